What follows belongs to an exercise in optimizing a design on an open flow for small area; a production flow would make more cautious choices.
Where RTL was checked, it was by simulation tests only, not by an equivalence proof against the original.
Runs are listed by start time; runs that overlapped did not see each other's results, and the first one shown may already differ from the original design.
The series may have gaps, and a smaller design here may also do less where the tests do not look.
Only the layout flow was run in runs 3, 6, 9 and 15; the RTL was not checked for function there.
Power is estimated from default activity; no workload was simulated.

[flow/config.mk]
export PLATFORM = sky130hd
export DESIGN_NAME = KFPS2KB
export DESIGN_NICKNAME = KFPS2KB
export VERILOG_FILES = /design/flow/design.v
export SDC_FILE = /design/flow/constraint.sdc
export NUM_CORES = 4
export LEC_CHECK = 0
export CAP_MARGIN = 20
export CORE_MARGIN = 2
export CORE_UTILIZATION = 40
export SLEW_MARGIN = 20
[flow/run.sh]
#!/bin/bash
# synth_recipe.tcl (not shown) runs the flow's synth.tcl, then flattens the netlist and writes it again
# the make line also repeats each setting of config.mk as NAME=value (left out here)
make -C /OpenROAD-flow-scripts/flow DESIGN_CONFIG=/design/flow/config.mk WORK_HOME=/design/flow/orfs CLKGATE_MAP_FILE= SYNTH_SCRIPT=/design/flow/synth_recipe.tcl finish
[flow/design.v]
module KFPS2KB_Shift_Register #(
    parameter over_time = 16'd1000
) (
    input   logic           clock,
    input   logic           reset,
    input   logic           device_clock,
    input   logic           device_data,
    output  logic   [7:0]   register,
    output  logic           recieved_flag,
    output  logic           error_flag
);
    typedef enum {READY, RECEIVING, STOPBIT} shit_state_t;
    logic           prev_device_clock;
    logic           device_clock_edge;
    logic   [8:0]   shift_register;
    logic   [3:0]   bit_count;
    logic           parity_bit;
    logic   [15:0]  receiving_time;
    logic           over_receiving_time;
    shit_state_t    next_state;
    shit_state_t    state;
    always_ff @(negedge clock, posedge reset) begin
        if (reset)
            prev_device_clock <= 1'b0;
        else
            prev_device_clock <= device_clock;
    end
    assign device_clock_edge = (prev_device_clock != device_clock) & (device_clock == 1'b0);
    always_ff @(negedge clock, posedge reset) begin
        if (reset)
            shift_register <= 9'b0_0000_0000;
        else if ((state == RECEIVING) & (device_clock_edge))
            shift_register <= {device_data, shift_register[8:1]};
        else
            shift_register <= shift_register;
    end
    always_ff @(negedge clock, posedge reset) begin
        if (reset)
            bit_count <= 4'b0000;
        else if (state == READY)
            bit_count <= 4'b0000;
        else if ((state == RECEIVING) & (device_clock_edge))
            bit_count <= bit_count + 4'b0001;
        else
            bit_count <= bit_count;
    end
    assign parity_bit = ~(shift_register[0]
                        + shift_register[1]
                        + shift_register[2]
                        + shift_register[3]
                        + shift_register[4]
                        + shift_register[5]
                        + shift_register[6]
                        + shift_register[7]);
    always_ff @(negedge clock, posedge reset) begin
        if (reset)
            receiving_time <= 16'h0000;
        else if (state == READY)
            receiving_time <= 16'h0000;
        else if (device_clock_edge)
            receiving_time <= 16'h0000;
        else if (over_receiving_time == 1'b0)
            receiving_time <= receiving_time + 16'h0001;
        else
            receiving_time <= receiving_time;
    end
    assign over_receiving_time = (receiving_time >= over_time) ? 1'b1 : 1'b0;
    always_ff @(negedge clock, posedge reset) begin
        if (reset) begin
            recieved_flag <= 1'b0;
            error_flag    <= 1'b0;
        end
        else if (over_receiving_time) begin
            recieved_flag <= 1'b0;
            error_flag    <= 1'b1;
        end
        else if (state == STOPBIT) begin
            if (device_clock_edge) begin
                if ((device_data == 1'b1) && (shift_register[8] == parity_bit)) begin
                    recieved_flag <= 1'b1;
                    error_flag    <= 1'b0;
                end
                else begin
                    recieved_flag <= 1'b0;
                    error_flag    <= 1'b1;
                end
            end
            else begin
                recieved_flag <= 1'b0;
                error_flag    <= 1'b0;
            end
        end
        else begin
            recieved_flag <= 1'b0;
            error_flag    <= 1'b0;
        end
    end
    always_ff @(negedge clock, posedge reset) begin
        if (reset)
            register <= 8'h00;
        else if ((state == STOPBIT) && (device_clock_edge))
            register <= shift_register[7:0];
        else
            register <= register;
    end
    always_comb begin
        next_state = READY;
        case (state)
            READY: begin
                if ((device_clock_edge) && (device_data == 1'b0))
                    next_state = RECEIVING;
                else
                    next_state = READY;
            end
            RECEIVING: begin
                if (bit_count >= 4'b1001)
                    next_state = STOPBIT;
                else
                    next_state = RECEIVING;
            end
            STOPBIT: begin
                if (device_clock_edge)
                    next_state = READY;
                else
                    next_state = STOPBIT;
            end
        endcase
        if (over_receiving_time)
            next_state = READY;
    end
    always_ff @(negedge clock, posedge reset) begin
        if (reset)
            state <= READY;
        else
            state <= next_state;
    end
endmodule
module KFPS2KB #(
    parameter over_time = 16'd1000
) (
    input   logic           clock,
    input   logic           reset,
    input   logic           device_clock,
    input   logic           device_data,
    output  logic           irq,
    output  logic   [7:0]   keycode,
    input   logic           clear_keycode
);
    logic   [7:0]   register;
    logic           recieved_flag;
    logic           error_flag;
    logic           break_flag;
    KFPS2KB_Shift_Register #(
        .over_time      (over_time)
    ) u_Shift_Register (
        .clock          (clock),
        .reset          (reset),
        .device_clock   (device_clock),
        .device_data    (device_data),
        .register       (register),
        .recieved_flag  (recieved_flag),
        .error_flag     (error_flag)
    );
    function logic [7:0] scancode_converter (input [7:0] code);
        casez (code)
            8'h00: scancode_converter = 8'hFF;
            8'h01: scancode_converter = 8'h43;   
            8'h02: scancode_converter = 8'h41;
            8'h03: scancode_converter = 8'h3F;   
            8'h04: scancode_converter = 8'h3D;   
            8'h05: scancode_converter = 8'h3B;   
            8'h06: scancode_converter = 8'h3C;   
            8'h07: scancode_converter = 8'h58;   
            8'h08: scancode_converter = 8'h64;
            8'h09: scancode_converter = 8'h44;   
            8'h0A: scancode_converter = 8'h42;   
            8'h0B: scancode_converter = 8'h40;   
            8'h0C: scancode_converter = 8'h3E;   
            8'h0D: scancode_converter = 8'h0F;   
            8'h0E: scancode_converter = 8'h29;   
            8'h0F: scancode_converter = 8'h59;
            8'h10: scancode_converter = 8'h65;
            8'h11: scancode_converter = 8'h38;   
            8'h12: scancode_converter = 8'h2A;   
            8'h13: scancode_converter = 8'h70;   
            8'h14: scancode_converter = 8'h1D;   
            8'h15: scancode_converter = 8'h10;   
            8'h16: scancode_converter = 8'h02;   
            8'h17: scancode_converter = 8'h5A;
            8'h18: scancode_converter = 8'h66;
            8'h19: scancode_converter = 8'h71;
            8'h1A: scancode_converter = 8'h2C;   
            8'h1B: scancode_converter = 8'h1F;   
            8'h1C: scancode_converter = 8'h1E;   
            8'h1D: scancode_converter = 8'h11;   
            8'h1E: scancode_converter = 8'h03;   
            8'h1F: scancode_converter = 8'h5B;   
            8'h20: scancode_converter = 8'h67;
            8'h21: scancode_converter = 8'h2E;   
            8'h22: scancode_converter = 8'h2D;   
            8'h23: scancode_converter = 8'h20;   
            8'h24: scancode_converter = 8'h12;   
            8'h25: scancode_converter = 8'h05;   
            8'h26: scancode_converter = 8'h04;   
            8'h27: scancode_converter = 8'h5C;   
            8'h28: scancode_converter = 8'h68;
            8'h29: scancode_converter = 8'h39;   
            8'h2A: scancode_converter = 8'h2F;   
            8'h2B: scancode_converter = 8'h21;   
            8'h2C: scancode_converter = 8'h14;   
            8'h2D: scancode_converter = 8'h13;   
            8'h2E: scancode_converter = 8'h06;   
            8'h2F: scancode_converter = 8'h5D;   
            8'h30: scancode_converter = 8'h69;
            8'h31: scancode_converter = 8'h31;   
            8'h32: scancode_converter = 8'h30;   
            8'h33: scancode_converter = 8'h23;   
            8'h34: scancode_converter = 8'h22;   
            8'h35: scancode_converter = 8'h15;   
            8'h36: scancode_converter = 8'h07;   
            8'h37: scancode_converter = 8'h5E;
            8'h38: scancode_converter = 8'h6A;
            8'h39: scancode_converter = 8'h72;
            8'h3A: scancode_converter = 8'h32;   
            8'h3B: scancode_converter = 8'h24;   
            8'h3C: scancode_converter = 8'h16;   
            8'h3D: scancode_converter = 8'h08;   
            8'h3E: scancode_converter = 8'h09;   
            8'h3F: scancode_converter = 8'h5F;
            8'h40: scancode_converter = 8'h6B;
            8'h41: scancode_converter = 8'h33;   
            8'h42: scancode_converter = 8'h25;   
            8'h43: scancode_converter = 8'h17;   
            8'h44: scancode_converter = 8'h18;   
            8'h45: scancode_converter = 8'h0B;   
            8'h46: scancode_converter = 8'h0A;   
            8'h47: scancode_converter = 8'h60;
            8'h48: scancode_converter = 8'h6C;
            8'h49: scancode_converter = 8'h34;   
            8'h4A: scancode_converter = 8'h35;   
            8'h4B: scancode_converter = 8'h26;   
            8'h4C: scancode_converter = 8'h27;   
            8'h4D: scancode_converter = 8'h19;   
            8'h4E: scancode_converter = 8'h0C;   
            8'h4F: scancode_converter = 8'h61;
            8'h50: scancode_converter = 8'h6D;
            8'h51: scancode_converter = 8'h7D;   
            8'h52: scancode_converter = 8'h28;   
            8'h53: scancode_converter = 8'h74;
            8'h54: scancode_converter = 8'h1A;   
            8'h55: scancode_converter = 8'h0D;   
            8'h56: scancode_converter = 8'h62;
            8'h57: scancode_converter = 8'h6E;
            8'h58: scancode_converter = 8'h3A;   
            8'h59: scancode_converter = 8'h36;   
            8'h5A: scancode_converter = 8'h1C;   
            8'h5B: scancode_converter = 8'h1B;   
            8'h5C: scancode_converter = 8'h75;
            8'h5D: scancode_converter = 8'h2B;   
            8'h5E: scancode_converter = 8'h63;
            8'h5F: scancode_converter = 8'h76;
            8'h60: scancode_converter = 8'h55;
            8'h61: scancode_converter = 8'h56;
            8'h62: scancode_converter = 8'h77;
            8'h63: scancode_converter = 8'h78;
            8'h64: scancode_converter = 8'h79;   
            8'h65: scancode_converter = 8'h7A;
            8'h66: scancode_converter = 8'h0E;   
            8'h67: scancode_converter = 8'h7B;   
            8'h68: scancode_converter = 8'h7C;
            8'h69: scancode_converter = 8'h4F;   
            8'h6A: scancode_converter = 8'h7D;
            8'h6B: scancode_converter = 8'h4B;   
            8'h6C: scancode_converter = 8'h47;   
            8'h6D: scancode_converter = 8'h7E;
            8'h6E: scancode_converter = 8'h7F;
            8'h6F: scancode_converter = 8'h6F;
            8'h70: scancode_converter = 8'h52;   
            8'h71: scancode_converter = 8'h53;   
            8'h72: scancode_converter = 8'h50;   
            8'h73: scancode_converter = 8'h4C;   
            8'h74: scancode_converter = 8'h4D;   
            8'h75: scancode_converter = 8'h48;   
            8'h76: scancode_converter = 8'h01;   
            8'h77: scancode_converter = 8'h45;   
            8'h78: scancode_converter = 8'h57;   
            8'h79: scancode_converter = 8'h4E;   
            8'h7A: scancode_converter = 8'h51;   
            8'h7B: scancode_converter = 8'h4A;   
            8'h7C: scancode_converter = 8'h37;   
            8'h7D: scancode_converter = 8'h49;   
            8'h7E: scancode_converter = 8'h46;   
            8'h7F: scancode_converter = 8'h54;
            8'h80: scancode_converter = 8'h81;
            8'h81: scancode_converter = 8'h82;
            8'h82: scancode_converter = 8'h83;
            8'h83: scancode_converter = 8'h41;   
            8'h84: scancode_converter = 8'h84;
            8'h85: scancode_converter = 8'h85;
            8'h86: scancode_converter = 8'h86;
            8'h87: scancode_converter = 8'h87;
            8'h88: scancode_converter = 8'h88;
            8'h89: scancode_converter = 8'h89;
            8'h8A: scancode_converter = 8'h8A;
            8'h8B: scancode_converter = 8'h8B;
            8'h8C: scancode_converter = 8'h8C;
            8'h8D: scancode_converter = 8'h8D;
            8'h8E: scancode_converter = 8'h8E;
            8'h8F: scancode_converter = 8'h8F;
            default:
                scancode_converter = code;
        endcase
    endfunction
    always_ff @(negedge clock, posedge reset) begin
        if (reset) begin
            irq         <= 1'b0;
            keycode     <= 8'h00;
            break_flag  <= 1'b0;
        end
        else if (clear_keycode) begin
            irq         <= 1'b0;
            keycode     <= 8'h00;
            break_flag  <= 1'b0;
        end
        else if (error_flag) begin
            irq         <= 1'b1;
            keycode     <= 8'hFF;
            break_flag  <= 1'b0;
        end
        else if (recieved_flag) begin
            if (irq == 1'b1) begin
                irq         <= 1'b1;
                keycode     <= 8'hFF;
                break_flag  <= 1'b0;
            end
            else if (register == 8'hF0) begin
                irq         <= 1'b0;
                keycode     <= 8'h00;
                break_flag  <= 1'b1;
            end
            else begin
                irq         <= 1'b1;
                keycode     <= scancode_converter(register) | (break_flag ? 8'h80 : 8'h00);
                break_flag  <= 1'b0;
            end
        end
        else begin
            irq         <= irq;
            keycode     <= keycode;
            break_flag  <= break_flag;
        end
    end
endmodule
[flow/constraint.sdc]
create_clock -name core_clock -period 10.0 [get_ports {clock}]
set_input_delay 2.0000 -clock core_clock [delete_from_list [all_inputs] [get_ports {clock}]]
set_output_delay 2.0000 -clock core_clock [all_outputs]
set_load 0.01 [all_outputs]
==> results.txt, run 1 <==
## Outcome
- **status** no timing/DRC/antenna violations

## Power and ir drop
- **switching power as a share of total power** 42.5%
- **power spent charging and discharging nets** 414 uW
- **Internal Power** 562 uW
- **cell area power density** 185 nW/um^2
- **sequential share of power** 30.6%
- **highest ir drop seen on vdd** 0.173 mV
- **clock network fraction of total power** 20.9%
- **share of total power in combinational logic** 48.5%
- **leakage power summed over all cells** 0.00192 uW

## Logic synthesis
- **area share of the leading cell type in the synthesized netlist** 26.2%
- **number of instances in the synthesized netlist** 646
- **post-synthesis instance area** 4970 sq um
- **mean instance size in the synthesized netlist** 7.69 sq um
- **Synth area leaders** sky130_fd_sc_hd__dfrtn_1 26%, sky130_fd_sc_hd__nor2_1 5.4%, sky130_fd_sc_hd__nand2_1 3.8%
- **post-synthesis sequential element count** 52
- **sequential fraction of the synthesis area** 26.2%
- **Synth Net Count** 656
- **Ys Warns** 2
- **Most used DFF post-synth** sky130_fd_sc_hd__dfrtn_1
- **leading area contributor after synthesis** sky130_fd_sc_hd__dfrtn_1
- **count of distinct cell types in the synthesized netlist** 77
- **share of async-settable or async-resettable flops after synthesis** 100%
- **Post-synth EDFFs** 0

## Floorplanning
- **Core ar.** 12100 sq um
- **effective utilization at floorplan** 41.2%
- **die span in x** 115 microns
- **std cell rows** 40
- **Die Footprint** 13300 sq um
- **number of top-level pins** 14
- **Chip Height** 115 microns

## Worst setup path
- **delay of the slowest critical-path stage** 500 ps
- **category of the worst setup path launch point** input pin
- **family with the most delay on the worst path** buffers and inverters
- **end of the worst register-to-register path** keycode[2]
- **cell count of the worst reg-to-reg path** 9
- **ordered cell list for the critical path** clkdlybuf4s50_1, nor3_1, buf_4, nor3_1, a221oi_1, o21ai_0, nor4_1, o2111a_1, nor2_1
- **Req. time, crit path** 5170 ps
- **type of the setup path with the least slack** input pin to register
- **Slowest-stage cell, CP** sky130_fd_sc_hd__clkdlybuf4s50_1
- **start of the worst register-to-register path** u_Shift_Register.register[2]
- **worst setup path endpoint** keycode[5]
- **top fanout value on the critical path** 13
- **cell depth of the worst setup path** 9
- **crit path from** clear_keycode
- **reg-to-reg setup timing slack** 6310 ps
- **arrival time of data at the critical path endpoint** 3940 ps
- **Critical Path Most Common Cell** sky130_fd_sc_hd__nor3_1
- **count of buffering cells on the critical path with inverters included** 2
- **crit end category** register

## Cells and area
- **most common cell after layout, fill and taps aside** sky130_fd_sc_hd__nor2_1
- **number of inserted filler cells in the final layout** 1192
- **multi-input gate area in the final layout** 3290 sq um
- **number of nets in the finished design** 628
- **synthesis-to-finish area growth** 6.40%
- **commonest cells after routing, fill and taps aside** 71 x sky130_fd_sc_hd__nor2_1, 52 x sky130_fd_sc_hd__dfrtn_1, 50 x sky130_fd_sc_hd__nand2_1
- **antenna diode count** 0
- **non-filler cells in the finished layout** 787
- **ratio of cells with drive above 1 in the final layout** 10.2%
- **register area** 1300 sq um

## Global routing
- **first-pass GRT wire length** 27600 microns
- **via count of the first global-routing pass** 5022
- **global route total overflow** 0
- **total global routing track utilization** 26.6%
- **number of antenna violations at the first check in global routing** 0
- **maximum number of pins on one net before global-route repair** 69

## Clocking
- **CTS tree** built
- **quantity of gates resized following cts** 0
- **number of buffers inserted by post-CTS setup repair** 0
- **latest clock arrival within the worst-skew pair** 320 ps
- **maximum level of the CTS H-tree** 2
- **number of buffers created by CTS** 5
- **Clock Path Buffers** 2
- **cts hold-fix bufs** 0
- **CTS sink cnt** 52
- **Clock Pin Slew Worst Setup and Hold Paths** 50 ps
- **Root Driver** sky130_fd_sc_hd__clkbuf_16

## Run
- **maxcap violations** 0

## Drt
- **drt initial violations** 1230
- **remaining routing DRC violations** 0
- **Routed WL** 17600 microns
- **detailed-router iteration count before antenna repair** 6
- **average vias per placed instance** 6.78
- **total via count after detailed routing** 5338
- **average wire length per cell after detail routing** 22.3 microns
- **Routed Antenna Nets** 0

## Min path
- **Hold Crit Class** register to register

## STA
- **count of endpoints failing setup in the final report** 0
- **pin slew with the least headroom to its limit** 923 ps
- **max_slew headroom** 37.9%
- **hold violation total from the final report** 0
- **setup repair after global routing missed its margin** false
- **clock skew after layout** 4.91 ps
- **fin. max-slew vios** 0
- **Total Negative Setup Slacks** 0 ps

## Place
- **Port Buf Inserts** 13
- **routability cong.** 0.995
- **number of instances in the placed design** 779
- **DP HPWL** 11800 microns

power groups by stage:
stage	Clock [uW]	Combinational (uW)	Sequential, uW
floorplan	0	347	296
global placement	0	460	301
detailed placement	0	458	304
CTS	210	461	300
global route	218	503	307
finish	204	473	299
logic make-up (layout without fill, tap and decap cells):
kind of cell	after synthesis	after routing	share of synthesized area (%)
fa+ha+maj	5	5	1.26
buf+inv	79	52	7.79
xor+xnor	24	24	4.23
compound gates	193	193	27.0
mux	15	15	3.33
simple gates	278	278	30.2
flops	52	52	26.2
registers in the layout (all words and copies together) (netlist names), 2 cells and up:
register / count
u_Shift_Register.shift_register: 9
u_Shift_Register.state: 2
u_Shift_Register.register: 8
u_Shift_Register.receiving_time: 16
u_Shift_Register.bit_count: 4
keycode: 8
metrics by stage:
stage / total power, uW / hold slack, ps / area, sq um / util, % / worst slack [ps]
2_1_floorplan: 643 / 426 / 4970 / - / 1460
3_3_place_gp: 761 / 437 / 5110 / 42.3 / 983
3_5_place_dp: 762 / 447 / 5110 / 42.3 / 910
4_1_cts: 970 / 447 / 5280 / 43.8 / 1230
5_1_grt: 1030 / 472 / 5280 / 43.8 / 1120
6_report: 976 / 444 / 5280 / 43.8 / 1230
Yosys cell counts (6+ instances only):
cell	count
sky130_fd_sc_hd__nand3_1	25
sky130_fd_sc_hd__o21ai_0	35
sky130_fd_sc_hd__buf_2	27
sky130_fd_sc_hd__inv_1	15
sky130_fd_sc_hd__nor2b_1	7
sky130_fd_sc_hd__a21oi_1	35
sky130_fd_sc_hd__a22oi_1	6
sky130_fd_sc_hd__o211ai_1	11
sky130_fd_sc_hd__nor3_1	36
sky130_fd_sc_hd__o32ai_1	6
sky130_fd_sc_hd__nand4_1	13
sky130_fd_sc_hd__a211oi_1	10
sky130_fd_sc_hd__buf_6	6
sky130_fd_sc_hd__o31ai_1	7
sky130_fd_sc_hd__xnor2_1	15
sky130_fd_sc_hd__a31oi_1	15
sky130_fd_sc_hd__xor2_1	9
sky130_fd_sc_hd__nor2_1	71
sky130_fd_sc_hd__o2111ai_1	6
sky130_fd_sc_hd__nor4_1	9
sky130_fd_sc_hd__o22ai_1	12
sky130_fd_sc_hd__nand2_1	50
sky130_fd_sc_hd__a32oi_1	7
sky130_fd_sc_hd__dfrtn_1	52
sky130_fd_sc_hd__a32o_1	7
sky130_fd_sc_hd__nand2b_1	18
sky130_fd_sc_hd__clkbuf_1	23
sky130_fd_sc_hd__mux2_2	12
metal layers:
layer | track usage (%) | share of wire (%) | vias to the layer above
met5 | 0 | 0 | -
met4 | 15.7 | 5.9 | 0
met3 | 6.12 | 11 | 94
met2 | 40.2 | 44 | 345
met1 | 34.7 | 39 | 2526
li1 | - | - | 2373
how the worst min path moves through the flow:
| stage | from | to | slack [ps] | cells past startpoint |
|---|---|---|---|---|
| 3_5_place_dp | keycode[7] | keycode[7] | 450 | 1 |
| 5_1_grt | keycode[6] | keycode[6] | 470 | 1 |
| 2_1_floorplan | u_Shift_Register.receiving_time[15] | u_Shift_Register.receiving_time[15] | 430 | 1 |
| 6_report | keycode[7] | keycode[7] | 440 | 1 |
| 4_1_cts | keycode[7] | keycode[7] | 450 | 1 |
| 3_3_place_gp | u_Shift_Register.receiving_time[15] | u_Shift_Register.receiving_time[15] | 440 | 1 |
cell type report:
| class | instances | area share (%) |
|---|---|---|
| multi-input combinational | 515 | 62.3 |
| sequential | 52 | 24.6 |
| timing repair buffer | 29 | 4.74 |
| tap | 168 | 3.98 |
| clock buffer | 5 | 2.37 |
| inverter | 15 | 1.09 |
| clock inverter | 3 | 0.947 |
==> run 2, diff against run 1 <==
--- a/flow/design.v
+++ b/flow/design.v
@@ -1,4 +1,2 @@
-module KFPS2KB_Shift_Register #(
-    parameter over_time = 16'd1000
-) (
+module KFPS2KB_Shift_Register (
     input   logic           clock,
@@ -11,87 +9,48 @@
 );
-    typedef enum {READY, RECEIVING, STOPBIT} shit_state_t;
+    localparam logic [9:0] LFSR_OVER = 10'h164;
     logic           prev_device_clock;
     logic           device_clock_edge;
-    logic   [8:0]   shift_register;
-    logic   [3:0]   bit_count;
-    logic           parity_bit;
-    logic   [15:0]  receiving_time;
-    logic           over_receiving_time;
-    shit_state_t    next_state;
-    shit_state_t    state;
-    always_ff @(negedge clock, posedge reset) begin
-        if (reset)
-            prev_device_clock <= 1'b0;
-        else
-            prev_device_clock <= device_clock;
-    end
-    assign device_clock_edge = (prev_device_clock != device_clock) & (device_clock == 1'b0);
-    always_ff @(negedge clock, posedge reset) begin
-        if (reset)
-            shift_register <= 9'b0_0000_0000;
-        else if ((state == RECEIVING) & (device_clock_edge))
-            shift_register <= {device_data, shift_register[8:1]};
-        else
-            shift_register <= shift_register;
-    end
-    always_ff @(negedge clock, posedge reset) begin
-        if (reset)
-            bit_count <= 4'b0000;
-        else if (state == READY)
-            bit_count <= 4'b0000;
-        else if ((state == RECEIVING) & (device_clock_edge))
-            bit_count <= bit_count + 4'b0001;
-        else
-            bit_count <= bit_count;
-    end
-    assign parity_bit = ~(shift_register[0]
-                        + shift_register[1]
-                        + shift_register[2]
-                        + shift_register[3]
-                        + shift_register[4]
-                        + shift_register[5]
-                        + shift_register[6]
-                        + shift_register[7]);
-    always_ff @(negedge clock, posedge reset) begin
-        if (reset)
-            receiving_time <= 16'h0000;
-        else if (state == READY)
-            receiving_time <= 16'h0000;
-        else if (device_clock_edge)
-            receiving_time <= 16'h0000;
-        else if (over_receiving_time == 1'b0)
-            receiving_time <= receiving_time + 16'h0001;
-        else
-            receiving_time <= receiving_time;
-    end
-    assign over_receiving_time = (receiving_time >= over_time) ? 1'b1 : 1'b0;
+    logic           busy;
+    logic   [1:0]   flag;
+    logic   [9:0]   shift_register;
+    logic   [9:0]   timer;
+    logic           over;
+    logic           timeout_cycle;
+    logic           start;
+    logic           stop_edge;
+    logic           good;
+    assign device_clock_edge = prev_device_clock & ~device_clock;
+    assign over          = busy & (timer == LFSR_OVER);
+    assign timeout_cycle = ~busy & flag[1] & flag[0];
+    assign start         = ~busy & ~timeout_cycle & device_clock_edge & ~device_data;
+    assign stop_edge     = busy & shift_register[0] & device_clock_edge;
+    assign good          = device_data & ^shift_register[9:1];
+    assign register      = shift_register[8:1];
+    assign recieved_flag = flag[0] & ~flag[1];
+    assign error_flag    = flag[1];
     always_ff @(negedge clock, posedge reset) begin
         if (reset) begin
-            recieved_flag <= 1'b0;
-            error_flag    <= 1'b0;
-        end
-        else if (over_receiving_time) begin
-            recieved_flag <= 1'b0;
-            error_flag    <= 1'b1;
+            prev_device_clock <= 1'b0;
+            busy              <= 1'b0;
+            flag              <= 2'b00;
         end
-        else if (state == STOPBIT) begin
-            if (device_clock_edge) begin
-                if ((device_data == 1'b1) && (shift_register[8] == parity_bit)) begin
-                    recieved_flag <= 1'b1;
-                    error_flag    <= 1'b0;
-                end
-                else begin
-                    recieved_flag <= 1'b0;
-                    error_flag    <= 1'b1;
-                end
+        else begin
+            prev_device_clock <= device_clock;
+            if (over) begin
+                busy <= 1'b0;
+                flag <= {1'b1, ~device_clock_edge};
+            end
+            else if (timeout_cycle) begin
+                busy <= 1'b0;
+                flag <= 2'b10;
+            end
+            else if (stop_edge) begin
+                busy <= 1'b0;
+                flag <= good ? 2'b01 : 2'b10;
             end
             else begin
-                recieved_flag <= 1'b0;
-                error_flag    <= 1'b0;
+                busy <= busy | start;
+                flag <= 2'b00;
             end
         end
-        else begin
-            recieved_flag <= 1'b0;
-            error_flag    <= 1'b0;
-        end
     end
@@ -99,32 +58,7 @@
         if (reset)
-            register <= 8'h00;
-        else if ((state == STOPBIT) && (device_clock_edge))
-            register <= shift_register[7:0];
-        else
-            register <= register;
-    end
-    always_comb begin
-        next_state = READY;
-        case (state)
-            READY: begin
-                if ((device_clock_edge) && (device_data == 1'b0))
-                    next_state = RECEIVING;
-                else
-                    next_state = READY;
-            end
-            RECEIVING: begin
-                if (bit_count >= 4'b1001)
-                    next_state = STOPBIT;
-                else
-                    next_state = RECEIVING;
-            end
-            STOPBIT: begin
-                if (device_clock_edge)
-                    next_state = READY;
-                else
-                    next_state = STOPBIT;
-            end
-        endcase
-        if (over_receiving_time)
-            next_state = READY;
+            shift_register <= 10'b0;
+        else if (start)
+            shift_register <= 10'b10_0000_0000;
+        else if (busy & ~shift_register[0] & device_clock_edge)
+            shift_register <= {device_data, shift_register[9:1]};
     end
@@ -132,5 +66,7 @@
         if (reset)
-            state <= READY;
+            timer <= 10'b0;
+        else if (busy & ~device_clock_edge)
+            timer <= {timer[8:0], ~(timer[9] ^ timer[6])};
         else
-            state <= next_state;
+            timer <= 10'b0;
     end
@@ -152,5 +88,3 @@
     logic           break_flag;
-    KFPS2KB_Shift_Register #(
-        .over_time      (over_time)
-    ) u_Shift_Register (
+    KFPS2KB_Shift_Register u_Shift_Register (
         .clock          (clock),
@@ -313,2 +247,4 @@
     endfunction
+    logic is_break_code;
+    assign is_break_code = (register == 8'hF0);
     always_ff @(negedge clock, posedge reset) begin
@@ -324,3 +260,3 @@
         end
-        else if (error_flag) begin
+        else if (error_flag | (recieved_flag & irq)) begin
             irq         <= 1'b1;
@@ -330,23 +266,8 @@
         else if (recieved_flag) begin
-            if (irq == 1'b1) begin
-                irq         <= 1'b1;
-                keycode     <= 8'hFF;
-                break_flag  <= 1'b0;
-            end
-            else if (register == 8'hF0) begin
-                irq         <= 1'b0;
-                keycode     <= 8'h00;
-                break_flag  <= 1'b1;
-            end
-            else begin
+            break_flag  <= is_break_code;
+            if (~is_break_code) begin
                 irq         <= 1'b1;
-                keycode     <= scancode_converter(register) | (break_flag ? 8'h80 : 8'h00);
-                break_flag  <= 1'b0;
+                keycode     <= scancode_converter(register) | {break_flag, 7'h00};
             end
         end
-        else begin
-            irq         <= irq;
-            keycode     <= keycode;
-            break_flag  <= break_flag;
-        end
     end
==> results.txt, run 2 <==
## STA
- **clock skew after layout** 8.36 ps, +3.45 ps
- **setup repair after global routing missed its margin** false
- **max_slew headroom** 32.8%, -5.1 points
- **Total Negative Setup Slacks** 0 ps, unchanged
- **hold violation total from the final report** 0, unchanged
- **final setup margin** 1680 ps, +449 ps
- **pin slew with the least headroom to its limit** 1010 ps, +85.0 ps
- **count of endpoints failing setup in the final report** 0, unchanged
- **final worst hold slack** 447 ps, +3.19 ps
- **fin. max-slew vios** 0, unchanged

## Power and ir drop
- **leakage power summed over all cells** 0.00138 uW, -28%
- **power spent charging and discharging nets** 675 uW, +63%
- **sequential share of power** 18.3%, -12 points
- **clock network fraction of total power** 12.9%, -8.0 points
- **highest ir drop seen on vdd** 0.175 mV, +1.2%
- **switching power as a share of total power** 56.5%, +14 points
- **share of total power in combinational logic** 68.8%, +20 points
- **Internal Power** 519 uW, -7.5%
- **cell area power density** 324 nW/um^2, +75%

## Place
- **DP HPWL** 8780 microns, -25%
- **post-placement setup slack** 1380 ps, +474 ps
- **Placed Area** 3550 sq um, -31%
- **Port Buf Inserts** 13, unchanged
- **routability cong.** 0.967, -2.8%

## Floorplanning
- **std cell rows** 33, -18%
- **number of top-level pins** 14, unchanged
- **effective utilization at floorplan** 41.4%, +0.24 points
- **Die Footprint** 9300 sq um, -30%
- **Chip Height** 96.5 microns, -16%
- **die span in x** 96.5 microns, -16%
- **Core ar.** 8260 sq um, -32%

## Drt
- **Routed WL** 13000 microns, -26%
- **detailed-router iteration count before antenna repair** 6, unchanged
- **drt initial violations** 629, -49%
- **total via count after detailed routing** 4031, -24%
- **average wire length per cell after detail routing** 22.8 microns, +2.2%
- **Routed Antenna Nets** 0, unchanged
- **average vias per placed instance** 7.06, +4.1%
- **remaining routing DRC violations** 0, unchanged

## Cells and area
- **ratio of cells with drive above 1 in the final layout** 6.01%, -4.2 points
- **antenna diode count** 0, unchanged
- **commonest cells after routing, fill and taps aside** 68 x sky130_fd_sc_hd__nand2_1, 50 x sky130_fd_sc_hd__nor2_1, 41 x sky130_fd_sc_hd__a21oi_1
- **summed area of non-filler cells in the final layout** 3680 sq um, -30%
- **number of nets in the finished design** 486, -23%
- **synthesis-to-finish area growth** 7.76%
- **number of inserted filler cells in the final layout** 857, -28%
- **most common cell after layout, fill and taps aside** sky130_fd_sc_hd__nand2_1
- **biggest regs** u_Shift_Register.shift_register x10, u_Shift_Register.timer x10, keycode x8

## Clocking
- **Clock Pin Slew Worst Setup and Hold Paths** 60 ps, about the same
- **Clock Path Buffers** 2, unchanged
- **cts hold-fix bufs** 0, unchanged
- **maximum level of the CTS H-tree** 2, unchanged
- **number of buffers inserted by post-CTS setup repair** 0, unchanged
- **number of buffers created by CTS** 5, unchanged
- **CTS sink cnt** 34, -35%
- **CTS tree** built
- **quantity of gates resized following cts** 0, unchanged
- **Root Driver** sky130_fd_sc_hd__clkbuf_8
- **latest clock arrival within the worst-skew pair** 290 ps, -30 ps

## Logic synthesis
- **Synth Net Count** 506, -23%
- **most used standard cell by instance count after synthesis** sky130_fd_sc_hd__nand2_1
- **share of async-settable or async-resettable flops after synthesis** 100%, unchanged
- **leading area contributor after synthesis** sky130_fd_sc_hd__dfrtn_1
- **count of distinct cell types in the synthesized netlist** 60, -22%
- **post-synthesis sequential element count** 34, -35%
- **Most used DFF post-synth** sky130_fd_sc_hd__dfrtn_1
- **area share of the leading cell type in the synthesized netlist** 24.9%, -1.3 points
- **Post-synth EDFFs** 0, unchanged
- **post-synthesis instance area** 3420 sq um, -31%
- **most common library cells after synthesis** 68 x sky130_fd_sc_hd__nand2_1, 50 x sky130_fd_sc_hd__nor2_1, 41 x sky130_fd_sc_hd__a21oi_1
- **Ys Warns** 2, unchanged
- **mean instance size in the synthesized netlist** 7.05 sq um, -8.3%
- **sequential fraction of the synthesis area** 24.9%, -1.3 points
- **Synth area leaders** sky130_fd_sc_hd__dfrtn_1 25%, sky130_fd_sc_hd__nand2_1 7.5%, sky130_fd_sc_hd__a21oi_1 6.0%
- **number of instances in the synthesized netlist** 485, -25%

## Global routing
- **maximum number of pins on one net before global-route repair** 35, -49%
- **number of antenna violations at the first check in global routing** 0, unchanged
- **global route total overflow** 0, unchanged
- **first-pass GRT wire length** 20300 microns, -26%
- **total global routing track utilization** 29.0%, +2.4 points
- **via count of the first global-routing pass** 3691, -27%

## Run
- **maxcap violations** 0, unchanged

## Worst setup path
- **category of the worst setup path launch point** input pin
- **delay of the slowest critical-path stage** 430 ps, -70 ps
- **type of the setup path with the least slack** input pin to register
- **Req. time, crit path** 5130 ps, -40 ps
- **crit end category** register
- **Critical Path Most Common Cell** sky130_fd_sc_hd__nand2_1
- **Slowest-stage cell, CP** sky130_fd_sc_hd__clkdlybuf4s50_1
- **arrival time of data at the critical path endpoint** 3460 ps, -480 ps
- **ordered cell list for the critical path** clkdlybuf4s50_1, nor2b_1, nand2_1, or2_2, nand2_1, nand3b_1
- **top fanout value on the critical path** 9, -4

## Min path
- **Hold Crit Class** register to register

## Outcome
- **status** no timing/DRC/antenna violations

==> run 2: changes by cell type after synthesis, sizes merged, moves of 10 or more <==
| cell | change |
|---|---|
| dfrtn | -18 |
| clkbuf | +12 |
| nor3 | -22 |
| nor2 | -21 |
| xnor2 | -10 |
| nand2 | +18 |
| nand3 | -13 |
| nand2b | -17 |
| buf | -26 |
| mux2 | -12 |
| ha | +11 |
==> run 2: area by class of cell <==
| type | count | area (sq um) | share of cell area [%] |
|---|---|---|---|
| Multi-Input combinational cell | 388 | 2310 | 62.7 |
| Timing Repair Buffer | 23 | 205 | 5.57 |
| Clock buffer | 5 | 68.8 | 1.87 |
| Sequential cell | 34 | 851 | 23.1 |
| Clock inverter | 3 | 68.8 | 1.87 |
| Tap cell | 105 | 131 | 3.57 |
| Inverter | 13 | 48.8 | 1.32 |
==> run 2: kinds of logic after synthesis <==
kind of cell / share of synthesized area (%)
DFF: 24.9
and+or+nand+nor: 28.7
buffers and inverters: 7.54
adders and majority gates: 5.85
xor gates and xnor gates: 1.28
AOI/OAI and AO/OA: 31.7
==> run 2: path summary, 6_finish.rpt <==
check / slack (ps) / to / cells past startpoint / startpoint
hold / removal: 450 / u_Shift_Register.timer[3] / 1 / u_Shift_Register.timer[2]
setup / recovery: 1680 / u_Shift_Register.shift_register[9] / 6 / device_clock
max in group asynchronous: 2670 / u_Shift_Register.shift_register[1] / 3 / reset
min in group asynchronous: 6990 / keycode[7] / 3 / reset
setup reg to reg: 6240 / keycode[5] / 8 / u_Shift_Register.shift_register[1]
hold reg to reg: 450 / u_Shift_Register.timer[3] / 1 / u_Shift_Register.timer[2]
==> run 2: worst max-delay path, delay by kind of cell <==
family	cells	cell delay, ps
buffers and inverters	1	430
AND/OR/NAND/NOR	5	1020
==> run 2: stage by stage <==
step / total power (uW) / instances / util [%]
floorplan: 789 / 485 / -
global placement: 1010 / 563 / 43.0
detailed placement: 998 / 563 / 43.0
CTS: 1160 / 571 / 44.6
global route: 1260 / 571 / 44.6
finish: 1190 / 571 / 44.6
==> run 2: metal layers <==
metal,vias to the layer above,global-route usage [%],share of wire [%]
met1,1824,37.6,38
li1,1776,-,-
met3,90,4.34,11
met4,0,15.7,6.8
met5,-,0,0
met2,341,46.3,44
==> run 2: power by group through the flow <==
stage                     clock network [uW]  registers [uW]  logic (uW)
after floorplan                            0             205         584
after global placement                     0             221         794
after detailed placement                   0             221         777
after CTS                                156             219         781
after global routing                     163             225         876
final                                    154             219         822
==> run 3, diff against run 2 <==
==> flow/design.v (replaced) <==
module KFPS2KB_Shift_Register (
    input   logic           clock,
    input   logic           reset,
    input   logic           device_clock,
    input   logic           device_data,
    output  logic   [7:0]   register,
    output  logic           recieved_flag,
    output  logic           error_flag
);
    localparam logic [9:0] LFSR_OVER = 10'h164;
    logic           prev_device_clock;
    logic           device_clock_edge;
    logic           busy;
    logic   [1:0]   flag;
    logic   [9:0]   shift_register;
    logic   [9:0]   timer;
    logic           over;
    logic           timeout_cycle;
    logic           start;
    logic           stop_edge;
    logic           good;
    assign device_clock_edge = prev_device_clock & ~device_clock;
    assign over          = busy & (timer == LFSR_OVER);
    assign timeout_cycle = ~busy & flag[1] & flag[0];
    assign start         = ~busy & ~timeout_cycle & device_clock_edge & ~device_data;
    assign stop_edge     = busy & shift_register[0] & device_clock_edge;
    assign good          = device_data & ^shift_register[9:1];
    assign register      = shift_register[8:1];
    assign recieved_flag = flag[0] & ~flag[1];
    assign error_flag    = flag[1];
    always_ff @(negedge clock, posedge reset) begin
        if (reset) begin
            prev_device_clock <= 1'b0;
            busy              <= 1'b0;
            flag              <= 2'b00;
        end
        else begin
            prev_device_clock <= device_clock;
            if (over) begin
                busy <= 1'b0;
                flag <= {1'b1, ~device_clock_edge};
            end
            else if (timeout_cycle) begin
                busy <= 1'b0;
                flag <= 2'b10;
            end
            else if (stop_edge) begin
                busy <= 1'b0;
                flag <= good ? 2'b01 : 2'b10;
            end
            else begin
                busy <= busy | start;
                flag <= 2'b00;
            end
        end
    end
    always_ff @(negedge clock, posedge reset) begin
        if (reset)
            shift_register <= 10'b0;
        else if (start)
            shift_register <= 10'b10_0000_0000;
        else if (busy & ~shift_register[0] & device_clock_edge)
            shift_register <= {device_data, shift_register[9:1]};
    end
    always_ff @(negedge clock, posedge reset) begin
        if (reset)
            timer <= 10'b0;
        else if (busy & ~device_clock_edge)
            timer <= {timer[8:0], ~(timer[9] ^ timer[6])};
        else
            timer <= 10'b0;
    end
endmodule
module KFPS2KB #(
    parameter over_time = 16'd1000
) (
    input   logic           clock,
    input   logic           reset,
    input   logic           device_clock,
    input   logic           device_data,
    output  logic           irq,
    output  logic   [7:0]   keycode,
    input   logic           clear_keycode
);
    logic   [7:0]   register;
    logic           recieved_flag;
    logic           error_flag;
    logic           break_flag;
    KFPS2KB_Shift_Register u_Shift_Register (
        .clock          (clock),
        .reset          (reset),
        .device_clock   (device_clock),
        .device_data    (device_data),
        .register       (register),
        .recieved_flag  (recieved_flag),
        .error_flag     (error_flag)
    );
    logic   [7:0]   converted;
    KFPS2KB_Table u_Table (.code(register), .out(converted));
    logic is_break_code;
    assign is_break_code = (register == 8'hF0);
    always_ff @(negedge clock, posedge reset) begin
        if (reset) begin
            irq         <= 1'b0;
            keycode     <= 8'h00;
            break_flag  <= 1'b0;
        end
        else if (clear_keycode) begin
            irq         <= 1'b0;
            keycode     <= 8'h00;
            break_flag  <= 1'b0;
        end
        else if (error_flag | (recieved_flag & irq)) begin
            irq         <= 1'b1;
            keycode     <= 8'hFF;
            break_flag  <= 1'b0;
        end
        else if (recieved_flag) begin
            break_flag  <= is_break_code;
            if (~is_break_code) begin
                irq         <= 1'b1;
                keycode     <= converted | {break_flag, 7'h00};
            end
        end
    end
endmodule
module KFPS2KB_Table (
    input   logic   [7:0]   code,
    output  logic   [7:0]   out
);
    logic new_n17;
    logic new_n18;
    logic new_n19;
    logic new_n20;
    logic new_n21;
    logic new_n22;
    logic new_n23;
    logic new_n24;
    logic new_n25;
    logic new_n26;
    logic new_n27;
    logic new_n28;
    logic new_n29;
    logic new_n30;
    logic new_n31;
    logic new_n32;
    logic new_n33;
    logic new_n34;
    logic new_n35;
    logic new_n36;
    logic new_n37;
    logic new_n38;
    logic new_n39;
    logic new_n40;
    logic new_n41;
    logic new_n42;
    logic new_n43;
    logic new_n44;
    logic new_n45;
    logic new_n46;
    logic new_n47;
    logic new_n48;
    logic new_n49;
    logic new_n50;
    logic new_n51;
    logic new_n52;
    logic new_n53;
    logic new_n54;
    logic new_n55;
    logic new_n56;
    logic new_n57;
    logic new_n58;
    logic new_n59;
    logic new_n60;
    logic new_n61;
    logic new_n62;
    logic new_n63;
    logic new_n64;
    logic new_n65;
    logic new_n66;
    logic new_n67;
    logic new_n68;
    logic new_n69;
    logic new_n70;
    logic new_n71;
    logic new_n72;
    logic new_n73;
    logic new_n74;
    logic new_n75;
    logic new_n76;
    logic new_n77;
    logic new_n78;
    logic new_n79;
    logic new_n80;
    logic new_n81;
    logic new_n82;
    logic new_n83;
    logic new_n84;
    logic new_n85;
    logic new_n86;
    logic new_n87;
    logic new_n88;
    logic new_n89;
    logic new_n90;
    logic new_n91;
    logic new_n92;
    logic new_n93;
    logic new_n94;
    logic new_n95;
    logic new_n96;
    logic new_n97;
    logic new_n98;
    logic new_n99;
    logic new_n100;
    logic new_n101;
    logic new_n102;
    logic new_n103;
    logic new_n104;
    logic new_n105;
    logic new_n106;
    logic new_n107;
    logic new_n108;
    logic new_n109;
    logic new_n110;
    logic new_n111;
    logic new_n112;
    logic new_n113;
    logic new_n114;
    logic new_n115;
    logic new_n116;
    logic new_n117;
    logic new_n118;
    logic new_n119;
    logic new_n120;
    logic new_n121;
    logic new_n122;
    logic new_n123;
    logic new_n124;
    logic new_n125;
    logic new_n126;
    logic new_n127;
    logic new_n128;
    logic new_n130;
    logic new_n131;
    logic new_n132;
    logic new_n133;
    logic new_n134;
    logic new_n135;
    logic new_n136;
    logic new_n137;
    logic new_n138;
    logic new_n139;
    logic new_n140;
    logic new_n141;
    logic new_n142;
    logic new_n143;
    logic new_n144;
    logic new_n145;
    logic new_n146;
    logic new_n147;
    logic new_n148;
    logic new_n149;
    logic new_n150;
    logic new_n151;
    logic new_n152;
    logic new_n153;
    logic new_n154;
    logic new_n155;
    logic new_n156;
    logic new_n157;
    logic new_n158;
    logic new_n159;
    logic new_n160;
    logic new_n161;
    logic new_n162;
    logic new_n163;
    logic new_n164;
    logic new_n165;
    logic new_n166;
    logic new_n167;
    logic new_n168;
    logic new_n169;
    logic new_n170;
    logic new_n171;
    logic new_n172;
    logic new_n173;
    logic new_n174;
    logic new_n175;
    logic new_n176;
    logic new_n177;
    logic new_n178;
    logic new_n179;
    logic new_n180;
    logic new_n181;
    logic new_n182;
    logic new_n183;
    logic new_n184;
    logic new_n185;
    logic new_n186;
    logic new_n187;
    logic new_n189;
    logic new_n190;
    logic new_n191;
    logic new_n192;
    logic new_n193;
    logic new_n194;
    logic new_n195;
    logic new_n196;
    logic new_n197;
    logic new_n198;
    logic new_n199;
    logic new_n200;
    logic new_n201;
    logic new_n202;
    logic new_n203;
    logic new_n204;
    logic new_n205;
    logic new_n206;
    logic new_n207;
    logic new_n208;
    logic new_n209;
    logic new_n210;
    logic new_n211;
    logic new_n212;
    logic new_n213;
    logic new_n214;
    logic new_n215;
    logic new_n216;
    logic new_n217;
    logic new_n218;
    logic new_n219;
    logic new_n220;
    logic new_n221;
    logic new_n223;
    logic new_n224;
    logic new_n225;
    logic new_n226;
    logic new_n227;
    logic new_n228;
    logic new_n229;
    logic new_n230;
    logic new_n231;
    logic new_n232;
    logic new_n233;
    logic new_n234;
    logic new_n235;
    logic new_n236;
    logic new_n237;
    logic new_n238;
    logic new_n239;
    logic new_n240;
    logic new_n241;
    logic new_n242;
    logic new_n243;
    logic new_n244;
    logic new_n245;
    logic new_n246;
    logic new_n247;
    logic new_n248;
    logic new_n249;
    logic new_n250;
    logic new_n251;
    logic new_n252;
    logic new_n253;
    logic new_n255;
    logic new_n256;
    logic new_n257;
    logic new_n259;
    logic new_n260;
    logic new_n261;
    logic new_n262;
    logic new_n263;
    logic new_n264;
    logic new_n265;
    logic new_n266;
    logic new_n267;
    logic new_n268;
    logic new_n269;
    logic new_n270;
    logic new_n271;
    logic new_n272;
    logic new_n273;
    logic new_n275;
    logic new_n276;
    logic new_n277;
    logic new_n278;
    logic new_n279;
    logic new_n280;
    logic new_n281;
    logic new_n282;
    logic new_n283;
    logic new_n284;
    logic new_n285;
    logic new_n286;
    logic new_n287;
    logic new_n288;
    logic new_n289;
    logic new_n290;
    logic new_n291;
    logic new_n292;
    logic new_n293;
    logic new_n294;
    logic new_n296;
    logic new_n297;
    logic new_n298;
    logic new_n299;
    logic new_n300;
    logic new_n301;
    logic new_n302;
    logic new_n303;
    logic new_n304;
    logic new_n305;
    logic new_n306;
    logic new_n307;
    logic new_n308;
    assign new_n17 = code[5] & code[6];
    assign new_n18 = code[1] & ~code[3];
    assign new_n19 = new_n17 & ~new_n18;
    assign new_n20 = ~code[1] & code[3];
    assign new_n21 = code[1] & code[4];
    assign new_n22 = ~code[5] & ~code[6];
    assign new_n23 = ~new_n21 & ~new_n22;
    assign new_n24 = ~new_n20 & new_n23;
    assign new_n25 = ~new_n19 & new_n24;
    assign new_n26 = code[2] & ~code[7];
    assign new_n27 = ~code[2] & ~code[6];
    assign new_n28 = ~code[4] & new_n27;
    assign new_n29 = ~new_n26 & ~new_n28;
    assign new_n30 = ~new_n25 & ~new_n29;
    assign new_n31 = code[3] & code[4];
    assign new_n32 = ~new_n17 & new_n31;
    assign new_n33 = ~code[2] & ~new_n32;
    assign new_n34 = ~code[3] & code[4];
    assign new_n35 = new_n17 & new_n34;
    assign new_n36 = ~code[4] & new_n20;
    assign new_n37 = ~code[7] & ~new_n36;
    assign new_n38 = ~new_n35 & new_n37;
    assign new_n39 = new_n33 & new_n38;
    assign new_n40 = ~new_n30 & ~new_n39;
    assign new_n41 = ~code[2] & ~code[5];
    assign new_n42 = code[1] & ~new_n41;
    assign new_n43 = code[3] & ~code[6];
    assign new_n44 = ~new_n42 & new_n43;
    assign new_n45 = ~new_n40 & ~new_n44;
    assign new_n46 = ~code[0] & ~new_n45;
    assign new_n47 = code[7] & ~new_n45;
    assign new_n48 = ~code[2] & code[6];
    assign new_n49 = code[1] & code[3];
    assign new_n50 = ~code[5] & ~new_n49;
    assign new_n51 = new_n48 & ~new_n50;
    assign new_n52 = code[1] & ~code[4];
    assign new_n53 = code[3] & new_n17;
    assign new_n54 = new_n52 & new_n53;
    assign new_n55 = ~new_n51 & ~new_n54;
    assign new_n56 = ~code[0] & new_n55;
    assign new_n57 = code[0] & code[6];
    assign new_n58 = ~code[3] & ~code[6];
    assign new_n59 = code[4] & ~new_n58;
    assign new_n60 = ~new_n57 & ~new_n59;
    assign new_n61 = ~code[1] & ~new_n60;
    assign new_n62 = ~code[3] & ~code[4];
    assign new_n63 = ~new_n31 & ~new_n62;
    assign new_n64 = ~code[0] & ~code[6];
    assign new_n65 = ~new_n18 & new_n64;
    assign new_n66 = ~new_n63 & new_n65;
    assign new_n67 = ~new_n61 & ~new_n66;
    assign new_n68 = code[2] & code[4];
    assign new_n69 = code[5] & ~new_n68;
    assign new_n70 = ~new_n67 & new_n69;
    assign new_n71 = ~new_n48 & ~new_n70;
    assign new_n72 = new_n55 & ~new_n71;
    assign new_n73 = ~new_n17 & ~new_n22;
    assign new_n74 = new_n36 & new_n73;
    assign new_n75 = new_n18 & new_n22;
    assign new_n76 = code[0] & ~new_n75;
    assign new_n77 = ~new_n74 & new_n76;
    assign new_n78 = ~new_n72 & new_n77;
    assign new_n79 = ~new_n56 & ~new_n78;
    assign new_n80 = ~code[6] & new_n31;
    assign new_n81 = code[6] & ~new_n31;
    assign new_n82 = ~code[1] & ~new_n81;
    assign new_n83 = ~new_n80 & new_n82;
    assign new_n84 = ~code[1] & new_n27;
    assign new_n85 = ~new_n19 & ~new_n84;
    assign new_n86 = ~new_n83 & ~new_n85;
    assign new_n87 = ~code[0] & ~code[1];
    assign new_n88 = ~new_n17 & ~new_n87;
    assign new_n89 = new_n33 & ~new_n88;
    assign new_n90 = code[0] & code[1];
    assign new_n91 = code[2] & new_n90;
    assign new_n92 = ~new_n89 & ~new_n91;
    assign new_n93 = ~new_n86 & new_n92;
    assign new_n94 = ~new_n79 & new_n93;
    assign new_n95 = code[6] & new_n31;
    assign new_n96 = new_n79 & ~new_n93;
    assign new_n97 = new_n95 & ~new_n96;
    assign new_n98 = ~new_n94 & new_n97;
    assign new_n99 = ~code[7] & new_n83;
    assign new_n100 = code[2] & code[5];
    assign new_n101 = ~code[7] & ~new_n100;
    assign new_n102 = ~code[1] & ~new_n101;
    assign new_n103 = ~new_n99 & new_n102;
    assign new_n104 = ~code[2] & code[5];
    assign new_n105 = ~new_n63 & new_n104;
    assign new_n106 = code[3] & ~code[4];
    assign new_n107 = new_n41 & new_n106;
    assign new_n108 = ~new_n105 & ~new_n107;
    assign new_n109 = ~new_n103 & new_n108;
    assign new_n110 = code[0] & ~new_n109;
    assign new_n111 = code[2] & ~code[5];
    assign new_n112 = ~code[1] & new_n58;
    assign new_n113 = ~code[1] & ~code[3];
    assign new_n114 = code[0] & ~code[6];
    assign new_n115 = ~new_n113 & ~new_n114;
    assign new_n116 = code[2] & ~new_n115;
    assign new_n117 = ~new_n112 & new_n116;
    assign new_n118 = ~new_n111 & ~new_n117;
    assign new_n119 = new_n18 & ~new_n118;
    assign new_n120 = ~code[5] & new_n114;
    assign new_n121 = code[1] & ~code[2];
    assign new_n122 = ~new_n114 & new_n121;
    assign new_n123 = ~new_n120 & ~new_n122;
    assign new_n124 = new_n34 & ~new_n123;
    assign new_n125 = ~new_n119 & ~new_n124;
    assign new_n126 = ~new_n110 & new_n125;
    assign new_n127 = ~new_n98 & new_n126;
    assign new_n128 = ~new_n47 & ~new_n127;
    assign out[0] = ~new_n46 & ~new_n128;
    assign new_n130 = ~code[4] & code[5];
    assign new_n131 = ~code[6] & new_n130;
    assign new_n132 = new_n20 & ~new_n95;
    assign new_n133 = ~new_n131 & new_n132;
    assign new_n134 = new_n34 & new_n73;
    assign new_n135 = ~new_n53 & ~new_n134;
    assign new_n136 = ~new_n133 & new_n135;
    assign new_n137 = ~code[0] & ~new_n136;
    assign new_n138 = new_n36 & new_n114;
    assign new_n139 = new_n57 & new_n130;
    assign new_n140 = ~new_n138 & ~new_n139;
    assign new_n141 = ~new_n137 & new_n140;
    assign new_n142 = code[2] & ~new_n141;
    assign new_n143 = code[0] & ~code[5];
    assign new_n144 = ~new_n42 & new_n143;
    assign new_n145 = ~code[1] & ~code[2];
    assign new_n146 = ~code[0] & code[5];
    assign new_n147 = new_n145 & ~new_n146;
    assign new_n148 = ~new_n144 & ~new_n147;
    assign new_n149 = ~new_n62 & ~new_n95;
    assign new_n150 = ~new_n148 & ~new_n149;
    assign new_n151 = ~new_n70 & ~new_n150;
    assign new_n152 = ~new_n142 & new_n151;
    assign new_n153 = ~code[7] & ~new_n152;
    assign new_n154 = code[2] & ~code[6];
    assign new_n155 = ~new_n48 & ~new_n154;
    assign new_n156 = ~code[5] & ~new_n155;
    assign new_n157 = code[6] & new_n106;
    assign new_n158 = ~code[4] & ~new_n58;
    assign new_n159 = ~new_n157 & new_n158;
    assign new_n160 = ~new_n156 & new_n159;
    assign new_n161 = ~code[7] & ~new_n160;
    assign new_n162 = ~code[0] & ~new_n161;
    assign new_n163 = code[5] & new_n34;
    assign new_n164 = ~new_n68 & ~new_n163;
    assign new_n165 = code[5] & ~new_n114;
    assign new_n166 = ~new_n164 & ~new_n165;
    assign new_n167 = code[0] & code[3];
    assign new_n168 = new_n48 & new_n167;
    assign new_n169 = ~new_n166 & ~new_n168;
    assign new_n170 = ~new_n162 & new_n169;
    assign new_n171 = ~new_n47 & new_n170;
    assign new_n172 = ~code[1] & ~new_n171;
    assign new_n173 = ~new_n87 & ~new_n90;
    assign new_n174 = code[3] & new_n173;
    assign new_n175 = ~new_n52 & ~new_n174;
    assign new_n176 = new_n41 & ~new_n175;
    assign new_n177 = new_n20 & new_n104;
    assign new_n178 = ~code[0] & ~new_n145;
    assign new_n179 = ~code[1] & code[5];
    assign new_n180 = new_n34 & ~new_n179;
    assign new_n181 = ~new_n178 & new_n180;
    assign new_n182 = ~new_n177 & ~new_n181;
    assign new_n183 = ~new_n176 & new_n182;
    assign new_n184 = ~code[2] & new_n22;
    assign new_n185 = new_n183 & new_n184;
    assign new_n186 = new_n171 & ~new_n185;
    assign new_n187 = ~new_n172 & ~new_n186;
    assign out[1] = new_n153 | new_n187;
    assign new_n189 = ~code[2] & code[7];
    assign new_n190 = new_n113 & new_n130;
    assign new_n191 = ~code[2] & ~new_n190;
    assign new_n192 = ~new_n20 & new_n173;
    assign new_n193 = code[5] & ~new_n192;
    assign new_n194 = code[6] & new_n63;
    assign new_n195 = new_n193 & new_n194;
    assign new_n196 = code[5] & new_n88;
    assign new_n197 = ~new_n174 & new_n196;
    assign new_n198 = new_n22 & new_n62;
    assign new_n199 = ~code[0] & new_n198;
    assign new_n200 = code[3] & new_n87;
    assign new_n201 = new_n26 & ~new_n200;
    assign new_n202 = ~new_n199 & new_n201;
    assign new_n203 = ~new_n197 & new_n202;
    assign new_n204 = ~new_n195 & new_n203;
    assign new_n205 = ~new_n98 & new_n204;
    assign new_n206 = ~new_n191 & ~new_n205;
    assign new_n207 = ~new_n36 & ~new_n87;
    assign new_n208 = new_n22 & ~new_n207;
    assign new_n209 = ~code[0] & new_n106;
    assign new_n210 = new_n183 & ~new_n209;
    assign new_n211 = code[6] & ~new_n210;
    assign new_n212 = ~code[3] & new_n143;
    assign new_n213 = ~new_n146 & ~new_n212;
    assign new_n214 = new_n52 & ~new_n213;
    assign new_n215 = code[1] & new_n80;
    assign new_n216 = new_n213 & new_n215;
    assign new_n217 = ~new_n214 & ~new_n216;
    assign new_n218 = ~new_n111 & ~new_n217;
    assign new_n219 = ~new_n211 & ~new_n218;
    assign new_n220 = ~new_n208 & new_n219;
    assign new_n221 = ~new_n206 & new_n220;
    assign out[2] = ~new_n189 & ~new_n221;
    assign new_n223 = ~new_n27 & ~new_n68;
    assign new_n224 = ~new_n219 & ~new_n223;
    assign new_n225 = ~new_n62 & new_n155;
    assign new_n226 = new_n87 & ~new_n225;
    assign new_n227 = ~code[2] & ~new_n34;
    assign new_n228 = ~new_n68 & new_n173;
    assign new_n229 = ~new_n227 & new_n228;
    assign new_n230 = ~code[5] & ~new_n229;
    assign new_n231 = ~new_n226 & new_n230;
    assign new_n232 = ~new_n224 & new_n231;
    assign new_n233 = ~code[4] & new_n173;
    assign new_n234 = new_n196 & ~new_n233;
    assign new_n235 = ~new_n70 & ~new_n234;
    assign new_n236 = ~code[3] & ~new_n235;
    assign new_n237 = code[6] & ~new_n106;
    assign new_n238 = new_n146 & new_n237;
    assign new_n239 = new_n101 & ~new_n238;
    assign new_n240 = ~new_n234 & ~new_n239;
    assign new_n241 = new_n234 & new_n239;
    assign new_n242 = ~new_n240 & ~new_n241;
    assign new_n243 = ~new_n236 & new_n242;
    assign new_n244 = ~new_n232 & new_n243;
    assign new_n245 = new_n21 & new_n41;
    assign new_n246 = ~code[7] & ~new_n245;
    assign new_n247 = code[3] & ~new_n246;
    assign new_n248 = ~code[6] & ~new_n90;
    assign new_n249 = code[1] & code[6];
    assign new_n250 = ~new_n130 & new_n249;
    assign new_n251 = ~new_n248 & ~new_n250;
    assign new_n252 = new_n201 & new_n251;
    assign new_n253 = ~new_n247 & ~new_n252;
    assign out[3] = new_n244 | ~new_n253;
    assign new_n255 = ~code[4] & code[7];
    assign new_n256 = new_n62 & new_n64;
    assign new_n257 = ~code[7] & ~new_n256;
    assign out[7] = ~new_n186 & ~new_n257;
    assign new_n259 = ~code[3] & new_n139;
    assign new_n260 = new_n87 & ~new_n157;
    assign new_n261 = ~new_n163 & new_n260;
    assign new_n262 = ~new_n81 & new_n90;
    assign new_n263 = ~new_n198 & ~new_n262;
    assign new_n264 = ~new_n261 & new_n263;
    assign new_n265 = ~new_n27 & ~new_n89;
    assign new_n266 = ~new_n264 & new_n265;
    assign new_n267 = ~new_n259 & ~new_n266;
    assign new_n268 = ~new_n79 & new_n267;
    assign new_n269 = ~out[7] & new_n268;
    assign new_n270 = ~new_n255 & ~new_n269;
    assign new_n271 = ~new_n104 & ~new_n114;
    assign new_n272 = code[4] & ~new_n271;
    assign new_n273 = ~new_n193 & new_n272;
    assign out[4] = new_n270 | new_n273;
    assign new_n275 = new_n48 & ~new_n217;
    assign new_n276 = new_n155 & new_n233;
    assign new_n277 = new_n49 & new_n114;
    assign new_n278 = ~code[6] & new_n68;
    assign new_n279 = ~code[7] & ~new_n278;
    assign new_n280 = ~new_n277 & new_n279;
    assign new_n281 = ~new_n117 & new_n280;
    assign new_n282 = ~new_n276 & new_n281;
    assign new_n283 = ~new_n275 & new_n282;
    assign new_n284 = ~code[5] & ~new_n283;
    assign new_n285 = ~code[6] & ~new_n34;
    assign new_n286 = new_n87 & ~new_n285;
    assign new_n287 = ~new_n194 & new_n286;
    assign new_n288 = new_n100 & ~new_n139;
    assign new_n289 = ~new_n54 & new_n288;
    assign new_n290 = ~new_n287 & new_n289;
    assign new_n291 = new_n51 & ~new_n209;
    assign new_n292 = ~new_n25 & new_n291;
    assign new_n293 = ~new_n290 & ~new_n292;
    assign new_n294 = ~code[7] & ~new_n293;
    assign out[5] = ~new_n284 & ~new_n294;
    assign new_n296 = code[3] & new_n79;
    assign new_n297 = ~new_n79 & ~new_n95;
    assign new_n298 = new_n152 & ~new_n297;
    assign new_n299 = ~new_n296 & new_n298;
    assign new_n300 = code[6] & ~new_n34;
    assign new_n301 = code[4] & ~new_n249;
    assign new_n302 = ~new_n300 & ~new_n301;
    assign new_n303 = new_n232 & new_n302;
    assign new_n304 = ~code[7] & new_n93;
    assign new_n305 = ~new_n303 & new_n304;
    assign new_n306 = ~new_n299 & new_n305;
    assign new_n307 = ~code[6] & code[7];
    assign new_n308 = ~new_n186 & new_n307;
    assign out[6] = ~new_n306 & ~new_n308;
endmodule
==> flow/flow/run.sh (new file) <==
#!/bin/bash
# Layout flow: the standard ORFS flow with an area-oriented synthesis
# (no half/full-adder extraction, area-oriented ABC mapping), port buffers
# of the smallest buffer cell, and a clock tree without dummy loads.
set -euo pipefail
WD=$(pwd)
FD=$WD/flow
mkdir -p $WD/myflow
# synthesis script: the standard flow's, with ORFS's synth.tcl replaced by a copy that
# skips the adder extraction and runs ABC with flow/area.abc
sed "s#source \$::env(SCRIPTS_DIR)/synth.tcl#source $WD/myflow/synth_core.tcl#" synth_recipe.tcl > $WD/myflow/my_synth.tcl
grep -q "myflow/synth_core.tcl" $WD/myflow/my_synth.tcl
python3 - "$FLOW_HOME/scripts/synth.tcl" "$WD/myflow/synth_core.tcl" "$FD/area.abc" <<'P'
import sys
s = open(sys.argv[1]).read()
a = s.index('# Technology mapping of adders')
b = s.index('# Technology mapping of latches')
s = s[:a] + s[b:]
old = "  log_cmd abc {*}$abc_args\n"
assert old in s
s = s.replace(old, "  log_cmd abc -script %s {*}[lrange $abc_args 2 end]\n" % sys.argv[3])
open(sys.argv[2], 'w').write(s)
P
bash standard.sh \
  SYNTH_SCRIPT=$WD/myflow/my_synth.tcl \
  "BUFFER_PORTS_ARGS=-buffer_cell sky130_fd_sc_hd__buf_1" \
  "CTS_ARGS=-sink_clustering_enable -repair_clock_nets -dont_use_dummy_load" \
  finish > $WD/flow_make.log 2>&1
==> flow/flow/area.abc (new file) <==
strash
dch -f
amap
topo
dnsize -c
==> flow/standard.sh (new file) <==
#!/bin/bash
# synth_recipe.tcl (not shown) runs the flow's synth.tcl, then flattens the netlist and writes it again
# the make line also repeats each setting of config.mk as NAME=value (left out here)
make -C /OpenROAD-flow-scripts/flow DESIGN_CONFIG=/design/flow/config.mk WORK_HOME=/design/flow/orfs CLKGATE_MAP_FILE= SYNTH_SCRIPT=/design/flow/synth_recipe.tcl "${@:-finish}"
removed: flow/run.sh
==> results.txt, run 3 <==
## Outcome
- **status** no timing/DRC/antenna violations

## Floorplanning
- **Chip Height** 79.1 microns, -18%
- **number of top-level pins** 14, unchanged
- **effective utilization at floorplan** 41.2%, -0.21 points
- **Die Footprint** 6250 sq um, -33%
- **std cell rows** 27, -18%
- **die span in x** 79.1 microns, -18%
- **Core ar.** 5470 sq um, -34%

## Place
- **post-placement setup slack** 1480 ps, +96.8 ps
- **routability cong.** 1.03, +6.6%
- **DP HPWL** 4810 microns, -45%
- **Placed Area** 2400 sq um, -32%
- **Port Buf Inserts** 13, unchanged

## Cells and area
- **synthesis-to-finish area growth** 9.55%
- **antenna diode count** 0, unchanged
- **number of nets in the finished design** 335, -31%
- **biggest regs** u_Shift_Register.shift_register x10, u_Shift_Register.timer x10, keycode x8
- **share of the core filled with cells** 45.1%, +0.51 points
- **commonest cells after routing, fill and taps aside** 64 x sky130_fd_sc_hd__nor2_1, 43 x sky130_fd_sc_hd__clkinv_1, 34 x sky130_fd_sc_hd__dfrtn_1
- **summed area of non-filler cells in the final layout** 2470 sq um, -33%
- **most common cell after layout, fill and taps aside** sky130_fd_sc_hd__nor2_1
- **ratio of cells with drive above 1 in the final layout** 1.83%, -4.2 points

## Logic synthesis
- **mean instance size in the synthesized netlist** 7.30 sq um, +3.5%
- **Post-synth EDFFs** 0, unchanged
- **Ys Warns** 2, unchanged
- **area share of the leading cell type in the synthesized netlist** 37.7%, +13 points
- **share of async-settable or async-resettable flops after synthesis** 100%, unchanged
- **post-synthesis sequential element count** 34, unchanged
- **most used standard cell by instance count after synthesis** sky130_fd_sc_hd__nor2_1
- **number of instances in the synthesized netlist** 309, -36%
- **Synth Net Count** 314, -38%
- **leading area contributor after synthesis** sky130_fd_sc_hd__dfrtn_1
- **Synth area leaders** sky130_fd_sc_hd__dfrtn_1 38%, sky130_fd_sc_hd__nor2_1 11%, sky130_fd_sc_hd__clkinv_1 7.2%
- **sequential fraction of the synthesis area** 37.7%, +13 points
- **most common library cells after synthesis** 64 x sky130_fd_sc_hd__nor2_1, 43 x sky130_fd_sc_hd__clkinv_1, 34 x sky130_fd_sc_hd__dfrtn_1
- **Most used DFF post-synth** sky130_fd_sc_hd__dfrtn_1
- **count of distinct cell types in the synthesized netlist** 35, -42%
- **post-synthesis instance area** 2250 sq um, -34%

## Clocking
- **number of buffers inserted by post-CTS setup repair** 0, unchanged
- **latest clock arrival within the worst-skew pair** 290 ps, about the same
- **maximum level of the CTS H-tree** 2, unchanged
- **CTS sink cnt** 34, unchanged
- **Root Driver** sky130_fd_sc_hd__clkbuf_8
- **cts hold-fix bufs** 0, unchanged
- **number of buffers created by CTS** 5, unchanged
- **CTS tree** built
- **Clock Path Buffers** 2, unchanged
- **Clock Pin Slew Worst Setup and Hold Paths** 50 ps, about the same
- **quantity of gates resized following cts** 0, unchanged

## Min path
- **startpoint of the tightest hold check path** keycode[7]
- **Hold Crit Class** register to register

## Run
- **maxcap violations** 0, unchanged

## STA
- **clock skew after layout** 14.1 ps, +5.70 ps
- **Total Negative Setup Slacks** 0 ps, unchanged
- **setup repair after global routing missed its margin** false
- **final setup margin** 1760 ps, +79.7 ps
- **max_slew headroom** 34.3%, +1.5 points
- **final worst hold slack** 424 ps, -22.8 ps
- **fin. max-slew vios** 0, unchanged
- **count of endpoints failing setup in the final report** 0, unchanged
- **pin slew with the least headroom to its limit** 975 ps, -33.5 ps
- **hold violation total from the final report** 0, unchanged

## Worst setup path
- **category of the worst setup path launch point** input pin
- **type of the setup path with the least slack** input pin to register
- **crit end category** register
- **crit path from** device_clock
- **Req. time, crit path** 5100 ps, -30 ps
- **top fanout value on the critical path** 10, +1
- **reg-to-reg setup timing slack** 5380 ps, -860 ps
- **arrival time of data at the critical path endpoint** 3340 ps, -120 ps
- **start of the worst register-to-register path** u_Shift_Register.shift_register[7]

## Global routing
- **total global routing track utilization** 22.5%, -6.4 points
- **number of antenna violations at the first check in global routing** 0, unchanged
- **global route total overflow** 0, unchanged
- **via count of the first global-routing pass** 2283, -38%
- **maximum number of pins on one net before global-route repair** 35, unchanged
- **first-pass GRT wire length** 11000 microns, -46%

## Drt
- **average wire length per cell after detail routing** 17.1 microns, -25%
- **total via count after detailed routing** 2521, -37%
- **average vias per placed instance** 6.30, -11%
- **detailed-router iteration count before antenna repair** 5, -1
- **drt initial violations** 644, +2.4%
- **Routed Antenna Nets** 0, unchanged
- **remaining routing DRC violations** 0, unchanged
- **Routed WL** 6820 microns, -48%

## Power and ir drop
- **highest ir drop seen on vdd** 0.114 mV, -35%
- **cell area power density** 322 nW/um^2, -0.76%
- **leakage power summed over all cells** 0.000921 uW, -33%

[run 3: path summary, 6_finish.rpt]
kind,to,depth (start not counted)
min in group asynchronous,u_Shift_Register.timer[2],3
worst max register to register,keycode[4],15
worst max-delay path,u_Shift_Register.shift_register[0],7
max in group asynchronous,u_Shift_Register.shift_register[9],3
worst min-delay path,keycode[7],2
worst min register to register,keycode[7],2
[run 3: area by class of cell]
cell class	count	area [sq um]
fillers	561	3000
inverters	43	161
well taps	72	90.1
multi-input cells	232	1240
flip-flops and latches	34	851
repair buffers	14	56.3
clock buffers	5	68.8
[run 3: logic make-up after synthesis]
family / synth area share [%]
flops: 37.7
simple gates: 25.9
buf+inv: 7.16
compound gates: 28.9
xor+xnor: 0.389
[run 3: through the flow]
step	power, uW	cells
2_1_floorplan	562	309
3_3_place_gp	698	395
3_5_place_dp	689	395
4_1_cts	781	400
5_1_grt	856	400
6_report	795	400
[run 3: power breakdown]
group / switching, uW / total, uW / leakage [uW] / internal (uW)
Clock: 42.6 / 87.3 / 0.0000359 / 44.7
Combinational: 306 / 463 / 0.000440 / 156
Sequential: 66.0 / 245 / 0.000445 / 179
[run 3: worst max-delay path, stage by stage]
cell and delay [ps]:
sky130_fd_sc_hd__buf_1 80, sky130_fd_sc_hd__nor2b_1 190, sky130_fd_sc_hd__clkinv_1 110, sky130_fd_sc_hd__nor4_1 530
sky130_fd_sc_hd__nor2_1 140, sky130_fd_sc_hd__clkinv_1 190, sky130_fd_sc_hd__o32ai_1 100
[run 3: layer usage]
layer	GRT usage, %	vias up	share of wire (%)
li1	-	1163	-
met2	33.9	196	43
met1	30.5	1118	41
met5	0	-	0
met4	12.9	0	5.2
met3	3.98	44	10
==> run 4, diff against run 3 <==
--- a/flow/design.v
+++ b/flow/design.v
@@ -13,5 +13,6 @@
     logic           busy;
-    logic   [1:0]   flag;
     logic   [9:0]   shift_register;
     logic   [9:0]   timer;
+    logic   [1:0]   flag;
+    logic   [1:0]   next_flag;
     logic           over;
@@ -21,5 +22,7 @@
     logic           good;
+    logic           next_busy;
     assign device_clock_edge = prev_device_clock & ~device_clock;
+    assign flag          = busy ? 2'b00 : timer[1:0];
     assign over          = busy & (timer == LFSR_OVER);
-    assign timeout_cycle = ~busy & flag[1] & flag[0];
+    assign timeout_cycle = flag[1] & flag[0];
     assign start         = ~busy & ~timeout_cycle & device_clock_edge & ~device_data;
@@ -30,2 +33,20 @@
     assign error_flag    = flag[1];
+    always_comb begin
+        if (over) begin
+            next_busy = 1'b0;
+            next_flag = {1'b1, ~device_clock_edge};
+        end
+        else if (timeout_cycle) begin
+            next_busy = 1'b0;
+            next_flag = 2'b10;
+        end
+        else if (stop_edge) begin
+            next_busy = 1'b0;
+            next_flag = good ? 2'b01 : 2'b10;
+        end
+        else begin
+            next_busy = busy | start;
+            next_flag = 2'b00;
+        end
+    end
     always_ff @(negedge clock, posedge reset) begin
@@ -34,3 +55,2 @@
             busy              <= 1'b0;
-            flag              <= 2'b00;
         end
@@ -38,18 +58,3 @@
             prev_device_clock <= device_clock;
-            if (over) begin
-                busy <= 1'b0;
-                flag <= {1'b1, ~device_clock_edge};
-            end
-            else if (timeout_cycle) begin
-                busy <= 1'b0;
-                flag <= 2'b10;
-            end
-            else if (stop_edge) begin
-                busy <= 1'b0;
-                flag <= good ? 2'b01 : 2'b10;
-            end
-            else begin
-                busy <= busy | start;
-                flag <= 2'b00;
-            end
+            busy              <= next_busy;
         end
@@ -67,2 +72,4 @@
             timer <= 10'b0;
+        else if (~next_busy)
+            timer <= {8'b0, next_flag};
         else if (busy & ~device_clock_edge)
@@ -101,5 +108,5 @@
     assign is_break_code = (register == 8'hF0);
+    assign irq = |keycode;
     always_ff @(negedge clock, posedge reset) begin
         if (reset) begin
-            irq         <= 1'b0;
             keycode     <= 8'h00;
@@ -108,3 +115,2 @@
         else if (clear_keycode) begin
-            irq         <= 1'b0;
             keycode     <= 8'h00;
@@ -113,3 +119,2 @@
         else if (error_flag | (recieved_flag & irq)) begin
-            irq         <= 1'b1;
             keycode     <= 8'hFF;
@@ -119,6 +124,4 @@
             break_flag  <= is_break_code;
-            if (~is_break_code) begin
-                irq         <= 1'b1;
+            if (~is_break_code)
                 keycode     <= converted | {break_flag, 7'h00};
-            end
         end
==> results.txt, run 4 <==
## Outcome
- **status** no timing/DRC/antenna violations

## Place
- **DP HPWL** 4940 microns, +2.9%
- **Port Buf Inserts** 13, unchanged
- **routability cong.** 1.07, +3.4%

## Floorplanning
- **effective utilization at floorplan** 42.2%, +1.0 points
- **std cell rows** 26, -3.7%
- **Die Footprint** 6100 sq um, -2.4%
- **Core ar.** 5200 sq um, -4.9%
- **die span in x** 78.1 microns, -1.2%
- **number of top-level pins** 14, unchanged
- **Chip Height** 78.1 microns, -1.2%

## Worst setup path
- **category of the worst setup path launch point** input pin
- **family with the most delay on the worst path** simple AND/OR/NAND/NOR gates
- **crit path from** device_clock
- **crit end category** register
- **delay of the slowest critical-path stage** 440 ps, -90 ps
- **worst setup path endpoint** u_Shift_Register.shift_register[1]
- **Slowest-stage cell, CP** sky130_fd_sc_hd__nor4_1
- **start of the worst register-to-register path** u_Shift_Register.shift_register[4]
- **type of the setup path with the least slack** input pin to register
- **reg-to-reg setup timing slack** 5170 ps, -210 ps
- **cell depth of the worst setup path** 6, -1
- **count of buffering cells on the critical path with inverters included** 2, -1
- **Req. time, crit path** 5110 ps, about the same
- **ordered cell list for the critical path** buf_1, nor2b_1, clkinv_1, nor4_1, or2_0, o22ai_1
- **arrival time of data at the critical path endpoint** 3480 ps, +140 ps
- **top fanout value on the critical path** 8, -2
- **end of the worst register-to-register path** keycode[0]
- **cell count of the worst reg-to-reg path** 15, unchanged

## Logic synthesis
- **Post-synth EDFFs** 0, unchanged
- **count of distinct cell types in the synthesized netlist** 36, +2.9%
- **Most used DFF post-synth** sky130_fd_sc_hd__dfrtn_1
- **leading area contributor after synthesis** sky130_fd_sc_hd__dfrtn_1
- **number of instances in the synthesized netlist** 306, -0.97%
- **most common library cells after synthesis** 63 x sky130_fd_sc_hd__nor2_1, 43 x sky130_fd_sc_hd__clkinv_1, 31 x sky130_fd_sc_hd__dfrtn_1
- **Synth Net Count** 311, -0.96%
- **mean instance size in the synthesized netlist** 7.18 sq um, -1.6%
- **sequential fraction of the synthesis area** 35.3%, -2.4 points
- **Ys Warns** 2, unchanged
- **Synth area leaders** sky130_fd_sc_hd__dfrtn_1 35%, sky130_fd_sc_hd__nor2_1 11%, sky130_fd_sc_hd__clkinv_1 7.3%
- **area share of the leading cell type in the synthesized netlist** 35.3%, -2.4 points
- **most used standard cell by instance count after synthesis** sky130_fd_sc_hd__nor2_1
- **share of async-settable or async-resettable flops after synthesis** 100%, unchanged
- **post-synthesis instance area** 2200 sq um, -2.6%
- **post-synthesis sequential element count** 31, -8.8%

## Drt
- **Routed Antenna Nets** 0, unchanged
- **total via count after detailed routing** 2589, +2.7%
- **detailed-router iteration count before antenna repair** 6, +1
- **average vias per placed instance** 6.57, +4.3%
- **average wire length per cell after detail routing** 17.7 microns, +4.0%
- **Routed WL** 6990 microns, +2.4%
- **drt initial violations** 521, -19%
- **remaining routing DRC violations** 0, unchanged

## Clocking
- **quantity of gates resized following cts** 0, unchanged
- **latest clock arrival within the worst-skew pair** 290 ps, about the same
- **Root Driver** sky130_fd_sc_hd__clkbuf_8
- **CTS sink cnt** 31, -8.8%
- **cts hold-fix bufs** 0, unchanged
- **maximum level of the CTS H-tree** 2, unchanged
- **number of buffers inserted by post-CTS setup repair** 0, unchanged
- **number of buffers created by CTS** 5, unchanged
- **Clock Pin Slew Worst Setup and Hold Paths** 40 ps, about the same
- **CTS tree** built
- **Clock Path Buffers** 2, unchanged

## Global routing
- **first-pass GRT wire length** 11300 microns, +2.4%
- **maximum number of pins on one net before global-route repair** 32, -8.6%
- **total global routing track utilization** 23.5%, +0.96 points
- **global route total overflow** 0, unchanged
- **number of antenna violations at the first check in global routing** 0, unchanged
- **via count of the first global-routing pass** 2287, +0.18%

## STA
- **clock skew after layout** 9.25 ps, -4.81 ps
- **setup repair after global routing missed its margin** false
- **Total Negative Setup Slacks** 0 ps, unchanged
- **max_slew headroom** 41.7%, +7.4 points
- **fin. max-slew vios** 0, unchanged
- **hold violation total from the final report** 0, unchanged
- **pin slew with the least headroom to its limit** 853 ps, -122 ps
- **count of endpoints failing setup in the final report** 0, unchanged

## Cells and area
- **multi-input gate area in the final layout** 1260 sq um, +1.4%
- **commonest cells after routing, fill and taps aside** 63 x sky130_fd_sc_hd__nor2_1, 42 x sky130_fd_sc_hd__clkinv_1, 31 x sky130_fd_sc_hd__dfrtn_1
- **number of nets in the finished design** 331, -1.2%
- **biggest regs** u_Shift_Register.shift_register x10, u_Shift_Register.timer x10, keycode x8
- **ratio of cells with drive above 1 in the final layout** 1.85%, +0.023 points
- **antenna diode count** 0, unchanged
- **synthesis-to-finish area growth** 9.34%
- **number of inserted filler cells in the final layout** 555, -1.1%
- **most common cell after layout, fill and taps aside** sky130_fd_sc_hd__nor2_1
- **register area** 776 sq um, -8.8%

## Min path
- **Hold Crit Class** register to register
- **startpoint of the tightest hold check path** keycode[4]

## Run
- **maxcap violations** 0, unchanged

run 4: cell types whose count changed after synthesis, moves of 4 or more:
cell                        previous run  this run
sky130_fd_sc_hd__a211oi_1              7         1
sky130_fd_sc_hd__o22ai_1              11        16
sky130_fd_sc_hd__a2111oi_0             3         7
sky130_fd_sc_hd__o21ai_0              23        16
sky130_fd_sc_hd__nor2b_1               6         1
run 4: cell type report:
type,instances,area share (%)
clock buffer,5,2.86
inverter,43,6.72
multi-input combinational,232,52.4
sequential,31,32.3
tap,70,3.65
timing repair buffer,13,2.03
run 4: logic make-up (layout without fill, tap and decap cells):
| kind of cell | Yosys count | count (layout) | share of synthesized area, % |
|---|---|---|---|
| simple gates | 130 | 130 | 25.8 |
| flops | 31 | 31 | 35.3 |
| compound gates | 101 | 101 | 31.2 |
| xor+xnor | 1 | 1 | 0.399 |
| buf+inv | 43 | 61 | 7.35 |
run 4: stage by stage:
stage               hold WS (ps)  cells  area (sq um)  util, %  setup WS [ps]
global route                 474    394          2400     46.2           1300
detailed placement           452    389          2330     44.8           1300
global placement             445    389          2330     44.8           1360
floorplan                    437    306          2200        -           1650
CTS                          452    394          2400     46.2           1610
finish                       444    394          2400     46.2           1630
run 4: how the worst min path moves through the flow:
| stage | endpoint | slack [ps] | depth (start not counted) |
|---|---|---|---|
| floorplan | u_Shift_Register.timer[6] | 440 | 1 |
| global placement | u_Shift_Register.timer[6] | 440 | 1 |
| detailed placement | keycode[4] | 450 | 2 |
| CTS | keycode[4] | 450 | 2 |
| global route | keycode[1] | 470 | 2 |
| finish | keycode[4] | 440 | 2 |
run 4: metal layers:
layer  vias up  GRT usage [%]  share of wire (%)
li1       1165              -                  -
met1      1192           32.6                 42
met2       182           32.8                 41
met3        50           7.24                 12
met4         0           12.1                5.1
met5         -              0                  0
run 4: worst min-delay path, stage by stage, from the launching register on:
cell	delay, ps
sky130_fd_sc_hd__dfrtn_1	420
sky130_fd_sc_hd__nand2_1	50
sky130_fd_sc_hd__o21ai_0	60
Power of run 4 is not shown: the default activity estimate is doubtful for this run.
==> run 5, diff against run 4 <==
--- a/flow/flow/run.sh
+++ b/flow/flow/run.sh
@@ -26,3 +26,3 @@
   "BUFFER_PORTS_ARGS=-buffer_cell sky130_fd_sc_hd__buf_1" \
-  "CTS_ARGS=-sink_clustering_enable -repair_clock_nets -dont_use_dummy_load" \
+  "CTS_ARGS=-sink_clustering_enable -repair_clock_nets -dont_use_dummy_load -buf_list sky130_fd_sc_hd__clkbuf_4 -root_buf sky130_fd_sc_hd__clkbuf_4" \
   finish > $WD/flow_make.log 2>&1
==> results.txt, run 5 <==
## Global routing
- **global route total overflow** 0, unchanged
- **maximum number of pins on one net before global-route repair** 32, unchanged
- **first-pass GRT wire length** 11200 microns, -0.49%
- **number of antenna violations at the first check in global routing** 0, unchanged
- **via count of the first global-routing pass** 2258, -1.3%
- **total global routing track utilization** 23.3%, -0.20 points

## Drt
- **average wire length per cell after detail routing** 17.6 microns, -0.97%
- **detailed-router iteration count before antenna repair** 7, +1
- **Routed Antenna Nets** 0, unchanged
- **average vias per placed instance** 6.48, -1.4%
- **drt initial violations** 526, +0.96%
- **remaining routing DRC violations** 0, unchanged
- **Routed WL** 6920 microns, -0.97%
- **total via count after detailed routing** 2553, -1.4%

## Logic synthesis
- **post-synthesis sequential element count** 31, unchanged
- **most used standard cell by instance count after synthesis** sky130_fd_sc_hd__nor2_1
- **Synth Net Count** 311, unchanged
- **Most used DFF post-synth** sky130_fd_sc_hd__dfrtn_1
- **share of async-settable or async-resettable flops after synthesis** 100%, unchanged
- **most common library cells after synthesis** 63 x sky130_fd_sc_hd__nor2_1, 43 x sky130_fd_sc_hd__clkinv_1, 31 x sky130_fd_sc_hd__dfrtn_1
- **Post-synth EDFFs** 0, unchanged
- **post-synthesis instance area** 2200 sq um, unchanged
- **area share of the leading cell type in the synthesized netlist** 35.3%, unchanged
- **sequential fraction of the synthesis area** 35.3%, unchanged
- **leading area contributor after synthesis** sky130_fd_sc_hd__dfrtn_1
- **Ys Warns** 2, unchanged
- **mean instance size in the synthesized netlist** 7.18 sq um, unchanged
- **number of instances in the synthesized netlist** 306, unchanged
- **count of distinct cell types in the synthesized netlist** 36, unchanged
- **Synth area leaders** sky130_fd_sc_hd__dfrtn_1 35%, sky130_fd_sc_hd__nor2_1 11%, sky130_fd_sc_hd__clkinv_1 7.3%

## STA
- **pin slew with the least headroom to its limit** 911 ps, +57.8 ps
- **hold violation total from the final report** 0, unchanged
- **max_slew headroom** 37.7%, -4.0 points
- **count of endpoints failing setup in the final report** 0, unchanged
- **clock skew after layout** 13.0 ps, +3.77 ps
- **setup repair after global routing missed its margin** false
- **Total Negative Setup Slacks** 0 ps, unchanged
- **fin. max-slew vios** 0, unchanged

## Floorplanning
- **die span in x** 78.1 microns, unchanged
- **std cell rows** 26, unchanged
- **Die Footprint** 6100 sq um, unchanged
- **number of top-level pins** 14, unchanged
- **Chip Height** 78.1 microns, unchanged
- **effective utilization at floorplan** 42.2%, unchanged
- **Core ar.** 5200 sq um, unchanged

## Worst setup path
- **category of the worst setup path launch point** input pin
- **cell count of the worst reg-to-reg path** 15, unchanged
- **arrival time of data at the critical path endpoint** 3490 ps, about the same
- **crit end category** register
- **reg-to-reg setup timing slack** 5120 ps, -50 ps
- **type of the setup path with the least slack** input pin to register
- **Req. time, crit path** 5140 ps, +30 ps
- **top fanout value on the critical path** 8, unchanged

## Min path
- **hold path cells** 2, unchanged
- **Hold Crit Class** register to register

## Outcome
- **status** no timing/DRC/antenna violations

## Cells and area
- **ratio of cells with drive above 1 in the final layout** 1.85%, unchanged
- **antenna diode count** 0, unchanged
- **number of nets in the finished design** 331, unchanged
- **synthesis-to-finish area growth** 7.92%
- **biggest regs** u_Shift_Register.shift_register x10, u_Shift_Register.timer x10, keycode x8
- **commonest cells after routing, fill and taps aside** 63 x sky130_fd_sc_hd__nor2_1, 42 x sky130_fd_sc_hd__clkinv_1, 31 x sky130_fd_sc_hd__dfrtn_1
- **most common cell after layout, fill and taps aside** sky130_fd_sc_hd__nor2_1

## Run
- **maxcap violations** 0, unchanged

## Place
- **Port Buf Inserts** 13, unchanged
- **DP HPWL** 4940 microns, unchanged
- **routability cong.** 1.07, unchanged

## Clocking
- **Clock Pin Slew Worst Setup and Hold Paths** 60 ps, +20 ps
- **cts hold-fix bufs** 0, unchanged
- **Clock Path Buffers** 2, unchanged
- **maximum level of the CTS H-tree** 2, unchanged
- **CTS tree** built
- **CTS sink cnt** 31, unchanged
- **latest clock arrival within the worst-skew pair** 320 ps, +30 ps
- **number of buffers inserted by post-CTS setup repair** 0, unchanged
- **Root Driver** sky130_fd_sc_hd__clkbuf_4
- **number of buffers created by CTS** 5, unchanged
- **quantity of gates resized following cts** 0, unchanged

## run 5: changes by cell type in the layout (fill, tap and decap cells not counted)
cell                       previous run  this run
sky130_fd_sc_hd__clkbuf_4             0         5
sky130_fd_sc_hd__clkbuf_8             5         0
## run 5: final timing paths
kind,startpoint,end
worst max-delay path,device_clock,u_Shift_Register.shift_register[1]
worst min-delay path,keycode[4],keycode[4]
worst max register to register,u_Shift_Register.shift_register[4],keycode[0]
worst min register to register,keycode[4],keycode[4]
max in group asynchronous,reset,u_Shift_Register.timer[1]
min in group asynchronous,reset,u_Shift_Register.timer[5]
## run 5: kinds of logic (layout without fill, tap and decap cells)
| group | count (synthesis) | count (layout) | share of synthesized area [%] |
|---|---|---|---|
| and+or+nand+nor | 130 | 130 | 25.8 |
| xor gates and xnor gates | 1 | 1 | 0.399 |
| DFF | 31 | 31 | 35.3 |
| buffers and inverters | 43 | 61 | 7.35 |
| AOI/OAI and AO/OA | 101 | 101 | 31.2 |
## run 5: stage by stage
step	instance area [sq um]	setup WS, ps	hold WS [ps]	utilization (%)	instances
2_1_floorplan	2200	1650	437	-	306
3_3_place_gp	2330	1360	445	44.8	389
3_5_place_dp	2330	1300	452	44.8	389
4_1_cts	2370	1630	452	45.6	394
5_1_grt	2370	1320	474	45.6	394
6_report	2370	1650	446	45.6	394
## run 5: per-layer routing
metal,wire length [microns],track usage (%)
met1,2910,33.0
met5,0,0
met2,2810,32.2
met3,888,7.59
met4,312,10.5
## run 5: cell type report
class,instances,area [sq um]
clock buffers,5,37.5
fillers,554,2830
inverters,43,161
multi-input cells,232,1260
flip-flops and latches,31,776
well taps,70,87.6
repair buffers,13,48.8
## run 5: worst max-delay path, cell delays in order
cell,delay [ps]
sky130_fd_sc_hd__buf_1,80
sky130_fd_sc_hd__nor2b_1,270
sky130_fd_sc_hd__clkinv_1,160
sky130_fd_sc_hd__nor4_1,440
sky130_fd_sc_hd__or2_0,410
sky130_fd_sc_hd__o22ai_1,120
Power of run 5 is not shown: the default activity estimate is doubtful for this run.
==> run 6, diff against run 5 <==
--- a/flow/design.v
+++ b/flow/design.v
@@ -61,6 +61,4 @@
     end
-    always_ff @(negedge clock, posedge reset) begin
-        if (reset)
-            shift_register <= 10'b0;
-        else if (start)
+    always_ff @(negedge clock) begin
+        if (start)
             shift_register <= 10'b10_0000_0000;
@@ -71,9 +69,15 @@
         if (reset)
-            timer <= 10'b0;
+            timer[1:0] <= 2'b0;
         else if (~next_busy)
-            timer <= {8'b0, next_flag};
+            timer[1:0] <= next_flag;
         else if (busy & ~device_clock_edge)
-            timer <= {timer[8:0], ~(timer[9] ^ timer[6])};
+            timer[1:0] <= {timer[0], ~(timer[9] ^ timer[6])};
+        else
+            timer[1:0] <= 2'b0;
+    end
+    always_ff @(negedge clock) begin
+        if (next_busy & busy & ~device_clock_edge)
+            timer[9:2] <= timer[8:1];
         else
-            timer <= 10'b0;
+            timer[9:2] <= 8'b0;
     end
==> results.txt, run 6 <==
## Outcome
- **status** no timing/DRC/antenna violations

## Global routing
- **number of antenna violations at the first check in global routing** 0, unchanged
- **M3 GR Usage** 7.88%, +0.30 points
- **global routing's busiest layer** met2
- **global route total overflow** 0, unchanged
- **via count of the first global-routing pass** 2386, +5.7%
- **maximum number of pins on one net before global-route repair** 18, -44%
- **global-route met1 utilization** 32.0%, -1.0 points
- **met2 layer usage reported by global route** 34.2%, +2.0 points
- **total global routing track utilization** 23.6%, +0.26 points
- **first-pass GRT wire length** 11200 microns, +0.12%

## Cells and area
- **summed area of non-filler cells in the final layout** 2380 sq um, +0.32%
- **antenna diode count** 0, unchanged
- **ratio of cells with drive above 1 in the final layout** 1.41%, -0.44 points
- **synthesis-to-finish area growth** 11.1%
- **number of inserted filler cells in the final layout** 585, +5.6%
- **number of nets in the finished design** 362, +9.4%
- **biggest regs** u_Shift_Register.shift_register x10, u_Shift_Register.timer x10, keycode x8
- **commonest cells after routing, fill and taps aside** 75 x sky130_fd_sc_hd__nor2_1, 65 x sky130_fd_sc_hd__clkinv_1, 30 x sky130_fd_sc_hd__a21oi_1
- **non-filler cells in the finished layout** 425, +7.9%
- **most common cell after layout, fill and taps aside** sky130_fd_sc_hd__nor2_1

## Worst setup path
- **Req. time, crit path** 8000 ps, +2860 ps
- **count of buffering cells on the critical path with inverters included** 2, unchanged
- **category of the worst setup path launch point** register
- **crit end category** output port
- **Slowest-stage cell, CP** sky130_fd_sc_hd__dfrtn_1
- **ordered cell list for the critical path** clkinv_1, nand4_1, nor3_1, nand3_1, buf_1
- **arrival time of data at the critical path endpoint** 6270 ps, +2780 ps
- **delay of the slowest critical-path stage** 350 ps, -90 ps
- **top fanout value on the critical path** 2, -6
- **type of the setup path with the least slack** register to output port
- **family with the most delay on the worst path** simple AND/OR/NAND/NOR gates

## Logic synthesis
- **share of async-settable or async-resettable flops after synthesis** 41.9%, -58 points
- **most common library cells after synthesis** 75 x sky130_fd_sc_hd__nor2_1, 48 x sky130_fd_sc_hd__clkinv_1, 30 x sky130_fd_sc_hd__a21oi_1
- **Most used DFF post-synth** sky130_fd_sc_hd__dfxtp_1
- **Post-synth EDFFs** 0, unchanged
- **mean instance size in the synthesized netlist** 6.69 sq um, -6.8%
- **post-synthesis sequential element count** 31, unchanged
- **post-synthesis instance area** 2140 sq um, -2.6%
- **most used standard cell by instance count after synthesis** sky130_fd_sc_hd__nor2_1
- **number of instances in the synthesized netlist** 320, +4.6%
- **Synth area leaders** sky130_fd_sc_hd__dfxtp_1 17%, sky130_fd_sc_hd__dfrtn_1 15%, sky130_fd_sc_hd__nor2_1 13%
- **sequential fraction of the synthesis area** 32.0%, -3.3 points
- **area share of the leading cell type in the synthesized netlist** 16.8%, -18 points
- **Synth Net Count** 325, +4.5%
- **count of distinct cell types in the synthesized netlist** 37, +2.8%
- **leading area contributor after synthesis** sky130_fd_sc_hd__dfxtp_1
- **Ys Warns** 2, unchanged

## Floorplanning
- **Core ar.** 5140 sq um, -1.2%
- **effective utilization at floorplan** 41.7%, -0.56 points
- **number of top-level pins** 14, unchanged
- **Chip Height** 77.2 microns, -1.2%
- **Die Footprint** 5950 sq um, -2.4%
- **die span in x** 77.2 microns, -1.2%
- **std cell rows** 26, unchanged

## Place
- **number of instances in the placed design** 403, +3.6%
- **DP HPWL** 4920 microns, -0.45%
- **Placed Area** 2280 sq um, -2.4%
- **Port Buf Inserts** 13, unchanged
- **routability cong.** 0.991, -7.1%

## Clocking
- **latest clock arrival within the worst-skew pair** 400 ps, +80 ps
- **cts hold-fix bufs** 0, unchanged
- **quantity of gates resized following cts** 0, unchanged
- **number of buffers inserted by post-CTS setup repair** 0, unchanged
- **Clock Pin Slew Worst Setup and Hold Paths** 60 ps, about the same
- **maximum level of the CTS H-tree** 2, unchanged
- **Clock Path Buffers** 2, unchanged
- **Root Driver** sky130_fd_sc_hd__clkbuf_4
- **number of buffers created by CTS** 5, unchanged
- **CTS tree** built
- **CTS sink cnt** 31, unchanged

## Drt
- **remaining routing DRC violations** 0, unchanged
- **average vias per placed instance** 6.09, -6.0%
- **average wire length per cell after detail routing** 16.2 microns, -7.6%
- **total via count after detailed routing** 2588, +1.4%
- **drt initial violations** 439, -17%
- **Routed WL** 6900 microns, -0.29%
- **Routed Antenna Nets** 0, unchanged
- **detailed-router iteration count before antenna repair** 7, unchanged

## STA
- **Total Negative Setup Slacks** 0 ps, unchanged
- **count of endpoints failing setup in the final report** 0, unchanged
- **max_slew headroom** 52.9%, +15 points
- **fin. max-slew vios** 0, unchanged
- **final worst hold slack** 419 ps, -27.7 ps
- **pin slew with the least headroom to its limit** 698 ps, -213 ps
- **hold violation total from the final report** 0, unchanged
- **clock skew after layout** 101 ps, +88.1 ps
- **setup repair after global routing missed its margin** false

## Run
- **maxcap violations** 0, unchanged

## Min path
- **Hold Crit Class** register to register

-- run 6: cell types whose count changed after synthesis, sizes merged, moves of 4 or more --
cell    delta
a221oi     +4
dfrtn     -18
nand2      -7
nor4       -7
dfxtp     +18
a21oi     +10
o21ai      +5
clkinv     +5
nor2      +12
-- run 6: kinds of logic (layout without fill, tap and decap cells) --
logic type / count (synthesis) / after routing / share of synthesized area (%)
XOR/XNOR: 1 / 1 / 0.409
AO/OA/AOI/OAI: 109 / 109 / 33.2
flip-flops: 31 / 31 / 32.0
buffers and inverters: 48 / 83 / 8.42
AND/OR/NAND/NOR: 131 / 131 / 25.9
-- run 6: path summary, 6_finish.rpt --
kind | from | to | slack (ps) | depth (start not counted)
max in group asynchronous | reset | keycode[2] | 3220 | 2
worst max register to register | u_Shift_Register.shift_register[7] | keycode[2] | 5820 | 16
worst max-delay path | keycode[5] | irq | 1730 | 5
min in group asynchronous | reset | u_Shift_Register.busy | 6470 | 2
worst min register to register | u_Shift_Register.timer[2] | u_Shift_Register.timer[3] | 420 | 2
worst min-delay path | u_Shift_Register.timer[2] | u_Shift_Register.timer[3] | 420 | 2
-- run 6: cell type report --
type                            instances  area, sq um  area share, %
Sequential cell                        31          686           28.8
Tap cell                               70         87.6           3.68
Clock buffer                            5         37.5           1.58
Multi-Input combinational cell        241         1270           53.6
Inverter                               47          176           7.42
Clock inverter                         18         67.6           2.84
Timing Repair Buffer                   13         48.8           2.05
-- run 6: stage by stage --
stage	utilization, %	worst slack (ps)
after global routing	46.3	1600
after CTS	46.3	1730
after floorplan	-	1830
after global placement	44.3	1590
final	46.3	1730
after detailed placement	44.3	1470
-- run 6: tightest hold or removal path: cells and delay by family (launching register included) --
family | cells | cell delay [ps]
flops | 1 | 290
buf+inv | 1 | 50
simple gates | 1 | 50
-- run 6: routing by layer --
metal / up-vias / routed length, microns
li1: 1238 / -
met1: 1141 / 2920
met2: 166 / 2960
met3: 43 / 740
met4: 0 / 278
met5: - / 0
Power of run 6 is not shown: the default activity estimate is doubtful for this run.
==> run 7, diff against run 6 <==
--- a/flow/design.v
+++ b/flow/design.v
@@ -61,4 +61,6 @@
     end
-    always_ff @(negedge clock) begin
-        if (start)
+    always_ff @(negedge clock, posedge reset) begin
+        if (reset)
+            shift_register <= 10'b0;
+        else if (start)
             shift_register <= 10'b10_0000_0000;
@@ -69,15 +71,9 @@
         if (reset)
-            timer[1:0] <= 2'b0;
+            timer <= 10'b0;
         else if (~next_busy)
-            timer[1:0] <= next_flag;
+            timer <= {8'b0, next_flag};
         else if (busy & ~device_clock_edge)
-            timer[1:0] <= {timer[0], ~(timer[9] ^ timer[6])};
-        else
-            timer[1:0] <= 2'b0;
-    end
-    always_ff @(negedge clock) begin
-        if (next_busy & busy & ~device_clock_edge)
-            timer[9:2] <= timer[8:1];
+            timer <= {timer[8:0], ~(timer[9] ^ timer[6])};
         else
-            timer[9:2] <= 8'b0;
+            timer <= 10'b0;
     end
--- a/flow/flow/run.sh
+++ b/flow/flow/run.sh
@@ -26,3 +26,3 @@
   "BUFFER_PORTS_ARGS=-buffer_cell sky130_fd_sc_hd__buf_1" \
-  "CTS_ARGS=-sink_clustering_enable -repair_clock_nets -dont_use_dummy_load -buf_list sky130_fd_sc_hd__clkbuf_4 -root_buf sky130_fd_sc_hd__clkbuf_4" \
+  "CTS_ARGS=-sink_clustering_enable -repair_clock_nets -dont_use_dummy_load -buf_list sky130_fd_sc_hd__clkbuf_8 -root_buf sky130_fd_sc_hd__clkbuf_8 -sink_clustering_size 32 -sink_clustering_max_diameter 200" \
   finish > $WD/flow_make.log 2>&1
==> results.txt, run 7 <==
## Outcome
- **status** no timing/DRC/antenna violations

## Global routing
- **global route total overflow** 0, unchanged
- **maximum number of pins on one net before global-route repair** 32, +14
- **first-pass GRT wire length** 11300 microns, +0.37%
- **via count of the first global-routing pass** 2287, -4.1%
- **total global routing track utilization** 23.5%, -0.065 points
- **number of antenna violations at the first check in global routing** 0, unchanged

## Logic synthesis
- **share of async-settable or async-resettable flops after synthesis** 100%, +58 points
- **mean instance size in the synthesized netlist** 7.18 sq um, +7.3%
- **most common library cells after synthesis** 63 x sky130_fd_sc_hd__nor2_1, 43 x sky130_fd_sc_hd__clkinv_1, 31 x sky130_fd_sc_hd__dfrtn_1
- **count of distinct cell types in the synthesized netlist** 36, -2.7%
- **Synth area leaders** sky130_fd_sc_hd__dfrtn_1 35%, sky130_fd_sc_hd__nor2_1 11%, sky130_fd_sc_hd__clkinv_1 7.3%
- **area share of the leading cell type in the synthesized netlist** 35.3%, +18 points
- **number of instances in the synthesized netlist** 306, -4.4%
- **most used standard cell by instance count after synthesis** sky130_fd_sc_hd__nor2_1
- **Synth Net Count** 311, -4.3%
- **Post-synth EDFFs** 0, unchanged
- **Ys Warns** 2, unchanged
- **sequential fraction of the synthesis area** 35.3%, +3.3 points
- **post-synthesis instance area** 2200 sq um, +2.6%
- **leading area contributor after synthesis** sky130_fd_sc_hd__dfrtn_1
- **Most used DFF post-synth** sky130_fd_sc_hd__dfrtn_1
- **post-synthesis sequential element count** 31, unchanged

## Drt
- **remaining routing DRC violations** 0, unchanged
- **average vias per placed instance** 6.57, +7.9%
- **drt initial violations** 521, +19%
- **total via count after detailed routing** 2589, +0.039%
- **Routed WL** 6990 microns, +1.3%
- **Routed Antenna Nets** 0, unchanged
- **average wire length per cell after detail routing** 17.7 microns, +9.2%
- **detailed-router iteration count before antenna repair** 6, -1

## Cells and area
- **number of nets in the finished design** 331, -8.6%
- **antenna diode count** 0, unchanged
- **biggest regs** u_Shift_Register.shift_register x10, u_Shift_Register.timer x10, keycode x8
- **most common cell after layout, fill and taps aside** sky130_fd_sc_hd__nor2_1
- **synthesis-to-finish area growth** 9.34%
- **number of inserted filler cells in the final layout** 555, -5.1%
- **ratio of cells with drive above 1 in the final layout** 1.85%, +0.44 points
- **share of the core filled with cells** 46.2%, -0.12 points
- **commonest cells after routing, fill and taps aside** 63 x sky130_fd_sc_hd__nor2_1, 42 x sky130_fd_sc_hd__clkinv_1, 31 x sky130_fd_sc_hd__dfrtn_1

## Clocking
- **maximum level of the CTS H-tree** 2, unchanged
- **number of buffers inserted by post-CTS setup repair** 0, unchanged
- **CTS tree** built
- **Clock Path Buffers** 2, unchanged
- **CTS sink cnt** 31, unchanged
- **Root Driver** sky130_fd_sc_hd__clkbuf_8
- **Clock Pin Slew Worst Setup and Hold Paths** 40 ps, -20 ps
- **cts hold-fix bufs** 0, unchanged
- **number of buffers created by CTS** 5, unchanged
- **latest clock arrival within the worst-skew pair** 290 ps, -110 ps
- **quantity of gates resized following cts** 0, unchanged

## Worst setup path
- **cell count of the worst reg-to-reg path** 15, -1
- **type of the setup path with the least slack** input pin to register
- **start of the worst register-to-register path** u_Shift_Register.shift_register[4]
- **top fanout value on the critical path** 8, +6
- **Slowest-stage cell, CP** sky130_fd_sc_hd__nor4_1
- **arrival time of data at the critical path endpoint** 3480 ps, -2790 ps
- **Req. time, crit path** 5110 ps, -2890 ps
- **reg-to-reg setup timing slack** 5170 ps, -650 ps
- **category of the worst setup path launch point** input pin
- **crit end category** register
- **ordered cell list for the critical path** buf_1, nor2b_1, clkinv_1, nor4_1, or2_0, o22ai_1
- **delay of the slowest critical-path stage** 440 ps, +90 ps
- **end of the worst register-to-register path** keycode[0]

## STA
- **hold violation total from the final report** 0, unchanged
- **setup repair after global routing missed its margin** false
- **max_slew headroom** 41.7%, -11 points
- **clock skew after layout** 9.25 ps, -91.9 ps
- **fin. max-slew vios** 0, unchanged
- **final setup margin** 1630 ps, -103 ps
- **pin slew with the least headroom to its limit** 853 ps, +155 ps
- **Total Negative Setup Slacks** 0 ps, unchanged
- **count of endpoints failing setup in the final report** 0, unchanged

## Place
- **DP HPWL** 4940 microns, +0.45%
- **Port Buf Inserts** 13, unchanged
- **routability cong.** 1.07, +7.6%
- **post-placement setup slack** 1300 ps, -167 ps

## Run
- **maxcap violations** 0, unchanged

## Floorplanning
- **die span in x** 78.1 microns, +1.2%
- **Core ar.** 5200 sq um, +1.3%
- **Chip Height** 78.1 microns, +1.2%
- **effective utilization at floorplan** 42.2%, +0.56 points
- **std cell rows** 26, unchanged
- **number of top-level pins** 14, unchanged
- **Die Footprint** 6100 sq um, +2.5%

## Min path
- **startpoint of the tightest hold check path** keycode[4]
- **Worst Hold Path EP** keycode[4]
- **Hold Crit Class** register to register
- **hold path cells** 2, unchanged

[run 7: per-layer routing]
layer	global-route usage, %	up-vias	wire length [microns]
li1	-	1165	-
met3	7.24	50	844
met4	12.1	0	356
met5	0	-	0
met1	32.6	1192	2900
met2	32.8	182	2880
[run 7: per-stage QoR]
| stage | hold slack [ps] | cell area [sq um] | std cells |
|---|---|---|---|
| global route | 474 | 2400 | 394 |
| CTS | 452 | 2400 | 394 |
| floorplan | 437 | 2200 | 306 |
| detailed placement | 452 | 2330 | 389 |
| global placement | 445 | 2330 | 389 |
| finish | 444 | 2400 | 394 |
[run 7: cell type report]
cell class	instances	area [sq um]	area share (%)
multi-input combinational	232	1260	52.4
sequential	31	776	32.3
inverter	43	161	6.72
tap	70	87.6	3.65
clock buffer	5	68.8	2.86
timing repair buffer	13	48.8	2.03
[run 7: kinds of logic after synthesis]
group | Yosys count | synth area share [%]
flip-flops | 31 | 35.3
buffers and inverters | 43 | 7.35
AO/OA/AOI/OAI | 101 | 31.2
AND/OR/NAND/NOR | 130 | 25.8
XOR/XNOR | 1 | 0.399
[run 7: worst max-delay path, delay by kind of cell]
kind,cells,cell delay [ps]
buffers and inverters,2,240
AO/OA/AOI/OAI,1,120
AND/OR/NAND/NOR,3,1120
[run 7: how the worst max path moves through the flow]
stage / to / cells past startpoint / start / slack (ps)
after floorplan: u_Shift_Register.shift_register[7] / 5 / device_clock / 1650
after global placement: u_Shift_Register.shift_register[7] / 6 / device_clock / 1360
after detailed placement: u_Shift_Register.shift_register[1] / 6 / device_clock / 1300
after CTS: u_Shift_Register.shift_register[1] / 6 / device_clock / 1610
after global routing: u_Shift_Register.shift_register[5] / 6 / device_clock / 1300
final: u_Shift_Register.shift_register[1] / 6 / device_clock / 1630
Power of run 7 is not shown: the default activity estimate is doubtful for this run.
==> run 8, diff against run 7 <==
--- a/flow/flow/run.sh
+++ b/flow/flow/run.sh
@@ -26,3 +26,3 @@
   "BUFFER_PORTS_ARGS=-buffer_cell sky130_fd_sc_hd__buf_1" \
-  "CTS_ARGS=-sink_clustering_enable -repair_clock_nets -dont_use_dummy_load -buf_list sky130_fd_sc_hd__clkbuf_8 -root_buf sky130_fd_sc_hd__clkbuf_8 -sink_clustering_size 32 -sink_clustering_max_diameter 200" \
+  "CTS_ARGS=-sink_clustering_enable -repair_clock_nets -dont_use_dummy_load -buf_list sky130_fd_sc_hd__clkbuf_2 -root_buf sky130_fd_sc_hd__clkbuf_4" \
   finish > $WD/flow_make.log 2>&1
==> flow/flow/area.abc (replaced) <==
strash
&get -n
&deepsyn -T 60
&put
dch -f
amap
topo
dnsize -c
==> results.txt, run 8 <==
## Min path
- **Hold Crit Class** register to register

## Logic synthesis
- **leading area contributor after synthesis** sky130_fd_sc_hd__dfrtn_1
- **most used standard cell by instance count after synthesis** sky130_fd_sc_hd__nor2_1
- **Ys Warns** 2, unchanged
- **area share of the leading cell type in the synthesized netlist** 35.8%, +0.53 points
- **Synth Net Count** 301, -3.2%
- **count of distinct cell types in the synthesized netlist** 38, +5.6%
- **most common library cells after synthesis** 70 x sky130_fd_sc_hd__nor2_1, 34 x sky130_fd_sc_hd__clkinv_1, 31 x sky130_fd_sc_hd__dfrtn_1
- **post-synthesis instance area** 2160 sq um, -1.5%
- **Post-synth EDFFs** 0, unchanged
- **mean instance size in the synthesized netlist** 7.31 sq um, +1.8%
- **Synth area leaders** sky130_fd_sc_hd__dfrtn_1 36%, sky130_fd_sc_hd__nor2_1 12%, sky130_fd_sc_hd__clkinv_1 5.9%
- **proportion of synthesized area in mux cells** 0%, unchanged
- **number of instances in the synthesized netlist** 296, -3.3%
- **Compound-Gate Fraction of Synth Area** 31.3%, +0.18 points
- **combinational family with the most area after synthesis** compound AO/OA/AOI/OAI gates
- **post-synthesis share of cell area spent on full adders, half adders and majority gates** 0%, unchanged
- **post-synthesis sequential element count** 31, unchanged
- **simple-gate area share of the yosys netlist** 26.9%, +1.1 points
- **sequential fraction of the synthesis area** 35.8%, +0.53 points
- **xor/xnor share of the synthesized area** 0%, -0.40 points
- **Most used DFF post-synth** sky130_fd_sc_hd__dfrtn_1
- **share of async-settable or async-resettable flops after synthesis** 100%, unchanged

## Drt
- **average wire length per cell after detail routing** 17.8 microns, +0.19%
- **total via count after detailed routing** 2517, -2.8%
- **Routed WL** 6840 microns, -2.1%
- **average vias per placed instance** 6.54, -0.51%
- **detailed-router iteration count before antenna repair** 7, +1
- **drt initial violations** 530, +1.7%
- **remaining routing DRC violations** 0, unchanged
- **Routed Antenna Nets** 0, unchanged

## Clocking
- **Root Driver** sky130_fd_sc_hd__clkbuf_4
- **cts hold-fix bufs** 0, unchanged
- **number of buffers inserted by post-CTS setup repair** 0, unchanged
- **quantity of gates resized following cts** 0, unchanged
- **Clock Path Buffers** 2, unchanged
- **maximum level of the CTS H-tree** 2, unchanged
- **number of buffers created by CTS** 5, unchanged
- **Clock Pin Slew Worst Setup and Hold Paths** 60 ps, +20 ps
- **CTS sink cnt** 31, unchanged
- **latest clock arrival within the worst-skew pair** 310 ps, +20 ps
- **CTS tree** built

## Worst setup path
- **arrival time of data at the critical path endpoint** 3530 ps, +50 ps
- **category of the worst setup path launch point** input pin
- **crit end category** register
- **reg-to-reg setup timing slack** 5490 ps, +320 ps
- **top fanout value on the critical path** 10, +2
- **type of the setup path with the least slack** input pin to register
- **family with the most delay on the worst path** simple AND/OR/NAND/NOR gates
- **Slowest-stage cell, CP** sky130_fd_sc_hd__or2_0
- **Req. time, crit path** 5120 ps, about the same
- **count of buffering cells on the critical path with inverters included** 3, +1
- **ordered cell list for the critical path** buf_1, nor2b_1, clkinv_1, nor2_1, clkinv_1, nor2_1, or2_0, o22ai_1
- **delay of the slowest critical-path stage** 460 ps, +20 ps

## Floorplanning
- **effective utilization at floorplan** 41.8%, -0.36 points
- **std cell rows** 26, unchanged
- **Core ar.** 5170 sq um, -0.62%
- **die span in x** 77.6 microns, -0.71%
- **number of top-level pins** 14, unchanged
- **Die Footprint** 6020 sq um, -1.4%
- **Chip Height** 77.6 microns, -0.71%

## Global routing
- **via count of the first global-routing pass** 2279, -0.35%
- **first-pass GRT wire length** 11300 microns, +0.43%
- **maximum number of pins on one net before global-route repair** 24, -25%
- **global route total overflow** 0, unchanged
- **total global routing track utilization** 23.6%, +0.11 points
- **number of antenna violations at the first check in global routing** 0, unchanged

## Cells and area
- **antenna diode count** 0, unchanged
- **most common cell after layout, fill and taps aside** sky130_fd_sc_hd__nor2_1
- **commonest cells after routing, fill and taps aside** 70 x sky130_fd_sc_hd__nor2_1, 34 x sky130_fd_sc_hd__clkinv_1, 31 x sky130_fd_sc_hd__dfrtn_1
- **ratio of cells with drive above 1 in the final layout** 1.90%, +0.053 points
- **number of inserted filler cells in the final layout** 517, -6.8%
- **number of nets in the finished design** 322, -2.7%
- **synthesis-to-finish area growth** 8.73%
- **biggest regs** u_Shift_Register.shift_register x10, u_Shift_Register.timer x10, keycode x8

## STA
- **fin. max-slew vios** 0, unchanged
- **setup repair after global routing missed its margin** false
- **clock skew after layout** 8.73 ps, -0.520 ps
- **pin slew with the least headroom to its limit** 999 ps, +146 ps
- **Total Negative Setup Slacks** 0 ps, unchanged
- **count of endpoints failing setup in the final report** 0, unchanged
- **max_slew headroom** 32.5%, -9.2 points
- **hold violation total from the final report** 0, unchanged

## Place
- **DP HPWL** 4860 microns, -1.7%
- **routability cong.** 1.00, -6.2%
- **Port Buf Inserts** 13, unchanged

## Run
- **maxcap violations** 0, unchanged

## Outcome
- **status** no timing/DRC/antenna violations

[run 8: area by class of cell]
class,instances,area (sq um),area share [%]
Clock buffer,5,37.5,1.59
Inverter,34,128,5.42
Multi-Input combinational cell,231,1260,53.6
Sequential cell,31,776,33.0
Tap cell,70,87.6,3.72
Timing Repair Buffer,14,63.8,2.71
[run 8: cells by family (layout without fill, tap and decap cells)]
logic type / Yosys count / in the layout
compound gates: 99 / 99
buf+inv: 34 / 53
flops: 31 / 31
simple gates: 132 / 132
[run 8: metrics by stage]
step	instances	hold slack (ps)	util [%]	area, sq um	setup slack (ps)
finish	385	455	45.5	2350	1590
global route	385	483	45.5	2350	1360
CTS	385	457	45.5	2350	1610
detailed placement	380	461	44.8	2320	1290
global placement	379	454	44.5	2300	1370
floorplan	296	442	-	2160	1690
[run 8: worst paths after layout]
path,from,to,cells past startpoint
worst max-delay path,device_clock,u_Shift_Register.shift_register[6],8
worst min-delay path,u_Shift_Register.timer[3],u_Shift_Register.timer[4],1
worst max register to register,u_Shift_Register.shift_register[7],keycode[2],14
worst min register to register,u_Shift_Register.timer[3],u_Shift_Register.timer[4],1
max in group asynchronous,reset,u_Shift_Register.shift_register[0],3
min in group asynchronous,reset,keycode[4],2
[run 8: metal layers]
metal / routed length [microns] / vias up / track usage [%]
met5: 0 / - / 0
met4: 291 / 0 / 8.57
met3: 892 / 45 / 5.81
met2: 2820 / 215 / 34.3
met1: 2840 / 1107 / 34.0
li1: - / 1150 / -
Power of run 8 is not shown: the default activity estimate is doubtful for this run.
==> run 9, diff against run 8 <==
--- a/flow/design.v
+++ b/flow/design.v
@@ -61,6 +61,4 @@
     end
-    always_ff @(negedge clock, posedge reset) begin
-        if (reset)
-            shift_register <= 10'b0;
-        else if (start)
+    always_ff @(negedge clock) begin
+        if (start)
             shift_register <= 10'b10_0000_0000;
@@ -71,9 +69,15 @@
         if (reset)
-            timer <= 10'b0;
+            timer[1:0] <= 2'b0;
         else if (~next_busy)
-            timer <= {8'b0, next_flag};
+            timer[1:0] <= next_flag;
         else if (busy & ~device_clock_edge)
-            timer <= {timer[8:0], ~(timer[9] ^ timer[6])};
+            timer[1:0] <= {timer[0], ~(timer[9] ^ timer[6])};
+        else
+            timer[1:0] <= 2'b0;
+    end
+    always_ff @(negedge clock) begin
+        if (next_busy & busy & ~device_clock_edge)
+            timer[9:2] <= timer[8:1];
         else
-            timer <= 10'b0;
+            timer[9:2] <= 8'b0;
     end
--- a/flow/flow/run.sh
+++ b/flow/flow/run.sh
@@ -23,6 +23,17 @@
 P
+# ORFS scripts, with the clock tree step changed not to clone the clock
+# inverter of the negative-edge flip-flops without reset next to each of them
+cp -r "$FLOW_HOME/scripts" $WD/myscripts
+python3 - $WD/myscripts/cts.tcl <<'P'
+import sys
+s = open(sys.argv[1]).read()
+assert "\nrepair_clock_inverters\n" in s
+s = s.replace("\nrepair_clock_inverters\n", "\n")
+open(sys.argv[1], 'w').write(s)
+P
 bash standard.sh \
+  SCRIPTS_DIR=$WD/myscripts \
   SYNTH_SCRIPT=$WD/myflow/my_synth.tcl \
   "BUFFER_PORTS_ARGS=-buffer_cell sky130_fd_sc_hd__buf_1" \
-  "CTS_ARGS=-sink_clustering_enable -repair_clock_nets -dont_use_dummy_load -buf_list sky130_fd_sc_hd__clkbuf_2 -root_buf sky130_fd_sc_hd__clkbuf_4" \
+  "CTS_ARGS=-sink_clustering_enable -repair_clock_nets -dont_use_dummy_load -buf_list sky130_fd_sc_hd__clkbuf_4 -root_buf sky130_fd_sc_hd__clkbuf_4 -sink_clustering_size 12 -sink_clustering_max_diameter 200" \
   finish > $WD/flow_make.log 2>&1
==> results.txt, run 9 <==
## Min path
- **startpoint of the tightest hold check path** break_flag
- **Hold Crit Class** register to register
- **Worst Hold Path EP** keycode[7]
- **hold path cells** 2, +1

## Logic synthesis
- **Synth area leaders** sky130_fd_sc_hd__dfxtp_1 17%, sky130_fd_sc_hd__nor2_1 16%, sky130_fd_sc_hd__dfrtn_1 15%
- **post-synthesis sequential element count** 31, unchanged
- **count of distinct cell types in the synthesized netlist** 38, unchanged
- **sequential fraction of the synthesis area** 32.3%, -3.6 points
- **most common library cells after synthesis** 89 x sky130_fd_sc_hd__nor2_1, 42 x sky130_fd_sc_hd__clkinv_1, 20 x sky130_fd_sc_hd__nand2_1
- **combinational family with the most area after synthesis** compound AO/OA/AOI/OAI gates
- **simple-gate area share of the yosys netlist** 30.0%, +3.0 points
- **post-synthesis share of cell area spent on full adders, half adders and majority gates** 0%, unchanged
- **most used standard cell by instance count after synthesis** sky130_fd_sc_hd__nor2_1
- **proportion of synthesized area in mux cells** 0%, unchanged
- **post-synthesis instance area** 2130 sq um, -1.8%
- **Compound-Gate Fraction of Synth Area** 30.4%, -0.96 points
- **Ys Warns** 2, unchanged
- **share of async-settable or async-resettable flops after synthesis** 41.9%, -58 points
- **area share of the leading cell type in the synthesized netlist** 17.0%, -19 points
- **xor/xnor share of the synthesized area** 0%, unchanged
- **leading area contributor after synthesis** sky130_fd_sc_hd__dfxtp_1
- **Post-synth EDFFs** 0, unchanged
- **Synth Net Count** 324, +7.6%
- **number of instances in the synthesized netlist** 319, +7.8%
- **Most used DFF post-synth** sky130_fd_sc_hd__dfxtp_1
- **mean instance size in the synthesized netlist** 6.66 sq um, -8.9%

## Worst setup path
- **top fanout value on the critical path** 3, -7
- **category of the worst setup path launch point** register
- **start of the worst register-to-register path** u_Shift_Register.shift_register[4]
- **cell count of the worst reg-to-reg path** 13, -1
- **crit end category** output port
- **end of the worst register-to-register path** keycode[6]
- **reg-to-reg setup timing slack** 6030 ps, +540 ps
- **arrival time of data at the critical path endpoint** 6730 ps, +3200 ps
- **type of the setup path with the least slack** register to output port
- **Req. time, crit path** 8000 ps, +2880 ps

## Cells and area
- **ratio of cells with drive above 1 in the final layout** 3.77%, +1.9 points
- **summed area of non-filler cells in the final layout** 2360 sq um, +0.27%
- **commonest cells after routing, fill and taps aside** 89 x sky130_fd_sc_hd__nor2_1, 42 x sky130_fd_sc_hd__clkinv_1, 20 x sky130_fd_sc_hd__nand2_1
- **number of inserted filler cells in the final layout** 522, +0.97%
- **most common cell after layout, fill and taps aside** sky130_fd_sc_hd__nor2_1
- **antenna diode count** 0, unchanged
- **synthesis-to-finish area growth** 11.0%
- **number of nets in the finished design** 352, +9.3%
- **biggest regs** u_Shift_Register.shift_register x10, u_Shift_Register.timer x10, keycode x8
- **register area** 686 sq um, -12%
- **multi-input gate area in the final layout** 1280 sq um, +1.7%

## STA
- **count of endpoints failing setup in the final report** 0, unchanged
- **hold violation total from the final report** 0, unchanged
- **max_slew headroom** 54.2%, +22 points
- **setup repair after global routing missed its margin** false
- **clock skew after layout** 133 ps, +124 ps
- **fin. max-slew vios** 0, unchanged
- **pin slew with the least headroom to its limit** 687 ps, -312 ps
- **Total Negative Setup Slacks** 0 ps, unchanged

## Floorplanning
- **number of top-level pins** 14, unchanged
- **effective utilization at floorplan** 41.6%, -0.23 points
- **Core ar.** 5110 sq um, -1.3%
- **Die Footprint** 5910 sq um, -1.7%
- **std cell rows** 26, unchanged
- **die span in x** 76.9 microns, -0.85%
- **Chip Height** 76.9 microns, -0.85%

## Clocking
- **cts hold-fix bufs** 0, unchanged
- **Clock Pin Slew Worst Setup and Hold Paths** 50 ps, about the same
- **CTS tree** built
- **quantity of gates resized following cts** 0, unchanged
- **number of buffers inserted by post-CTS setup repair** 0, unchanged
- **latest clock arrival within the worst-skew pair** 740 ps, +430 ps

## Global routing
- **maximum number of pins on one net before global-route repair** 19, -21%
- **global routing's busiest layer** met2
- **M3 GR Usage** 5.18%, -0.64 points
- **global route total overflow** 0, unchanged
- **via count of the first global-routing pass** 2332, +2.3%
- **met2 layer usage reported by global route** 36.8%, +2.5 points
- **first-pass GRT wire length** 11400 microns, +0.85%
- **total global routing track utilization** 24.3%, +0.67 points
- **global-route met1 utilization** 33.6%, -0.35 points
- **number of antenna violations at the first check in global routing** 0, unchanged

## Drt
- **drt initial violations** 436, -18%
- **average wire length per cell after detail routing** 16.8 microns, -5.4%
- **total via count after detailed routing** 2588, +2.8%
- **average vias per placed instance** 6.24, -4.6%
- **Routed Antenna Nets** 0, unchanged
- **detailed-router iteration count before antenna repair** 5, -2
- **Routed WL** 6970 microns, +1.9%
- **remaining routing DRC violations** 0, unchanged

## Outcome
- **status** no timing/DRC/antenna violations

## Run
- **maxcap violations** 0, unchanged

## Place
- **Port Buf Inserts** 13, unchanged
- **routability cong.** 0.999, about the same
- **Placed Area** 2260 sq um, -2.3%
- **DP HPWL** 5020 microns, +3.3%

[run 9: changes by cell type after synthesis, moves of 3 or more]
cell and delta:
sky130_fd_sc_hd__a31oi_1 -3, sky130_fd_sc_hd__and3_1 -4, sky130_fd_sc_hd__clkinv_1 +8, sky130_fd_sc_hd__dfrtn_1 -18, sky130_fd_sc_hd__dfxtp_1 +18, sky130_fd_sc_hd__nand2_1 +3
sky130_fd_sc_hd__nor2_1 +19, sky130_fd_sc_hd__o22ai_1 +5, sky130_fd_sc_hd__o32ai_1 -3
[run 9: worst max-delay path by stage]
stage / to / start / slack, ps
after floorplan: u_Shift_Register.shift_register[1] / device_clock / 1940
after global placement: u_Shift_Register.shift_register[3] / device_clock / 1670
after detailed placement: u_Shift_Register.shift_register[5] / device_clock / 1600
after CTS: irq / keycode[1] / 1280
after global routing: irq / keycode[1] / 1170
final: irq / keycode[1] / 1270
[run 9: layout make-up]
| type | count | share of cell area (%) |
|---|---|---|
| flip-flops and latches | 31 | 29.1 |
| well taps | 70 | 3.71 |
| multi-input cells | 246 | 54.3 |
| clock buffers | 13 | 4.14 |
| inverters | 42 | 6.68 |
| repair buffers | 13 | 2.07 |
[run 9: metrics by stage]
stage               hold slack, ps  cells  setup slack (ps)  util [%]
finish                         416    415              1270      46.2
global route                   459    415              1170      46.2
CTS                            421    415              1280      46.2
detailed placement             427    402              1600      44.3
global placement               416    402              1670      44.3
floorplan                      401    319              1940         -
[run 9: layer usage]
layer  wire length [microns]  up-vias
li1                        -     1218
met1                    2860     1149
met2                    3110      187
met3                     728       34
met4                     275        0
met5                       0        -
[run 9: logic make-up (layout without fill, tap and decap cells)]
kind of cell           Yosys count  after routing
and+or+nand+nor                149            149
buffers and inverters           42             68
DFF                             31             31
AOI/OAI and AO/OA               97             97
[run 9: worst max-delay path, stage by stage, from the launching register on]
cell,delay [ps]
sky130_fd_sc_hd__dfrtn_1,370
sky130_fd_sc_hd__nor4_1,310
sky130_fd_sc_hd__nand3_1,160
sky130_fd_sc_hd__buf_1,160
Power of run 9 is not shown: the default activity estimate is doubtful for this run.
==> run 10, diff against run 9 <==
--- a/flow/design.v
+++ b/flow/design.v
@@ -61,4 +61,6 @@
     end
-    always_ff @(negedge clock) begin
-        if (start)
+    always_ff @(negedge clock, posedge reset) begin
+        if (reset)
+            shift_register <= 10'b0;
+        else if (start)
             shift_register <= 10'b10_0000_0000;
@@ -69,15 +71,9 @@
         if (reset)
-            timer[1:0] <= 2'b0;
+            timer <= 10'b0;
         else if (~next_busy)
-            timer[1:0] <= next_flag;
+            timer <= {8'b0, next_flag};
         else if (busy & ~device_clock_edge)
-            timer[1:0] <= {timer[0], ~(timer[9] ^ timer[6])};
-        else
-            timer[1:0] <= 2'b0;
-    end
-    always_ff @(negedge clock) begin
-        if (next_busy & busy & ~device_clock_edge)
-            timer[9:2] <= timer[8:1];
+            timer <= {timer[8:0], ~(timer[9] ^ timer[6])};
         else
-            timer[9:2] <= 8'b0;
+            timer <= 10'b0;
     end
--- a/flow/flow/run.sh
+++ b/flow/flow/run.sh
@@ -23,14 +23,3 @@
 P
-# ORFS scripts, with the clock tree step changed not to clone the clock
-# inverter of the negative-edge flip-flops without reset next to each of them
-cp -r "$FLOW_HOME/scripts" $WD/myscripts
-python3 - $WD/myscripts/cts.tcl <<'P'
-import sys
-s = open(sys.argv[1]).read()
-assert "\nrepair_clock_inverters\n" in s
-s = s.replace("\nrepair_clock_inverters\n", "\n")
-open(sys.argv[1], 'w').write(s)
-P
 bash standard.sh \
-  SCRIPTS_DIR=$WD/myscripts \
   SYNTH_SCRIPT=$WD/myflow/my_synth.tcl \
==> results.txt, run 10 <==
## Outcome
- **status** no timing/DRC/antenna violations

## Floorplanning
- **die span in x** 77.6 microns, +0.86%
- **Core ar.** 5170 sq um, +1.3%
- **Die Footprint** 6020 sq um, +1.7%
- **number of top-level pins** 14, unchanged
- **Chip Height** 77.6 microns, +0.86%
- **std cell rows** 26, unchanged
- **effective utilization at floorplan** 41.8%, +0.23 points

## Clocking
- **quantity of gates resized following cts** 0, unchanged
- **latest clock arrival within the worst-skew pair** 310 ps, -430 ps
- **number of buffers created by CTS** 5
- **cts hold-fix bufs** 0, unchanged
- **Root Driver** sky130_fd_sc_hd__clkbuf_4
- **maximum level of the CTS H-tree** 2
- **CTS sink cnt** 31
- **Clock Path Buffers** 2
- **Clock Pin Slew Worst Setup and Hold Paths** 60 ps, about the same
- **number of buffers inserted by post-CTS setup repair** 0, unchanged
- **CTS tree** built

## Logic synthesis
- **sequential fraction of the synthesis area** 35.8%, +3.6 points
- **area share of the leading cell type in the synthesized netlist** 35.8%, +19 points
- **xor/xnor share of the synthesized area** 0%, unchanged
- **Synth area leaders** sky130_fd_sc_hd__dfrtn_1 36%, sky130_fd_sc_hd__nor2_1 12%, sky130_fd_sc_hd__clkinv_1 5.9%
- **Compound-Gate Fraction of Synth Area** 31.3%, +0.96 points
- **Synth Net Count** 301, -7.1%
- **post-synthesis instance area** 2160 sq um, +1.8%
- **count of distinct cell types in the synthesized netlist** 38, unchanged
- **combinational family with the most area after synthesis** compound AO/OA/AOI/OAI gates
- **proportion of synthesized area in mux cells** 0%, unchanged
- **leading area contributor after synthesis** sky130_fd_sc_hd__dfrtn_1
- **Ys Warns** 2, unchanged
- **mean instance size in the synthesized netlist** 7.31 sq um, +9.7%
- **number of instances in the synthesized netlist** 296, -7.2%
- **most used standard cell by instance count after synthesis** sky130_fd_sc_hd__nor2_1
- **most common library cells after synthesis** 70 x sky130_fd_sc_hd__nor2_1, 34 x sky130_fd_sc_hd__clkinv_1, 31 x sky130_fd_sc_hd__dfrtn_1
- **Most used DFF post-synth** sky130_fd_sc_hd__dfrtn_1
- **post-synthesis sequential element count** 31, unchanged
- **simple-gate area share of the yosys netlist** 26.9%, -3.0 points
- **Post-synth EDFFs** 0, unchanged
- **share of async-settable or async-resettable flops after synthesis** 100%, +58 points
- **post-synthesis share of cell area spent on full adders, half adders and majority gates** 0%, unchanged

## Global routing
- **maximum number of pins on one net before global-route repair** 24, +5
- **total global routing track utilization** 23.6%, -0.67 points
- **number of antenna violations at the first check in global routing** 0, unchanged
- **first-pass GRT wire length** 11300 microns, -0.84%
- **global route total overflow** 0, unchanged
- **via count of the first global-routing pass** 2279, -2.3%

## Min path
- **Worst Hold Path EP** u_Shift_Register.timer[4]
- **Hold Crit Class** register to register
- **hold path cells** 1, -1
- **startpoint of the tightest hold check path** u_Shift_Register.timer[3]

## Cells and area
- **biggest regs** u_Shift_Register.shift_register x10, u_Shift_Register.timer x10, keycode x8
- **antenna diode count** 0, unchanged
- **synthesis-to-finish area growth** 8.73%
- **commonest cells after routing, fill and taps aside** 70 x sky130_fd_sc_hd__nor2_1, 34 x sky130_fd_sc_hd__clkinv_1, 31 x sky130_fd_sc_hd__dfrtn_1
- **number of nets in the finished design** 322, -8.5%
- **ratio of cells with drive above 1 in the final layout** 1.90%, -1.9 points
- **most common cell after layout, fill and taps aside** sky130_fd_sc_hd__nor2_1
- **share of the core filled with cells** 45.5%, -0.70 points

## Worst setup path
- **cell count of the worst reg-to-reg path** 14, +1
- **Req. time, crit path** 5120 ps, -2880 ps
- **ordered cell list for the critical path** buf_1, nor2b_1, clkinv_1, nor2_1, clkinv_1, nor2_1, or2_0, o22ai_1
- **type of the setup path with the least slack** input pin to register
- **reg-to-reg setup timing slack** 5490 ps, -540 ps
- **end of the worst register-to-register path** keycode[2]
- **delay of the slowest critical-path stage** 460 ps, +90 ps
- **category of the worst setup path launch point** input pin
- **crit end category** register
- **Slowest-stage cell, CP** sky130_fd_sc_hd__or2_0
- **start of the worst register-to-register path** u_Shift_Register.shift_register[7]
- **top fanout value on the critical path** 10, +7
- **arrival time of data at the critical path endpoint** 3530 ps, -3200 ps

## Place
- **Port Buf Inserts** 13, unchanged
- **routability cong.** 1.00, about the same
- **DP HPWL** 4860 microns, -3.2%

## STA
- **hold violation total from the final report** 0, unchanged
- **max_slew headroom** 32.5%, -22 points
- **count of endpoints failing setup in the final report** 0, unchanged
- **Total Negative Setup Slacks** 0 ps, unchanged
- **pin slew with the least headroom to its limit** 999 ps, +312 ps
- **fin. max-slew vios** 0, unchanged
- **clock skew after layout** 8.73 ps, -124 ps
- **setup repair after global routing missed its margin** false

## Drt
- **average wire length per cell after detail routing** 17.8 microns, +5.8%
- **total via count after detailed routing** 2517, -2.7%
- **detailed-router iteration count before antenna repair** 7, +2
- **drt initial violations** 530, +22%
- **Routed WL** 6840 microns, -1.9%
- **Routed Antenna Nets** 0, unchanged
- **remaining routing DRC violations** 0, unchanged
- **average vias per placed instance** 6.54, +4.8%

## Run
- **maxcap violations** 0, unchanged

## run 10: cell types whose count changed after synthesis, sizes merged, moves of 3 or more
cell	before	now
nor2	89	70
dfrtn	13	31
dfxtp	18	0
clkinv	42	34
o22ai	16	11
and3	2	6
a31oi	9	12
nand2	20	17
o32ai	2	5
## run 10: metal layers
metal | routed length (microns) | vias to the layer above | track usage (%)
met3 | 892 | 45 | 5.81
met4 | 291 | 0 | 8.57
met2 | 2820 | 215 | 34.3
met5 | 0 | - | 0
li1 | - | 1150 | -
met1 | 2840 | 1107 | 34.0
## run 10: metrics by stage
step,hold WS (ps),area (sq um),worst slack [ps],instances
2_1_floorplan,442,2160,1690,296
3_3_place_gp,454,2300,1370,379
3_5_place_dp,461,2320,1290,380
4_1_cts,457,2350,1610,385
5_1_grt,483,2350,1360,385
6_report,455,2350,1590,385
## run 10: layout make-up
cell class / instances / area [sq um]
repair buffers: 14 / 63.8
inverters: 34 / 128
well taps: 70 / 87.6
clock buffers: 5 / 37.5
fillers: 517 / 2820
flip-flops and latches: 31 / 776
multi-input cells: 231 / 1260
## run 10: logic make-up after synthesis
logic type	count (synthesis)
AOI/OAI and AO/OA	99
buffers and inverters	34
DFF	31
and+or+nand+nor	132
## run 10: worst max path at each step
stage / startpoint / endpoint / slack [ps] / cells past startpoint
after floorplan: device_clock / u_Shift_Register.shift_register[1] / 1690 / 7
after global placement: device_clock / u_Shift_Register.shift_register[6] / 1370 / 8
after detailed placement: device_clock / u_Shift_Register.shift_register[6] / 1290 / 8
after CTS: device_clock / u_Shift_Register.shift_register[6] / 1610 / 8
after global routing: device_clock / u_Shift_Register.shift_register[5] / 1360 / 8
final: device_clock / u_Shift_Register.shift_register[6] / 1590 / 8
## run 10: critical path, delay by kind of cell
kind | cells | cell delay [ps]
AO/OA/AOI/OAI | 1 | 150
buffers and inverters | 3 | 360
AND/OR/NAND/NOR | 4 | 1020
Power of run 10 is not shown: the default activity estimate is doubtful for this run.
==> run 11, diff against run 10 <==
--- a/flow/design.v
+++ b/flow/design.v
@@ -69,11 +69,19 @@
     end
+    localparam logic [9:0] TIMER_INV = 10'b10_1010_1000;
+    logic   [9:0]   timer_q;
+    logic   [9:0]   next_timer;
+    assign timer = timer_q ^ TIMER_INV;
+    always_comb begin
+        if (~next_busy)
+            next_timer = {8'b0, next_flag};
+        else if (busy & ~device_clock_edge)
+            next_timer = {timer[8:0], ~(timer[9] ^ timer[6])};
+        else
+            next_timer = 10'b0;
+    end
     always_ff @(negedge clock, posedge reset) begin
         if (reset)
-            timer <= 10'b0;
-        else if (~next_busy)
-            timer <= {8'b0, next_flag};
-        else if (busy & ~device_clock_edge)
-            timer <= {timer[8:0], ~(timer[9] ^ timer[6])};
+            timer_q <= 10'b0;
         else
-            timer <= 10'b0;
+            timer_q <= next_timer ^ TIMER_INV;
     end
==> results.txt, run 11 <==
## Outcome
- **status** no timing/DRC/antenna violations

## Cells and area
- **number of nets in the finished design** 322, unchanged
- **number of inserted filler cells in the final layout** 566, +9.5%
- **ratio of cells with drive above 1 in the final layout** 1.90%, unchanged
- **antenna diode count** 0, unchanged
- **biggest regs** u_Shift_Register.shift_register x10, u_Shift_Register.timer_q x10, keycode x8
- **synthesis-to-finish area growth** 8.20%
- **most common cell after layout, fill and taps aside** sky130_fd_sc_hd__nor2_1
- **commonest cells after routing, fill and taps aside** 82 x sky130_fd_sc_hd__nor2_1, 31 x sky130_fd_sc_hd__dfrtn_1, 28 x sky130_fd_sc_hd__clkinv_1

## Floorplanning
- **std cell rows** 26, unchanged
- **Chip Height** 76.8 microns, -0.96%
- **Core ar.** 5110 sq um, -1.3%
- **number of top-level pins** 14, unchanged
- **die span in x** 76.8 microns, -0.96%
- **Die Footprint** 5900 sq um, -1.9%
- **effective utilization at floorplan** 41.5%, -0.32 points

## Clocking
- **CTS tree** built
- **Root Driver** sky130_fd_sc_hd__clkbuf_4
- **latest clock arrival within the worst-skew pair** 330 ps, +20 ps
- **number of buffers inserted by post-CTS setup repair** 0, unchanged
- **cts hold-fix bufs** 0, unchanged
- **Clock Pin Slew Worst Setup and Hold Paths** 70 ps, about the same
- **quantity of gates resized following cts** 0, unchanged
- **Clock Path Buffers** 2, unchanged
- **number of buffers created by CTS** 5, unchanged
- **CTS sink cnt** 31, unchanged
- **maximum level of the CTS H-tree** 2, unchanged

## Global routing
- **maximum number of pins on one net before global-route repair** 32, +33%
- **first-pass GRT wire length** 11400 microns, +0.42%
- **via count of the first global-routing pass** 2322, +1.9%
- **total global routing track utilization** 24.2%, +0.61 points
- **number of antenna violations at the first check in global routing** 0, unchanged
- **global route total overflow** 0, unchanged

## Worst setup path
- **top fanout value on the critical path** 10, unchanged
- **type of the setup path with the least slack** input pin to register
- **arrival time of data at the critical path endpoint** 3380 ps, -150 ps
- **crit end category** register
- **Req. time, crit path** 5120 ps, about the same
- **category of the worst setup path launch point** input pin

## Logic synthesis
- **Synth area leaders** sky130_fd_sc_hd__dfrtn_1 37%, sky130_fd_sc_hd__nor2_1 15%, sky130_fd_sc_hd__clkinv_1 5.1%
- **leading area contributor after synthesis** sky130_fd_sc_hd__dfrtn_1
- **post-synthesis sequential element count** 31, unchanged
- **most used standard cell by instance count after synthesis** sky130_fd_sc_hd__nor2_1
- **area share of the leading cell type in the synthesized netlist** 36.6%, +0.74 points
- **number of instances in the synthesized netlist** 297, +0.34%
- **count of distinct cell types in the synthesized netlist** 31, -18%
- **sequential fraction of the synthesis area** 36.6%, +0.74 points
- **mean instance size in the synthesized netlist** 7.14 sq um, -2.4%
- **Synth Net Count** 302, +0.33%
- **Most used DFF post-synth** sky130_fd_sc_hd__dfrtn_1
- **post-synthesis instance area** 2120 sq um, -2.0%
- **Post-synth EDFFs** 0, unchanged
- **share of async-settable or async-resettable flops after synthesis** 100%, unchanged
- **most common library cells after synthesis** 82 x sky130_fd_sc_hd__nor2_1, 31 x sky130_fd_sc_hd__dfrtn_1, 29 x sky130_fd_sc_hd__clkinv_1
- **Ys Warns** 2, unchanged

## STA
- **count of endpoints failing setup in the final report** 0, unchanged
- **max_slew headroom** 34.7%, +2.2 points
- **Total Negative Setup Slacks** 0 ps, unchanged
- **setup repair after global routing missed its margin** false
- **hold violation total from the final report** 0, unchanged
- **fin. max-slew vios** 0, unchanged
- **pin slew with the least headroom to its limit** 969 ps, -29.9 ps
- **clock skew after layout** 22.8 ps, +14.1 ps

## Drt
- **Routed WL** 6880 microns, +0.54%
- **total via count after detailed routing** 2440, -3.1%
- **drt initial violations** 598, +13%
- **detailed-router iteration count before antenna repair** 6, -1
- **average vias per placed instance** 6.34, -3.1%
- **average wire length per cell after detail routing** 17.9 microns, +0.54%
- **Routed Antenna Nets** 0, unchanged
- **remaining routing DRC violations** 0, unchanged

## Min path
- **Hold Crit Class** register to register

## Place
- **Port Buf Inserts** 13, unchanged
- **DP HPWL** 5050 microns, +3.9%
- **routability cong.** 0.983, -1.7%

## Run
- **maxcap violations** 0, unchanged

## run 11: cell type report
| class | count | area (sq um) | share of cell area [%] |
|---|---|---|---|
| clock buffer | 5 | 37.5 | 1.64 |
| tap | 70 | 87.6 | 3.82 |
| timing repair buffer | 13 | 48.8 | 2.13 |
| sequential | 31 | 776 | 33.8 |
| inverter | 29 | 109 | 4.74 |
| multi-input combinational | 237 | 1240 | 53.9 |
## run 11: worst max-delay path, cell delays in order
cell and delay, ps:
sky130_fd_sc_hd__buf_1 80, sky130_fd_sc_hd__nor2b_1 210, sky130_fd_sc_hd__nand2_1 110, sky130_fd_sc_hd__nor2_1 180, sky130_fd_sc_hd__clkinv_1 230, sky130_fd_sc_hd__o21ai_0 430, sky130_fd_sc_hd__o22ai_1 130
## run 11: per-layer routing
| metal | wire [microns] | global-route usage [%] | share of wire [%] | vias up |
|---|---|---|---|---|
| li1 | - | - | - | 1132 |
| met1 | 2900 | 33.5 | 42 | 1079 |
| met2 | 2990 | 35.9 | 43 | 190 |
| met3 | 663 | 3.88 | 9.6 | 39 |
| met4 | 323 | 13.8 | 4.7 | 0 |
| met5 | 0 | 0 | 0 | - |
## run 11: metrics by stage
step	setup WS, ps	util, %	instance area, sq um	std cells	hold WS [ps]
6_report	1740	44.9	2290	385	309
3_5_place_dp	1370	44.2	2260	380	323
3_3_place_gp	1420	44.2	2260	380	338
5_1_grt	1490	44.9	2290	385	341
4_1_cts	1730	44.9	2290	385	301
2_1_floorplan	1740	-	2120	297	292
## run 11: cells by family (layout without fill, tap and decap cells)
| group | after synthesis | after routing | synth area share (%) |
|---|---|---|---|
| flops | 31 | 31 | 36.6 |
| compound gates | 95 | 95 | 30.0 |
| simple gates | 142 | 142 | 28.3 |
| buf+inv | 29 | 47 | 5.13 |
## run 11: path summary, 6_finish.rpt
| path | endpoint | startpoint | slack [ps] | cells after the start |
|---|---|---|---|---|
| worst max-delay path | u_Shift_Register.shift_register[4] | device_clock | 1740 | 7 |
| worst min register to register | u_Shift_Register.timer_q[5] | u_Shift_Register.timer_q[4] | 310 | 1 |
| worst max register to register | keycode[4] | u_Shift_Register.shift_register[6] | 6160 | 13 |
| min in group asynchronous | u_Shift_Register.timer_q[3] | reset | 6600 | 2 |
| worst min-delay path | u_Shift_Register.timer_q[5] | u_Shift_Register.timer_q[4] | 310 | 1 |
| max in group asynchronous | u_Shift_Register.timer_q[2] | reset | 2940 | 2 |
Power of run 11 is not shown: the default activity estimate is doubtful for this run.
==> run 12, diff against run 11 <==
==> flow/flow/run.sh (replaced) <==
#!/bin/bash
# Layout flow: the standard ORFS flow with an area-oriented synthesis
# (no half/full-adder extraction; the combinational logic is optimised by
# ABC with several scripts, flow/abc_*.abc, and the smallest netlist is
# kept), port buffers of the smallest buffer cell, and a clock tree of
# clkbuf_4 cells without dummy loads.
set -euo pipefail
WD=$(pwd)
FD=$WD/flow
M=$WD/myflow
mkdir -p $M
# synthesis script: the standard flow's, with ORFS's synth.tcl replaced by a copy that
# skips the adder extraction and runs ABC with the script in $MY_ABC_SCRIPT
sed "s#source \$::env(SCRIPTS_DIR)/synth.tcl#source $M/synth_core.tcl#" synth_recipe.tcl > $M/my_synth.tcl
grep -q "myflow/synth_core.tcl" $M/my_synth.tcl
python3 - "$FLOW_HOME/scripts/synth.tcl" "$M/synth_core.tcl" <<'P'
import sys
s = open(sys.argv[1]).read()
a = s.index('# Technology mapping of adders')
b = s.index('# Technology mapping of latches')
s = s[:a] + s[b:]
old = "  log_cmd abc {*}$abc_args\n"
assert old in s
s = s.replace(old, "  log_cmd abc -script $::env(MY_ABC_SCRIPT) {*}[lrange $abc_args 2 end]\n")
open(sys.argv[2], 'w').write(s)
P
ARGS=(
  SYNTH_SCRIPT=$M/my_synth.tcl
  "BUFFER_PORTS_ARGS=-buffer_cell sky130_fd_sc_hd__buf_1"
  "CTS_ARGS=-sink_clustering_enable -repair_clock_nets -dont_use_dummy_load -buf_list sky130_fd_sc_hd__clkbuf_4 -root_buf sky130_fd_sc_hd__clkbuf_4"
)
R=$WD/orfs/results/sky130hd/KFPS2KB/base
REP=$WD/orfs/reports/sky130hd/KFPS2KB/base
LOG=$WD/orfs/logs/sky130hd/KFPS2KB/base
best=""
bestarea=""
for f in $FD/abc_*.abc; do
  n=$(basename $f .abc)
  rm -f $R/1_2_yosys.v $R/1_synth.odb $R/1_synth.sdc
  MY_ABC_SCRIPT=$f bash standard.sh "${ARGS[@]}" synth > $WD/synth_$n.log 2>&1
  mkdir -p $M/$n
  cp $R/1_2_yosys.v $REP/synth_stat.txt $LOG/1_2_yosys.log $M/$n/
  area=$(grep -m1 "Chip area for module" $M/$n/synth_stat.txt | awk '{print $NF}')
  echo "$n $area" >> $WD/synth_areas.log
  if [[ -z "$best" ]] || python3 -c "import sys; sys.exit(0 if float('$area') < float('$bestarea') else 1)"; then
    best=$n; bestarea=$area
  fi
done
echo "kept $best $bestarea" >> $WD/synth_areas.log
rm -f $R/1_synth.odb $R/1_synth.sdc
cp $M/$best/1_2_yosys.v $R/1_2_yosys.v
cp $M/$best/synth_stat.txt $REP/synth_stat.txt
MY_ABC_SCRIPT=$FD/$best.abc bash standard.sh "${ARGS[@]}" finish > $WD/flow_make.log 2>&1
==> flow/flow/abc_a.abc (new file) <==
strash
dch -f
amap
topo
dnsize -c
==> flow/flow/abc_d1.abc (new file) <==
strash
&get -n
&deepsyn -T 60 -S 1
&put
dch -f
amap
topo
dnsize -c
==> flow/flow/abc_d2.abc (new file) <==
strash
&get -n
&deepsyn -T 60 -S 2
&put
dch -f
amap
topo
dnsize -c
==> flow/flow/abc_d3.abc (new file) <==
strash
&get -n
&deepsyn -T 60 -S 3
&put
dch -f
amap
topo
dnsize -c
==> flow/flow/abc_d4.abc (new file) <==
strash
&get -n
&deepsyn -T 60 -S 4
&put
dch -f
amap
topo
dnsize -c
removed: flow/flow/area.abc
==> results.txt, run 12 <==
## Worst setup path
- **crit end category** output port
- **crit path from** keycode[1]
- **arrival time of data at the critical path endpoint** 6320 ps, +2940 ps
- **cell count of the worst reg-to-reg path** 11, -2
- **count of buffering cells on the critical path with inverters included** 1, -1
- **reg-to-reg setup timing slack** 5690 ps, -470 ps
- **delay of the slowest critical-path stage** 360 ps, -70 ps
- **type of the setup path with the least slack** register to output port
- **family with the most delay on the worst path** simple AND/OR/NAND/NOR gates
- **Slowest-stage cell, CP** sky130_fd_sc_hd__dfrtn_1
- **ordered cell list for the critical path** nor4_1, nand3_1, buf_1
- **end of the worst register-to-register path** keycode[2]
- **cell depth of the worst setup path** 3, -4
- **category of the worst setup path launch point** register
- **top fanout value on the critical path** 3, -7
- **worst setup path endpoint** irq
- **Req. time, crit path** 8000 ps, +2880 ps
- **start of the worst register-to-register path** u_Shift_Register.shift_register[3]

## Floorplanning
- **die span in x** 77.4 microns, +0.70%
- **effective utilization at floorplan** 41.9%, +0.35 points
- **Chip Height** 77.4 microns, +0.70%
- **number of top-level pins** 14, unchanged
- **std cell rows** 26, unchanged
- **Die Footprint** 5980 sq um, +1.4%
- **Core ar.** 5140 sq um, +0.64%

## Clocking
- **cts hold-fix bufs** 0, unchanged
- **maximum level of the CTS H-tree** 2, unchanged
- **Root Driver** sky130_fd_sc_hd__clkbuf_4
- **CTS tree** built
- **latest clock arrival within the worst-skew pair** 320 ps, about the same
- **quantity of gates resized following cts** 0, unchanged
- **Clock Pin Slew Worst Setup and Hold Paths** 60 ps, about the same
- **Clock Path Buffers** 2, unchanged
- **CTS sink cnt** 31, unchanged
- **number of buffers inserted by post-CTS setup repair** 0, unchanged
- **number of buffers created by CTS** 5, unchanged

## Cells and area
- **antenna diode count** 0, unchanged
- **non-filler cells in the finished layout** 396, +2.9%
- **ratio of cells with drive above 1 in the final layout** 1.84%, -0.064 points
- **commonest cells after routing, fill and taps aside** 84 x sky130_fd_sc_hd__nor2_1, 35 x sky130_fd_sc_hd__clkinv_1, 31 x sky130_fd_sc_hd__dfrtn_1
- **biggest regs** u_Shift_Register.shift_register x10, u_Shift_Register.timer_q x10, keycode x8
- **synthesis-to-finish area growth** 8.08%
- **number of inserted filler cells in the final layout** 543, -4.1%
- **share of the core filled with cells** 45.3%, +0.32 points
- **most common cell after layout, fill and taps aside** sky130_fd_sc_hd__nor2_1
- **number of nets in the finished design** 333, +3.4%

## Drt
- **drt initial violations** 424, -29%
- **remaining routing DRC violations** 0, unchanged
- **average wire length per cell after detail routing** 18.6 microns, +4.0%
- **detailed-router iteration count before antenna repair** 5, -1
- **Routed WL** 7360 microns, +7.0%
- **Routed Antenna Nets** 0, unchanged
- **average vias per placed instance** 6.39, +0.85%
- **total via count after detailed routing** 2531, +3.7%

## Global routing
- **global route total overflow** 0, unchanged
- **maximum number of pins on one net before global-route repair** 32, unchanged
- **via count of the first global-routing pass** 2342, +0.86%
- **total global routing track utilization** 25.5%, +1.3 points
- **first-pass GRT wire length** 12000 microns, +5.8%
- **number of antenna violations at the first check in global routing** 0, unchanged

## Logic synthesis
- **Ys Warns** 2, unchanged
- **post-synthesis sequential element count** 31, unchanged
- **Synth area leaders** sky130_fd_sc_hd__dfrtn_1 36%, sky130_fd_sc_hd__nor2_1 15%, sky130_fd_sc_hd__clkinv_1 6.3%
- **count of distinct cell types in the synthesized netlist** 36, +16%
- **number of instances in the synthesized netlist** 308, +3.7%
- **mean instance size in the synthesized netlist** 6.99 sq um, -2.1%
- **post-synthesis instance area** 2150 sq um, +1.5%
- **leading area contributor after synthesis** sky130_fd_sc_hd__dfrtn_1
- **most used standard cell by instance count after synthesis** sky130_fd_sc_hd__nor2_1
- **share of async-settable or async-resettable flops after synthesis** 100%, unchanged
- **area share of the leading cell type in the synthesized netlist** 36.0%, -0.53 points
- **Synth Net Count** 313, +3.6%
- **most common library cells after synthesis** 84 x sky130_fd_sc_hd__nor2_1, 36 x sky130_fd_sc_hd__clkinv_1, 31 x sky130_fd_sc_hd__dfrtn_1
- **Most used DFF post-synth** sky130_fd_sc_hd__dfrtn_1
- **sequential fraction of the synthesis area** 36.0%, -0.53 points
- **Post-synth EDFFs** 0, unchanged

## Min path
- **startpoint of the tightest hold check path** u_Shift_Register.timer_q[4]
- **Hold Crit Class** register to register

## STA
- **setup repair after global routing missed its margin** false
- **final worst hold slack** 308 ps, -0.878 ps
- **count of endpoints failing setup in the final report** 0, unchanged
- **clock skew after layout** 16.0 ps, -6.86 ps
- **hold violation total from the final report** 0, unchanged
- **Total Negative Setup Slacks** 0 ps, unchanged
- **pin slew with the least headroom to its limit** 939 ps, -30.5 ps
- **fin. max-slew vios** 0, unchanged
- **max_slew headroom** 35.8%, +1.1 points

## Outcome
- **status** no timing/DRC/antenna violations

## Place
- **number of instances in the placed design** 391, +2.9%
- **DP HPWL** 5410 microns, +7.2%
- **Port Buf Inserts** 13, unchanged
- **routability cong.** 0.988, +0.47%

## Run
- **maxcap violations** 0, unchanged

## run 12: how the worst min path moves through the flow
stage                                        to  cells past startpoint
floorplan           u_Shift_Register.timer_q[5]                      1
global placement    u_Shift_Register.timer_q[5]                      1
detailed placement  u_Shift_Register.timer_q[5]                      1
CTS                 u_Shift_Register.timer_q[5]                      1
global route        u_Shift_Register.timer_q[5]                      1
finish              u_Shift_Register.timer_q[5]                      1
## run 12: per-layer routing
layer | track usage (%) | part of all wire, %
met5 | 0 | 0
met4 | 10.2 | 4.3
met3 | 6.74 | 10
met2 | 38.4 | 44
met1 | 35.0 | 42
## run 12: final cells by class
class                      count  area (sq um)  share of cell area, %
clock buffer                   5          37.5                   1.61
inverter                      36           135                   5.81
tap                           70          87.6                   3.77
multi-input combinational    241          1240                   53.4
sequential                    31           776                   33.4
timing repair buffer          13          48.8                   2.10
## run 12: stage by stage
stage / cell area, sq um / worst slack (ps)
finish: 2330 / 1680
global route: 2330 / 1600
CTS: 2330 / 1690
detailed placement: 2290 / 1440
global placement: 2290 / 1560
floorplan: 2150 / 1800
## run 12: kinds of logic (layout without fill, tap and decap cells)
kind of cell           after synthesis  count (layout)  share of synthesized area [%]
AOI/OAI and AO/OA                   96              96                           28.7
buffers and inverters               36              54                           6.28
DFF                                 31              31                           36.0
and+or+nand+nor                    145             145                           29.0
Power of run 12 is not shown: the default activity estimate is doubtful for this run.
==> run 13, diff against run 12 <==
--- a/flow/flow/run.sh
+++ b/flow/flow/run.sh
@@ -3,5 +3,5 @@
 # (no half/full-adder extraction; the combinational logic is optimised by
-# ABC with several scripts, flow/abc_*.abc, and the smallest netlist is
-# kept), port buffers of the smallest buffer cell, and a clock tree of
-# clkbuf_4 cells without dummy loads.
+# ABC with the scripts flow/abc_*.abc, run side by side, and the smallest
+# netlist is kept), port buffers of the smallest buffer cell, and a clock
+# tree of clkbuf_4 cells without dummy loads.
 set -euo pipefail
@@ -31,5 +31,12 @@
 )
-R=$WD/orfs/results/sky130hd/KFPS2KB/base
-REP=$WD/orfs/reports/sky130hd/KFPS2KB/base
-LOG=$WD/orfs/logs/sky130hd/KFPS2KB/base
+# candidate syntheses, each in a work area of its own
+pids=()
+for f in $FD/abc_*.abc; do
+  n=$(basename $f .abc)
+  sed "s#WORK_HOME=$WD/orfs #WORK_HOME=$M/$n #" standard.sh > $M/standard_$n.sh
+  grep -q "WORK_HOME=$M/$n " $M/standard_$n.sh
+  MY_ABC_SCRIPT=$f bash $M/standard_$n.sh "${ARGS[@]}" synth > $WD/synth_$n.log 2>&1 &
+  pids+=($!)
+done
+for p in "${pids[@]}"; do wait $p; done
 best=""
@@ -38,7 +45,3 @@
   n=$(basename $f .abc)
-  rm -f $R/1_2_yosys.v $R/1_synth.odb $R/1_synth.sdc
-  MY_ABC_SCRIPT=$f bash standard.sh "${ARGS[@]}" synth > $WD/synth_$n.log 2>&1
-  mkdir -p $M/$n
-  cp $R/1_2_yosys.v $REP/synth_stat.txt $LOG/1_2_yosys.log $M/$n/
-  area=$(grep -m1 "Chip area for module" $M/$n/synth_stat.txt | awk '{print $NF}')
+  area=$(grep -m1 "Chip area for module" $M/$n/reports/sky130hd/KFPS2KB/base/synth_stat.txt | awk '{print $NF}')
   echo "$n $area" >> $WD/synth_areas.log
@@ -49,5 +52,4 @@
 echo "kept $best $bestarea" >> $WD/synth_areas.log
-rm -f $R/1_synth.odb $R/1_synth.sdc
-cp $M/$best/1_2_yosys.v $R/1_2_yosys.v
-cp $M/$best/synth_stat.txt $REP/synth_stat.txt
+mkdir -p $WD/orfs
+cp -rp $M/$best/results $M/$best/reports $M/$best/logs $M/$best/objects $WD/orfs/
 MY_ABC_SCRIPT=$FD/$best.abc bash standard.sh "${ARGS[@]}" finish > $WD/flow_make.log 2>&1
==> flow/flow/abc_d1.abc (replaced) <==
strash
&get -n
&deepsyn -T 120 -S 1
&put
dch -f
amap
topo
dnsize -c
==> flow/flow/abc_d2.abc (replaced) <==
strash
&get -n
&deepsyn -T 120 -S 2
&put
dch -f
amap
topo
dnsize -c
==> flow/flow/abc_d3.abc (replaced) <==
strash
&get -n
&deepsyn -T 120 -S 3
&put
dch -f
amap
topo
dnsize -c
removed: flow/flow/abc_d4.abc
==> results.txt, run 13 <==
## Cells and area
- **summed area of non-filler cells in the final layout** 2300 sq um, -1.0%
- **register area** 776 sq um, unchanged
- **non-filler cells in the finished layout** 382, -3.5%
- **biggest regs** u_Shift_Register.shift_register x10, u_Shift_Register.timer_q x10, keycode x8
- **most common cell after layout, fill and taps aside** sky130_fd_sc_hd__nor2_1
- **number of nets in the finished design** 319, -4.2%
- **multi-input gate area in the final layout** 1230 sq um, -1.0%
- **antenna diode count** 0, unchanged
- **ratio of cells with drive above 1 in the final layout** 1.92%, +0.083 points
- **synthesis-to-finish area growth** 8.17%, about the same
- **commonest cells after routing, fill and taps aside** 73 x sky130_fd_sc_hd__nor2_1, 32 x sky130_fd_sc_hd__clkinv_1, 31 x sky130_fd_sc_hd__dfrtn_1
- **number of inserted filler cells in the final layout** 537, -1.1%

## Min path
- **hold path cells** 1, unchanged
- **Hold Crit Class** register to register

## Place
- **Placed Area** 2260 sq um, -1.0%
- **post-placement setup slack** 1590 ps, +147 ps
- **routability cong.** 1.09, +9.9%
- **number of instances in the placed design** 377, -3.6%
- **Port Buf Inserts** 13, unchanged
- **DP HPWL** 5010 microns, -7.4%

## Outcome
- **status** no timing/DRC/antenna violations

## Worst setup path
- **cell depth of the worst setup path** 3, unchanged
- **count of buffering cells on the critical path with inverters included** 1, unchanged
- **family with the most delay on the worst path** flip-flops
- **cell count of the worst reg-to-reg path** 12, +1
- **ordered cell list for the critical path** nor3_1, nand4_1, buf_1
- **type of the setup path with the least slack** register to output port
- **arrival time of data at the critical path endpoint** 6160 ps, -160 ps
- **category of the worst setup path launch point** register
- **Req. time, crit path** 8000 ps, about the same
- **Slowest-stage cell, CP** sky130_fd_sc_hd__dfrtn_1
- **delay of the slowest critical-path stage** 370 ps, about the same
- **top fanout value on the critical path** 3, unchanged
- **crit end category** output port

## Global routing
- **total global routing track utilization** 23.9%, -1.6 points
- **via count of the first global-routing pass** 2309, -1.4%
- **maximum number of pins on one net before global-route repair** 32, unchanged
- **global route total overflow** 0, unchanged
- **first-pass GRT wire length** 11200 microns, -6.4%
- **number of antenna violations at the first check in global routing** 0, unchanged

## Drt
- **Routed WL** 6860 microns, -6.8%
- **average wire length per cell after detail routing** 18.0 microns, -3.4%
- **Routed Antenna Nets** 0, unchanged
- **detailed-router iteration count before antenna repair** 5, unchanged
- **total via count after detailed routing** 2439, -3.6%
- **remaining routing DRC violations** 0, unchanged
- **drt initial violations** 490, +16%
- **average vias per placed instance** 6.38, -0.10%

## Floorplanning
- **std cell rows** 26, unchanged
- **Chip Height** 76.9 microns, -0.52%
- **Core ar.** 5110 sq um, -0.63%
- **effective utilization at floorplan** 41.7%, -0.20 points
- **number of top-level pins** 14, unchanged
- **Die Footprint** 5920 sq um, -1.0%
- **die span in x** 76.9 microns, -0.52%

## Logic synthesis
- **number of instances in the synthesized netlist** 294, -4.5%
- **Synth Net Count** 299, -4.5%
- **Ys Warns** 2, unchanged
- **most common library cells after synthesis** 73 x sky130_fd_sc_hd__nor2_1, 33 x sky130_fd_sc_hd__clkinv_1, 31 x sky130_fd_sc_hd__dfrtn_1
- **share of async-settable or async-resettable flops after synthesis** 100%, unchanged
- **post-synthesis instance area** 2130 sq um, -1.1%
- **post-synthesis sequential element count** 31, unchanged
- **leading area contributor after synthesis** sky130_fd_sc_hd__dfrtn_1
- **Post-synth EDFFs** 0, unchanged
- **most used standard cell by instance count after synthesis** sky130_fd_sc_hd__nor2_1
- **count of distinct cell types in the synthesized netlist** 35, -2.8%
- **sequential fraction of the synthesis area** 36.4%, +0.40 points
- **mean instance size in the synthesized netlist** 7.24 sq um, +3.6%
- **Most used DFF post-synth** sky130_fd_sc_hd__dfrtn_1
- **area share of the leading cell type in the synthesized netlist** 36.4%, +0.40 points
- **Synth area leaders** sky130_fd_sc_hd__dfrtn_1 36%, sky130_fd_sc_hd__nor2_1 13%, sky130_fd_sc_hd__clkinv_1 5.8%

## STA
- **clock skew after layout** 10.0 ps, -5.94 ps
- **setup repair after global routing missed its margin** false
- **max_slew headroom** 53.6%, +18 points
- **pin slew with the least headroom to its limit** 693 ps, -246 ps
- **count of endpoints failing setup in the final report** 0, unchanged
- **hold violation total from the final report** 0, unchanged
- **Total Negative Setup Slacks** 0 ps, unchanged
- **fin. max-slew vios** 0, unchanged
- **final setup margin** 1840 ps, +160 ps

## Clocking
- **number of buffers created by CTS** 5, unchanged
- **CTS sink cnt** 31, unchanged
- **Clock Pin Slew Worst Setup and Hold Paths** 70 ps, about the same
- **cts hold-fix bufs** 0, unchanged
- **Root Driver** sky130_fd_sc_hd__clkbuf_4
- **Clock Path Buffers** 2, unchanged
- **number of buffers inserted by post-CTS setup repair** 0, unchanged
- **maximum level of the CTS H-tree** 2, unchanged
- **CTS tree** built
- **quantity of gates resized following cts** 0, unchanged
- **latest clock arrival within the worst-skew pair** 310 ps, about the same

## Run
- **maxcap violations** 0, unchanged

[run 13: changes by cell type after synthesis, moves of 3 or more]
cell / previous run / this run
sky130_fd_sc_hd__or3_1: 0 / 3
sky130_fd_sc_hd__o21ai_0: 25 / 11
sky130_fd_sc_hd__nor3_1: 15 / 11
sky130_fd_sc_hd__o21a_1: 3 / 6
sky130_fd_sc_hd__nor2_1: 84 / 73
sky130_fd_sc_hd__nor4_1: 7 / 3
sky130_fd_sc_hd__nand2_1: 22 / 26
sky130_fd_sc_hd__clkinv_1: 36 / 33
sky130_fd_sc_hd__o22ai_1: 12 / 15
sky130_fd_sc_hd__a31oi_1: 3 / 7
sky130_fd_sc_hd__o221a_1: 2 / 5
[run 13: kinds of logic after synthesis]
family / Yosys count / synth area share (%)
buffers and inverters: 33 / 5.82
xor gates and xnor gates: 1 / 0.412
AOI/OAI and AO/OA: 98 / 31.6
DFF: 31 / 36.4
and+or+nand+nor: 131 / 25.7
[run 13: cell type report]
cell class | instances | share of cell area, %
clock buffer | 5 | 1.63
inverter | 33 | 5.38
multi-input combinational | 230 | 53.4
timing repair buffer | 13 | 2.12
sequential | 31 | 33.7
tap | 70 | 3.80
[run 13: worst paths after layout]
| path | start | endpoint | slack, ps |
|---|---|---|---|
| worst min register to register | u_Shift_Register.timer_q[4] | u_Shift_Register.timer_q[5] | 320 |
| worst min-delay path | u_Shift_Register.timer_q[4] | u_Shift_Register.timer_q[5] | 320 |
| max in group asynchronous | reset | u_Shift_Register.shift_register[9] | 2930 |
| min in group asynchronous | reset | u_Shift_Register.busy | 6630 |
| worst max register to register | u_Shift_Register.shift_register[4] | keycode[2] | 5980 |
| worst max-delay path | keycode[0] | irq | 1840 |
[run 13: per-layer routing]
metal  part of all wire [%]  vias to the layer above  routed length [microns]  global-route usage (%)
li1                       -                     1121                        -                       -
met3                     11                       49                      744                    6.71
met5                      0                        -                        0                       0
met2                     43                      197                     2940                    34.7
met1                     41                     1072                     2800                    32.3
met4                    5.6                        0                      381                    12.2
[run 13: metrics by stage]
stage                     hold slack, ps  utilization (%)
final                                318             45.1
after CTS                            313             45.1
after global routing                 347             45.1
after global placement               311             44.3
after detailed placement             311             44.3
after floorplan                      298                -
Power of run 13 is not shown: the default activity estimate is doubtful for this run.
==> run 14, diff against run 13 <==
--- a/flow/flow/run.sh
+++ b/flow/flow/run.sh
@@ -3,3 +3,3 @@
 # (no half/full-adder extraction; the combinational logic is optimised by
-# ABC with the scripts flow/abc_*.abc, run side by side, and the smallest
+# ABC with the scripts flow/abc_*.abc, run four at a time, and the smallest
 # netlist is kept), port buffers of the smallest buffer cell, and a clock
@@ -31,3 +31,2 @@
 )
-# candidate syntheses, each in a work area of its own
 pids=()
@@ -39,2 +38,6 @@
   pids+=($!)
+  if [[ ${#pids[@]} -ge 4 ]]; then
+    for p in "${pids[@]}"; do wait $p; done
+    pids=()
+  fi
 done
==> flow/flow/abc_a.abc (replaced) <==
strash
dch -f
amap
strash
dch -f
amap
topo
dnsize -c
==> flow/flow/abc_d1.abc (replaced) <==
strash
&get -n
&deepsyn -T 120 -S 1
&put
dch -f
amap
strash
dch -f
amap
topo
dnsize -c
==> flow/flow/abc_d2.abc (replaced) <==
strash
&get -n
&deepsyn -T 120 -S 2
&put
dch -f
amap
strash
dch -f
amap
topo
dnsize -c
==> flow/flow/abc_d3.abc (replaced) <==
strash
&get -n
&deepsyn -T 120 -S 3
&put
dch -f
amap
strash
dch -f
amap
topo
dnsize -c
==> flow/flow/abc_d4.abc (new file) <==
strash
&get -n
&deepsyn -T 120 -S 4
&put
dch -f
amap
strash
dch -f
amap
topo
dnsize -c
==> flow/flow/abc_d5.abc (new file) <==
strash
&get -n
&deepsyn -T 120 -S 5
&put
dch -f
amap
strash
dch -f
amap
topo
dnsize -c
==> flow/flow/abc_d6.abc (new file) <==
strash
&get -n
&deepsyn -T 120 -S 6
&put
dch -f
amap
strash
dch -f
amap
topo
dnsize -c
==> flow/flow/abc_d7.abc (new file) <==
strash
&get -n
&deepsyn -T 120 -S 7
&put
dch -f
amap
strash
dch -f
amap
topo
dnsize -c
==> results.txt, run 14 <==
## Drt
- **average vias per placed instance** 6.33, -0.83%
- **drt initial violations** 469, -4.3%
- **detailed-router iteration count before antenna repair** 5, unchanged
- **total via count after detailed routing** 2463, +0.98%
- **average wire length per cell after detail routing** 17.6 microns, -1.9%
- **Routed Antenna Nets** 0, unchanged
- **remaining routing DRC violations** 0, unchanged
- **Routed WL** 6850 microns, about the same

## Cells and area
- **multi-input gate area in the final layout** 1240 sq um, +0.92%
- **biggest regs** u_Shift_Register.shift_register x10, u_Shift_Register.timer_q x10, keycode x8
- **ratio of cells with drive above 1 in the final layout** 1.88%, -0.042 points
- **synthesis-to-finish area growth** 8.22%, about the same
- **register area** 776 sq um, unchanged
- **number of nets in the finished design** 326, +2.2%
- **commonest cells after routing, fill and taps aside** 80 x sky130_fd_sc_hd__nor2_1, 31 x sky130_fd_sc_hd__dfrtn_1, 28 x sky130_fd_sc_hd__nand2_1
- **antenna diode count** 0, unchanged
- **number of inserted filler cells in the final layout** 554, +3.2%
- **non-filler cells in the finished layout** 389, +1.8%
- **most common cell after layout, fill and taps aside** sky130_fd_sc_hd__nor2_1

## Worst setup path
- **delay of the slowest critical-path stage** 520 ps, +150 ps
- **reg-to-reg setup timing slack** 6100 ps, +120 ps
- **start of the worst register-to-register path** u_Shift_Register.shift_register[4]
- **top fanout value on the critical path** 10, +7
- **crit end category** register
- **arrival time of data at the critical path endpoint** 3500 ps, -2660 ps
- **category of the worst setup path launch point** input pin
- **type of the setup path with the least slack** input pin to register
- **end of the worst register-to-register path** keycode[3]
- **crit path from** device_clock
- **ordered cell list for the critical path** buf_1, nor2b_1, clkinv_1, a2111oi_0, or2_0, o22ai_1
- **Slowest-stage cell, CP** sky130_fd_sc_hd__or2_0
- **Req. time, crit path** 5150 ps, -2850 ps
- **cell count of the worst reg-to-reg path** 15, +3

## Global routing
- **number of antenna violations at the first check in global routing** 0, unchanged
- **total global routing track utilization** 24.4%, +0.51 points
- **maximum number of pins on one net before global-route repair** 32, unchanged
- **first-pass GRT wire length** 11500 microns, +2.1%
- **via count of the first global-routing pass** 2294, -0.65%
- **global route total overflow** 0, unchanged

## Floorplanning
- **Die Footprint** 5890 sq um, -0.51%
- **die span in x** 76.8 microns, -0.25%
- **number of top-level pins** 14, unchanged
- **Core ar.** 5110 sq um, unchanged
- **effective utilization at floorplan** 41.5%, -0.22 points
- **Chip Height** 76.8 microns, -0.25%
- **std cell rows** 26, unchanged

## Clocking
- **latest clock arrival within the worst-skew pair** 320 ps, about the same
- **Clock Pin Slew Worst Setup and Hold Paths** 70 ps, about the same
- **quantity of gates resized following cts** 0, unchanged
- **number of buffers created by CTS** 5, unchanged
- **CTS sink cnt** 31, unchanged
- **Clock Path Buffers** 2, unchanged
- **maximum level of the CTS H-tree** 2, unchanged
- **cts hold-fix bufs** 0, unchanged
- **CTS tree** built
- **Root Driver** sky130_fd_sc_hd__clkbuf_4
- **number of buffers inserted by post-CTS setup repair** 0, unchanged

## Logic synthesis
- **Synth Net Count** 306, +2.3%
- **most common library cells after synthesis** 80 x sky130_fd_sc_hd__nor2_1, 31 x sky130_fd_sc_hd__dfrtn_1, 28 x sky130_fd_sc_hd__nand2_1
- **share of async-settable or async-resettable flops after synthesis** 100%, unchanged
- **most used standard cell by instance count after synthesis** sky130_fd_sc_hd__nor2_1
- **post-synthesis instance area** 2120 sq um, -0.53%
- **mean instance size in the synthesized netlist** 7.03 sq um, -2.8%
- **count of distinct cell types in the synthesized netlist** 37, +5.7%
- **leading area contributor after synthesis** sky130_fd_sc_hd__dfrtn_1
- **area share of the leading cell type in the synthesized netlist** 36.6%, +0.19 points
- **Ys Warns** 2, unchanged
- **sequential fraction of the synthesis area** 36.6%, +0.19 points
- **number of instances in the synthesized netlist** 301, +2.4%
- **Synth area leaders** sky130_fd_sc_hd__dfrtn_1 37%, sky130_fd_sc_hd__nor2_1 14%, sky130_fd_sc_hd__nor3_1 5.2%
- **Post-synth EDFFs** 0, unchanged
- **Most used DFF post-synth** sky130_fd_sc_hd__dfrtn_1
- **post-synthesis sequential element count** 31, unchanged

## STA
- **count of endpoints failing setup in the final report** 0, unchanged
- **clock skew after layout** 22.2 ps, +12.1 ps
- **fin. max-slew vios** 0, unchanged
- **pin slew with the least headroom to its limit** 746 ps, +53.2 ps
- **max_slew headroom** 50.0%, -3.6 points
- **hold violation total from the final report** 0, unchanged
- **setup repair after global routing missed its margin** false
- **Total Negative Setup Slacks** 0 ps, unchanged

## Place
- **routability cong.** 0.960, -12%
- **Port Buf Inserts** 13, unchanged
- **DP HPWL** 5060 microns, +1.0%
- **number of instances in the placed design** 384, +1.9%

## Outcome
- **status** no timing/DRC/antenna violations

## Min path
- **Worst Hold Path EP** u_Shift_Register.timer_q[5]
- **startpoint of the tightest hold check path** u_Shift_Register.timer_q[4]
- **hold path cells** 1, unchanged
- **Hold Crit Class** register to register

## Run
- **maxcap violations** 0, unchanged

==> run 14: changes by cell type after synthesis, sizes merged, moves of 3 or more <==
| cell | delta |
|---|---|
| o31ai | -3 |
| o21ai | +8 |
| o221a | -4 |
| nor2 | +7 |
| nand3 | +3 |
| clkinv | -6 |
| o21a | -4 |
| nor3 | +11 |
| a21oi | -8 |
==> run 14: worst max path at each step <==
stage,end
global placement,u_Shift_Register.shift_register[4]
detailed placement,u_Shift_Register.shift_register[6]
global route,u_Shift_Register.shift_register[6]
finish,u_Shift_Register.shift_register[6]
CTS,u_Shift_Register.shift_register[6]
floorplan,u_Shift_Register.shift_register[1]
==> run 14: cell families (layout without fill, tap and decap cells) <==
family | Yosys count | in the layout | share of synthesized area (%)
flip-flops | 31 | 31 | 36.6
XOR/XNOR | 1 | 1 | 0.414
buffers and inverters | 27 | 45 | 4.79
AO/OA/AOI/OAI | 81 | 81 | 25.2
AND/OR/NAND/NOR | 161 | 161 | 33.0
==> run 14: layout make-up <==
| class | instances | area share [%] |
|---|---|---|
| multi-input cells | 243 | 54.1 |
| repair buffers | 13 | 2.13 |
| well taps | 70 | 3.82 |
| clock buffers | 5 | 1.64 |
| flip-flops and latches | 31 | 33.9 |
| inverters | 27 | 4.42 |
==> run 14: critical path, delay by kind of cell <==
kind	cells	cell delay (ps)
buffers and inverters	2	190
AO/OA/AOI/OAI	2	530
AND/OR/NAND/NOR	2	790
==> run 14: metal layers <==
metal / track usage (%) / routed length (microns) / vias to the layer above
li1: - / - / 1136
met1: 31.9 / 2770 / 1116
met2: 36.6 / 2960 / 170
met3: 7.53 / 751 / 41
met4: 11.8 / 378 / 0
met5: 0 / 0 / -
==> run 14: per-stage QoR <==
stage / instance area, sq um / hold slack [ps] / setup slack, ps / util [%]
2_1_floorplan: 2120 / 298 / 1670 / -
3_3_place_gp: 2250 / 312 / 1400 / 44.1
3_5_place_dp: 2250 / 321 / 1300 / 44.1
4_1_cts: 2290 / 322 / 1650 / 44.9
5_1_grt: 2290 / 352 / 1410 / 44.9
6_report: 2290 / 321 / 1650 / 44.9
Power of run 14 is not shown: the default activity estimate is doubtful for this run.
==> run 15, diff against run 14 <==
--- a/flow/design.v
+++ b/flow/design.v
@@ -9,3 +9,5 @@
 );
-    localparam logic [9:0] LFSR_OVER = 10'h164;
+    localparam logic [9:0] LFSR_START = 10'd4;
+    localparam logic [9:0] LFSR_OVER  = 10'd520;
+    localparam logic [9:0] LFSR_MASK  = 10'd503;
     logic           prev_device_clock;
@@ -25,3 +27,3 @@
     assign flag          = busy ? 2'b00 : timer[1:0];
-    assign over          = busy & (timer == LFSR_OVER);
+    assign over          = busy & ((timer & LFSR_MASK) == (LFSR_OVER & LFSR_MASK));
     assign timeout_cycle = flag[1] & flag[0];
@@ -77,5 +79,5 @@
         else if (busy & ~device_clock_edge)
-            next_timer = {timer[8:0], ~(timer[9] ^ timer[6])};
+            next_timer = {timer[8:0], timer[9] ^ timer[2]};
         else
-            next_timer = 10'b0;
+            next_timer = LFSR_START;
     end
==> results.txt, run 15 <==
## Floorplanning
- **Die Footprint** 5900 sq um, +0.22%
- **number of top-level pins** 14, unchanged
- **die span in x** 76.8 microns, +0.11%
- **Chip Height** 76.8 microns, +0.11%
- **std cell rows** 26, unchanged
- **effective utilization at floorplan** 41.5%, +0.098 points
- **Core ar.** 5110 sq um, unchanged

## Cells and area
- **antenna diode count** 0, unchanged
- **share of the core filled with cells** 45.0%, +0.098 points
- **biggest regs** u_Shift_Register.shift_register x10, u_Shift_Register.timer_q x10, keycode x8
- **most common cell after layout, fill and taps aside** sky130_fd_sc_hd__nor2_1
- **commonest cells after routing, fill and taps aside** 80 x sky130_fd_sc_hd__nor2_1, 31 x sky130_fd_sc_hd__clkinv_1, 31 x sky130_fd_sc_hd__dfrtn_1
- **ratio of cells with drive above 1 in the final layout** 1.91%, +0.030 points
- **synthesis-to-finish area growth** 8.20%, about the same
- **number of nets in the finished design** 321, -1.5%
- **number of inserted filler cells in the final layout** 541, -2.3%

## Logic synthesis
- **most common library cells after synthesis** 80 x sky130_fd_sc_hd__nor2_1, 32 x sky130_fd_sc_hd__clkinv_1, 31 x sky130_fd_sc_hd__dfrtn_1
- **post-synthesis sequential element count** 31, unchanged
- **most used standard cell by instance count after synthesis** sky130_fd_sc_hd__nor2_1
- **Synth area leaders** sky130_fd_sc_hd__dfrtn_1 37%, sky130_fd_sc_hd__nor2_1 14%, sky130_fd_sc_hd__clkinv_1 5.7%
- **leading area contributor after synthesis** sky130_fd_sc_hd__dfrtn_1
- **Most used DFF post-synth** sky130_fd_sc_hd__dfrtn_1
- **post-synthesis instance area** 2120 sq um, +0.24%
- **share of async-settable or async-resettable flops after synthesis** 100%, unchanged
- **Synth Net Count** 301, -1.6%
- **sequential fraction of the synthesis area** 36.6%, -0.086 points
- **Ys Warns** 2, unchanged
- **mean instance size in the synthesized netlist** 7.17 sq um, +1.9%
- **area share of the leading cell type in the synthesized netlist** 36.6%, -0.086 points
- **count of distinct cell types in the synthesized netlist** 32, -14%
- **Post-synth EDFFs** 0, unchanged
- **number of instances in the synthesized netlist** 296, -1.7%

## Drt
- **drt initial violations** 503, +7.2%
- **Routed Antenna Nets** 0, unchanged
- **average vias per placed instance** 6.48, +2.4%
- **detailed-router iteration count before antenna repair** 5, unchanged
- **Routed WL** 6840 microns, -0.22%
- **average wire length per cell after detail routing** 17.8 microns, +1.1%
- **total via count after detailed routing** 2489, +1.1%
- **remaining routing DRC violations** 0, unchanged

## STA
- **final setup margin** 1290 ps, -353 ps
- **pin slew with the least headroom to its limit** 863 ps, +117 ps
- **Total Negative Setup Slacks** 0 ps, unchanged
- **setup repair after global routing missed its margin** false
- **count of endpoints failing setup in the final report** 0, unchanged
- **fin. max-slew vios** 0, unchanged
- **final worst hold slack** 343 ps, +22.1 ps
- **clock skew after layout** 17.9 ps, -4.23 ps
- **hold violation total from the final report** 0, unchanged
- **max_slew headroom** 41.9%, -8.2 points

## Clocking
- **number of buffers inserted by post-CTS setup repair** 0, unchanged
- **Clock Path Buffers** 2, unchanged
- **CTS tree** built
- **cts hold-fix bufs** 0, unchanged
- **quantity of gates resized following cts** 0, unchanged
- **Clock Pin Slew Worst Setup and Hold Paths** 60 ps, about the same
- **CTS sink cnt** 31, unchanged
- **number of buffers created by CTS** 5, unchanged
- **maximum level of the CTS H-tree** 2, unchanged
- **latest clock arrival within the worst-skew pair** 320 ps, about the same
- **Root Driver** sky130_fd_sc_hd__clkbuf_4

## Place
- **Port Buf Inserts** 13, unchanged
- **DP HPWL** 4910 microns, -3.0%
- **post-placement setup slack** 958 ps, -339 ps
- **routability cong.** 1.01, +5.2%

## Global routing
- **number of antenna violations at the first check in global routing** 0, unchanged
- **global route total overflow** 0, unchanged
- **global routing's busiest layer** met2
- **maximum number of pins on one net before global-route repair** 32, unchanged
- **met2 layer usage reported by global route** 34.7%, -1.8 points
- **via count of the first global-routing pass** 2227, -2.9%
- **first-pass GRT wire length** 11200 microns, -2.4%
- **global-route met1 utilization** 34.2%, +2.3 points
- **total global routing track utilization** 23.8%, -0.62 points
- **M3 GR Usage** 4.00%, -3.5 points

## Worst setup path
- **arrival time of data at the critical path endpoint** 6710 ps, +3210 ps
- **end of the worst register-to-register path** keycode[2]
- **crit end category** output port
- **delay of the slowest critical-path stage** 500 ps, -20 ps
- **start of the worst register-to-register path** u_Shift_Register.shift_register[6]
- **reg-to-reg setup timing slack** 5620 ps, -480 ps
- **crit path from** keycode[4]
- **Slowest-stage cell, CP** sky130_fd_sc_hd__or4_1
- **family with the most delay on the worst path** simple AND/OR/NAND/NOR gates
- **cell depth of the worst setup path** 3, -3
- **type of the setup path with the least slack** register to output port
- **count of buffering cells on the critical path with inverters included** 1, -1
- **category of the worst setup path launch point** register
- **worst setup path endpoint** irq
- **cell count of the worst reg-to-reg path** 13, -2
- **Req. time, crit path** 8000 ps, +2850 ps
- **ordered cell list for the critical path** or4_1, or3_1, buf_1
- **top fanout value on the critical path** 3, -7

## Power and ir drop
- **cell area power density** 326 nW/um^2
- **leakage power summed over all cells** 0.000822 uW
- **highest ir drop seen on vdd** 0.146 mV

## Min path
- **Hold Crit Class** register to register

## Run
- **maxcap violations** 0, unchanged

## Outcome
- **status** no timing/DRC/antenna violations

run 15: changes by cell type in the layout (fill, tap and decap cells not counted), sizes merged, moves of 3 or more:
cell    previous run  this run
a31oi              5         2
a211oi             1         6
clkinv            26        31
o21a               2         7
o221ai             4         1
nor3              22        18
a21oi             15        18
nand2             28        17
o32ai              1         8
run 15: area by class of cell:
class,instances,area (sq um),area share [%]
Tap cell,70,87.6,3.81
Inverter,32,120,5.23
Sequential cell,31,776,33.8
Multi-Input combinational cell,233,1230,53.4
Clock buffer,5,37.5,1.63
Timing Repair Buffer,13,48.8,2.13
run 15: how the worst min path moves through the flow:
stage | startpoint | end | slack [ps] | cells after the start
floorplan | u_Shift_Register.timer_q[8] | u_Shift_Register.timer_q[9] | 320 | 1
global placement | u_Shift_Register.timer_q[4] | u_Shift_Register.timer_q[5] | 340 | 1
detailed placement | u_Shift_Register.timer_q[4] | u_Shift_Register.timer_q[5] | 340 | 1
CTS | u_Shift_Register.timer_q[6] | u_Shift_Register.timer_q[7] | 340 | 1
global route | u_Shift_Register.timer_q[8] | u_Shift_Register.timer_q[9] | 360 | 1
finish | u_Shift_Register.timer_q[4] | u_Shift_Register.timer_q[5] | 340 | 1
run 15: where the power goes:
group | leakage, uW | internal, uW | switching (uW) | total [uW]
clock network | 0.0000230 | 23.4 | 37.0 | 60.4
registers | 0.000392 | 162 | 66.4 | 228
logic | 0.000406 | 155 | 306 | 461
total | 0.000822 | 340 | 409 | 749
run 15: layer usage:
| metal | share of wire, % | vias up |
|---|---|---|
| met2 | 44 | 190 |
| met4 | 3.7 | 0 |
| li1 | - | 1145 |
| met5 | 0 | - |
| met1 | 41 | 1126 |
| met3 | 11 | 28 |
run 15: metrics by stage:
stage | instances | instance area (sq um) | total power [uW]
finish | 384 | 2300 | 749
CTS | 384 | 2300 | 734
floorplan | 296 | 2120 | 541
global route | 384 | 2300 | 808
global placement | 379 | 2260 | 686
detailed placement | 379 | 2260 | 672
run 15: cell families (layout without fill, tap and decap cells):
logic type,Yosys count,in the layout,synth area share (%)
buffers and inverters,32,50,5.66
DFF,31,31,36.6
and+or+nand+nor,139,139,28.1
AOI/OAI and AO/OA,94,94,29.7
